Background: an optimization exercise with open tools, aiming at small area, a short achievable clock period and few clock cycles. Do not read the settings as production practice.
Where RTL was checked, it was by simulation tests only, not by an equivalence proof against the original.
Runs are listed by start time; runs that overlapped did not see each other's results, and the first one shown may already differ from the original design.
Some runs may be left out. An edit can pass the tests and still lose a function that they never use.
For run 3, only the layout was checked, not whether the RTL still works.
Power is estimated from default activity; no workload was simulated.

==> design/flow/run.sh <==
#!/bin/bash
# synth_recipe.tcl (not shown) runs the flow's synth.tcl, then flattens the netlist and writes it again
# the make line also repeats each setting of config.mk as NAME=value (left out here)
make -C /OpenROAD-flow-scripts/flow DESIGN_CONFIG=/design/flow/config.mk WORK_HOME=/design/flow/orfs CLKGATE_MAP_FILE= SYNTH_SCRIPT=/design/flow/synth_recipe.tcl finish
==> design/flow/config.mk <==
export PLATFORM = sky130hd
export DESIGN_NAME = alu
export DESIGN_NICKNAME = alu
export VERILOG_FILES = /design/flow/design.v
export SDC_FILE = /design/flow/constraint.sdc
export NUM_CORES = 4
export LEC_CHECK = 0
export CAP_MARGIN = 20
export CORE_MARGIN = 2
export CORE_UTILIZATION = 40
export SLEW_MARGIN = 20
==> design/flow/constraint.sdc <==
create_clock -name core_clock -period 24.0 [get_ports {clk}]
set_input_delay 4.8000 -clock core_clock [delete_from_list [all_inputs] [get_ports {clk}]]
set_output_delay 4.8000 -clock core_clock [all_outputs]
set_load 0.01 [all_outputs]
==> design/flow/design.v <==
module alu(
    input [31:0] A,          
    input [31:0] B,          
    input [2:0] ALUop,       
    input clk,               
    input reset,             
    output reg [31:0] Result,  
    output done              
);
wire [31:0] and_result, or_result, xor_result, nor_result, add_result, sub_result, less_than_result;
wire [31:0] mod_result;
wire mod_done;
wire mod_start = (ALUop == 3'b111);  
assign done = mod_done;
mod mod_instance (
    .clk(clk),          
    .reset(reset),      
    .start(mod_start),  
    .A(A),
    .B(B),
    .Result(mod_result),
    .done(mod_done)
);
and_module and_op(A, B, and_result);
or_module or_op(A, B, or_result);
xor_module xor_op(A, B, xor_result);
nor_module nor_op(A, B, nor_result);
cla_32bit add_op(A, B, 0, add_result);         
subtractor_32bit sub_op(A, B, sub_result);     
less_than_module lt_op(A, B, less_than_result);  
always @(*) begin
    Result = 32'b0;  
    case (ALUop)
        3'b000: Result = and_result;
        3'b001: Result = or_result;
        3'b010: Result = xor_result;
        3'b011: Result = nor_result;
        3'b101: Result = add_result;
        3'b110: Result = sub_result;
        3'b100: Result[0] = less_than_result;  
        3'b111: begin
                if (mod_done) begin
                    Result = mod_result;  
                end else begin
                    Result = 32'b0;  
                end
            end  
        default: Result = 32'b0;
    endcase
end
endmodule
module and_module(input [31:0] A, input [31:0] B, output [31:0] result);
    and and_gate0(result[0], A[0], B[0]);
    and and_gate1(result[1], A[1], B[1]);
	 and and_gate2(result[2], A[2], B[2]);
    and and_gate3(result[3], A[3], B[3]);
	 and and_gate4(result[4], A[4], B[4]);
	 and and_gate5(result[5], A[5], B[5]);
	 and and_gate6(result[6], A[6], B[6]);
	 and and_gate7(result[7], A[7], B[7]);
	 and and_gate8(result[8], A[8], B[8]);
	 and and_gate9(result[9], A[9], B[9]);
	 and and_gate10(result[10], A[10], B[10]);
	 and and_gate11(result[11], A[11], B[11]);
	 and and_gate12(result[12], A[12], B[12]);
	 and and_gate13(result[13], A[13], B[13]);
	 and and_gate14(result[14], A[14], B[14]);
	 and and_gate15(result[15], A[15], B[15]);
	 and and_gate16(result[16], A[16], B[16]);
	 and and_gate17(result[17], A[17], B[17]);
	 and and_gate18(result[18], A[18], B[18]);
	 and and_gate19(result[19], A[19], B[19]);
	 and and_gate20(result[20], A[20], B[20]);
	 and and_gate21(result[21], A[21], B[21]);
	 and and_gate22(result[22], A[22], B[22]);
	 and and_gate23(result[23], A[23], B[23]);
	 and and_gate24(result[24], A[24], B[24]);
	 and and_gate25(result[25], A[25], B[25]);
	 and and_gate26(result[26], A[26], B[26]);
	 and and_gate27(result[27], A[27], B[27]);
	 and and_gate28(result[28], A[28], B[28]);
	 and and_gate29(result[29], A[29], B[29]);
	 and and_gate30(result[30], A[30], B[30]);
	 and and_gate31(result[31], A[31], B[31]);
endmodule
module or_module(input [31:0] A, input [31:0] B, output [31:0] result);
    or or_gate0(result[0], A[0], B[0]);
    or or_gate1(result[1], A[1], B[1]);
	 or or_gate2(result[2], A[2], B[2]);
    or or_gate3(result[3], A[3], B[3]);
	 or or_gate4(result[4], A[4], B[4]);
	 or or_gate5(result[5], A[5], B[5]);
	 or or_gate6(result[6], A[6], B[6]);
	 or or_gate7(result[7], A[7], B[7]);
	 or or_gate8(result[8], A[8], B[8]);
	 or or_gate9(result[9], A[9], B[9]);
	 or or_gate10(result[10], A[10], B[10]);
	 or or_gate11(result[11], A[11], B[11]);
	 or or_gate12(result[12], A[12], B[12]);
	 or or_gate13(result[13], A[13], B[13]);
	 or or_gate14(result[14], A[14], B[14]);
	 or or_gate15(result[15], A[15], B[15]);
	 or or_gate16(result[16], A[16], B[16]);
	 or or_gate17(result[17], A[17], B[17]);
	 or or_gate18(result[18], A[18], B[18]);
	 or or_gate19(result[19], A[19], B[19]);
	 or or_gate20(result[20], A[20], B[20]);
	 or or_gate21(result[21], A[21], B[21]);
	 or or_gate22(result[22], A[22], B[22]);
	 or or_gate23(result[23], A[23], B[23]);
	 or or_gate24(result[24], A[24], B[24]);
	 or or_gate25(result[25], A[25], B[25]);
	 or or_gate26(result[26], A[26], B[26]);
	 or or_gate27(result[27], A[27], B[27]);
	 or or_gate28(result[28], A[28], B[28]);
	 or or_gate29(result[29], A[29], B[29]);
	 or or_gate30(result[30], A[30], B[30]);
	 or or_gate31(result[31], A[31], B[31]);
endmodule
module xor_module(input [31:0] A, input [31:0] B, output [31:0] result);
    xor xor_gate0(result[0], A[0], B[0]);
    xor xor_gate1(result[1], A[1], B[1]);
	 xor xor_gate2(result[2], A[2], B[2]);
    xor xor_gate3(result[3], A[3], B[3]);
	 xor xor_gate4(result[4], A[4], B[4]);
	 xor xor_gate5(result[5], A[5], B[5]);
	 xor xor_gate6(result[6], A[6], B[6]);
	 xor xor_gate7(result[7], A[7], B[7]);
	 xor xor_gate8(result[8], A[8], B[8]);
	 xor xor_gate9(result[9], A[9], B[9]);
	 xor xor_gate10(result[10], A[10], B[10]);
	 xor xor_gate11(result[11], A[11], B[11]);
	 xor xor_gate12(result[12], A[12], B[12]);
	 xor xor_gate13(result[13], A[13], B[13]);
	 xor xor_gate14(result[14], A[14], B[14]);
	 xor xor_gate15(result[15], A[15], B[15]);
	 xor xor_gate16(result[16], A[16], B[16]);
	 xor xor_gate17(result[17], A[17], B[17]);
	 xor xor_gate18(result[18], A[18], B[18]);
	 xor xor_gate19(result[19], A[19], B[19]);
	 xor xor_gate20(result[20], A[20], B[20]);
	 xor xor_gate21(result[21], A[21], B[21]);
	 xor xor_gate22(result[22], A[22], B[22]);
	 xor xor_gate23(result[23], A[23], B[23]);
	 xor xor_gate24(result[24], A[24], B[24]);
	 xor xor_gate25(result[25], A[25], B[25]);
	 xor xor_gate26(result[26], A[26], B[26]);
	 xor xor_gate27(result[27], A[27], B[27]);
	 xor xor_gate28(result[28], A[28], B[28]);
	 xor xor_gate29(result[29], A[29], B[29]);
	 xor xor_gate30(result[30], A[30], B[30]);
	 xor xor_gate31(result[31], A[31], B[31]);
endmodule
module nor_module(input [31:0] A, input [31:0] B, output [31:0] result);
    nor nor_gate0(result[0], A[0], B[0]);
    nor nor_gate1(result[1], A[1], B[1]);
	 nor nor_gate2(result[2], A[2], B[2]);
    nor nor_gate3(result[3], A[3], B[3]);
	 nor nor_gate4(result[4], A[4], B[4]);
	 nor nor_gate5(result[5], A[5], B[5]);
	 nor nor_gate6(result[6], A[6], B[6]);
	 nor nor_gate7(result[7], A[7], B[7]);
	 nor nor_gate8(result[8], A[8], B[8]);
	 nor nor_gate9(result[9], A[9], B[9]);
	 nor nor_gate10(result[10], A[10], B[10]);
	 nor nor_gate11(result[11], A[11], B[11]);
	 nor nor_gate12(result[12], A[12], B[12]);
	 nor nor_gate13(result[13], A[13], B[13]);
	 nor nor_gate14(result[14], A[14], B[14]);
	 nor nor_gate15(result[15], A[15], B[15]);
	 nor nor_gate16(result[16], A[16], B[16]);
	 nor nor_gate17(result[17], A[17], B[17]);
	 nor nor_gate18(result[18], A[18], B[18]);
	 nor nor_gate19(result[19], A[19], B[19]);
	 nor nor_gate20(result[20], A[20], B[20]);
	 nor nor_gate21(result[21], A[21], B[21]);
	 nor nor_gate22(result[22], A[22], B[22]);
	 nor nor_gate23(result[23], A[23], B[23]);
	 nor nor_gate24(result[24], A[24], B[24]);
	 nor nor_gate25(result[25], A[25], B[25]);
	 nor nor_gate26(result[26], A[26], B[26]);
	 nor nor_gate27(result[27], A[27], B[27]);
	 nor nor_gate28(result[28], A[28], B[28]);
	 nor nor_gate29(result[29], A[29], B[29]);
	 nor nor_gate30(result[30], A[30], B[30]);
	 nor nor_gate31(result[31], A[31], B[31]);
endmodule
module cla_4bit(
    input [3:0] a,          
    input [3:0] b,          
    input cin,              
    output [3:0] sum,       
    output cout             
);
    wire [3:0] g, p;         
    wire [4:0] c;            
    and and_g0(g[0], a[0], b[0]);  
    and and_g1(g[1], a[1], b[1]);  
    and and_g2(g[2], a[2], b[2]);  
    and and_g3(g[3], a[3], b[3]);  
    xor xor_p0(p[0], a[0], b[0]);  
    xor xor_p1(p[1], a[1], b[1]);  
    xor xor_p2(p[2], a[2], b[2]);  
    xor xor_p3(p[3], a[3], b[3]);  
    buf buf_c0(c[0], cin);  
    wire temp_and0, temp_and1, temp_and2, temp_and3;
    and and_temp0(temp_and0, p[0], c[0]);  
    and and_temp1(temp_and1, p[1], c[1]);  
    and and_temp2(temp_and2, p[2], c[2]);  
    and and_temp3(temp_and3, p[3], c[3]);  
    or or_c1(c[1], g[0], temp_and0);      
    or or_c2(c[2], g[1], temp_and1);      
    or or_c3(c[3], g[2], temp_and2);      
    or or_c4(c[4], g[3], temp_and3);      
    xor xor_sum0(sum[0], p[0], c[0]);  
    xor xor_sum1(sum[1], p[1], c[1]);  
    xor xor_sum2(sum[2], p[2], c[2]);  
    xor xor_sum3(sum[3], p[3], c[3]);  
    buf buf_cout(cout, c[4]);  
endmodule
module cla_32bit(
    input [31:0] a,          
    input [31:0] b,          
    input cin,               
    output [31:0] sum,       
    output cout              
);
    wire [7:0] carry;         
    cla_4bit cla0(a[3:0], b[3:0], cin, sum[3:0], carry[0]);     
    cla_4bit cla1(a[7:4], b[7:4], carry[0], sum[7:4], carry[1]);  
    cla_4bit cla2(a[11:8], b[11:8], carry[1], sum[11:8], carry[2]);  
    cla_4bit cla3(a[15:12], b[15:12], carry[2], sum[15:12], carry[3]);  
    cla_4bit cla4(a[19:16], b[19:16], carry[3], sum[19:16], carry[4]);  
    cla_4bit cla5(a[23:20], b[23:20], carry[4], sum[23:20], carry[5]);  
    cla_4bit cla6(a[27:24], b[27:24], carry[5], sum[27:24], carry[6]);  
    cla_4bit cla7(a[31:28], b[31:28], carry[6], sum[31:28], carry[7]);  
    buf buf_cout(cout, carry[7]);
endmodule
module subtractor_32bit(
    input [31:0] A,           
    input [31:0] B,           
    output [31:0] Result,     
    output CarryOut           
);
    wire [31:0] B_complement;  
    wire CarryIn = 1'b1;       
	 not (B_complement[0], B[0]);
    not (B_complement[1], B[1]);
	 not (B_complement[2], B[2]);
    not (B_complement[3], B[3]);
	 not (B_complement[4], B[4]);
	 not (B_complement[5], B[5]);
	 not (B_complement[6], B[6]);
	 not (B_complement[7], B[7]);
	 not (B_complement[8], B[8]);
	 not (B_complement[9], B[9]);
	 not (B_complement[10], B[10]);
	 not (B_complement[11], B[11]);
	 not (B_complement[12], B[12]);
	 not (B_complement[13], B[13]);
	 not (B_complement[14], B[14]);
	 not (B_complement[15], B[15]);
	 not (B_complement[16], B[16]);
	 not (B_complement[17], B[17]);
	 not (B_complement[18], B[18]);
	 not (B_complement[19], B[19]);
	 not (B_complement[20], B[20]);
	 not (B_complement[21], B[21]);
	 not (B_complement[22], B[22]);
	 not (B_complement[23], B[23]);
	 not (B_complement[24], B[24]);
	 not (B_complement[25], B[25]);
	 not (B_complement[26], B[26]);
	 not (B_complement[27], B[27]);
	 not (B_complement[28], B[28]);
	 not (B_complement[29], B[29]);
	 not (B_complement[30], B[30]);
	 not (B_complement[31], B[31]);
    cla_32bit adder(
        .a(A),
        .b(B_complement),
        .cin(CarryIn),
        .sum(Result),
        .cout(CarryOut)
    );
endmodule
module less_than_module(
    input [31:0] A,        
    input [31:0] B,        
    output LessThan        
);
    wire [31:0] notA, sum;  
    wire carryOut;         
	 not not_gate0(notA[0], A[0]);
    not not_gate1(notA[1], A[1]);
	 not not_gate2(notA[2], A[2]);
    not not_gate3(notA[3], A[3]);
	 not not_gate4(notA[4], A[4]);
	 not not_gate5(notA[5], A[5]);
	 not not_gate6(notA[6], A[6]);
	 not not_gate7(notA[7], A[7]);
	 not not_gate8(notA[8], A[8]);
	 not not_gate9(notA[9], A[9]);
	 not not_gate10(notA[10], A[10]);
	 not not_gate11(notA[11], A[11]);
	 not not_gate12(notA[12], A[12]);
	 not not_gate13(notA[13], A[13]);
	 not not_gate14(notA[14], A[14]);
	 not not_gate15(notA[15], A[15]);
	 not not_gate16(notA[16], A[16]);
	 not not_gate17(notA[17], A[17]);
	 not not_gate18(notA[18], A[18]);
	 not not_gate19(notA[19], A[19]);
	 not not_gate20(notA[20], A[20]);
	 not not_gate21(notA[21], A[21]);
	 not not_gate22(notA[22], A[22]);
	 not not_gate23(notA[23], A[23]);
	 not not_gate24(notA[24], A[24]);
	 not not_gate25(notA[25], A[25]);
	 not not_gate26(notA[26], A[26]);
	 not not_gate27(notA[27], A[27]);
	 not not_gate28(notA[28], A[28]);
	 not not_gate29(notA[29], A[29]);
	 not not_gate30(notA[30], A[30]);
	 not not_gate31(notA[31], A[31]);
    cla_32bit adder(
        .a(notA),
        .b(B),
        .cin(1'b1),        
        .sum(sum),
        .cout(carryOut)
    );
    not buf_LessThan(LessThan, carryOut);
endmodule
module mod_cu(
    input clk,                 
    input reset,               
    input start,               
    input [31:0] A,            
    input [31:0] B,            
    input subtract_ack,        
    output reg subtract,       
    output reg load,           
    output reg done            
);
    parameter IDLE = 0, LOAD = 1, CALCULATE = 2, DONE_STATE = 3;
    reg [1:0] state;             
    reg [1:0] next_state;        
    always @(posedge clk or posedge reset) begin
        if (reset) begin
            state <= IDLE;       
        end else begin
            state <= next_state;  
        end
    end
    always @(*) begin
        load = 0;                
        subtract = 0;            
        done = 0;                
        next_state = state;      
        case (state)
            IDLE: begin
                if (start) next_state = LOAD;  
            end
            LOAD: begin
                load = 1;             
                next_state = CALCULATE;
            end
            CALCULATE: begin
                subtract = 1;         
                if (subtract_ack) next_state = DONE_STATE;  
            end
            DONE_STATE: begin
                done = 1;             
                if (!start) next_state = IDLE;  
            end
        endcase
    end
endmodule
module mod_dp(
    input clk,                 
    input reset,               
    input [31:0] A,            
    input [31:0] B,            
    input load,                
    input subtract,            
    output reg [31:0] Result,  
    output reg subtract_ack    
);
    reg [31:0] temp_A;          
    reg processing;             
    wire [31:0] subtractor_output;          
    wire subtractor_carry_out;              
    subtractor_32bit subtractor(
        .A(temp_A),
        .B(B),
        .Result(subtractor_output),
        .CarryOut(subtractor_carry_out)
    );
    always @(posedge clk or posedge reset) begin
        if (reset) begin
            temp_A <= 0;             
            Result <= 0;             
            processing <= 0;         
            subtract_ack <= 0;       
        end else begin
            if (load) begin
                temp_A <= A;         
                processing <= 1;     
                subtract_ack <= 0;   
            end else if (subtract && processing) begin
                if (temp_A >= B && B != 0) begin
                    temp_A <= temp_A - B;  
                end else begin
                    processing <= 0;     
                    subtract_ack <= 1;   
                end
            end
            if (!processing) begin
                Result <= temp_A;     
            end
        end
    end
endmodule
module mod(
    input clk,                   
    input reset,                 
    input start,                 
    input [31:0] A,              
    input [31:0] B,              
    output [31:0] Result,        
    output done                   
);
    wire subtract, load, subtract_ack;    
    wire [31:0] mod_result;              
    mod_cu control_unit(
        .clk(clk),
        .reset(reset),
        .start(start),
        .A(A),
        .B(B),
        .subtract_ack(subtract_ack),     
        .subtract(subtract),
        .load(load),
        .done(done)
    );
    mod_dp datapath(
        .clk(clk),
        .reset(reset),
        .A(A),
        .B(B),
        .load(load),
        .subtract(subtract),
        .Result(mod_result),
        .subtract_ack(subtract_ack)      
    );
    assign Result = mod_result;
endmodule
==> results of run 1 <==
## worst max-delay path, delay by kind of cell
family / cells / cell delay [ns]
compound gates: 3 / 0.45
fa+ha+maj: 31 / 12.23
buf+inv: 3 / 1.25
## stage by stage
stage               util (%)  instance area, sq um  std cells  power (mW)  hold slack [ns]
floorplan                  -                  9320       1069       0.607            0.449
global placement        46.5                 10600       1443       0.742            0.471
detailed placement      46.5                 10600       1443       0.749            0.479
CTS                     47.7                 10900       1458       0.884            0.494
global route            47.8                 10900       1459       0.960            0.508
finish                  47.8                 10900       1459       0.882            0.494
## state kept, by name, summed over array words and instances (netlist names)
register and count:
mod_instance.datapath.Result 32, mod_instance.control_unit.state 2, mod_instance.datapath.processing 1, mod_instance.datapath.temp_A 32, mod_instance.datapath.subtract_ack 1
## worst paths after layout
| kind | from | to | slack (ns) |
|---|---|---|---|
| min in group asynchronous | reset | mod_instance.datapath.Result[3]$_DFFE_PP0N_ | 4.91 |
| setup / recovery | B[0] | Result[30] | 0.44 |
| setup reg to reg | mod_instance.datapath.temp_A[0]$_DFFE_PP0P_ | mod_instance.datapath.temp_A[30]$_DFFE_PP0P_ | 19.89 |
| hold reg to reg | mod_instance.datapath.Result[0]$_DFFE_PP0N_ | mod_instance.datapath.Result[0]$_DFFE_PP0N_ | 0.49 |
| hold / removal | mod_instance.datapath.Result[0]$_DFFE_PP0N_ | mod_instance.datapath.Result[0]$_DFFE_PP0N_ | 0.49 |
| max in group asynchronous | reset | mod_instance.datapath.temp_A[21]$_DFFE_PP0P_ | 18.47 |
## cell usage in the layout (no fill, tap or decap), types with 3 or more instances in the layout
cell,count
buf_2,3
and3_1,3
a21oi_1,97
o21ai_1,16
o21bai_1,4
clkdlybuf4s50_1,98
dfrtp_1,68
a211oi_1,8
xor2_1,9
inv_1,92
and2_1,3
mux2i_1,51
nand2_1,99
a21o_1,11
nand3_1,14
clkbuf_16,9
nand2b_1,7
a31oi_1,6
nor3b_1,7
xnor2_1,14
nand4_1,7
nor2_1,60
o31ai_1,5
o21a_1,10
or3_1,7
o21ai_0,69
nor4_1,11
ha_1,133
a221oi_1,32
a2111oi_0,3
nor3_1,18
buf_4,13
fa_1,61
nor2b_1,14
o2111ai_1,3
mux2_2,30
## area by class of cell
cell class | instances | area [sq um]
Fill cell | 2239 | 11900
Multi-Input combinational cell | 855 | 7050
Sequential cell | 68 | 1700
Timing Repair Buffer | 115 | 1110
Tap cell | 313 | 392
Inverter | 93 | 349
Clock buffer | 13 | 260
Clock inverter | 2 | 10.0
## cell families (layout without fill, tap and decap cells)
group | Yosys count | count (layout)
buffers and inverters | 146 | 223
AO/OA/AOI/OAI | 294 | 294
adder cells (fa/ha/maj) | 195 | 195
flip-flops | 68 | 68
AND/OR/NAND/NOR | 262 | 262
XOR/XNOR | 23 | 23
multiplexers | 81 | 81
## per-layer routing
| layer | GRT usage [%] | vias up | part of all wire (%) |
|---|---|---|---|
| li1 | - | 3926 | - |
| met1 | 32.2 | 3908 | 48 |
| met2 | 36.8 | 184 | 46 |
| met3 | 2.80 | 21 | 4.1 |
| met4 | 5.33 | 0 | 1.6 |
| met5 | 0 | - | 0 |
## power by group
group          total, mW  switching [mW]  internal (mW)
Clock              0.131          0.0563         0.0750
Combinational      0.539           0.296          0.244
Sequential         0.212          0.0392          0.173
Total              0.882           0.391          0.491
==> report_table.html, run 1 <==
<table>
<tr><th>Metric</th><th>Value</th></tr>
<tr><th colspan="2">Setup path</th></tr>
<tr><td>Cell with the biggest individual delay on the critical path</td><td>clkdlybuf4s50_1</td></tr>
<tr><td>Most numerous cell on the critical path</td><td>fa_1</td></tr>
<tr><td>Data required time of the critical path</td><td>19.20 ns</td></tr>
<tr><td>Worst path max stage delay</td><td>0.61 ns</td></tr>
<tr><td>Worst Reg-to-Reg Cells</td><td>12</td></tr>
<tr><td>Critical Path Source Type</td><td>input port</td></tr>
<tr><td>CP Capture Type</td><td>output port</td></tr>
<tr><td>Worst Setup Path Type</td><td>input port to output port</td></tr>
<tr><td>Maximum net fanout on the critical path</td><td>5</td></tr>
<tr><td>Worst EP arrival</td><td>18.76 ns</td></tr>
<tr><th colspan="2">Layout</th></tr>
<tr><td>Proportion of layout cells with a drive suffix above 1</td><td>6.11%</td></tr>
<tr><td>Final net count</td><td>1,406</td></tr>
<tr><td>Ant diodes</td><td>0</td></tr>
<tr><td>Signed area change from the synthesized netlist to the final layout</td><td>16.7%</td></tr>
<tr><th colspan="2">CTS</th></tr>
<tr><td>Number of buffers added to fix hold violations after cts</td><td>0</td></tr>
<tr><td>H-Tree Level Count</td><td>3</td></tr>
<tr><td>Clock transition at path regs</td><td>0.06 ns</td></tr>
<tr><td>Library cell used as clock root buffer</td><td>clkbuf_16</td></tr>
<tr><td>Insertion delay of the later-clocked pin in the worst-skew pair</td><td>0.35 ns</td></tr>
<tr><td>Number of sinks handled by clock tree synthesis</td><td>68</td></tr>
<tr><td>Number of post-CTS setup repair buffers</td><td>0</td></tr>
<tr><td>CTS tree</td><td>yes</td></tr>
<tr><td>Number of instances resized during post-cts repair</td><td>0</td></tr>
<tr><td>Clock buffer depth</td><td>2</td></tr>
<tr><td>Number of clock buffers inserted by TritonCTS</td><td>9</td></tr>
<tr><th colspan="2">Die</th></tr>
<tr><td>Core area</td><td>0.0228 sq mm</td></tr>
<tr><td>I/O Pins</td><td>about 100</td></tr>
<tr><td>Effective utilization at floorplan</td><td>40.9%</td></tr>
<tr><td>Die area</td><td>0.0245 sq mm</td></tr>
<tr><td>Horizontal die dimension</td><td>between 150 and 200 microns</td></tr>
<tr><td>Vertical extent of the die</td><td>157 microns</td></tr>
<tr><td>Number of core rows</td><td>55</td></tr>
<tr><th colspan="2">STA</th></tr>
<tr><td>Sum Neg Setup Slack</td><td>0 ns</td></tr>
<tr><td>Part of the cycle the worst path needs</td><td>98.1%</td></tr>
<tr><td>FMAX</td><td>about 42 MHz</td></tr>
<tr><td>Setup slack of the critical path after layout</td><td>0.445 ns</td></tr>
<tr><td>Fin. max-slew vios</td><td>0</td></tr>
<tr><td>Normalized max-slew margin</td><td>40.5%</td></tr>
<tr><td>Setup Skew</td><td>roughly 0.011 ns</td></tr>
<tr><td>Actual transition at the worst max-transition pin</td><td>0.893 ns</td></tr>
<tr><td>Number of hold-slack violations in the final timing report</td><td>0</td></tr>
<tr><td>Unrepaired setup endpoints after global routing</td><td>false</td></tr>
<tr><td>Count of endpoints failing setup in the final report</td><td>0</td></tr>
<tr><td>Final min period</td><td>between 20 and 25 ns</td></tr>
<tr><th colspan="2">Global route</th></tr>
<tr><td>Initial antenna violation count</td><td>0</td></tr>
<tr><td>Maximum number of pins on one net before global-route repair</td><td>between 60 and 70</td></tr>
<tr><td>GRT Util Overall</td><td>22.7%</td></tr>
<tr><td>Wire length of the first global-routing pass</td><td>about 43,000 microns</td></tr>
<tr><td>Vias in the first global route</td><td>approximately 8,000</td></tr>
<tr><td>GR Overflow Total</td><td>0</td></tr>
<tr><th colspan="2">Logic synthesis</th></tr>
<tr><td>Multiplexer share of the synthesized area</td><td>9.10%</td></tr>
<tr><td>Compound-Gate Fraction of Synth Area</td><td>20.1%</td></tr>
<tr><td>Synthesized area per cell</td><td>8.72 sq um</td></tr>
<tr><td>Cell type with the largest total area after synthesis</td><td>dfrtp_1</td></tr>
<tr><td>Main combinational cell family by area after synthesis</td><td>adder cells</td></tr>
<tr><td>Leading register cell type out of synthesis</td><td>dfrtp_1</td></tr>
<tr><td>Xor and xnor fraction of the mapped netlist area</td><td>2.16%</td></tr>
<tr><td>Most area-consuming cells after synthesis</td><td>dfrtp_1 18%, ha_1 18%, fa_1 13%</td></tr>
<tr><td>Post-Synthesis Cell Area</td><td>about 0.0093 sq mm</td></tr>
<tr><td>Area fraction of the dominant cell type after synthesis</td><td>18.3%</td></tr>
<tr><td>Syn. warnings</td><td>5</td></tr>
<tr><td>Synth Instances</td><td>1,069</td></tr>
<tr><td>Post-synth ARST share</td><td>100%</td></tr>
<tr><td>Register bit total from synthesis</td><td>68</td></tr>
<tr><td>Number of flops mapped to enable cells by yosys</td><td>0</td></tr>
<tr><td>Distinct cell type count of the synthesized netlist</td><td>68</td></tr>
<tr><td>Most frequent cells after synthesis</td><td>134 x ha_1, 99 x nand2_1, 97 x a21oi_1</td></tr>
<tr><td>Adder and majority cell fraction of the synthesized area</td><td>between 30% and 40%</td></tr>
<tr><td>Seq/Total Area, Yosys</td><td>18.3%</td></tr>
<tr><td>Synthesized net count</td><td>1,333</td></tr>
<tr><td>Share of synthesized cell area in and, or, nand and nor gates</td><td>13.1%</td></tr>
<tr><td>Most used standard cell by instance count after synthesis</td><td>ha_1</td></tr>
<tr><th colspan="2">Place</th></tr>
<tr><td>Pre-CTS setup slack</td><td>around 0.44 ns</td></tr>
<tr><td>Dpl hpwl</td><td>20,200 microns</td></tr>
<tr><td>RePlAce Congestion</td><td>roughly 0.86</td></tr>
<tr><td>Port Buffers</td><td>101</td></tr>
<tr><th colspan="2">Job</th></tr>
<tr><td>Number of max-cap violations</td><td>0</td></tr>
<tr><th colspan="2">Detailed routing</th></tr>
<tr><td>DRT antenna net count</td><td>0</td></tr>
<tr><td>Routed Wire Length</td><td>27,000 microns</td></tr>
<tr><td>DRC violation count after routing</td><td>0</td></tr>
<tr><td>Post-DR vias/cell</td><td>5.51</td></tr>
<tr><td>Routed length per placed instance</td><td>18.5 microns</td></tr>
<tr><td>Number of design-rule violations left by the first detailed-router iteration</td><td>440</td></tr>
<tr><td>Number of detailed-route iterations in the first pass</td><td>5</td></tr>
<tr><td>Via Count</td><td>~8,000</td></tr>
<tr><th colspan="2">Power</th></tr>
<tr><td>Power density of the placed cells</td><td>81.1 mW/mm^2</td></tr>
<tr><td>Static leakage</td><td>approximately 4.8 nW</td></tr>
<tr><td>Worst voltage drop across the vdd grid</td><td>about 0.044 mV</td></tr>
<tr><th colspan="2">Min path</th></tr>
<tr><td>Class of the tightest hold or removal check</td><td>flop to flop</td></tr>
<tr><td>Cell depth of the worst hold path</td><td>2</td></tr>
<tr><th colspan="2">Status</th></tr>
<tr><td>Run status</td><td>no timing/DRC/antenna violations</td></tr>
</table>
Testbench counts, summed over its fixed seeds: cycles 1,205,805.
==> run 2: changes to the inputs <==
==> design/flow/design.v (replaced) <==
module alu(
    input [31:0] A,
    input [31:0] B,
    input [2:0] ALUop,
    input clk,
    input reset,
    output reg [31:0] Result,
    output done
);
wire [31:0] mod_result;
wire mod_sel = (ALUop == 3'b111);
mod mod_instance (
    .clk(clk),
    .reset(reset),
    .start(mod_sel),
    .A(A),
    .B(B),
    .Result(mod_result),
    .done(done)
);
always @(*) begin
    case (ALUop)
        3'b000: Result = A & B;
        3'b001: Result = A | B;
        3'b010: Result = A ^ B;
        3'b011: Result = ~(A | B);
        3'b100: Result = {31'b0, A > B};
        3'b101: Result = A + B;
        3'b110: Result = A - B;
        default: Result = mod_result;
    endcase
end
endmodule
module mod_cu #(parameter CW = 5) (
    input clk,
    input reset,
    input start,               
    input [CW-1:0] cnt,        
    output first,              
    output load,               
    output last,               
    output done
);
    reg active;                
    always @(posedge clk or posedge reset) begin
        if (reset) active <= 1'b0;
        else       active <= start;
    end
    assign load  = start & ~active;
    assign last  = (cnt == 0);
    assign done  = active & last;
    assign first = load;
endmodule
module mod_dp #(parameter R_STEPS = 4, parameter CW = 5) (
    input clk,
    input [31:0] A,
    input [31:0] B,
    input load,
    input last,
    input done,
    output [31:0] Result,
    output reg [CW-1:0] cnt
);
    localparam DW = 32 + R_STEPS - 1;
    localparam NG = (32 + R_STEPS - 1) / R_STEPS;    
    reg [31:0] R;
    reg [DW-1:0] D;
    function [5:0] clz;
        input [31:0] x;
        integer i;
        begin
            clz = 6'd32;
            for (i = 0; i < 32; i = i + 1)
                if (x[i]) clz = 31 - i;
        end
    endfunction
    wire [5:0] ca = clz(A);
    wire [5:0] cb = clz(B);
    wire [6:0] dd = {1'b0, cb} - {1'b0, ca};
    wire [5:0] d = dd[6] ? 6'd0 : dd[5:0];
    wire [CW-1:0] g = d / R_STEPS;                      
    wire [DW-1:0] d0 = ({{(R_STEPS-1){1'b0}}, B} << (R_STEPS - 1)) << (g * R_STEPS);
    reg [31:0] r;
    reg [DW:0] diff;
    integer j;
    always @(*) begin
        r = R;
        for (j = 0; j < R_STEPS; j = j + 1) begin
            diff = {{(DW+1-32){1'b0}}, r} - {1'b0, D >> j};
            if (!diff[DW]) r = diff[31:0];
        end
    end
    always @(posedge clk) begin
        if (load) begin
            R   <= A;
            D   <= d0;
            cnt <= g;
        end else begin
            R   <= r;
            D   <= last ? {DW{1'b0}} : (D >> R_STEPS);
            cnt <= last ? cnt : cnt - 1'b1;
        end
    end
    assign Result = done ? r : 32'd0;
endmodule
module mod #(parameter R_STEPS = 4) (
    input clk,
    input reset,
    input start,               
    input [31:0] A,
    input [31:0] B,
    output [31:0] Result,      
    output done
);
    localparam CW = 5;
    wire [CW-1:0] cnt;
    wire last, first, load;
    mod_cu #(.CW(CW)) control_unit(
        .clk(clk), .reset(reset), .start(start),
        .cnt(cnt), .first(first), .load(load), .last(last), .done(done)
    );
    mod_dp #(.R_STEPS(R_STEPS), .CW(CW)) datapath(
        .clk(clk), .A(A), .B(B), .load(load), .last(last),
        .done(done), .Result(Result), .cnt(cnt)
    );
endmodule
==> run 2 against run 1 <==
Still clean on timing, DRC and antenna. Global-route usage up 6.2 points. Die area grew 85%. Clock skew up 0.0015 ns. Clock-buffer cell count down 2. Synthesized cell count up 130%. Fmax rose by 27%. Area after synthesis grew 88%. Critical path depth rose by 9. Routed wire length is 150% higher. First-iteration DRC count rose to 4.0 times the previous value. Cell count up 110%.
==> report_table.html, run 2 <==
<table>
<tr><th>Metric</th><th>Value</th></tr>
<tr><th colspan="2">Status</th></tr>
<tr><td>Run status</td><td>no timing/DRC/antenna violations</td></tr>
<tr><th colspan="2">Detailed routing</th></tr>
<tr><td>Routed Wire Length</td><td>66,800 microns (+150%)</td></tr>
<tr><td>DRC violation count after routing</td><td>0 (unchanged)</td></tr>
<tr><td>Routed length per placed instance</td><td>21.8 microns (+18%)</td></tr>
<tr><td>Via Count</td><td>19,200 (+140%)</td></tr>
<tr><td>Post-DR vias/cell</td><td>6.29 (+14%)</td></tr>
<tr><td>Number of design-rule violations left by the first detailed-router iteration</td><td>1,763 (+300%)</td></tr>
<tr><td>Number of detailed-route iterations in the first pass</td><td>5 (unchanged)</td></tr>
<tr><td>DRT antenna net count</td><td>0 (unchanged)</td></tr>
<tr><th colspan="2">Logic synthesis</th></tr>
<tr><td>Distinct cell type count of the synthesized netlist</td><td>90 (+32%)</td></tr>
<tr><td>Post-synth ARST share</td><td>1.37% (-99 points)</td></tr>
<tr><td>Most frequent cells after synthesis</td><td>247 x nor2_1, 243 x a21oi_1, 231 x ha_1</td></tr>
<tr><td>Xor and xnor fraction of the mapped netlist area</td><td>6.96% (+4.8 points)</td></tr>
<tr><td>Main combinational cell family by area after synthesis</td><td>compound AO/OA/AOI/OAI gates</td></tr>
<tr><td>Area fraction of the dominant cell type after synthesis</td><td>16.5% (-1.7 points)</td></tr>
<tr><td>Syn. warnings</td><td>3 (-2)</td></tr>
<tr><td>Adder and majority cell fraction of the synthesized area</td><td>17.2% (-14 points)</td></tr>
<tr><td>Most area-consuming cells after synthesis</td><td>ha_1 17%, dfxtp_1 7.8%, a21oi_1 7.0%</td></tr>
<tr><td>Most used standard cell by instance count after synthesis</td><td>nor2_1</td></tr>
<tr><td>Synth Instances</td><td>2,441 (+130%)</td></tr>
<tr><td>Seq/Total Area, Yosys</td><td>8.61% (-9.6 points)</td></tr>
<tr><td>Share of synthesized cell area in and, or, nand and nor gates</td><td>18.9% (+5.8 points)</td></tr>
<tr><td>Compound-Gate Fraction of Synth Area</td><td>33.1% (+13 points)</td></tr>
<tr><td>Register bit total from synthesis</td><td>73 (+7.4%)</td></tr>
<tr><td>Cell type with the largest total area after synthesis</td><td>ha_1</td></tr>
<tr><td>Number of flops mapped to enable cells by yosys</td><td>4 (+4)</td></tr>
<tr><td>Multiplexer share of the synthesized area</td><td>9.04% (-0.059 points)</td></tr>
<tr><td>Synthesized area per cell</td><td>7.17 sq um (-18%)</td></tr>
<tr><td>Post-Synthesis Cell Area</td><td>0.0175 sq mm (+88%)</td></tr>
<tr><td>Leading register cell type out of synthesis</td><td>dfxtp_1</td></tr>
<tr><td>Synthesized net count</td><td>2,747 (+110%)</td></tr>
<tr><th colspan="2">STA</th></tr>
<tr><td>Actual transition at the worst max-transition pin</td><td>1.01 ns (+0.116 ns)</td></tr>
<tr><td>Number of hold-slack violations in the final timing report</td><td>0 (unchanged)</td></tr>
<tr><td>Sum Neg Setup Slack</td><td>0 ns (unchanged)</td></tr>
<tr><td>Count of endpoints failing setup in the final report</td><td>0 (unchanged)</td></tr>
<tr><td>Setup Skew</td><td>0.0128 ns (+0.00146 ns)</td></tr>
<tr><td>Normalized max-slew margin</td><td>32.2% (-8.3 points)</td></tr>
<tr><td>Part of the cycle the worst path needs</td><td>77.5% (-21 points)</td></tr>
<tr><td>Fin. max-slew vios</td><td>0 (unchanged)</td></tr>
<tr><td>Final min period</td><td>18.60 ns (-4.96 ns)</td></tr>
<tr><td>FMAX</td><td>53.8 MHz (+27%)</td></tr>
<tr><td>Unrepaired setup endpoints after global routing</td><td>false</td></tr>
<tr><th colspan="2">Place</th></tr>
<tr><td>Dpl hpwl</td><td>54,400 microns (+170%)</td></tr>
<tr><td>RePlAce Congestion</td><td>0.955 (+11%)</td></tr>
<tr><td>Port Buffers</td><td>101 (unchanged)</td></tr>
<tr><th colspan="2">CTS</th></tr>
<tr><td>Number of post-CTS setup repair buffers</td><td>0 (unchanged)</td></tr>
<tr><td>Library cell used as clock root buffer</td><td>clkbuf_16</td></tr>
<tr><td>Number of sinks handled by clock tree synthesis</td><td>73 (+7.4%)</td></tr>
<tr><td>CTS tree</td><td>yes</td></tr>
<tr><td>H-Tree Level Count</td><td>3 (unchanged)</td></tr>
<tr><td>Clock buffer depth</td><td>2 (unchanged)</td></tr>
<tr><td>Number of instances resized during post-cts repair</td><td>0 (unchanged)</td></tr>
<tr><td>Clock transition at path regs</td><td>0.07 ns (about the same)</td></tr>
<tr><td>Insertion delay of the later-clocked pin in the worst-skew pair</td><td>0.36 ns (about the same)</td></tr>
<tr><td>Number of buffers added to fix hold violations after cts</td><td>0 (unchanged)</td></tr>
<tr><td>Number of clock buffers inserted by TritonCTS</td><td>9 (unchanged)</td></tr>
<tr><th colspan="2">Job</th></tr>
<tr><td>Number of max-cap violations</td><td>0 (unchanged)</td></tr>
<tr><th colspan="2">Setup path</th></tr>
<tr><td>Worst Setup Path Type</td><td>flop to output port</td></tr>
<tr><td>Worst EP arrival</td><td>13.80 ns (-4.96 ns)</td></tr>
<tr><td>Critical Path Source Type</td><td>flop</td></tr>
<tr><td>Maximum net fanout on the critical path</td><td>32 (+27)</td></tr>
<tr><td>Data required time of the critical path</td><td>19.20 ns (about the same)</td></tr>
<tr><td>Cell with the biggest individual delay on the critical path</td><td>nor3_1</td></tr>
<tr><td>CP Capture Type</td><td>output port</td></tr>
<tr><td>Worst path max stage delay</td><td>0.88 ns (+0.27 ns)</td></tr>
<tr><th colspan="2">Layout</th></tr>
<tr><td>Register containing the most flip-flops in the final layout</td><td>mod_instance.datapath.D</td></tr>
<tr><td>Max FFs per register</td><td>35</td></tr>
<tr><td>Signed area change from the synthesized netlist to the final layout</td><td>9.98%</td></tr>
<tr><td>Top flop regs</td><td>mod_instance.datapath.D x35, mod_instance.datapath.R x32, mod_instance.datapath.cnt x5</td></tr>
<tr><td>Proportion of layout cells with a drive suffix above 1</td><td>5.09% (-1.0 points)</td></tr>
<tr><td>Most used cells in the layout excluding fill and tap cells</td><td>246 x nor2_1, 243 x a21oi_1, 231 x ha_1, 173 x inv_1, 157 x o21ai_0</td></tr>
<tr><td>Leading cell type in the layout, fill and taps excluded</td><td>nor2_1</td></tr>
<tr><td>Number of filler instances in the final layout</td><td>4,483 (+100%)</td></tr>
<tr><td>Final net count</td><td>2,775 (+97%)</td></tr>
<tr><th colspan="2">Global route</th></tr>
<tr><td>Wire length of the first global-routing pass</td><td>103,000 microns (+140%)</td></tr>
<tr><td>GR Overflow Total</td><td>0 (unchanged)</td></tr>
<tr><td>Initial antenna violation count</td><td>3 (+3)</td></tr>
<tr><td>GRT Util Overall</td><td>28.9% (+6.2 points)</td></tr>
<tr><td>Maximum number of pins on one net before global-route repair</td><td>55 (-20%)</td></tr>
<tr><td>Vias in the first global route</td><td>18,200 (+130%)</td></tr>
<tr><th colspan="2">Die</th></tr>
<tr><td>Die area</td><td>0.0454 sq mm (+85%)</td></tr>
<tr><td>Horizontal die dimension</td><td>213 microns (+36%)</td></tr>
<tr><td>Core area</td><td>0.0432 sq mm (+90%)</td></tr>
<tr><td>Number of core rows</td><td>76 (+38%)</td></tr>
<tr><td>Effective utilization at floorplan</td><td>40.5% (-0.41 points)</td></tr>
<tr><td>Vertical extent of the die</td><td>213 microns (+36%)</td></tr>
<tr><td>I/O Pins</td><td>102 (unchanged)</td></tr>
<tr><th colspan="2">Min path</th></tr>
<tr><td>Class of the tightest hold or removal check</td><td>flop to flop</td></tr>
</table>
## run 2: cell types whose count changed in the layout (fill, tap and decap cells not counted), moves of 41 or more
cell and change:
xnor2_1 +85, nor3_1 +41, dfxtp_1 +68, ha_1 +98
a21o_1 +51, fa_1 -55, a21oi_1 +146, dfrtp_1 -67
nand2_1 +57, inv_1 +81, nor2_1 +186, o21ai_0 +88
a211oi_1 +44
## run 2: final cells by class
cell class | instances | area [sq um] | area share (%)
inverters | 174 | 653 | 3.39
clock buffers | 11 | 233 | 1.21
repair buffers | 119 | 1130 | 5.89
diodes | 1 | 2.50 | 0.0130
well taps | 585 | 732 | 3.80
clock inverters | 5 | 40.0 | 0.208
multi-input cells | 2092 | 14900 | 77.7
flip-flops and latches | 73 | 1510 | 7.83
## run 2: path summary, 6_finish.rpt
check                                                    start                                         end  slack [ns]  cells past startpoint
setup / recovery            mod_instance.datapath.D[4]$_DFF_P_                                  Result[30]        5.40                     46
hold / removal             mod_instance.datapath.D[14]$_DFF_P_         mod_instance.datapath.D[10]$_DFF_P_        0.48                      2
setup reg to reg            mod_instance.datapath.D[4]$_DFF_P_         mod_instance.datapath.R[10]$_DFF_P_       11.02                     46
hold reg to reg            mod_instance.datapath.D[14]$_DFF_P_         mod_instance.datapath.D[10]$_DFF_P_        0.48                      2
max in group asynchronous                                reset  mod_instance.control_unit.active$_DFF_PP0_       19.31                      2
min in group asynchronous                                reset  mod_instance.control_unit.active$_DFF_PP0_        4.59                      2
## run 2: stage by stage
stage | util [%] | hold slack (ns) | cells | setup slack [ns] | area [sq um]
floorplan | - | 0.425 | 2441 | 8.84 | 17500
global placement | 43.9 | 0.467 | 3043 | 6.05 | 19000
detailed placement | 43.9 | 0.471 | 3043 | 5.67 | 19000
CTS | 44.6 | 0.477 | 3059 | 5.27 | 19200
global route | 44.6 | 0.502 | 3059 | 4.68 | 19200
finish | 44.6 | 0.483 | 3060 | 5.40 | 19200
## run 2: logic make-up after synthesis
family                     count (synthesis)
AOI/OAI and AO/OA                        870
and+or+nand+nor                          703
buffers and inverters                    276
adders and majority gates                237
muxes                                    143
xor gates and xnor gates                 139
DFF                                       73
## run 2: critical path, delay by kind of cell (launching register included)
kind / cells / cell delay, ns
flip-flops: 1 / 0.32
multiplexers: 3 / 0.79
adder cells (fa/ha/maj): 6 / 1.91
AO/OA/AOI/OAI: 18 / 5.45
AND/OR/NAND/NOR: 12 / 3.43
buffers and inverters: 7 / 1.52
## run 2: per-layer routing
metal | up-vias | share of wire [%] | GRT usage, %
li1 | 9119 | - | -
met1 | 9169 | 45 | 39.9
met2 | 853 | 45 | 47.6
met3 | 108 | 6.6 | 1.76
met4 | 0 | 3.5 | 10.1
met5 | - | 0 | 0
Testbench counts for the RTL of run 2, summed over its fixed seeds: cycles 2,131.
Power of run 2 is not shown: default switching activity piles up to over one toggle a cycle in this logic, so the estimate is an artifact.
==> run 3: changes to the inputs <==
==> design/flow/design.v (replaced) <==
module alu(
    input [31:0] A,
    input [31:0] B,
    input [2:0] ALUop,
    input clk,
    input reset,
    output reg [31:0] Result,
    output done
);
wire mod_sel = (ALUop == 3'b111);
wire [31:0] mod_result;
wire [31:0] diff;              
wire no_borrow;                
mod #(.R_STEPS(2)) mod_instance (
    .clk(clk),
    .reset(reset),
    .start(mod_sel),
    .ALUop(ALUop),
    .A(A),
    .B(B),
    .Result(mod_result),
    .diff(diff),
    .no_borrow(no_borrow),
    .done(done)
);
always @(*) begin
    case (ALUop)
        3'b000: Result = A & B;
        3'b001: Result = A | B;
        3'b010: Result = A ^ B;
        3'b011: Result = ~(A | B);
        3'b100: Result = {31'b0, no_borrow};
        3'b101: Result = diff;
        3'b110: Result = diff;
        default: Result = mod_result;
    endcase
end
endmodule
module mod_cu(
    input clk,
    input reset,
    input start,               
    input [4:0] g,             
    output load,               
    output last,               
    output done
);
    reg active;                
    reg [4:0] cnt;
    always @(posedge clk or posedge reset) begin
        if (reset) begin
            active <= 1'b0;
            cnt    <= 5'd0;
        end else begin
            active <= start;
            if (load)       cnt <= g;
            else if (!last) cnt <= cnt - 5'd1;
        end
    end
    assign load = start & ~active;
    assign last = (cnt == 5'd0);
    assign done = active & last;
endmodule
module mod_dp #(parameter R_STEPS = 2) (
    input clk,
    input [2:0] ALUop,
    input [31:0] A,
    input [31:0] B,
    input load,
    input last,
    input done,
    output [4:0] g,
    output [31:0] Result,
    output [31:0] diff,
    output no_borrow
);
    localparam DW = 32 + R_STEPS - 1;
    reg [31:0] R;
    reg [DW-1:0] D;
    function [2:0] lz4;
        input [3:0] x;
        begin
            lz4[2] = ~|x;
            lz4[1] = ~|x[3:2];
            lz4[0] = ~x[3] & (x[2] | ~x[1]);
        end
    endfunction
    function [5:0] lz32;
        input [31:0] x;
        reg [2:0] n [0:7];
        reg [3:0] m [0:3];
        reg [4:0] k [0:1];
        integer i;
        begin
            for (i = 0; i < 8; i = i + 1) n[i] = lz4(x[31-4*i -: 4]);
            for (i = 0; i < 4; i = i + 1)
                m[i] = n[2*i][2] ? {n[2*i+1][2], 1'b1, n[2*i+1][1:0]} : {2'b00, n[2*i][1:0]};
            for (i = 0; i < 2; i = i + 1)
                k[i] = m[2*i][3] ? {m[2*i+1][3], 1'b1, m[2*i+1][2:0]} : {2'b00, m[2*i][2:0]};
            lz32 = k[0][4] ? {k[1][4], 1'b1, k[1][3:0]} : {2'b00, k[0][3:0]};
        end
    endfunction
    wire [5:0] ca = lz32(A);
    wire [5:0] cb = lz32(B);
    wire [6:0] dd = {1'b0, cb} - {1'b0, ca};
    wire [4:0] d = dd[6] ? 5'd0 : dd[4:0];
    assign g = d / R_STEPS;
    wire [DW-1:0] dn = {B, {(R_STEPS-1){1'b0}}} << (g * R_STEPS);
    wire alu_mode = ~(ALUop == 3'b111);
    wire add = (ALUop == 3'b101);
    wire bin = alu_mode & ~ALUop[1];
    wire [31:0] rc [0:R_STEPS];
    assign rc[0] = R;
    genvar j;
    generate for (j = 0; j < R_STEPS - 1; j = j + 1) begin : chain
        wire b;
        wire [31:0] df;
        mod_step #(.DW(DW - j)) st(.r(rc[j]), .d(D[DW-1:j]), .bin(1'b0), .q(rc[j+1]), .diff(df), .bout(b));
    end endgenerate
    wire [31:0] r_last = alu_mode ? A : rc[R_STEPS-1];
    wire [31:0] d_last = alu_mode ? (B ^ {32{add}}) : D[31 + R_STEPS - 1:R_STEPS - 1];
    wire bout_last;
    mod_step #(.DW(32)) st_last(.r(r_last), .d(d_last), .bin(bin), .q(rc[R_STEPS]), .diff(diff), .bout(bout_last));
    assign no_borrow = ~bout_last;
    always @(posedge clk) begin
        if (load) begin
            R <= A;
            D <= dn;
        end else begin
            R <= rc[R_STEPS];
            D <= last ? {DW{1'b0}} : (D >> R_STEPS);
        end
    end
    assign Result = done ? rc[R_STEPS] : 32'd0;
endmodule
module mod_step #(parameter DW = 33) (
    input [31:0] r,
    input [DW-1:0] d,
    input bin,
    output [31:0] q,
    output [31:0] diff,
    output bout
);
    wire [32:0] b;
    pfx32 borrow(.g(~r & d[31:0]), .p(~(r ^ d[31:0])), .cin(bin), .c(b));
    generate
        if (DW > 32) assign bout = b[32] | (|d[DW-1:32]);
        else         assign bout = b[32];
    endgenerate
    assign diff = r ^ d[31:0] ^ b[31:0];
    assign q = bout ? r : diff;
endmodule
module pfx32(input [31:0] g, input [31:0] p, input cin, output [32:0] c);
  wire G0c = g[0] | (p[0] & cin);
  wire G2 = g[1] | (p[1] & G0c);
  wire G3 = g[3] | (p[3] & g[2]);
  wire P3 = p[3] & p[2];
  wire G4 = g[5] | (p[5] & g[4]);
  wire P4 = p[5] & p[4];
  wire G5 = g[7] | (p[7] & g[6]);
  wire P5 = p[7] & p[6];
  wire G6 = g[9] | (p[9] & g[8]);
  wire P6 = p[9] & p[8];
  wire G7 = g[11] | (p[11] & g[10]);
  wire P7 = p[11] & p[10];
  wire G8 = g[13] | (p[13] & g[12]);
  wire P8 = p[13] & p[12];
  wire G9 = g[15] | (p[15] & g[14]);
  wire P9 = p[15] & p[14];
  wire G10 = g[17] | (p[17] & g[16]);
  wire P10 = p[17] & p[16];
  wire G11 = g[19] | (p[19] & g[18]);
  wire P11 = p[19] & p[18];
  wire G12 = g[21] | (p[21] & g[20]);
  wire P12 = p[21] & p[20];
  wire G13 = g[23] | (p[23] & g[22]);
  wire P13 = p[23] & p[22];
  wire G14 = g[25] | (p[25] & g[24]);
  wire P14 = p[25] & p[24];
  wire G15 = g[27] | (p[27] & g[26]);
  wire P15 = p[27] & p[26];
  wire G16 = g[29] | (p[29] & g[28]);
  wire P16 = p[29] & p[28];
  wire G17 = g[31] | (p[31] & g[30]);
  wire P17 = p[31] & p[30];
  wire G18 = G3 | (P3 & G2);
  wire G19 = G5 | (P5 & G4);
  wire P19 = P5 & P4;
  wire G20 = G7 | (P7 & G6);
  wire P20 = P7 & P6;
  wire G21 = G9 | (P9 & G8);
  wire P21 = P9 & P8;
  wire G22 = G11 | (P11 & G10);
  wire P22 = P11 & P10;
  wire G23 = G13 | (P13 & G12);
  wire P23 = P13 & P12;
  wire G24 = G15 | (P15 & G14);
  wire P24 = P15 & P14;
  wire G25 = G17 | (P17 & G16);
  wire P25 = P17 & P16;
  wire G26 = G19 | (P19 & G18);
  wire G27 = G21 | (P21 & G20);
  wire P27 = P21 & P20;
  wire G28 = G23 | (P23 & G22);
  wire P28 = P23 & P22;
  wire G29 = G25 | (P25 & G24);
  wire P29 = P25 & P24;
  wire G30 = G27 | (P27 & G26);
  wire G31 = G29 | (P29 & G28);
  wire P31 = P29 & P28;
  wire G32 = G31 | (P31 & G30);
  wire G33 = G28 | (P28 & G30);
  wire G34 = G20 | (P20 & G26);
  wire G35 = G22 | (P22 & G30);
  wire G36 = G24 | (P24 & G33);
  wire G37 = G4 | (P4 & G18);
  wire G38 = G6 | (P6 & G26);
  wire G39 = G8 | (P8 & G34);
  wire G40 = G10 | (P10 & G30);
  wire G41 = G12 | (P12 & G35);
  wire G42 = G14 | (P14 & G33);
  wire G43 = G16 | (P16 & G36);
  wire G44 = g[2] | (p[2] & G2);
  wire G45 = g[4] | (p[4] & G18);
  wire G46 = g[6] | (p[6] & G37);
  wire G47 = g[8] | (p[8] & G26);
  wire G48 = g[10] | (p[10] & G38);
  wire G49 = g[12] | (p[12] & G34);
  wire G50 = g[14] | (p[14] & G39);
  wire G51 = g[16] | (p[16] & G30);
  wire G52 = g[18] | (p[18] & G40);
  wire G53 = g[20] | (p[20] & G35);
  wire G54 = g[22] | (p[22] & G41);
  wire G55 = g[24] | (p[24] & G33);
  wire G56 = g[26] | (p[26] & G42);
  wire G57 = g[28] | (p[28] & G36);
  wire G58 = g[30] | (p[30] & G43);
  assign c[0] = cin;
  assign c[1] = G0c;
  assign c[2] = G2;
  assign c[3] = G44;
  assign c[4] = G18;
  assign c[5] = G45;
  assign c[6] = G37;
  assign c[7] = G46;
  assign c[8] = G26;
  assign c[9] = G47;
  assign c[10] = G38;
  assign c[11] = G48;
  assign c[12] = G34;
  assign c[13] = G49;
  assign c[14] = G39;
  assign c[15] = G50;
  assign c[16] = G30;
  assign c[17] = G51;
  assign c[18] = G40;
  assign c[19] = G52;
  assign c[20] = G35;
  assign c[21] = G53;
  assign c[22] = G41;
  assign c[23] = G54;
  assign c[24] = G33;
  assign c[25] = G55;
  assign c[26] = G42;
  assign c[27] = G56;
  assign c[28] = G36;
  assign c[29] = G57;
  assign c[30] = G43;
  assign c[31] = G58;
  assign c[32] = G32;
endmodule
module mod #(parameter R_STEPS = 2) (
    input clk,
    input reset,
    input start,               
    input [2:0] ALUop,
    input [31:0] A,
    input [31:0] B,
    output [31:0] Result,      
    output [31:0] diff,
    output no_borrow,
    output done
);
    wire load, last;
    wire [4:0] g;
    mod_cu control_unit(
        .clk(clk), .reset(reset), .start(start), .g(g),
        .load(load), .last(last), .done(done)
    );
    mod_dp #(.R_STEPS(R_STEPS)) datapath(
        .clk(clk), .ALUop(ALUop), .A(A), .B(B), .load(load), .last(last),
        .done(done), .g(g), .Result(Result), .diff(diff), .no_borrow(no_borrow)
    );
endmodule
==> run 3 against run 2 <==
First-iteration DRC count shrank 40%. Clock-buffer cell count is 1 lower. Synthesized cell count shrank 39%. Area after synthesis is 35% lower. Setup slack improved by 1.6 ns. Final area fell by 33%. Via count fell by 40%. Clock skew is 0.0038 ns higher. Largest cell class unchanged. Flip-flop and latch count fell by 2. Routed wire length decreased by 34%.
==> report_table.html, run 3 <==
<table>
<tr><th>Metric</th><th>Value</th></tr>
<tr><th colspan="2">Global route</th></tr>
<tr><td>Vias in the first global route</td><td>10,900 (-40%)</td></tr>
<tr><td>Initial antenna violation count</td><td>0 (-3)</td></tr>
<tr><td>Maximum number of pins on one net before global-route repair</td><td>81 (+47%)</td></tr>
<tr><td>GRT Util Overall</td><td>29.7% (+0.83 points)</td></tr>
<tr><td>GR Overflow Total</td><td>0 (unchanged)</td></tr>
<tr><td>Wire length of the first global-routing pass</td><td>65,800 microns (-36%)</td></tr>
<tr><th colspan="2">CTS</th></tr>
<tr><td>CTS tree</td><td>yes</td></tr>
<tr><td>Number of buffers added to fix hold violations after cts</td><td>0 (unchanged)</td></tr>
<tr><td>Insertion delay of the later-clocked pin in the worst-skew pair</td><td>0.37 ns (about the same)</td></tr>
<tr><td>H-Tree Level Count</td><td>3 (unchanged)</td></tr>
<tr><td>Number of sinks handled by clock tree synthesis</td><td>71 (-2.7%)</td></tr>
<tr><td>Clock buffer depth</td><td>2 (unchanged)</td></tr>
<tr><td>Number of post-CTS setup repair buffers</td><td>0 (unchanged)</td></tr>
<tr><td>Number of clock buffers inserted by TritonCTS</td><td>9 (unchanged)</td></tr>
<tr><td>Number of instances resized during post-cts repair</td><td>0 (unchanged)</td></tr>
<tr><td>Library cell used as clock root buffer</td><td>clkbuf_16</td></tr>
<tr><td>Clock transition at path regs</td><td>0.07 ns (about the same)</td></tr>
<tr><th colspan="2">Place</th></tr>
<tr><td>Dpl hpwl</td><td>33,800 microns (-38%)</td></tr>
<tr><td>RePlAce Congestion</td><td>0.971 (+1.7%)</td></tr>
<tr><td>Port Buffers</td><td>101 (unchanged)</td></tr>
<tr><th colspan="2">Die</th></tr>
<tr><td>Die area</td><td>0.0297 sq mm (-35%)</td></tr>
<tr><td>Number of core rows</td><td>61 (-20%)</td></tr>
<tr><td>Core area</td><td>0.0279 sq mm (-35%)</td></tr>
<tr><td>I/O Pins</td><td>102 (unchanged)</td></tr>
<tr><td>Effective utilization at floorplan</td><td>40.7% (+0.21 points)</td></tr>
<tr><td>Vertical extent of the die</td><td>172 microns (-19%)</td></tr>
<tr><td>Horizontal die dimension</td><td>172 microns (-19%)</td></tr>
<tr><th colspan="2">Logic synthesis</th></tr>
<tr><td>Cell type with the largest total area after synthesis</td><td>ha_1</td></tr>
<tr><td>Most area-consuming cells after synthesis</td><td>ha_1 14%, dfxtp_1 11%, mux2i_1 7.5%</td></tr>
<tr><td>Syn. warnings</td><td>15 (+12)</td></tr>
<tr><td>Most used standard cell by instance count after synthesis</td><td>inv_1</td></tr>
<tr><td>Most frequent cells after synthesis</td><td>153 x inv_1, 131 x ha_1, 124 x nand2_1</td></tr>
<tr><td>Leading register cell type out of synthesis</td><td>dfxtp_1</td></tr>
<tr><td>Number of flops mapped to enable cells by yosys</td><td>0 (-4)</td></tr>
<tr><td>Seq/Total Area, Yosys</td><td>12.8% (+4.2 points)</td></tr>
<tr><td>Post-Synthesis Cell Area</td><td>0.0113 sq mm (-35%)</td></tr>
<tr><td>Area fraction of the dominant cell type after synthesis</td><td>14.4% (-2.1 points)</td></tr>
<tr><td>Synth Instances</td><td>1,500 (-39%)</td></tr>
<tr><td>Synthesized net count</td><td>1,734 (-37%)</td></tr>
<tr><td>Register bit total from synthesis</td><td>71 (-2.7%)</td></tr>
<tr><td>Post-synth ARST share</td><td>8.45% (+7.1 points)</td></tr>
<tr><td>Synthesized area per cell</td><td>7.57 sq um (+5.5%)</td></tr>
<tr><td>Distinct cell type count of the synthesized netlist</td><td>68 (-24%)</td></tr>
<tr><th colspan="2">Setup path</th></tr>
<tr><td>Worst EP arrival</td><td>12.19 ns (-1.61 ns)</td></tr>
<tr><td>Critical Path Source Type</td><td>input port</td></tr>
<tr><td>CP Capture Type</td><td>output port</td></tr>
<tr><td>Data required time of the critical path</td><td>19.20 ns (about the same)</td></tr>
<tr><td>CP cell instances</td><td>buf_2, buf_4, nand3_4, inv_2, buf_4, nor2_1, a21oi_1, fa_1, inv_1, fa_1, a21oi_1, nor2_1, o311a_1, nor2_1, o21ai_0, o21a_1, buf_4, nor3_1, a21oi_1, o221ai_1, clkdlybuf4s50_1</td></tr>
<tr><td>Worst Reg-to-Reg Cells</td><td>25 (-46%)</td></tr>
<tr><td>Launch point of the worst reg-to-reg path</td><td>mod_instance.datapath.R[0]$_DFF_P_</td></tr>
<tr><td>Maximum net fanout on the critical path</td><td>80 (+150%)</td></tr>
<tr><td>Cell with the biggest individual delay on the critical path</td><td>nor3_1</td></tr>
<tr><td>Worst path max stage delay</td><td>0.77 ns (-0.11 ns)</td></tr>
<tr><td>Worst setup slack for register-to-register paths</td><td>16.41 ns (+5.39 ns)</td></tr>
<tr><td>Worst Setup Path Type</td><td>input port to output port</td></tr>
<tr><td>Capture point of the worst reg-to-reg path</td><td>mod_instance.datapath.R[7]$_DFF_P_</td></tr>
<tr><th colspan="2">Power</th></tr>
<tr><td>Power density of the placed cells</td><td>89.7 mW/mm^2</td></tr>
<tr><td>Worst voltage drop across the vdd grid</td><td>around 0.047 mV</td></tr>
<tr><td>Static leakage</td><td>around 6.1 nW</td></tr>
<tr><th colspan="2">Detailed routing</th></tr>
<tr><td>Post-DR vias/cell</td><td>6.05 (-3.9%)</td></tr>
<tr><td>Routed Wire Length</td><td>43,800 microns (-34%)</td></tr>
<tr><td>Routed length per placed instance</td><td>22.8 microns (+4.4%)</td></tr>
<tr><td>DRC violation count after routing</td><td>0 (unchanged)</td></tr>
<tr><td>Number of design-rule violations left by the first detailed-router iteration</td><td>1,059 (-40%)</td></tr>
<tr><td>Number of detailed-route iterations in the first pass</td><td>9 (+4)</td></tr>
<tr><td>DRT antenna net count</td><td>0 (unchanged)</td></tr>
<tr><td>Via Count</td><td>11,600 (-40%)</td></tr>
<tr><th colspan="2">STA</th></tr>
<tr><td>Actual transition at the worst max-transition pin</td><td>1.07 ns (+0.0587 ns)</td></tr>
<tr><td>Unrepaired setup endpoints after global routing</td><td>false</td></tr>
<tr><td>Part of the cycle the worst path needs</td><td>70.8% (-6.7 points)</td></tr>
<tr><td>Sum Neg Setup Slack</td><td>0 ns (unchanged)</td></tr>
<tr><td>Number of hold-slack violations in the final timing report</td><td>0 (unchanged)</td></tr>
<tr><td>Fin. max-slew vios</td><td>0 (unchanged)</td></tr>
<tr><td>Setup Skew</td><td>0.0165 ns (+0.00377 ns)</td></tr>
<tr><td>Normalized max-slew margin</td><td>28.2% (-4.0 points)</td></tr>
<tr><td>Final min period</td><td>16.99 ns (-1.61 ns)</td></tr>
<tr><td>Count of endpoints failing setup in the final report</td><td>0 (unchanged)</td></tr>
<tr><td>FMAX</td><td>58.9 MHz (+9.5%)</td></tr>
<tr><th colspan="2">Min path</th></tr>
<tr><td>Class of the tightest hold or removal check</td><td>flop to flop</td></tr>
<tr><td>Endpoint of the worst hold path</td><td>mod_instance.datapath.D[0]$_SDFF_PP0_</td></tr>
<tr><td>Start point of the worst hold path</td><td>mod_instance.datapath.D[2]$_DFF_P_</td></tr>
<tr><td>Cell depth of the worst hold path</td><td>2 (unchanged)</td></tr>
<tr><th colspan="2">Job</th></tr>
<tr><td>Number of max-cap violations</td><td>0 (unchanged)</td></tr>
<tr><th colspan="2">Layout</th></tr>
<tr><td>Ant diodes</td><td>0 (-1)</td></tr>
<tr><td>Max FFs per register</td><td>33 (-5.7%)</td></tr>
<tr><td>Post-layout utilization of the core</td><td>46.6% (+2.0 points)</td></tr>
<tr><td>Signed area change from the synthesized netlist to the final layout</td><td>14.4%</td></tr>
<tr><td>Proportion of layout cells with a drive suffix above 1</td><td>4.52% (-0.57 points)</td></tr>
<tr><td>Final net count</td><td>1,776 (-36%)</td></tr>
<tr><td>Register containing the most flip-flops in the final layout</td><td>mod_instance.datapath.D</td></tr>
<tr><td>Top flop regs</td><td>mod_instance.datapath.D x33, mod_instance.datapath.R x32, mod_instance.control_unit.cnt x5</td></tr>
<tr><td>Most used cells in the layout excluding fill and tap cells</td><td>153 x inv_1, 131 x ha_1, 123 x nand2_1, 112 x a21oi_1, 101 x o21ai_0</td></tr>
<tr><td>Leading cell type in the layout, fill and taps excluded</td><td>inv_1</td></tr>
<tr><th colspan="2">Status</th></tr>
<tr><td>Run status</td><td>no timing/DRC/antenna violations</td></tr>
</table>
==> run 3: cell types whose count changed in the layout (fill, tap and decap cells not counted), moves of 26 or more <==
| cell | delta |
|---|---|
| a21o_1 | -26 |
| xnor2_1 | -45 |
| nor2_1 | -147 |
| fa_1 | +28 |
| nor3_1 | -33 |
| nand3_1 | -26 |
| mux2_2 | -30 |
| nand2_1 | -33 |
| o21ai_0 | -56 |
| nand2b_1 | -27 |
| a21oi_1 | -131 |
| ha_1 | -100 |
==> run 3: worst max-delay path, delay by kind of cell <==
kind / cells / cell delay [ns]
AO/OA/AOI/OAI: 7 / 2.25
adder cells (fa/ha/maj): 2 / 0.59
buffers and inverters: 7 / 2.65
AND/OR/NAND/NOR: 5 / 1.84
==> run 3: stage by stage <==
stage	total power, mW	std cells	cell area [sq um]	worst slack, ns	hold WS (ns)
final	1.16	1925	13000	7.01	0.522
after CTS	1.15	1924	13000	7.17	0.527
after global placement	0.988	1908	12700	7.27	0.514
after floorplan	0.751	1500	11300	10.23	0.451
after global routing	1.26	1925	13000	6.62	0.559
after detailed placement	0.999	1908	12700	7.17	0.515
==> run 3: report_power, final <==
group / internal (mW) / switching, mW / total, mW / leakage, nW
registers: 0.171 / 0.0605 / 0.231 / 0.617
clock network: 0.0790 / 0.0705 / 0.150 / 0.149
logic: 0.325 / 0.458 / 0.783 / 5.31
==> run 3: cells by family after synthesis <==
logic type | Yosys count | synth area share, %
buffers and inverters | 240 | 8.07
adder cells (fa/ha/maj) | 165 | 20.4
flip-flops | 71 | 12.8
XOR/XNOR | 89 | 6.87
AO/OA/AOI/OAI | 480 | 28.4
AND/OR/NAND/NOR | 355 | 14.5
multiplexers | 100 | 8.99
==> run 3: final cells by class <==
| class | instances | area (sq um) |
|---|---|---|
| clock buffers | 10 | 250 |
| clock inverters | 6 | 56.3 |
| fillers | 2834 | 14900 |
| inverters | 154 | 578 |
| multi-input cells | 1189 | 9040 |
| flip-flops and latches | 71 | 1450 |
| well taps | 378 | 473 |
| repair buffers | 117 | 1130 |
==> run 3: how the worst max path moves through the flow <==
stage                   from         end
floorplan           ALUop[0]  Result[30]
global placement    ALUop[0]  Result[27]
detailed placement  ALUop[0]  Result[15]
CTS                 ALUop[0]  Result[19]
global route        ALUop[0]  Result[15]
finish              ALUop[0]  Result[15]
==> run 3: metal layers <==
layer  vias up  GRT usage (%)  wire [microns]
met5         -              0               0
met1      5574           41.6           19500
li1       5442              -               -
met2       542           45.6           18900
met3        81           6.13            4160
met4         0           9.39            1310
==> run 4: changes to the inputs <==
--- a/design/flow/design.v
+++ b/design/flow/design.v
@@ -24,15 +24,21 @@
     .done(done)
 );
+wire t11 = ~ALUop[1];
+wire t10 = ALUop[1] ^ ALUop[0];
+wire t00 = ALUop[1] & ALUop[0];
+wire [31:0] both = A & B;
+wire [31:0] any = A | B;
+reg [31:0] logic_res;
+integer i;
+always @(*)
+    for (i = 0; i < 32; i = i + 1)
+        logic_res[i] = both[i] ? t11 : (any[i] ? t10 : t00);
+wire is_logic = ~ALUop[2];
+wire is_arith = ALUop[2] & (ALUop[1] ^ ALUop[0]);
+wire is_gt = ALUop[2] & ~ALUop[1] & ~ALUop[0];
+wire mod_done = mod_sel & done;
 always @(*) begin
-    case (ALUop)
-        3'b000: Result = A & B;
-        3'b001: Result = A | B;
-        3'b010: Result = A ^ B;
-        3'b011: Result = ~(A | B);
-        3'b100: Result = {31'b0, no_borrow};
-        3'b101: Result = diff;
-        3'b110: Result = diff;
-        default: Result = mod_result;
-    endcase
+    Result = (logic_res & {32{is_logic}}) | (diff & {32{is_arith}}) | (mod_result & {32{mod_done}});
+    Result[0] = Result[0] | (is_gt & no_borrow);
 end
 endmodule
@@ -118,5 +124,5 @@
         mod_step #(.DW(DW - j)) st(.r(rc[j]), .d(D[DW-1:j]), .bin(1'b0), .q(rc[j+1]), .diff(df), .bout(b));
     end endgenerate
-    wire [31:0] r_last = alu_mode ? A : rc[R_STEPS-1];
+    wire [31:0] r_last = (alu_mode | load) ? A : rc[R_STEPS-1];
     wire [31:0] d_last = alu_mode ? (B ^ {32{add}}) : D[31 + R_STEPS - 1:R_STEPS - 1];
     wire bout_last;
@@ -124,13 +130,9 @@
     assign no_borrow = ~bout_last;
     always @(posedge clk) begin
-        if (load) begin
-            R <= A;
-            D <= dn;
-        end else begin
-            R <= rc[R_STEPS];
-            D <= last ? {DW{1'b0}} : (D >> R_STEPS);
-        end
+        R <= rc[R_STEPS];
+        if (load) D <= dn;
+        else      D <= last ? {DW{1'b0}} : (D >> R_STEPS);
     end
-    assign Result = done ? rc[R_STEPS] : 32'd0;
+    assign Result = rc[R_STEPS];
 endmodule
 module mod_step #(parameter DW = 33) (
==> run 4 against run 3 <==
Non-clock buffer count rose by 5. Still clean on timing, DRC and antenna. Synthesized cell count decreased by 6.4%. Area after synthesis down 11%. Critical path depth is 2 lower. Flip-flop and latch count stayed put. Worst hold slack worse by 0.011 ns. Largest power group unchanged. Core utilization down 0.29 points.
==> report_table.html, run 4 <==
<table>
<tr><th>Metric</th><th>Value</th></tr>
<tr><th colspan="2">CTS</th></tr>
<tr><td>Insertion delay of the later-clocked pin in the worst-skew pair</td><td>0.37 ns (about the same)</td></tr>
<tr><td>Number of post-CTS setup repair buffers</td><td>0 (unchanged)</td></tr>
<tr><td>Number of instances resized during post-cts repair</td><td>0 (unchanged)</td></tr>
<tr><td>CTS tree</td><td>yes</td></tr>
<tr><td>Library cell used as clock root buffer</td><td>clkbuf_16</td></tr>
<tr><td>Number of clock buffers inserted by TritonCTS</td><td>9 (unchanged)</td></tr>
<tr><td>Number of sinks handled by clock tree synthesis</td><td>71 (unchanged)</td></tr>
<tr><td>Number of buffers added to fix hold violations after cts</td><td>0 (unchanged)</td></tr>
<tr><td>Clock transition at path regs</td><td>0.06 ns (about the same)</td></tr>
<tr><td>Clock buffer depth</td><td>2 (unchanged)</td></tr>
<tr><td>H-Tree Level Count</td><td>3 (unchanged)</td></tr>
<tr><th colspan="2">Place</th></tr>
<tr><td>RePlAce Congestion</td><td>0.946 (-2.5%)</td></tr>
<tr><td>Port Buffers</td><td>101 (unchanged)</td></tr>
<tr><td>Dpl hpwl</td><td>28,900 microns (-14%)</td></tr>
<tr><td>Number of cells in the design after placement</td><td>1,743 (-8.6%)</td></tr>
<tr><th colspan="2">Layout</th></tr>
<tr><td>Final standard cell count with taps included and fillers excluded</td><td>1,759 (-8.6%)</td></tr>
<tr><td>Top flop regs</td><td>mod_instance.datapath.D x33, mod_instance.datapath.R x32, mod_instance.control_unit.cnt x5</td></tr>
<tr><td>Post-layout utilization of the core</td><td>46.3% (-0.29 points)</td></tr>
<tr><td>Final net count</td><td>1,597 (-10%)</td></tr>
<tr><td>Proportion of layout cells with a drive suffix above 1</td><td>4.90% (+0.37 points)</td></tr>
<tr><td>Signed area change from the synthesized netlist to the final layout</td><td>14.3% (about the same)</td></tr>
<tr><td>Most used cells in the layout excluding fill and tap cells</td><td>151 x nor2_1, 150 x nand2_1, 130 x a21oi_1, 101 x clkdlybuf4s50_1, 88 x inv_1</td></tr>
<tr><td>Max FFs per register</td><td>33 (unchanged)</td></tr>
<tr><td>Leading cell type in the layout, fill and taps excluded</td><td>nor2_1</td></tr>
<tr><td>Register containing the most flip-flops in the final layout</td><td>mod_instance.datapath.D</td></tr>
<tr><td>Ant diodes</td><td>0 (unchanged)</td></tr>
<tr><th colspan="2">Die</th></tr>
<tr><td>Core area</td><td>0.0250 sq mm (-10%)</td></tr>
<tr><td>Die area</td><td>0.0267 sq mm (-10%)</td></tr>
<tr><td>Effective utilization at floorplan</td><td>40.5% (-0.22 points)</td></tr>
<tr><td>Vertical extent of the die</td><td>163 microns (-5.3%)</td></tr>
<tr><td>I/O Pins</td><td>102 (unchanged)</td></tr>
<tr><td>Number of core rows</td><td>58 (-4.9%)</td></tr>
<tr><td>Horizontal die dimension</td><td>163 microns (-5.3%)</td></tr>
<tr><th colspan="2">Setup path</th></tr>
<tr><td>Most numerous cell on the critical path</td><td>buf_4</td></tr>
<tr><td>Worst Setup Path Type</td><td>input port to output port</td></tr>
<tr><td>Capture point of the worst reg-to-reg path</td><td>mod_instance.datapath.R[30]$_DFF_P_</td></tr>
<tr><td>Worst setup slack for register-to-register paths</td><td>17.05 ns (+0.64 ns)</td></tr>
<tr><td>Kind of cell adding the most delay to the critical path</td><td>compound AO/OA/AOI/OAI gates</td></tr>
<tr><td>Worst Reg-to-Reg Cells</td><td>25 (unchanged)</td></tr>
<tr><td>Count of buffer and inverter cells on the critical path</td><td>6 (-1)</td></tr>
<tr><td>Maximum net fanout on the critical path</td><td>77 (-3.8%)</td></tr>
<tr><td>Data required time of the critical path</td><td>19.20 ns (about the same)</td></tr>
<tr><td>Worst path max stage delay</td><td>0.96 ns (+0.19 ns)</td></tr>
<tr><td>CP Capture Type</td><td>output port</td></tr>
<tr><td>Critical path depth in cells</td><td>19 (-9.5%)</td></tr>
<tr><td>Critical path origin</td><td>ALUop[1]</td></tr>
<tr><td>Endpoint of the most critical setup path</td><td>Result[27]</td></tr>
<tr><td>CP cell instances</td><td>clkdlybuf4s50_1, buf_4, ha_1, and3_2, buf_4, mux2i_1, fa_1, inv_1, fa_1, o21a_1, o21ai_1, a21o_1, o211ai_1, o41ai_2, a2111o_1, o22ai_2, buf_4, a221o_1, clkdlybuf4s50_1</td></tr>
<tr><td>Cell with the biggest individual delay on the critical path</td><td>a2111o_1</td></tr>
<tr><td>Critical Path Source Type</td><td>input port</td></tr>
<tr><td>Launch point of the worst reg-to-reg path</td><td>mod_instance.datapath.D[10]$_DFF_P_</td></tr>
<tr><td>Worst EP arrival</td><td>12.02 ns (-0.17 ns)</td></tr>
<tr><th colspan="2">Detailed routing</th></tr>
<tr><td>DRT antenna net count</td><td>0 (unchanged)</td></tr>
<tr><td>Post-DR vias/cell</td><td>5.98 (-1.1%)</td></tr>
<tr><td>Number of design-rule violations left by the first detailed-router iteration</td><td>1,003 (-5.3%)</td></tr>
<tr><td>Routed Wire Length</td><td>37,900 microns (-14%)</td></tr>
<tr><td>Via Count</td><td>10,500 (-9.6%)</td></tr>
<tr><td>Number of detailed-route iterations in the first pass</td><td>7 (-2)</td></tr>
<tr><td>Routed length per placed instance</td><td>21.5 microns (-5.5%)</td></tr>
<tr><td>DRC violation count after routing</td><td>0 (unchanged)</td></tr>
<tr><th colspan="2">Logic synthesis</th></tr>
<tr><td>Post-Synthesis Cell Area</td><td>0.0101 sq mm (-11%)</td></tr>
<tr><td>Seq/Total Area, Yosys</td><td>14.3% (+1.5 points)</td></tr>
<tr><td>Synth Instances</td><td>1,404 (-6.4%)</td></tr>
<tr><td>Distinct cell type count of the synthesized netlist</td><td>70 (+2.9%)</td></tr>
<tr><td>Synthesized area per cell</td><td>7.23 sq um (-4.5%)</td></tr>
<tr><td>Syn. warnings</td><td>15 (unchanged)</td></tr>
<tr><td>Area fraction of the dominant cell type after synthesis</td><td>12.8% (-1.6 points)</td></tr>
<tr><td>Cell type with the largest total area after synthesis</td><td>dfxtp_1</td></tr>
<tr><td>Most frequent cells after synthesis</td><td>153 x nor2_1, 152 x nand2_1, 130 x a21oi_1</td></tr>
<tr><td>Leading register cell type out of synthesis</td><td>dfxtp_1</td></tr>
<tr><td>Most used standard cell by instance count after synthesis</td><td>nor2_1</td></tr>
<tr><td>Register bit total from synthesis</td><td>71 (unchanged)</td></tr>
<tr><td>Number of flops mapped to enable cells by yosys</td><td>0 (unchanged)</td></tr>
<tr><td>Synthesized net count</td><td>1,577 (-9.1%)</td></tr>
<tr><td>Most area-consuming cells after synthesis</td><td>dfxtp_1 13%, ha_1 8.6%, mux2i_1 8.3%</td></tr>
<tr><td>Post-synth ARST share</td><td>8.45% (unchanged)</td></tr>
<tr><th colspan="2">Global route</th></tr>
<tr><td>Initial antenna violation count</td><td>0 (unchanged)</td></tr>
<tr><td>Maximum number of pins on one net before global-route repair</td><td>78 (-3.7%)</td></tr>
<tr><td>Wire length of the first global-routing pass</td><td>57,000 microns (-13%)</td></tr>
<tr><td>GRT Util Overall</td><td>28.2% (-1.5 points)</td></tr>
<tr><td>Vias in the first global route</td><td>9,816 (-9.7%)</td></tr>
<tr><td>GR Overflow Total</td><td>0 (unchanged)</td></tr>
<tr><th colspan="2">Power</th></tr>
<tr><td>Static leakage</td><td>5.17 nW (-15%)</td></tr>
<tr><td>Power density of the placed cells</td><td>86.7 mW/mm^2 (-3.4%)</td></tr>
<tr><td>Total power of the final layout</td><td>1.00 mW (-14%)</td></tr>
<tr><td>Worst voltage drop across the vdd grid</td><td>0.0452 mV (-4.3%)</td></tr>
<tr><th colspan="2">Status</th></tr>
<tr><td>Run status</td><td>no timing/DRC/antenna violations</td></tr>
<tr><th colspan="2">STA</th></tr>
<tr><td>Number of hold-slack violations in the final timing report</td><td>0 (unchanged)</td></tr>
<tr><td>Normalized max-slew margin</td><td>24.0% (-4.1 points)</td></tr>
<tr><td>Final min period</td><td>16.82 ns (-0.173 ns)</td></tr>
<tr><td>Fin. max-slew vios</td><td>0 (unchanged)</td></tr>
<tr><td>Sum Neg Setup Slack</td><td>0 ns (unchanged)</td></tr>
<tr><td>Unrepaired setup endpoints after global routing</td><td>false</td></tr>
<tr><td>Part of the cycle the worst path needs</td><td>70.1% (-0.72 points)</td></tr>
<tr><td>Count of endpoints failing setup in the final report</td><td>0 (unchanged)</td></tr>
<tr><td>Actual transition at the worst max-transition pin</td><td>1.14 ns (+0.0708 ns)</td></tr>
<tr><td>FMAX</td><td>59.5 MHz (+1.0%)</td></tr>
<tr><td>Setup Skew</td><td>0.0166 ns (+0.0000607 ns)</td></tr>
<tr><th colspan="2">Job</th></tr>
<tr><td>Number of max-cap violations</td><td>0 (unchanged)</td></tr>
<tr><th colspan="2">Min path</th></tr>
<tr><td>Class of the tightest hold or removal check</td><td>flop to flop</td></tr>
</table>
## run 4: per-layer routing
metal / global-route usage [%] / wire [microns] / up-vias
met5: 0 / 0 / -
met4: 8.09 / 1020 / 0
met3: 6.27 / 3800 / 60
met2: 44.1 / 16500 / 461
met1: 39.0 / 16500 / 4985
li1: - / - / 5014
## run 4: tightest hold or removal path, cell delays in order, from the launching register on
cell,delay [ns]
dfxtp_1,0.34
nand2_1,0.07
o21ai_1,0.05
## run 4: logic make-up after synthesis
family | Yosys count | synth area share (%)
compound gates | 390 | 25.6
xor+xnor | 68 | 5.87
fa+ha+maj | 104 | 15.3
buf+inv | 201 | 7.62
flops | 71 | 14.3
mux | 111 | 11.3
simple gates | 459 | 20.0
## run 4: how the worst min path moves through the flow
stage                                  startpoint  depth (start not counted)  slack, ns                                  to
4_1_cts        mod_instance.datapath.D[3]$_DFF_P_                          2       0.50  mod_instance.datapath.D[1]$_DFF_P_
2_1_floorplan  mod_instance.datapath.D[3]$_DFF_P_                          2       0.45  mod_instance.datapath.D[1]$_DFF_P_
3_3_place_gp   mod_instance.datapath.D[3]$_DFF_P_                          2       0.49  mod_instance.datapath.D[1]$_DFF_P_
6_report       mod_instance.datapath.D[3]$_DFF_P_                          2       0.51  mod_instance.datapath.D[1]$_DFF_P_
5_1_grt        mod_instance.datapath.D[3]$_DFF_P_                          2       0.52  mod_instance.datapath.D[1]$_DFF_P_
3_5_place_dp   mod_instance.datapath.D[3]$_DFF_P_                          2       0.49  mod_instance.datapath.D[1]$_DFF_P_
## run 4: layout make-up
class	instances	area [sq um]
clock buffers	10	229
multi-input cells	1132	7950
well taps	330	413
fillers	2574	13400
flip-flops and latches	71	1450
clock inverters	6	45.0
repair buffers	122	1170
inverters	88	330
## run 4: where the power goes
group | internal [mW] | leakage [nW] | switching, mW
sequential | 0.163 | 0.617 | 0.0571
clock | 0.0708 | 0.126 | 0.0650
combinational | 0.275 | 4.42 | 0.373
total | 0.509 | 5.17 | 0.495
## run 4: metrics by stage
stage                     instance area (sq um)  setup WS (ns)  hold slack, ns
after floorplan                           10100           9.71           0.445
after global routing                      11600           6.92           0.524
after detailed placement                  11300           7.26           0.494
after CTS                                 11600           7.23           0.503
after global placement                    11300           7.39           0.491
final                                     11600           7.18           0.510
Testbench counts for the RTL of run 4, summed over its fixed seeds: cycles 2,985.
==> run 5: changes to the inputs <==
==> design/flow/flow/run.sh (new file) <==
#!/bin/bash
# The standard layout (standard.sh: standard synthesis, floorplan, place,
# CTS, route, finish) with two changes to how it is made:
#  - setup repair aims at 10 ns of slack instead of 0, so the resizer sizes up
#    the gates on the longest paths;
#  - the port buffers are sky130_fd_sc_hd__buf_2 instead of the default pick.
# The constraints (constraint.sdc) are the standard flow's, unchanged.
set -euo pipefail
bash standard.sh SETUP_SLACK_MARGIN=10 \
    "BUFFER_PORTS_ARGS=-buffer_cell sky130_fd_sc_hd__buf_2" \
    finish > flow_make.log 2>&1
==> design/flow/standard.sh (new file) <==
#!/bin/bash
# synth_recipe.tcl (not shown) runs the flow's synth.tcl, then flattens the netlist and writes it again
# the make line also repeats each setting of config.mk as NAME=value (left out here)
make -C /OpenROAD-flow-scripts/flow DESIGN_CONFIG=/design/flow/config.mk WORK_HOME=/design/flow/orfs CLKGATE_MAP_FILE= SYNTH_SCRIPT=/design/flow/synth_recipe.tcl "${@:-finish}"
removed: design/flow/run.sh
==> run 5 against run 4 <==
Still clean on timing, DRC and antenna. Worst hold slack worse by 0.0040 ns. Flip-flop and latch count stayed put. Global-route usage is 1.1 points higher. Routed wire length rose by 7.4%. Sequential power decreased by 3%. Total power grew 3.7%. Clock power is 21% higher. Final area rose by 2.1%. Critical path type unchanged.
==> report_table.html, run 5 <==
<table>
<tr><th>Metric</th><th>Value</th></tr>
<tr><th colspan="2">Status</th></tr>
<tr><td>Run status</td><td>no timing/DRC/antenna violations</td></tr>
<tr><th colspan="2">Detailed routing</th></tr>
<tr><td>Number of detailed-route iterations in the first pass</td><td>6 (-1)</td></tr>
<tr><td>Post-DR vias/cell</td><td>6.11 (+2.1%)</td></tr>
<tr><td>DRC violation count after routing</td><td>0 (unchanged)</td></tr>
<tr><td>Routed Wire Length</td><td>40,700 microns (+7.4%)</td></tr>
<tr><td>Via Count</td><td>10,900 (+3.9%)</td></tr>
<tr><td>Number of design-rule violations left by the first detailed-router iteration</td><td>1,265 (+26%)</td></tr>
<tr><td>DRT antenna net count</td><td>0 (unchanged)</td></tr>
<tr><td>Routed length per placed instance</td><td>22.7 microns (+5.6%)</td></tr>
<tr><th colspan="2">Logic synthesis</th></tr>
<tr><td>Post-Synthesis Cell Area</td><td>0.0101 sq mm (unchanged)</td></tr>
<tr><td>Seq/Total Area, Yosys</td><td>14.3% (unchanged)</td></tr>
<tr><td>Post-synth ARST share</td><td>8.45% (unchanged)</td></tr>
<tr><td>Area fraction of the dominant cell type after synthesis</td><td>12.8% (unchanged)</td></tr>
<tr><td>Leading register cell type out of synthesis</td><td>dfxtp_1</td></tr>
<tr><td>Synth Instances</td><td>1,404 (unchanged)</td></tr>
<tr><td>Cell type with the largest total area after synthesis</td><td>dfxtp_1</td></tr>
<tr><td>Most area-consuming cells after synthesis</td><td>dfxtp_1 13%, ha_1 8.6%, mux2i_1 8.3%</td></tr>
<tr><td>Syn. warnings</td><td>15 (unchanged)</td></tr>
<tr><td>Most used standard cell by instance count after synthesis</td><td>nor2_1</td></tr>
<tr><td>Register bit total from synthesis</td><td>71 (unchanged)</td></tr>
<tr><td>Synthesized net count</td><td>1,577 (unchanged)</td></tr>
<tr><td>Number of flops mapped to enable cells by yosys</td><td>0 (unchanged)</td></tr>
<tr><td>Most frequent cells after synthesis</td><td>153 x nor2_1, 152 x nand2_1, 130 x a21oi_1</td></tr>
<tr><td>Synthesized area per cell</td><td>7.23 sq um (unchanged)</td></tr>
<tr><td>Distinct cell type count of the synthesized netlist</td><td>70 (unchanged)</td></tr>
<tr><th colspan="2">Setup path</th></tr>
<tr><td>Critical Path Source Type</td><td>input port</td></tr>
<tr><td>Worst path max stage delay</td><td>0.56 ns (-0.40 ns)</td></tr>
<tr><td>Count of buffer and inverter cells on the critical path</td><td>8 (+2)</td></tr>
<tr><td>CP cell instances</td><td>buf_16, ha_4, and3_4, buf_12, nor2_1, a21oi_2, inv_1, ha_1, a21oi_1, a21boi_1, o311a_1, a21o_1, o211ai_1, buf_4, o41ai_4, buf_4, a2111o_2, o22ai_4, buf_12, buf_6, a221o_1, buf_2</td></tr>
<tr><td>Worst EP arrival</td><td>9.09 ns (-2.93 ns)</td></tr>
<tr><td>Data required time of the critical path</td><td>19.20 ns (about the same)</td></tr>
<tr><td>CP Capture Type</td><td>output port</td></tr>
<tr><td>Maximum net fanout on the critical path</td><td>19 (-75%)</td></tr>
<tr><td>Worst Setup Path Type</td><td>input port to output port</td></tr>
<tr><td>Cell with the biggest individual delay on the critical path</td><td>a2111o_2</td></tr>
<tr><td>Kind of cell adding the most delay to the critical path</td><td>compound AO/OA/AOI/OAI gates</td></tr>
<tr><th colspan="2">STA</th></tr>
<tr><td>Unrepaired setup endpoints after global routing</td><td>true</td></tr>
<tr><td>Setup slack of the critical path after layout</td><td>10.11 ns (+2.93 ns)</td></tr>
<tr><td>FMAX</td><td>72.0 MHz (+21%)</td></tr>
<tr><td>Sum Neg Setup Slack</td><td>0 ns (unchanged)</td></tr>
<tr><td>Setup Skew</td><td>0.0109 ns (-0.00569 ns)</td></tr>
<tr><td>Final min period</td><td>13.89 ns (-2.93 ns)</td></tr>
<tr><td>Normalized max-slew margin</td><td>25.7% (+1.7 points)</td></tr>
<tr><td>Worst hold-check slack</td><td>0.506 ns (-0.00404 ns)</td></tr>
<tr><td>Fin. max-slew vios</td><td>0 (unchanged)</td></tr>
<tr><td>Actual transition at the worst max-transition pin</td><td>1.11 ns (-0.0264 ns)</td></tr>
<tr><td>Part of the cycle the worst path needs</td><td>57.9% (-12 points)</td></tr>
<tr><td>Number of hold-slack violations in the final timing report</td><td>0 (unchanged)</td></tr>
<tr><td>Count of endpoints failing setup in the final report</td><td>0 (unchanged)</td></tr>
<tr><th colspan="2">Power</th></tr>
<tr><td>Switching part of the total power</td><td>48.2% (-1.1 points)</td></tr>
<tr><td>Switching component of the power</td><td>0.502 mW (+1.4%)</td></tr>
<tr><td>Fraction of power consumed by the clock network</td><td>15.8% (+2.3 points)</td></tr>
<tr><td>Static leakage</td><td>5.54 nW (+7.2%)</td></tr>
<tr><td>Total power of the final layout</td><td>1.04 mW (+3.7%)</td></tr>
<tr><td>Cell internal power dissipation</td><td>0.539 mW (+5.8%)</td></tr>
<tr><td>Power density of the placed cells</td><td>88.0 mW/mm^2 (+1.5%)</td></tr>
<tr><td>Share of power burned in registers</td><td>20.6% (-1.4 points)</td></tr>
<tr><td>Gate power share</td><td>63.6% (-0.9 points)</td></tr>
<tr><td>Worst voltage drop across the vdd grid</td><td>0.0408 mV (-9.6%)</td></tr>
<tr><th colspan="2">Die</th></tr>
<tr><td>I/O Pins</td><td>102 (unchanged)</td></tr>
<tr><td>Die area</td><td>0.0267 sq mm (unchanged)</td></tr>
<tr><td>Horizontal die dimension</td><td>163 microns (unchanged)</td></tr>
<tr><td>Vertical extent of the die</td><td>163 microns (unchanged)</td></tr>
<tr><td>Core area</td><td>0.0250 sq mm (unchanged)</td></tr>
<tr><td>Number of core rows</td><td>58 (unchanged)</td></tr>
<tr><td>Effective utilization at floorplan</td><td>40.5% (unchanged)</td></tr>
<tr><th colspan="2">CTS</th></tr>
<tr><td>Library cell used as clock root buffer</td><td>clkbuf_16</td></tr>
<tr><td>Number of sinks handled by clock tree synthesis</td><td>71 (unchanged)</td></tr>
<tr><td>Number of clock buffers inserted by TritonCTS</td><td>9 (unchanged)</td></tr>
<tr><td>CTS tree</td><td>yes</td></tr>
<tr><td>Clock transition at path regs</td><td>0.06 ns (about the same)</td></tr>
<tr><td>Clock buffer depth</td><td>2 (unchanged)</td></tr>
<tr><td>H-Tree Level Count</td><td>3 (unchanged)</td></tr>
<tr><td>Insertion delay of the later-clocked pin in the worst-skew pair</td><td>0.36 ns (about the same)</td></tr>
<tr><th colspan="2">Place</th></tr>
<tr><td>Pre-CTS setup slack</td><td>7.79 ns (+0.531 ns)</td></tr>
<tr><td>Dpl hpwl</td><td>29,200 microns (+0.96%)</td></tr>
<tr><td>Port Buffers</td><td>101 (unchanged)</td></tr>
<tr><td>DP Area</td><td>0.0108 sq mm (-4.5%)</td></tr>
<tr><td>Number of cells in the design after placement</td><td>1,742 (-0.057%)</td></tr>
<tr><td>RePlAce Congestion</td><td>0.933 (-1.4%)</td></tr>
<tr><th colspan="2">Layout</th></tr>
<tr><td>Signed area change from the synthesized netlist to the final layout</td><td>16.7%</td></tr>
<tr><td>Top flop regs</td><td>mod_instance.datapath.D x33, mod_instance.datapath.R x32, mod_instance.control_unit.cnt x5</td></tr>
<tr><td>Leading cell type in the layout, fill and taps excluded</td><td>nand2_1</td></tr>
<tr><td>Post-layout utilization of the core</td><td>47.3% (+0.98 points)</td></tr>
<tr><td>Final net count</td><td>1,627 (+1.9%)</td></tr>
<tr><td>Max FFs per register</td><td>33 (unchanged)</td></tr>
<tr><td>Multi-input combinational cell area</td><td>0.00814 sq mm (+2.4%)</td></tr>
<tr><td>Register containing the most flip-flops in the final layout</td><td>mod_instance.datapath.D</td></tr>
<tr><td>Register area</td><td>0.00145 sq mm (unchanged)</td></tr>
<tr><td>Number of filler instances in the final layout</td><td>2,537 (-1.4%)</td></tr>
<tr><td>Most used cells in the layout excluding fill and tap cells</td><td>150 x nand2_1, 149 x nor2_1, 121 x a21oi_1, 99 x buf_2, 88 x inv_1</td></tr>
<tr><td>Proportion of layout cells with a drive suffix above 1</td><td>15.2% (+10 points)</td></tr>
<tr><td>Final standard cell count with taps included and fillers excluded</td><td>1,789 (+1.7%)</td></tr>
<tr><td>Ant diodes</td><td>0 (unchanged)</td></tr>
<tr><td>Final std cell area, no fill</td><td>0.0118 sq mm (+2.1%)</td></tr>
<tr><th colspan="2">Min path</th></tr>
<tr><td>Class of the tightest hold or removal check</td><td>flop to flop</td></tr>
<tr><th colspan="2">Global route</th></tr>
<tr><td>Maximum number of pins on one net before global-route repair</td><td>68 (-13%)</td></tr>
<tr><td>Vias in the first global route</td><td>9,932 (+1.2%)</td></tr>
<tr><td>GR Overflow Total</td><td>0 (unchanged)</td></tr>
<tr><td>Wire length of the first global-routing pass</td><td>58,900 microns (+3.5%)</td></tr>
<tr><td>Initial antenna violation count</td><td>0 (unchanged)</td></tr>
<tr><td>GRT Util Overall</td><td>29.4% (+1.1 points)</td></tr>
<tr><th colspan="2">Job</th></tr>
<tr><td>Number of max-cap violations</td><td>0 (unchanged)</td></tr>
</table>
[run 5: changes by cell type in the layout (fill, tap and decap cells not counted), sizes merged]
cell,before,now
buf,21,144
nand2,152,153
clkdlybuf4s50,101,0
clkbuf,10,14
bufbuf,0,3
bufinv,0,3
clkinvlp,3,0
[run 5: path summary, 6_finish.rpt]
kind,start,slack (ns),end,cells past startpoint
setup reg to reg,mod_instance.datapath.D[10]$_DFF_P_,17.27,mod_instance.datapath.R[30]$_DFF_P_,25
setup / recovery,ALUop[1],10.11,Result[18],22
hold / removal,mod_instance.datapath.D[3]$_DFF_P_,0.51,mod_instance.datapath.D[1]$_DFF_P_,2
hold reg to reg,mod_instance.datapath.D[3]$_DFF_P_,0.51,mod_instance.datapath.D[1]$_DFF_P_,2
max in group asynchronous,reset,19.37,mod_instance.control_unit.active$_DFF_PP0_,2
min in group asynchronous,reset,4.38,mod_instance.control_unit.cnt[4]$_DFFE_PP0P_,2
[run 5: cell type report]
type,instances,area share [%]
flip-flops and latches,71,12.3
multi-input cells,1133,68.8
inverters,88,2.79
clock buffers,10,1.93
well taps,330,3.49
repair buffers,151,9.77
clock inverters,6,0.983
[run 5: per-layer routing]
metal / up-vias / global-route usage (%) / part of all wire (%)
li1: 5079 / - / -
met1: 5153 / 40.7 / 43
met2: 603 / 46.3 / 44
met3: 92 / 4.29 / 9.4
met4: 0 / 10.5 / 4.0
met5: - / 0 / 0
[run 5: timing repair]
item / CTS / global route
gates cloned: 5 / 5
hold buffers: 0 / 0
resized for setup: 33 / 24
pin swaps: 6 / 8
endpoints found under the setup margin: 32 / 32
setup buffers: 8 / 13
[run 5: kinds of logic (layout without fill, tap and decap cells)]
kind of cell	after synthesis	count (layout)	share of synthesized area, %
flops	71	71	14.3
fa+ha+maj	104	104	15.3
buf+inv	201	255	7.62
mux	111	111	11.3
simple gates	459	460	20.0
xor+xnor	68	68	5.87
compound gates	390	390	25.6
[run 5: worst register-to-register path: stages, from the launching register on]
cell and delay (ns):
dfxtp_1 0.52, ha_1 0.33, and4_1 0.22, nor2b_1 0.14, o311ai_1 0.47, nand3_1 0.23
and2_1 0.24, a21o_1 0.21, a21o_1 0.19, a21o_1 0.19, fa_1 0.46, nor3_1 0.19
a21oi_1 0.09, a21oi_1 0.31, inv_1 0.09, ha_1 0.34, a21o_1 0.18, a221oi_2 0.29
nor2_1 0.09, a211oi_2 0.29, o41ai_4 0.16, o31ai_2 0.32, o21bai_1 0.10, a21oi_1 0.19
fa_2 0.48, mux2_1 0.31
[run 5: power by group through the flow]
stage	combinational (mW)	sequential, mW	clock [mW]
6_report	0.662	0.214	0.165
4_1_cts	0.642	0.211	0.166
3_5_place_dp	0.625	0.213	0
5_1_grt	0.732	0.217	0.170
2_1_floorplan	0.469	0.191	0
3_3_place_gp	0.621	0.214	0
==> run 6: changes to the inputs <==
--- a/design/flow/design.v
+++ b/design/flow/design.v
@@ -12,5 +12,5 @@
 wire [31:0] diff;              
 wire no_borrow;                
-mod #(.R_STEPS(2)) mod_instance (
+mod #(.R_STEPS(3)) mod_instance (
     .clk(clk),
     .reset(reset),
@@ -47,5 +47,5 @@
     input reset,
     input start,               
-    input [4:0] g,             
+    input [3:0] g,             
     output load,               
     output last,               
@@ -53,17 +53,17 @@
 );
     reg active;                
-    reg [4:0] cnt;
+    reg [3:0] cnt;
     always @(posedge clk or posedge reset) begin
         if (reset) begin
             active <= 1'b0;
-            cnt    <= 5'd0;
+            cnt    <= 4'd0;
         end else begin
             active <= start;
             if (load)       cnt <= g;
-            else if (!last) cnt <= cnt - 5'd1;
+            else if (!last) cnt <= cnt - 4'd1;
         end
     end
     assign load = start & ~active;
-    assign last = (cnt == 5'd0);
+    assign last = (cnt == 4'd0);
     assign done = active & last;
 endmodule
@@ -76,5 +76,5 @@
     input last,
     input done,
-    output [4:0] g,
+    output [3:0] g,
     output [31:0] Result,
     output [31:0] diff,
@@ -111,6 +111,13 @@
     wire [6:0] dd = {1'b0, cb} - {1'b0, ca};
     wire [4:0] d = dd[6] ? 5'd0 : dd[4:0];
-    assign g = d / R_STEPS;
-    wire [DW-1:0] dn = {B, {(R_STEPS-1){1'b0}}} << (g * R_STEPS);
+    wire [4:0] gq = d / R_STEPS;
+    assign g = gq[3:0];
+    reg [DW-1:0] dn;
+    integer k;
+    always @(*) begin
+        dn = {B, {(R_STEPS-1){1'b0}}};
+        for (k = 0; k < 4; k = k + 1)
+            if (g[k]) dn = dn << (R_STEPS << k);
+    end
     wire alu_mode = ~(ALUop == 3'b111);
     wire add = (ALUop == 3'b101);
@@ -127,5 +134,5 @@
     wire [31:0] d_last = alu_mode ? (B ^ {32{add}}) : D[31 + R_STEPS - 1:R_STEPS - 1];
     wire bout_last;
-    mod_step #(.DW(32)) st_last(.r(r_last), .d(d_last), .bin(bin), .q(rc[R_STEPS]), .diff(diff), .bout(bout_last));
+    mod_step #(.DW(32), .FAST(1)) st_last(.r(r_last), .d(d_last), .bin(bin), .q(rc[R_STEPS]), .diff(diff), .bout(bout_last));
     assign no_borrow = ~bout_last;
     always @(posedge clk) begin
@@ -136,5 +143,5 @@
     assign Result = rc[R_STEPS];
 endmodule
-module mod_step #(parameter DW = 33) (
+module mod_step #(parameter DW = 33, parameter FAST = 0) (
     input [31:0] r,
     input [DW-1:0] d,
@@ -145,5 +152,8 @@
 );
     wire [32:0] b;
-    pfx32 borrow(.g(~r & d[31:0]), .p(~(r ^ d[31:0])), .cin(bin), .c(b));
+    generate
+        if (FAST) pfx32f borrow(.g(~r & d[31:0]), .p(~(r ^ d[31:0])), .cin(bin), .c(b));
+        else      pfx32 borrow(.g(~r & d[31:0]), .p(~(r ^ d[31:0])), .cin(bin), .c(b));
+    endgenerate
     generate
         if (DW > 32) assign bout = b[32] | (|d[DW-1:32]);
@@ -272,4 +282,267 @@
   assign c[32] = G32;
 endmodule
+module pfx32f(input [31:0] g, input [31:0] p, input cin, output [32:0] c);
+  wire G0c = g[0] | (p[0] & cin);
+  wire G2 = g[1] | (p[1] & G0c);
+  wire G3 = g[2] | (p[2] & g[1]);
+  wire P3 = p[2] & p[1];
+  wire G4 = g[3] | (p[3] & g[2]);
+  wire P4 = p[3] & p[2];
+  wire G5 = g[4] | (p[4] & g[3]);
+  wire P5 = p[4] & p[3];
+  wire G6 = g[5] | (p[5] & g[4]);
+  wire P6 = p[5] & p[4];
+  wire G7 = g[6] | (p[6] & g[5]);
+  wire P7 = p[6] & p[5];
+  wire G8 = g[7] | (p[7] & g[6]);
+  wire P8 = p[7] & p[6];
+  wire G9 = g[8] | (p[8] & g[7]);
+  wire P9 = p[8] & p[7];
+  wire G10 = g[9] | (p[9] & g[8]);
+  wire P10 = p[9] & p[8];
+  wire G11 = g[10] | (p[10] & g[9]);
+  wire P11 = p[10] & p[9];
+  wire G12 = g[11] | (p[11] & g[10]);
+  wire P12 = p[11] & p[10];
+  wire G13 = g[12] | (p[12] & g[11]);
+  wire P13 = p[12] & p[11];
+  wire G14 = g[13] | (p[13] & g[12]);
+  wire P14 = p[13] & p[12];
+  wire G15 = g[14] | (p[14] & g[13]);
+  wire P15 = p[14] & p[13];
+  wire G16 = g[15] | (p[15] & g[14]);
+  wire P16 = p[15] & p[14];
+  wire G17 = g[16] | (p[16] & g[15]);
+  wire P17 = p[16] & p[15];
+  wire G18 = g[17] | (p[17] & g[16]);
+  wire P18 = p[17] & p[16];
+  wire G19 = g[18] | (p[18] & g[17]);
+  wire P19 = p[18] & p[17];
+  wire G20 = g[19] | (p[19] & g[18]);
+  wire P20 = p[19] & p[18];
+  wire G21 = g[20] | (p[20] & g[19]);
+  wire P21 = p[20] & p[19];
+  wire G22 = g[21] | (p[21] & g[20]);
+  wire P22 = p[21] & p[20];
+  wire G23 = g[22] | (p[22] & g[21]);
+  wire P23 = p[22] & p[21];
+  wire G24 = g[23] | (p[23] & g[22]);
+  wire P24 = p[23] & p[22];
+  wire G25 = g[24] | (p[24] & g[23]);
+  wire P25 = p[24] & p[23];
+  wire G26 = g[25] | (p[25] & g[24]);
+  wire P26 = p[25] & p[24];
+  wire G27 = g[26] | (p[26] & g[25]);
+  wire P27 = p[26] & p[25];
+  wire G28 = g[27] | (p[27] & g[26]);
+  wire P28 = p[27] & p[26];
+  wire G29 = g[28] | (p[28] & g[27]);
+  wire P29 = p[28] & p[27];
+  wire G30 = g[29] | (p[29] & g[28]);
+  wire P30 = p[29] & p[28];
+  wire G31 = g[30] | (p[30] & g[29]);
+  wire P31 = p[30] & p[29];
+  wire G32 = g[31] | (p[31] & g[30]);
+  wire P32 = p[31] & p[30];
+  wire G33 = G3 | (P3 & G0c);
+  wire G34 = G4 | (P4 & G2);
+  wire G35 = G5 | (P5 & G3);
+  wire P35 = P5 & P3;
+  wire G36 = G6 | (P6 & G4);
+  wire P36 = P6 & P4;
+  wire G37 = G7 | (P7 & G5);
+  wire P37 = P7 & P5;
+  wire G38 = G8 | (P8 & G6);
+  wire P38 = P8 & P6;
+  wire G39 = G9 | (P9 & G7);
+  wire P39 = P9 & P7;
+  wire G40 = G10 | (P10 & G8);
+  wire P40 = P10 & P8;
+  wire G41 = G11 | (P11 & G9);
+  wire P41 = P11 & P9;
+  wire G42 = G12 | (P12 & G10);
+  wire P42 = P12 & P10;
+  wire G43 = G13 | (P13 & G11);
+  wire P43 = P13 & P11;
+  wire G44 = G14 | (P14 & G12);
+  wire P44 = P14 & P12;
+  wire G45 = G15 | (P15 & G13);
+  wire P45 = P15 & P13;
+  wire G46 = G16 | (P16 & G14);
+  wire P46 = P16 & P14;
+  wire G47 = G17 | (P17 & G15);
+  wire P47 = P17 & P15;
+  wire G48 = G18 | (P18 & G16);
+  wire P48 = P18 & P16;
+  wire G49 = G19 | (P19 & G17);
+  wire P49 = P19 & P17;
+  wire G50 = G20 | (P20 & G18);
+  wire P50 = P20 & P18;
+  wire G51 = G21 | (P21 & G19);
+  wire P51 = P21 & P19;
+  wire G52 = G22 | (P22 & G20);
+  wire P52 = P22 & P20;
+  wire G53 = G23 | (P23 & G21);
+  wire P53 = P23 & P21;
+  wire G54 = G24 | (P24 & G22);
+  wire P54 = P24 & P22;
+  wire G55 = G25 | (P25 & G23);
+  wire P55 = P25 & P23;
+  wire G56 = G26 | (P26 & G24);
+  wire P56 = P26 & P24;
+  wire G57 = G27 | (P27 & G25);
+  wire P57 = P27 & P25;
+  wire G58 = G28 | (P28 & G26);
+  wire P58 = P28 & P26;
+  wire G59 = G29 | (P29 & G27);
+  wire P59 = P29 & P27;
+  wire G60 = G30 | (P30 & G28);
+  wire P60 = P30 & P28;
+  wire G61 = G31 | (P31 & G29);
+  wire P61 = P31 & P29;
+  wire G62 = G32 | (P32 & G30);
+  wire P62 = P32 & P30;
+  wire G63 = G35 | (P35 & G0c);
+  wire G64 = G36 | (P36 & G2);
+  wire G65 = G37 | (P37 & G33);
+  wire G66 = G38 | (P38 & G34);
+  wire G67 = G39 | (P39 & G35);
+  wire P67 = P39 & P35;
+  wire G68 = G40 | (P40 & G36);
+  wire P68 = P40 & P36;
+  wire G69 = G41 | (P41 & G37);
+  wire P69 = P41 & P37;
+  wire G70 = G42 | (P42 & G38);
+  wire P70 = P42 & P38;
+  wire G71 = G43 | (P43 & G39);
+  wire P71 = P43 & P39;
+  wire G72 = G44 | (P44 & G40);
+  wire P72 = P44 & P40;
+  wire G73 = G45 | (P45 & G41);
+  wire P73 = P45 & P41;
+  wire G74 = G46 | (P46 & G42);
+  wire P74 = P46 & P42;
+  wire G75 = G47 | (P47 & G43);
+  wire P75 = P47 & P43;
+  wire G76 = G48 | (P48 & G44);
+  wire P76 = P48 & P44;
+  wire G77 = G49 | (P49 & G45);
+  wire P77 = P49 & P45;
+  wire G78 = G50 | (P50 & G46);
+  wire P78 = P50 & P46;
+  wire G79 = G51 | (P51 & G47);
+  wire P79 = P51 & P47;
+  wire G80 = G52 | (P52 & G48);
+  wire P80 = P52 & P48;
+  wire G81 = G53 | (P53 & G49);
+  wire P81 = P53 & P49;
+  wire G82 = G54 | (P54 & G50);
+  wire P82 = P54 & P50;
+  wire G83 = G55 | (P55 & G51);
+  wire P83 = P55 & P51;
+  wire G84 = G56 | (P56 & G52);
+  wire P84 = P56 & P52;
+  wire G85 = G57 | (P57 & G53);
+  wire P85 = P57 & P53;
+  wire G86 = G58 | (P58 & G54);
+  wire P86 = P58 & P54;
+  wire G87 = G59 | (P59 & G55);
+  wire P87 = P59 & P55;
+  wire G88 = G60 | (P60 & G56);
+  wire P88 = P60 & P56;
+  wire G89 = G61 | (P61 & G57);
+  wire P89 = P61 & P57;
+  wire G90 = G62 | (P62 & G58);
+  wire P90 = P62 & P58;
+  wire G91 = G67 | (P67 & G0c);
+  wire G92 = G68 | (P68 & G2);
+  wire G93 = G69 | (P69 & G33);
+  wire G94 = G70 | (P70 & G34);
+  wire G95 = G71 | (P71 & G63);
+  wire G96 = G72 | (P72 & G64);
+  wire G97 = G73 | (P73 & G65);
+  wire G98 = G74 | (P74 & G66);
+  wire G99 = G75 | (P75 & G67);
+  wire P99 = P75 & P67;
+  wire G100 = G76 | (P76 & G68);
+  wire P100 = P76 & P68;
+  wire G101 = G77 | (P77 & G69);
+  wire P101 = P77 & P69;
+  wire G102 = G78 | (P78 & G70);
+  wire P102 = P78 & P70;
+  wire G103 = G79 | (P79 & G71);
+  wire P103 = P79 & P71;
+  wire G104 = G80 | (P80 & G72);
+  wire P104 = P80 & P72;
+  wire G105 = G81 | (P81 & G73);
+  wire P105 = P81 & P73;
+  wire G106 = G82 | (P82 & G74);
+  wire P106 = P82 & P74;
+  wire G107 = G83 | (P83 & G75);
+  wire P107 = P83 & P75;
+  wire G108 = G84 | (P84 & G76);
+  wire P108 = P84 & P76;
+  wire G109 = G85 | (P85 & G77);
+  wire P109 = P85 & P77;
+  wire G110 = G86 | (P86 & G78);
+  wire P110 = P86 & P78;
+  wire G111 = G87 | (P87 & G79);
+  wire P111 = P87 & P79;
+  wire G112 = G88 | (P88 & G80);
+  wire P112 = P88 & P80;
+  wire G113 = G89 | (P89 & G81);
+  wire P113 = P89 & P81;
+  wire G114 = G90 | (P90 & G82);
+  wire P114 = P90 & P82;
+  wire G115 = G99 | (P99 & G0c);
+  wire G116 = G100 | (P100 & G2);
+  wire G117 = G101 | (P101 & G33);
+  wire G118 = G102 | (P102 & G34);
+  wire G119 = G103 | (P103 & G63);
+  wire G120 = G104 | (P104 & G64);
+  wire G121 = G105 | (P105 & G65);
+  wire G122 = G106 | (P106 & G66);
+  wire G123 = G107 | (P107 & G91);
+  wire G124 = G108 | (P108 & G92);
+  wire G125 = G109 | (P109 & G93);
+  wire G126 = G110 | (P110 & G94);
+  wire G127 = G111 | (P111 & G95);
+  wire G128 = G112 | (P112 & G96);
+  wire G129 = G113 | (P113 & G97);
+  wire G130 = G114 | (P114 & G98);
+  assign c[0] = cin;
+  assign c[1] = G0c;
+  assign c[2] = G2;
+  assign c[3] = G33;
+  assign c[4] = G34;
+  assign c[5] = G63;
+  assign c[6] = G64;
+  assign c[7] = G65;
+  assign c[8] = G66;
+  assign c[9] = G91;
+  assign c[10] = G92;
+  assign c[11] = G93;
+  assign c[12] = G94;
+  assign c[13] = G95;
+  assign c[14] = G96;
+  assign c[15] = G97;
+  assign c[16] = G98;
+  assign c[17] = G115;
+  assign c[18] = G116;
+  assign c[19] = G117;
+  assign c[20] = G118;
+  assign c[21] = G119;
+  assign c[22] = G120;
+  assign c[23] = G121;
+  assign c[24] = G122;
+  assign c[25] = G123;
+  assign c[26] = G124;
+  assign c[27] = G125;
+  assign c[28] = G126;
+  assign c[29] = G127;
+  assign c[30] = G128;
+  assign c[31] = G129;
+  assign c[32] = G130;
+endmodule
 module mod #(parameter R_STEPS = 2) (
     input clk,
@@ -285,5 +558,5 @@
 );
     wire load, last;
-    wire [4:0] g;
+    wire [3:0] g;
     mod_cu control_unit(
         .clk(clk), .reset(reset), .start(start), .g(g),
==> run 6 against run 5 <==
Non-clock buffer count grew 22. Sequential power is 13% higher. Synthesized cell count increased by 16%. Worst hold slack improved by 0.057 ns. Global-route usage fell by 0.79 points. Critical endpoint is now Result[0]. Largest power group unchanged.
==> report_table.html, run 6 <==
<table>
<tr><th>Metric</th><th>Value</th></tr>
<tr><th colspan="2">Status</th></tr>
<tr><td>Run status</td><td>no timing/DRC/antenna violations</td></tr>
<tr><th colspan="2">Layout</th></tr>
<tr><td>Register containing the most flip-flops in the final layout</td><td>mod_instance.datapath.D</td></tr>
<tr><td>Multi-input combinational cell area</td><td>0.0104 sq mm (+28%)</td></tr>
<tr><td>Most used cells in the layout excluding fill and tap cells</td><td>135 x nor2_1, 134 x nand2_1, 118 x inv_1, 116 x mux2i_1, 107 x a21oi_1</td></tr>
<tr><td>Post-layout utilization of the core</td><td>47.8% (+0.56 points)</td></tr>
<tr><td>Proportion of layout cells with a drive suffix above 1</td><td>19.7% (+4.5 points)</td></tr>
<tr><td>Number of filler instances in the final layout</td><td>3,026 (+19%)</td></tr>
<tr><td>Signed area change from the synthesized netlist to the final layout</td><td>18.5%</td></tr>
<tr><td>Register area</td><td>0.00145 sq mm (+0.17%)</td></tr>
<tr><td>Leading cell type in the layout, fill and taps excluded</td><td>nor2_1</td></tr>
<tr><td>Final net count</td><td>1,901 (+17%)</td></tr>
<tr><td>Max FFs per register</td><td>34 (+3.0%)</td></tr>
<tr><td>Top flop regs</td><td>mod_instance.datapath.D x34, mod_instance.datapath.R x32, mod_instance.control_unit.cnt x4</td></tr>
<tr><th colspan="2">CTS</th></tr>
<tr><td>Clock buffer depth</td><td>2 (unchanged)</td></tr>
<tr><td>Number of sinks handled by clock tree synthesis</td><td>71 (unchanged)</td></tr>
<tr><td>Insertion delay of the later-clocked pin in the worst-skew pair</td><td>0.36 ns (about the same)</td></tr>
<tr><td>H-Tree Level Count</td><td>3 (unchanged)</td></tr>
<tr><td>Number of clock buffers inserted by TritonCTS</td><td>9 (unchanged)</td></tr>
<tr><td>Clock transition at path regs</td><td>0.06 ns (about the same)</td></tr>
<tr><td>Library cell used as clock root buffer</td><td>clkbuf_16</td></tr>
<tr><td>CTS tree</td><td>yes</td></tr>
<tr><th colspan="2">Detailed routing</th></tr>
<tr><td>Via Count</td><td>12,800 (+18%)</td></tr>
<tr><td>Number of detailed-route iterations in the first pass</td><td>6 (unchanged)</td></tr>
<tr><td>Routed Wire Length</td><td>47,600 microns (+17%)</td></tr>
<tr><td>Number of design-rule violations left by the first detailed-router iteration</td><td>1,186 (-6.2%)</td></tr>
<tr><td>Routed length per placed instance</td><td>22.7 microns (-0.13%)</td></tr>
<tr><td>DRT antenna net count</td><td>0 (unchanged)</td></tr>
<tr><td>Post-DR vias/cell</td><td>6.13 (+0.41%)</td></tr>
<tr><td>DRC violation count after routing</td><td>0 (unchanged)</td></tr>
<tr><th colspan="2">STA</th></tr>
<tr><td>FMAX</td><td>71.6 MHz (-0.57%)</td></tr>
<tr><td>Part of the cycle the worst path needs</td><td>58.2% (+0.33 points)</td></tr>
<tr><td>Count of endpoints failing setup in the final report</td><td>0 (unchanged)</td></tr>
<tr><td>Normalized max-slew margin</td><td>21.1% (-4.6 points)</td></tr>
<tr><td>Fin. max-slew vios</td><td>0 (unchanged)</td></tr>
<tr><td>Actual transition at the worst max-transition pin</td><td>1.17 ns (+0.0561 ns)</td></tr>
<tr><td>Final min period</td><td>13.97 ns (+0.0799 ns)</td></tr>
<tr><td>Sum Neg Setup Slack</td><td>0 ns (unchanged)</td></tr>
<tr><td>Setup Skew</td><td>0.00795 ns (-0.00296 ns)</td></tr>
<tr><td>Unrepaired setup endpoints after global routing</td><td>true</td></tr>
<tr><td>Number of hold-slack violations in the final timing report</td><td>0 (unchanged)</td></tr>
<tr><th colspan="2">Logic synthesis</th></tr>
<tr><td>Seq/Total Area, Yosys</td><td>11.8% (-2.5 points)</td></tr>
<tr><td>Post-synth ARST share</td><td>7.04% (-1.4 points)</td></tr>
<tr><td>Cell type with the largest total area after synthesis</td><td>mux2i_1</td></tr>
<tr><td>Most used standard cell by instance count after synthesis</td><td>nor2_1</td></tr>
<tr><td>Syn. warnings</td><td>15 (unchanged)</td></tr>
<tr><td>Area fraction of the dominant cell type after synthesis</td><td>10.9% (-1.9 points)</td></tr>
<tr><td>Most area-consuming cells after synthesis</td><td>mux2i_1 11%, ha_1 11%, dfxtp_1 11%</td></tr>
<tr><td>Post-Synthesis Cell Area</td><td>0.0123 sq mm (+21%)</td></tr>
<tr><td>Synthesized area per cell</td><td>7.55 sq um (+4.5%)</td></tr>
<tr><td>Leading register cell type out of synthesis</td><td>dfxtp_1</td></tr>
<tr><td>Synthesized net count</td><td>1,837 (+16%)</td></tr>
<tr><td>Number of flops mapped to enable cells by yosys</td><td>0 (unchanged)</td></tr>
<tr><td>Register bit total from synthesis</td><td>71 (unchanged)</td></tr>
<tr><td>Distinct cell type count of the synthesized netlist</td><td>84 (+20%)</td></tr>
<tr><td>Synth Instances</td><td>1,627 (+16%)</td></tr>
<tr><td>Most frequent cells after synthesis</td><td>141 x nor2_1, 137 x nand2_1, 134 x mux2i_1</td></tr>
<tr><th colspan="2">Min path</th></tr>
<tr><td>Start point of the worst hold path</td><td>mod_instance.datapath.D[3]$_DFF_P_</td></tr>
<tr><td>Class of the tightest hold or removal check</td><td>flop to flop</td></tr>
<tr><th colspan="2">Die</th></tr>
<tr><td>Number of core rows</td><td>64 (+10%)</td></tr>
<tr><td>I/O Pins</td><td>102 (unchanged)</td></tr>
<tr><td>Die area</td><td>0.0321 sq mm (+21%)</td></tr>
<tr><td>Vertical extent of the die</td><td>179 microns (+9.8%)</td></tr>
<tr><td>Effective utilization at floorplan</td><td>40.4% (-0.13 points)</td></tr>
<tr><td>Horizontal die dimension</td><td>179 microns (+9.8%)</td></tr>
<tr><td>Core area</td><td>0.0304 sq mm (+22%)</td></tr>
<tr><th colspan="2">Place</th></tr>
<tr><td>Dpl hpwl</td><td>34,300 microns (+17%)</td></tr>
<tr><td>RePlAce Congestion</td><td>0.960 (+2.9%)</td></tr>
<tr><td>Port Buffers</td><td>101 (unchanged)</td></tr>
<tr><th colspan="2">Setup path</th></tr>
<tr><td>Maximum net fanout on the critical path</td><td>33 (+14)</td></tr>
<tr><td>CP Capture Type</td><td>output port</td></tr>
<tr><td>Critical path origin</td><td>ALUop[1]</td></tr>
<tr><td>Data required time of the critical path</td><td>19.20 ns (about the same)</td></tr>
<tr><td>Worst setup slack for register-to-register paths</td><td>15.25 ns (-2.02 ns)</td></tr>
<tr><td>Worst EP arrival</td><td>9.17 ns (+0.08 ns)</td></tr>
<tr><td>Critical Path Source Type</td><td>input port</td></tr>
<tr><td>Launch point of the worst reg-to-reg path</td><td>mod_instance.datapath.R[0]$_DFF_P_</td></tr>
<tr><td>Worst Setup Path Type</td><td>input port to output port</td></tr>
<tr><th colspan="2">Power</th></tr>
<tr><td>Power density of the placed cells</td><td>134 mW/mm^2 (+52%)</td></tr>
<tr><td>Total power of the final layout</td><td>1.95 mW (+87%)</td></tr>
<tr><td>Static leakage</td><td>6.29 nW (+14%)</td></tr>
<tr><td>Worst voltage drop across the vdd grid</td><td>0.0527 mV (+29%)</td></tr>
<tr><th colspan="2">Global route</th></tr>
<tr><td>Maximum number of pins on one net before global-route repair</td><td>68 (unchanged)</td></tr>
<tr><td>Vias in the first global route</td><td>11,900 (+20%)</td></tr>
<tr><td>Initial antenna violation count</td><td>3 (+3)</td></tr>
<tr><td>Wire length of the first global-routing pass</td><td>69,500 microns (+18%)</td></tr>
<tr><td>GRT Util Overall</td><td>28.6% (-0.79 points)</td></tr>
<tr><td>GR Overflow Total</td><td>0 (unchanged)</td></tr>
<tr><th colspan="2">Job</th></tr>
<tr><td>Number of max-cap violations</td><td>0 (unchanged)</td></tr>
</table>
[run 6: final timing paths]
check,end,cells past startpoint
worst max-delay path,Result[0],20
worst max register to register,mod_instance.datapath.R[26]$_DFF_P_,40
worst min register to register,mod_instance.datapath.D[0]$_SDFF_PP0_,2
min in group asynchronous,mod_instance.control_unit.cnt[0]$_DFFE_PP0P_,2
worst min-delay path,mod_instance.datapath.D[0]$_SDFF_PP0_,2
max in group asynchronous,mod_instance.control_unit.active$_DFF_PP0_,2
[run 6: power by group]
part	total, mW	internal (mW)	switching (mW)
clock	0.154	0.0920	0.0625
combinational	1.56	0.696	0.859
sequential	0.241	0.167	0.0738
[run 6: layer usage]
layer | GRT usage, % | wire length, microns
met2 | 45.4 | 21400
met1 | 40.3 | 20400
met3 | 2.76 | 4170
met5 | 0 | 0
met4 | 9.71 | 1620
[run 6: logic make-up (layout without fill, tap and decap cells)]
kind of cell             Yosys count  in the layout  share of synthesized area [%]
XOR/XNOR                         104            104                           7.47
AO/OA/AOI/OAI                    456            456                           25.1
buffers and inverters            241            309                           7.89
flip-flops                        71             71                           11.8
multiplexers                     173            173                           14.5
other                              0              3                              0
AND/OR/NAND/NOR                  441            442                           16.7
adder cells (fa/ha/maj)          141            141                           16.5
[run 6: what timing repair did]
| action | 4_1_cts | 5_1_grt |
|---|---|---|
| gates resized for setup | 68 | 80 |
| setup endpoints to repair | 32 | 32 |
| hold buffers | 0 | 0 |
| gates cloned | 4 | 5 |
| buffers inserted | 30 | 20 |
| pin swaps | 29 | 46 |
[run 6: worst max-delay path: stages]
cell	delay, ns
buf_12	0.18
ha_2	0.28
buf_12	0.17
and3_1	0.22
buf_12	0.12
buf_4	0.16
mux2i_1	0.30
ha_2	0.37
a21o_1	0.19
a221o_1	0.33
a21oi_2	0.19
nor3_2	0.09
a211oi_4	0.29
o21ai_2	0.10
o31a_1	0.33
a21oi_4	0.21
buf_12	0.13
nor2_4	0.08
a221o_1	0.44
buf_2	0.17
[run 6: cell type report]
| class | instances | area share (%) |
|---|---|---|
| well taps | 396 | 3.40 |
| repair buffers | 173 | 9.63 |
| multi-input cells | 1316 | 71.6 |
| diodes | 3 | 0.0516 |
| clock inverters | 6 | 0.645 |
| clock buffers | 10 | 1.57 |
| flip-flops and latches | 71 | 9.99 |
| inverters | 120 | 3.09 |
[run 6: per-stage QoR]
| stage | setup WS (ns) | cell area (sq um) | hold slack (ns) | cells |
|---|---|---|---|---|
| 5_1_grt | 9.90 | 14600 | 0.589 | 2095 |
| 6_report | 10.03 | 14600 | 0.563 | 2095 |
| 2_1_floorplan | 10.18 | 12300 | 0.471 | 1627 |
| 3_3_place_gp | 8.19 | 12900 | 0.575 | 2017 |
| 4_1_cts | 10.01 | 14000 | 0.576 | 2067 |
| 3_5_place_dp | 8.12 | 12900 | 0.567 | 2017 |
Testbench counts for the RTL of run 6, summed over its fixed seeds: cycles 2,414.
==> run 7: changes to the inputs <==
--- a/design/flow/design.v
+++ b/design/flow/design.v
@@ -10,18 +10,17 @@
 wire mod_sel = (ALUop == 3'b111);
 wire [31:0] mod_result;
-wire [31:0] diff;              
-wire no_borrow;                
-mod #(.R_STEPS(3)) mod_instance (
+mod #(.R_STEPS(2)) mod_instance (
     .clk(clk),
     .reset(reset),
     .start(mod_sel),
-    .ALUop(ALUop),
     .A(A),
     .B(B),
     .Result(mod_result),
-    .diff(diff),
-    .no_borrow(no_borrow),
     .done(done)
 );
+wire [31:0] y = B ^ {32{~ALUop[0]}};
+wire [32:0] c;
+pfx32f add_carry(.g(A & y), .p(A ^ y), .cin(ALUop[1]), .c(c));
+wire [31:0] sum = A ^ y ^ c[31:0];
 wire t11 = ~ALUop[1];
 wire t10 = ALUop[1] ^ ALUop[0];
@@ -39,6 +38,6 @@
 wire mod_done = mod_sel & done;
 always @(*) begin
-    Result = (logic_res & {32{is_logic}}) | (diff & {32{is_arith}}) | (mod_result & {32{mod_done}});
-    Result[0] = Result[0] | (is_gt & no_borrow);
+    Result = (logic_res & {32{is_logic}}) | (sum & {32{is_arith}}) | (mod_result & {32{mod_done}});
+    Result[0] = Result[0] | (is_gt & c[32]);
 end
 endmodule
@@ -70,14 +69,10 @@
 module mod_dp #(parameter R_STEPS = 2) (
     input clk,
-    input [2:0] ALUop,
     input [31:0] A,
     input [31:0] B,
     input load,
     input last,
-    input done,
     output [3:0] g,
-    output [31:0] Result,
-    output [31:0] diff,
-    output no_borrow
+    output [31:0] Result
 );
     localparam DW = 32 + R_STEPS - 1;
@@ -120,24 +115,20 @@
             if (g[k]) dn = dn << (R_STEPS << k);
     end
-    wire alu_mode = ~(ALUop == 3'b111);
-    wire add = (ALUop == 3'b101);
-    wire bin = alu_mode & ~ALUop[1];
     wire [31:0] rc [0:R_STEPS];
     assign rc[0] = R;
     genvar j;
-    generate for (j = 0; j < R_STEPS - 1; j = j + 1) begin : chain
-        wire b;
+    generate for (j = 0; j < R_STEPS; j = j + 1) begin : chain
         wire [31:0] df;
+        wire b;
         mod_step #(.DW(DW - j)) st(.r(rc[j]), .d(D[DW-1:j]), .bin(1'b0), .q(rc[j+1]), .diff(df), .bout(b));
     end endgenerate
-    wire [31:0] r_last = (alu_mode | load) ? A : rc[R_STEPS-1];
-    wire [31:0] d_last = alu_mode ? (B ^ {32{add}}) : D[31 + R_STEPS - 1:R_STEPS - 1];
-    wire bout_last;
-    mod_step #(.DW(32), .FAST(1)) st_last(.r(r_last), .d(d_last), .bin(bin), .q(rc[R_STEPS]), .diff(diff), .bout(bout_last));
-    assign no_borrow = ~bout_last;
     always @(posedge clk) begin
-        R <= rc[R_STEPS];
-        if (load) D <= dn;
-        else      D <= last ? {DW{1'b0}} : (D >> R_STEPS);
+        if (load) begin
+            R <= A;
+            D <= dn;
+        end else begin
+            R <= rc[R_STEPS];
+            D <= last ? {DW{1'b0}} : (D >> R_STEPS);
+        end
     end
     assign Result = rc[R_STEPS];
@@ -549,10 +540,7 @@
     input reset,
     input start,               
-    input [2:0] ALUop,
     input [31:0] A,
     input [31:0] B,
     output [31:0] Result,      
-    output [31:0] diff,
-    output no_borrow,
     output done
 );
@@ -564,6 +552,6 @@
     );
     mod_dp #(.R_STEPS(R_STEPS)) datapath(
-        .clk(clk), .ALUop(ALUop), .A(A), .B(B), .load(load), .last(last),
-        .done(done), .g(g), .Result(Result), .diff(diff), .no_borrow(no_borrow)
+        .clk(clk), .A(A), .B(B), .load(load), .last(last),
+        .g(g), .Result(Result)
     );
 endmodule
==> design/flow/flow/run.sh (replaced) <==
#!/bin/bash
# The standard layout (standard.sh: standard synthesis, floorplan, place,
# CTS, route, finish) with two changes to how it is made:
#  - setup repair aims at 12 ns of slack instead of 0, so the resizer sizes up
#    the gates on the longest paths;
#  - the port buffers are sky130_fd_sc_hd__buf_2 instead of the default pick.
# The constraints (constraint.sdc) are the standard flow's, unchanged.
set -euo pipefail
bash standard.sh SETUP_SLACK_MARGIN=12 \
    "BUFFER_PORTS_ARGS=-buffer_cell sky130_fd_sc_hd__buf_2" \
    finish > flow_make.log 2>&1
==> run 7 against run 6 <==
Critical endpoint is now Result[30]. Worst hold slack got worse by 0.036 ns. Area after synthesis decreased by 9.9%. Cell count fell by 13%. Core utilization down 1.8 points. Non-clock buffer count down 41. Fmax up 11%. Global-route usage decreased by 3.6 points. Critical path type unchanged. Total power decreased by 10%. Combinational power shrank 12%. Clock power is about 10% lower.
==> report_table.html, run 7 <==
<table>
<tr><th>Metric</th><th>Value</th></tr>
<tr><th colspan="2">Status</th></tr>
<tr><td>Run status</td><td>no timing/DRC/antenna violations</td></tr>
<tr><th colspan="2">STA</th></tr>
<tr><td>Count of endpoints failing setup in the final report</td><td>0 (unchanged)</td></tr>
<tr><td>Final min period</td><td>12.62 ns (-1.35 ns)</td></tr>
<tr><td>Setup Skew</td><td>0.0100 ns (+0.00206 ns)</td></tr>
<tr><td>Number of hold-slack violations in the final timing report</td><td>0 (unchanged)</td></tr>
<tr><td>FMAX</td><td>79.3 MHz (+11%)</td></tr>
<tr><td>Fin. max-slew vios</td><td>0 (unchanged)</td></tr>
<tr><td>Actual transition at the worst max-transition pin</td><td>1.02 ns (-0.153 ns)</td></tr>
<tr><td>Sum Neg Setup Slack</td><td>0 ns (unchanged)</td></tr>
<tr><td>Normalized max-slew margin</td><td>31.8% (+11 points)</td></tr>
<tr><td>Unrepaired setup endpoints after global routing</td><td>true</td></tr>
<tr><td>Part of the cycle the worst path needs</td><td>52.6% (-5.6 points)</td></tr>
<tr><td>Worst hold-check slack</td><td>0.527 ns (-0.0356 ns)</td></tr>
<tr><th colspan="2">Logic synthesis</th></tr>
<tr><td>Synthesized net count</td><td>1,595 (-13%)</td></tr>
<tr><td>Synthesized area per cell</td><td>7.95 sq um (+5.3%)</td></tr>
<tr><td>Most used standard cell by instance count after synthesis</td><td>mux2i_1</td></tr>
<tr><td>Synth Instances</td><td>1,392 (-14%)</td></tr>
<tr><td>Most area-consuming cells after synthesis</td><td>dfxtp_1 12%, ha_1 11%, mux2i_1 11%</td></tr>
<tr><td>Cell type with the largest total area after synthesis</td><td>dfxtp_1</td></tr>
<tr><td>Leading register cell type out of synthesis</td><td>dfxtp_1</td></tr>
<tr><td>Syn. warnings</td><td>15 (unchanged)</td></tr>
<tr><td>Distinct cell type count of the synthesized netlist</td><td>82 (-2.4%)</td></tr>
<tr><td>Register bit total from synthesis</td><td>70 (-1.4%)</td></tr>
<tr><td>Area fraction of the dominant cell type after synthesis</td><td>11.8% (+0.84 points)</td></tr>
<tr><td>Most frequent cells after synthesis</td><td>118 x mux2i_1, 104 x a21oi_1, 100 x ha_1</td></tr>
<tr><td>Post-synth ARST share</td><td>7.14% (+0.10 points)</td></tr>
<tr><td>Post-Synthesis Cell Area</td><td>0.0111 sq mm (-9.9%)</td></tr>
<tr><td>Number of flops mapped to enable cells by yosys</td><td>0 (unchanged)</td></tr>
<tr><td>Seq/Total Area, Yosys</td><td>12.9% (+1.1 points)</td></tr>
<tr><th colspan="2">Layout</th></tr>
<tr><td>Final net count</td><td>1,644 (-14%)</td></tr>
<tr><td>Post-layout utilization of the core</td><td>46.1% (-1.8 points)</td></tr>
<tr><td>Max FFs per register</td><td>33 (-2.9%)</td></tr>
<tr><td>Leading cell type in the layout, fill and taps excluded</td><td>mux2i_1</td></tr>
<tr><td>Top flop regs</td><td>mod_instance.datapath.D x33, mod_instance.datapath.R x32, mod_instance.control_unit.cnt x4</td></tr>
<tr><td>Signed area change from the synthesized netlist to the final layout</td><td>12.8%</td></tr>
<tr><td>Proportion of layout cells with a drive suffix above 1</td><td>16.3% (-3.4 points)</td></tr>
<tr><td>Final std cell area, no fill</td><td>0.0125 sq mm (-14%)</td></tr>
<tr><td>Number of filler instances in the final layout</td><td>2,711 (-10%)</td></tr>
<tr><td>Register containing the most flip-flops in the final layout</td><td>mod_instance.datapath.D</td></tr>
<tr><td>Most used cells in the layout excluding fill and tap cells</td><td>117 x mux2i_1, 99 x ha_1, 98 x buf_2, 94 x nand2_1, 93 x a21oi_1</td></tr>
<tr><th colspan="2">Setup path</th></tr>
<tr><td>CP cell instances</td><td>buf_16, xor2_4, fa_2, inv_2, fa_2, a211o_1, a2111oi_4, nor3_2, nor2_2, o21bai_2, o22ai_2, o31a_1, o21ai_2, xor2_1, a221o_1, buf_2</td></tr>
<tr><td>Critical Path Source Type</td><td>input port</td></tr>
<tr><td>CP Capture Type</td><td>output port</td></tr>
<tr><td>Critical path depth in cells</td><td>16 (-20%)</td></tr>
<tr><td>Cell with the biggest individual delay on the critical path</td><td>fa_2</td></tr>
<tr><td>Most numerous cell on the critical path</td><td>fa_2</td></tr>
<tr><td>Worst setup slack for register-to-register paths</td><td>17.56 ns (+2.31 ns)</td></tr>
<tr><td>Count of buffer and inverter cells on the critical path</td><td>3 (-3)</td></tr>
<tr><td>Maximum net fanout on the critical path</td><td>2 (-94%)</td></tr>
<tr><td>Worst Reg-to-Reg Cells</td><td>22 (-45%)</td></tr>
<tr><td>Worst EP arrival</td><td>7.82 ns (-1.35 ns)</td></tr>
<tr><td>Worst Setup Path Type</td><td>input port to output port</td></tr>
<tr><td>Kind of cell adding the most delay to the critical path</td><td>compound AO/OA/AOI/OAI gates</td></tr>
<tr><td>Worst path max stage delay</td><td>0.36 ns (-0.08 ns)</td></tr>
<tr><td>Data required time of the critical path</td><td>19.20 ns (about the same)</td></tr>
<tr><td>Launch point of the worst reg-to-reg path</td><td>mod_instance.datapath.R[0]$_DFF_P_</td></tr>
<tr><td>Endpoint of the most critical setup path</td><td>Result[30]</td></tr>
<tr><td>Capture point of the worst reg-to-reg path</td><td>mod_instance.datapath.R[18]$_DFF_P_</td></tr>
<tr><td>Critical path origin</td><td>ALUop[0]</td></tr>
<tr><th colspan="2">CTS</th></tr>
<tr><td>Clock transition at path regs</td><td>0.06 ns (about the same)</td></tr>
<tr><td>Number of sinks handled by clock tree synthesis</td><td>70 (-1.4%)</td></tr>
<tr><td>Number of clock buffers inserted by TritonCTS</td><td>9 (unchanged)</td></tr>
<tr><td>Insertion delay of the later-clocked pin in the worst-skew pair</td><td>0.34 ns (-0.02 ns)</td></tr>
<tr><td>H-Tree Level Count</td><td>3 (unchanged)</td></tr>
<tr><td>Clock buffer depth</td><td>2 (unchanged)</td></tr>
<tr><td>Number of buffers added to fix hold violations after cts</td><td>0 (unchanged)</td></tr>
<tr><td>CTS tree</td><td>yes</td></tr>
<tr><td>Library cell used as clock root buffer</td><td>clkbuf_16</td></tr>
<tr><th colspan="2">Power</th></tr>
<tr><td>Gate power share</td><td>79.0% (-0.7 points)</td></tr>
<tr><td>Static leakage</td><td>5.57 nW (-12%)</td></tr>
<tr><td>Cell internal power dissipation</td><td>0.824 mW (-14%)</td></tr>
<tr><td>Switching part of the total power</td><td>53.0% (+2.0 points)</td></tr>
<tr><td>Share of power burned in registers</td><td>13.2% (+0.8 points)</td></tr>
<tr><td>Worst voltage drop across the vdd grid</td><td>0.0584 mV (+11%)</td></tr>
<tr><td>Switching component of the power</td><td>0.930 mW (-6.6%)</td></tr>
<tr><td>Fraction of power consumed by the clock network</td><td>7.9% (about the same)</td></tr>
<tr><td>Power density of the placed cells</td><td>140 mW/mm^2 (+4.8%)</td></tr>
<tr><th colspan="2">Global route</th></tr>
<tr><td>Wire length of the first global-routing pass</td><td>56,600 microns (-19%)</td></tr>
<tr><td>GR Overflow Total</td><td>0 (unchanged)</td></tr>
<tr><td>Maximum number of pins on one net before global-route repair</td><td>70 (+2.9%)</td></tr>
<tr><td>GRT Util Overall</td><td>25.0% (-3.6 points)</td></tr>
<tr><td>Initial antenna violation count</td><td>1 (-2)</td></tr>
<tr><td>Vias in the first global route</td><td>10,100 (-15%)</td></tr>
<tr><th colspan="2">Die</th></tr>
<tr><td>Effective utilization at floorplan</td><td>40.9% (+0.47 points)</td></tr>
<tr><td>I/O Pins</td><td>102 (unchanged)</td></tr>
<tr><td>Number of core rows</td><td>60 (-6.3%)</td></tr>
<tr><td>Core area</td><td>0.0271 sq mm (-11%)</td></tr>
<tr><td>Vertical extent of the die</td><td>170 microns (-5.0%)</td></tr>
<tr><td>Die area</td><td>0.0290 sq mm (-9.7%)</td></tr>
<tr><td>Horizontal die dimension</td><td>170 microns (-5.0%)</td></tr>
<tr><th colspan="2">Job</th></tr>
<tr><td>Number of max-cap violations</td><td>0 (unchanged)</td></tr>
<tr><th colspan="2">Min path</th></tr>
<tr><td>Class of the tightest hold or removal check</td><td>flop to flop</td></tr>
<tr><td>Cell depth of the worst hold path</td><td>2 (unchanged)</td></tr>
<tr><th colspan="2">Detailed routing</th></tr>
<tr><td>Routed length per placed instance</td><td>20.1 microns (-11%)</td></tr>
<tr><td>DRT antenna net count</td><td>0 (unchanged)</td></tr>
<tr><td>Routed Wire Length</td><td>36,600 microns (-23%)</td></tr>
<tr><td>DRC violation count after routing</td><td>0 (unchanged)</td></tr>
<tr><td>Via Count</td><td>10,700 (-17%)</td></tr>
<tr><td>Number of design-rule violations left by the first detailed-router iteration</td><td>802 (-32%)</td></tr>
<tr><td>Number of detailed-route iterations in the first pass</td><td>5 (-1)</td></tr>
<tr><td>Post-DR vias/cell</td><td>5.86 (-4.5%)</td></tr>
<tr><th colspan="2">Place</th></tr>
<tr><td>RePlAce Congestion</td><td>0.930 (-3.1%)</td></tr>
<tr><td>Dpl hpwl</td><td>28,100 microns (-18%)</td></tr>
<tr><td>Port Buffers</td><td>101 (unchanged)</td></tr>
<tr><td>DP Area</td><td>0.0118 sq mm (-8.8%)</td></tr>
</table>
[run 7: changes by cell type after synthesis, moves of 16 or more]
cell | before | now
nor2_1 | 141 | 72
nand2_1 | 137 | 95
xor2_1 | 55 | 15
a211oi_1 | 31 | 68
o221ai_1 | 34 | 1
nor2b_1 | 14 | 45
xnor2_1 | 48 | 78
inv_1 | 120 | 91
clkbuf_1 | 89 | 66
a2bb2oi_1 | 17 | 0
a21oi_1 | 120 | 104
mux2i_1 | 134 | 118
[run 7: worst min-delay path, stage by stage, from the launching register on]
cell	delay (ns)
dfxtp_1	0.35
nand2_1	0.07
o21ai_0	0.06
[run 7: power by group through the flow]
stage	registers, mW	logic [mW]	clock network (mW)
after floorplan	0.212	0.973	0
after global placement	0.232	1.30	0
after detailed placement	0.233	1.33	0
after CTS	0.231	1.35	0.138
after global routing	0.237	1.53	0.143
final	0.231	1.38	0.138
[run 7: layout make-up]
class | instances | area, sq um | share of cell area [%]
clock inverter | 4 | 55.1 | 0.441
clock buffer | 12 | 246 | 1.97
timing repair buffer | 132 | 826 | 6.61
multi-input combinational | 1135 | 9100 | 72.9
tap | 372 | 465 | 3.73
timing repair inverter | 1 | 8.76 | 0.0701
inverter | 92 | 358 | 2.86
sequential | 70 | 1430 | 11.4
antenna | 1 | 2.50 | 0.0200
[run 7: how the worst min path moves through the flow]
stage | startpoint | endpoint | slack (ns)
finish | mod_instance.datapath.D[13]$_DFF_P_ | mod_instance.datapath.D[11]$_DFF_P_ | 0.53
CTS | mod_instance.datapath.D[13]$_DFF_P_ | mod_instance.datapath.D[11]$_DFF_P_ | 0.53
floorplan | mod_instance.datapath.D[14]$_DFF_P_ | mod_instance.datapath.D[12]$_DFF_P_ | 0.47
global placement | mod_instance.datapath.D[13]$_DFF_P_ | mod_instance.datapath.D[11]$_DFF_P_ | 0.52
detailed placement | mod_instance.datapath.D[13]$_DFF_P_ | mod_instance.datapath.D[11]$_DFF_P_ | 0.52
global route | mod_instance.datapath.D[12]$_DFF_P_ | mod_instance.datapath.D[10]$_DFF_P_ | 0.57
[run 7: logic make-up (layout without fill, tap and decap cells)]
family                   after synthesis  count (layout)  synth area share, %
adder cells (fa/ha/maj)              135             135                 17.5
XOR/XNOR                              93              93                 7.36
AND/OR/NAND/NOR                      324             324                 14.7
multiplexers                         152             152                 14.3
flip-flops                            70              70                 12.9
other                                  0               1                    0
buffers and inverters                187             241                 6.88
AO/OA/AOI/OAI                        431             431                 26.4
[run 7: per-stage QoR]
| step | worst slack, ns | power (mW) | std cells |
|---|---|---|---|
| 3_3_place_gp | 10.29 | 1.54 | 1779 |
| 4_1_cts | 11.24 | 1.72 | 1808 |
| 6_report | 11.38 | 1.75 | 1819 |
| 2_1_floorplan | 11.53 | 1.19 | 1392 |
| 5_1_grt | 11.27 | 1.91 | 1819 |
| 3_5_place_dp | 10.26 | 1.56 | 1779 |
[run 7: what timing repair did]
action,in CTS,in global routing
gates cloned,2,0
setup endpoints to repair,32,32
pin swaps,26,22
setup buffers,11,10
resized for setup,19,22
[run 7: routing by layer]
metal | GRT usage (%) | share of wire (%) | vias to the layer above
met3 | 2.02 | 5.1 | 48
met2 | 41.3 | 46 | 313
li1 | - | - | 5161
met5 | 0 | 0 | -
met4 | 6.61 | 2.2 | 0
met1 | 35.0 | 46 | 5134
Testbench counts for the RTL of run 7, summed over its fixed seeds: cycles 2,985.
==> run 8: changes to the inputs <==
--- a/design/flow/design.v
+++ b/design/flow/design.v
@@ -21,5 +21,5 @@
 wire [31:0] y = B ^ {32{~ALUop[0]}};
 wire [32:0] c;
-pfx32f add_carry(.g(A & y), .p(A ^ y), .cin(ALUop[1]), .c(c));
+pfx32s add_carry(.g(A & y), .p(A ^ y), .cin(ALUop[1]), .c(c));
 wire [31:0] sum = A ^ y ^ c[31:0];
 wire t11 = ~ALUop[1];
@@ -536,4 +536,169 @@
   assign c[32] = G130;
 endmodule
+module pfx32s(input [31:0] g, input [31:0] p, input cin, output [32:0] c);
+  wire G0c = g[0] | (p[0] & cin);
+  wire G2 = g[1] | (p[1] & G0c);
+  wire G3 = g[3] | (p[3] & g[2]);
+  wire P3 = p[3] & p[2];
+  wire G4 = g[5] | (p[5] & g[4]);
+  wire P4 = p[5] & p[4];
+  wire G5 = g[7] | (p[7] & g[6]);
+  wire P5 = p[7] & p[6];
+  wire G6 = g[9] | (p[9] & g[8]);
+  wire P6 = p[9] & p[8];
+  wire G7 = g[11] | (p[11] & g[10]);
+  wire P7 = p[11] & p[10];
+  wire G8 = g[13] | (p[13] & g[12]);
+  wire P8 = p[13] & p[12];
+  wire G9 = g[15] | (p[15] & g[14]);
+  wire P9 = p[15] & p[14];
+  wire G10 = g[17] | (p[17] & g[16]);
+  wire P10 = p[17] & p[16];
+  wire G11 = g[19] | (p[19] & g[18]);
+  wire P11 = p[19] & p[18];
+  wire G12 = g[21] | (p[21] & g[20]);
+  wire P12 = p[21] & p[20];
+  wire G13 = g[23] | (p[23] & g[22]);
+  wire P13 = p[23] & p[22];
+  wire G14 = g[25] | (p[25] & g[24]);
+  wire P14 = p[25] & p[24];
+  wire G15 = g[27] | (p[27] & g[26]);
+  wire P15 = p[27] & p[26];
+  wire G16 = g[29] | (p[29] & g[28]);
+  wire P16 = p[29] & p[28];
+  wire G17 = g[31] | (p[31] & g[30]);
+  wire P17 = p[31] & p[30];
+  wire G18 = g[2] | (p[2] & G2);
+  wire G19 = G3 | (P3 & G2);
+  wire G20 = g[6] | (p[6] & G4);
+  wire P20 = p[6] & P4;
+  wire G21 = G5 | (P5 & G4);
+  wire P21 = P5 & P4;
+  wire G22 = g[10] | (p[10] & G6);
+  wire P22 = p[10] & P6;
+  wire G23 = G7 | (P7 & G6);
+  wire P23 = P7 & P6;
+  wire G24 = g[14] | (p[14] & G8);
+  wire P24 = p[14] & P8;
+  wire G25 = G9 | (P9 & G8);
+  wire P25 = P9 & P8;
+  wire G26 = g[18] | (p[18] & G10);
+  wire P26 = p[18] & P10;
+  wire G27 = G11 | (P11 & G10);
+  wire P27 = P11 & P10;
+  wire G28 = g[22] | (p[22] & G12);
+  wire P28 = p[22] & P12;
+  wire G29 = G13 | (P13 & G12);
+  wire P29 = P13 & P12;
+  wire G30 = g[26] | (p[26] & G14);
+  wire P30 = p[26] & P14;
+  wire G31 = G15 | (P15 & G14);
+  wire P31 = P15 & P14;
+  wire G32 = g[30] | (p[30] & G16);
+  wire P32 = p[30] & P16;
+  wire G33 = G17 | (P17 & G16);
+  wire P33 = P17 & P16;
+  wire G34 = g[4] | (p[4] & G19);
+  wire G35 = G4 | (P4 & G19);
+  wire G36 = G20 | (P20 & G19);
+  wire G37 = G21 | (P21 & G19);
+  wire G38 = g[12] | (p[12] & G23);
+  wire P38 = p[12] & P23;
+  wire G39 = G8 | (P8 & G23);
+  wire P39 = P8 & P23;
+  wire G40 = G24 | (P24 & G23);
+  wire P40 = P24 & P23;
+  wire G41 = G25 | (P25 & G23);
+  wire P41 = P25 & P23;
+  wire G42 = g[20] | (p[20] & G27);
+  wire P42 = p[20] & P27;
+  wire G43 = G12 | (P12 & G27);
+  wire P43 = P12 & P27;
+  wire G44 = G28 | (P28 & G27);
+  wire P44 = P28 & P27;
+  wire G45 = G29 | (P29 & G27);
+  wire P45 = P29 & P27;
+  wire G46 = g[28] | (p[28] & G31);
+  wire P46 = p[28] & P31;
+  wire G47 = G16 | (P16 & G31);
+  wire P47 = P16 & P31;
+  wire G48 = G32 | (P32 & G31);
+  wire P48 = P32 & P31;
+  wire G49 = G33 | (P33 & G31);
+  wire P49 = P33 & P31;
+  wire G50 = g[8] | (p[8] & G37);
+  wire G51 = G6 | (P6 & G37);
+  wire G52 = G22 | (P22 & G37);
+  wire G53 = G23 | (P23 & G37);
+  wire G54 = G38 | (P38 & G37);
+  wire G55 = G39 | (P39 & G37);
+  wire G56 = G40 | (P40 & G37);
+  wire G57 = G41 | (P41 & G37);
+  wire G58 = g[24] | (p[24] & G45);
+  wire P58 = p[24] & P45;
+  wire G59 = G14 | (P14 & G45);
+  wire P59 = P14 & P45;
+  wire G60 = G30 | (P30 & G45);
+  wire P60 = P30 & P45;
+  wire G61 = G31 | (P31 & G45);
+  wire P61 = P31 & P45;
+  wire G62 = G46 | (P46 & G45);
+  wire P62 = P46 & P45;
+  wire G63 = G47 | (P47 & G45);
+  wire P63 = P47 & P45;
+  wire G64 = G48 | (P48 & G45);
+  wire P64 = P48 & P45;
+  wire G65 = G49 | (P49 & G45);
+  wire P65 = P49 & P45;
+  wire G66 = g[16] | (p[16] & G57);
+  wire G67 = G10 | (P10 & G57);
+  wire G68 = G26 | (P26 & G57);
+  wire G69 = G27 | (P27 & G57);
+  wire G70 = G42 | (P42 & G57);
+  wire G71 = G43 | (P43 & G57);
+  wire G72 = G44 | (P44 & G57);
+  wire G73 = G45 | (P45 & G57);
+  wire G74 = G58 | (P58 & G57);
+  wire G75 = G59 | (P59 & G57);
+  wire G76 = G60 | (P60 & G57);
+  wire G77 = G61 | (P61 & G57);
+  wire G78 = G62 | (P62 & G57);
+  wire G79 = G63 | (P63 & G57);
+  wire G80 = G64 | (P64 & G57);
+  wire G81 = G65 | (P65 & G57);
+  assign c[0] = cin;
+  assign c[1] = G0c;
+  assign c[2] = G2;
+  assign c[3] = G18;
+  assign c[4] = G19;
+  assign c[5] = G34;
+  assign c[6] = G35;
+  assign c[7] = G36;
+  assign c[8] = G37;
+  assign c[9] = G50;
+  assign c[10] = G51;
+  assign c[11] = G52;
+  assign c[12] = G53;
+  assign c[13] = G54;
+  assign c[14] = G55;
+  assign c[15] = G56;
+  assign c[16] = G57;
+  assign c[17] = G66;
+  assign c[18] = G67;
+  assign c[19] = G68;
+  assign c[20] = G69;
+  assign c[21] = G70;
+  assign c[22] = G71;
+  assign c[23] = G72;
+  assign c[24] = G73;
+  assign c[25] = G74;
+  assign c[26] = G75;
+  assign c[27] = G76;
+  assign c[28] = G77;
+  assign c[29] = G78;
+  assign c[30] = G79;
+  assign c[31] = G80;
+  assign c[32] = G81;
+endmodule
 module mod #(parameter R_STEPS = 2) (
     input clk,
==> run 8 against run 7 <==
Still clean on timing, DRC and antenna. Non-clock buffer count decreased by 7. Sequential power hardly changed. Area after synthesis is 4.4% lower. Clock-buffer cell count decreased by 3. Die area is 4.3% lower. Flip-flop and latch count unchanged. Clock skew rose by 0.0026 ns. Combinational power about the same. Worst hold slack worse by 0.011 ns. First-iteration DRC count grew 14%. Core utilization increased by 0.31 points. Setup slack got worse by 0.18 ns. Critical path type unchanged. Largest power group unchanged.
==> report_table.html, run 8 <==
<table>
<tr><th>Metric</th><th>Value</th></tr>
<tr><th colspan="2">Status</th></tr>
<tr><td>Run status</td><td>no timing/DRC/antenna violations</td></tr>
<tr><th colspan="2">Die</th></tr>
<tr><td>Die area</td><td>0.0278 sq mm (-4.3%)</td></tr>
<tr><td>I/O Pins</td><td>102 (unchanged)</td></tr>
<tr><td>Core area</td><td>0.0261 sq mm (-3.8%)</td></tr>
<tr><td>Effective utilization at floorplan</td><td>40.6% (-0.22 points)</td></tr>
<tr><td>Vertical extent of the die</td><td>167 microns (-2.2%)</td></tr>
<tr><td>Horizontal die dimension</td><td>167 microns (-2.2%)</td></tr>
<tr><td>Number of core rows</td><td>59 (-1.7%)</td></tr>
<tr><th colspan="2">Min path</th></tr>
<tr><td>Cell depth of the worst hold path</td><td>2 (unchanged)</td></tr>
<tr><td>Start point of the worst hold path</td><td>mod_instance.datapath.D[18]$_DFF_P_</td></tr>
<tr><td>Class of the tightest hold or removal check</td><td>flop to flop</td></tr>
<tr><td>Endpoint of the worst hold path</td><td>mod_instance.datapath.D[16]$_DFF_P_</td></tr>
<tr><th colspan="2">STA</th></tr>
<tr><td>Count of endpoints failing setup in the final report</td><td>0 (unchanged)</td></tr>
<tr><td>Unrepaired setup endpoints after global routing</td><td>true</td></tr>
<tr><td>Final min period</td><td>12.79 ns (+0.177 ns)</td></tr>
<tr><td>Fin. max-slew vios</td><td>0 (unchanged)</td></tr>
<tr><td>Part of the cycle the worst path needs</td><td>53.3% (+0.74 points)</td></tr>
<tr><td>Sum Neg Setup Slack</td><td>0 ns (unchanged)</td></tr>
<tr><td>Number of hold-slack violations in the final timing report</td><td>0 (unchanged)</td></tr>
<tr><td>Setup slack of the critical path after layout</td><td>11.21 ns (-0.177 ns)</td></tr>
<tr><td>Setup Skew</td><td>0.0126 ns (+0.00261 ns)</td></tr>
<tr><td>FMAX</td><td>78.2 MHz (-1.4%)</td></tr>
<tr><td>Normalized max-slew margin</td><td>37.8% (+6.0 points)</td></tr>
<tr><td>Actual transition at the worst max-transition pin</td><td>0.926 ns (-0.0893 ns)</td></tr>
<tr><th colspan="2">Logic synthesis</th></tr>
<tr><td>Cell type with the largest total area after synthesis</td><td>dfxtp_1</td></tr>
<tr><td>Post-Synthesis Cell Area</td><td>0.0106 sq mm (-4.4%)</td></tr>
<tr><td>Post-synth ARST share</td><td>7.14% (unchanged)</td></tr>
<tr><td>Area fraction of the dominant cell type after synthesis</td><td>12.3% (+0.54 points)</td></tr>
<tr><td>Seq/Total Area, Yosys</td><td>13.5% (+0.59 points)</td></tr>
<tr><td>Synthesized net count</td><td>1,519 (-4.8%)</td></tr>
<tr><td>Most used standard cell by instance count after synthesis</td><td>ha_1</td></tr>
<tr><td>Most frequent cells after synthesis</td><td>99 x ha_1, 98 x a21oi_1, 93 x inv_1</td></tr>
<tr><td>Syn. warnings</td><td>15 (unchanged)</td></tr>
<tr><td>Synth Instances</td><td>1,313 (-5.7%)</td></tr>
<tr><td>Distinct cell type count of the synthesized netlist</td><td>74 (-9.8%)</td></tr>
<tr><td>Most area-consuming cells after synthesis</td><td>dfxtp_1 12%, ha_1 12%, mux2i_1 8.4%</td></tr>
<tr><td>Synthesized area per cell</td><td>8.07 sq um (+1.4%)</td></tr>
<tr><td>Register bit total from synthesis</td><td>70 (unchanged)</td></tr>
<tr><td>Leading register cell type out of synthesis</td><td>dfxtp_1</td></tr>
<tr><td>Number of flops mapped to enable cells by yosys</td><td>0 (unchanged)</td></tr>
<tr><th colspan="2">Global route</th></tr>
<tr><td>GRT Util Overall</td><td>25.1% (+0.15 points)</td></tr>
<tr><td>Maximum number of pins on one net before global-route repair</td><td>62 (-11%)</td></tr>
<tr><td>Wire length of the first global-routing pass</td><td>55,200 microns (-2.5%)</td></tr>
<tr><td>Initial antenna violation count</td><td>0 (-1)</td></tr>
<tr><td>GR Overflow Total</td><td>0 (unchanged)</td></tr>
<tr><td>Vias in the first global route</td><td>9,559 (-5.6%)</td></tr>
<tr><th colspan="2">Setup path</th></tr>
<tr><td>Maximum net fanout on the critical path</td><td>2 (unchanged)</td></tr>
<tr><td>CP Capture Type</td><td>output port</td></tr>
<tr><td>Data required time of the critical path</td><td>19.20 ns (about the same)</td></tr>
<tr><td>Worst EP arrival</td><td>7.99 ns (+0.17 ns)</td></tr>
<tr><td>Capture point of the worst reg-to-reg path</td><td>mod_instance.datapath.R[14]$_DFF_P_</td></tr>
<tr><td>Worst setup slack for register-to-register paths</td><td>17.54 ns (-0.02 ns)</td></tr>
<tr><td>Worst Reg-to-Reg Cells</td><td>26 (+18%)</td></tr>
<tr><td>Worst Setup Path Type</td><td>input port to output port</td></tr>
<tr><td>Critical Path Source Type</td><td>input port</td></tr>
<tr><td>Critical path origin</td><td>B[0]</td></tr>
<tr><td>Launch point of the worst reg-to-reg path</td><td>mod_instance.datapath.R[0]$_DFF_P_</td></tr>
<tr><th colspan="2">Layout</th></tr>
<tr><td>Top flop regs</td><td>mod_instance.datapath.D x33, mod_instance.datapath.R x32, mod_instance.control_unit.cnt x4</td></tr>
<tr><td>Max FFs per register</td><td>33 (unchanged)</td></tr>
<tr><td>Ant diodes</td><td>0 (-1)</td></tr>
<tr><td>Final net count</td><td>1,565 (-4.8%)</td></tr>
<tr><td>Register containing the most flip-flops in the final layout</td><td>mod_instance.datapath.D</td></tr>
<tr><td>Most used cells in the layout excluding fill and tap cells</td><td>98 x ha_1, 97 x buf_2, 90 x inv_1, 89 x mux2i_1, 84 x nor2_1</td></tr>
<tr><td>Signed area change from the synthesized netlist to the final layout</td><td>14.2%</td></tr>
<tr><td>Proportion of layout cells with a drive suffix above 1</td><td>18.9% (+2.7 points)</td></tr>
<tr><td>Leading cell type in the layout, fill and taps excluded</td><td>ha_1</td></tr>
<tr><th colspan="2">CTS</th></tr>
<tr><td>Clock transition at path regs</td><td>0.06 ns (about the same)</td></tr>
<tr><td>CTS tree</td><td>yes</td></tr>
<tr><td>Insertion delay of the later-clocked pin in the worst-skew pair</td><td>0.34 ns (about the same)</td></tr>
<tr><td>H-Tree Level Count</td><td>3 (unchanged)</td></tr>
<tr><td>Number of buffers added to fix hold violations after cts</td><td>0 (unchanged)</td></tr>
<tr><td>Library cell used as clock root buffer</td><td>clkbuf_16</td></tr>
<tr><td>Number of sinks handled by clock tree synthesis</td><td>70 (unchanged)</td></tr>
<tr><td>Clock buffer depth</td><td>2 (unchanged)</td></tr>
<tr><td>Number of clock buffers inserted by TritonCTS</td><td>9 (unchanged)</td></tr>
<tr><th colspan="2">Place</th></tr>
<tr><td>Port Buffers</td><td>101 (unchanged)</td></tr>
<tr><td>Pre-CTS setup slack</td><td>10.14 ns (-0.122 ns)</td></tr>
<tr><td>Dpl hpwl</td><td>28,100 microns (about the same)</td></tr>
<tr><td>RePlAce Congestion</td><td>0.973 (+4.7%)</td></tr>
<tr><th colspan="2">Detailed routing</th></tr>
<tr><td>Via Count</td><td>10,200 (-4.6%)</td></tr>
<tr><td>Number of detailed-route iterations in the first pass</td><td>6 (+1)</td></tr>
<tr><td>Number of design-rule violations left by the first detailed-router iteration</td><td>918 (+14%)</td></tr>
<tr><td>Routed Wire Length</td><td>35,700 microns (-2.5%)</td></tr>
<tr><td>DRT antenna net count</td><td>0 (unchanged)</td></tr>
<tr><td>Routed length per placed instance</td><td>21.0 microns (+4.4%)</td></tr>
<tr><td>Post-DR vias/cell</td><td>5.98 (+2.1%)</td></tr>
<tr><td>DRC violation count after routing</td><td>0 (unchanged)</td></tr>
<tr><th colspan="2">Power</th></tr>
<tr><td>Static leakage</td><td>5.53 nW (-0.70%)</td></tr>
<tr><td>Worst voltage drop across the vdd grid</td><td>0.0562 mV (-3.8%)</td></tr>
<tr><td>Power density of the placed cells</td><td>146 mW/mm^2 (+3.8%)</td></tr>
<tr><th colspan="2">Job</th></tr>
<tr><td>Number of max-cap violations</td><td>0 (unchanged)</td></tr>
</table>
run 8: cell count changes after synthesis, sizes merged, moves of 10 or more:
cell	change
xnor2	-15
mux2i	-28
mux4	+10
nand2	-17
a211oi	-12
xor2	+11
nor2	+15
a22oi	+11
run 8: metal layers:
| layer | vias to the layer above | track usage [%] | routed length [microns] |
|---|---|---|---|
| li1 | 4858 | - | - |
| met1 | 4873 | 36.6 | 16600 |
| met2 | 373 | 39.5 | 16100 |
| met3 | 62 | 2.31 | 2110 |
| met4 | 0 | 7.38 | 966 |
| met5 | - | 0 | 0 |
run 8: worst max path at each step:
stage and to:
6_report Result[26], 3_5_place_dp Result[0], 5_1_grt Result[15], 4_1_cts Result[31], 3_3_place_gp Result[0], 2_1_floorplan Result[31]
run 8: layout make-up:
type	instances	area, sq um
Fill cell	2605	14000
Multi-Input combinational cell	1060	8720
Sequential cell	70	1430
Timing Repair Buffer	125	790
Tap cell	335	419
Inverter	93	362
Clock buffer	9	225
Clock inverter	7	146
run 8: cells by family (layout without fill, tap and decap cells):
logic type / count (synthesis) / after routing / synth area share (%)
muxes: 139 / 139 / 14.9
and+or+nand+nor: 299 / 299 / 13.8
adders and majority gates: 137 / 137 / 18.9
buffers and inverters: 183 / 234 / 6.83
xor gates and xnor gates: 89 / 89 / 7.36
DFF: 70 / 70 / 13.5
AOI/OAI and AO/OA: 396 / 396 / 24.7
run 8: worst max-delay path, stage by stage:
cell      delay [ns]
buf_12          0.11
xor2_4          0.16
fa_2            0.22
inv_2           0.04
fa_2            0.35
a21o_1          0.16
a21o_1          0.17
a2111o_1        0.40
nand4b_1        0.22
a211oi_2        0.15
or2_4           0.29
a21oi_4         0.20
o21bai_4        0.08
a21oi_2         0.14
xor2_1          0.21
o221ai_2        0.11
buf_2           0.17
run 8: repair_timing:
item | 4_1_cts | 5_1_grt
pin swaps | 16 | 25
gates cloned | 1 | 0
setup endpoints to repair | 32 | 32
buffers inserted | 13 | 0
resized for setup | 35 | 25
run 8: report_power, final:
group | total, mW | switching, mW | internal [mW]
combinational | 1.36 | 0.788 | 0.571
clock | 0.168 | 0.0557 | 0.113
sequential | 0.233 | 0.0530 | 0.180
total | 1.76 | 0.897 | 0.864
run 8: per-stage QoR:
| step | power (mW) | cells | utilization [%] | hold slack [ns] | cell area (sq um) |
|---|---|---|---|---|---|
| CTS | 1.74 | 1698 | 45.9 | 0.523 | 12000 |
| global route | 1.94 | 1699 | 46.4 | 0.570 | 12100 |
| finish | 1.76 | 1699 | 46.4 | 0.516 | 12100 |
| global placement | 1.53 | 1668 | 43.4 | 0.506 | 11300 |
| detailed placement | 1.55 | 1668 | 43.4 | 0.515 | 11300 |
| floorplan | 1.22 | 1313 | - | 0.475 | 10700 |
Testbench counts for the RTL of run 8, summed over its fixed seeds: cycles 2,985.
==> run 9: changes to the inputs <==
==> design/flow/flow/run.sh (replaced) <==
#!/bin/bash
# The standard layout (standard.sh: standard synthesis, floorplan, place,
# CTS, route, finish) with three changes to how it is made:
#  - setup repair aims at 11 ns of slack instead of 0, so the resizer sizes up
#    the gates on the longest paths;
#  - the port buffers are sky130_fd_sc_hd__buf_2 instead of the default pick;
#  - the clock tree is built from sky130_fd_sc_hd__clkbuf_8.
# The constraints (constraint.sdc) are the standard flow's, unchanged.
set -euo pipefail
bash standard.sh SETUP_SLACK_MARGIN=11 \
    "BUFFER_PORTS_ARGS=-buffer_cell sky130_fd_sc_hd__buf_2" \
    CTS_BUF_LIST=sky130_fd_sc_hd__clkbuf_8 \
    finish > flow_make.log 2>&1
==> run 9 against run 8 <==
Still clean. Combinational power barely moved. Worst hold slack improved by 0.0087 ns. Flip-flop and latch count did not move. Clock skew fell by 0.0011 ns. Final area fell by 4.4%. Routed wire length fell by 1.3%. Global-route usage fell by 0.31 points. Fmax fell by 0.53%. Setup slack got worse by 0.067 ns.
==> report_table.html, run 9 <==
<table>
<tr><th>Metric</th><th>Value</th></tr>
<tr><th colspan="2">Logic synthesis</th></tr>
<tr><td>Post-Synthesis Cell Area</td><td>0.0106 sq mm (unchanged)</td></tr>
<tr><td>Synthesized net count</td><td>1,519 (unchanged)</td></tr>
<tr><td>Post-synth ARST share</td><td>7.14% (unchanged)</td></tr>
<tr><td>Most used standard cell by instance count after synthesis</td><td>ha_1</td></tr>
<tr><td>Synthesized area per cell</td><td>8.07 sq um (unchanged)</td></tr>
<tr><td>Most area-consuming cells after synthesis</td><td>dfxtp_1 12%, ha_1 12%, mux2i_1 8.4%</td></tr>
<tr><td>Most frequent cells after synthesis</td><td>99 x ha_1, 98 x a21oi_1, 93 x inv_1</td></tr>
<tr><td>Synth Instances</td><td>1,313 (unchanged)</td></tr>
<tr><td>Syn. warnings</td><td>15 (unchanged)</td></tr>
<tr><td>Leading register cell type out of synthesis</td><td>dfxtp_1</td></tr>
<tr><td>Register bit total from synthesis</td><td>70 (unchanged)</td></tr>
<tr><td>Distinct cell type count of the synthesized netlist</td><td>74 (unchanged)</td></tr>
<tr><td>Area fraction of the dominant cell type after synthesis</td><td>12.3% (unchanged)</td></tr>
<tr><td>Cell type with the largest total area after synthesis</td><td>dfxtp_1</td></tr>
<tr><td>Number of flops mapped to enable cells by yosys</td><td>0 (unchanged)</td></tr>
<tr><td>Seq/Total Area, Yosys</td><td>13.5% (unchanged)</td></tr>
<tr><th colspan="2">Place</th></tr>
<tr><td>RePlAce Congestion</td><td>0.946 (-2.8%)</td></tr>
<tr><td>Dpl hpwl</td><td>27,900 microns (-0.73%)</td></tr>
<tr><td>Port Buffers</td><td>101 (unchanged)</td></tr>
<tr><td>Pre-CTS setup slack</td><td>10.04 ns (-0.0962 ns)</td></tr>
<tr><th colspan="2">Layout</th></tr>
<tr><td>Post-layout utilization of the core</td><td>44.3% (-2.1 points)</td></tr>
<tr><td>Top flop regs</td><td>mod_instance.datapath.D x33, mod_instance.datapath.R x32, mod_instance.control_unit.cnt x4</td></tr>
<tr><td>Number of filler instances in the final layout</td><td>2,628 (+0.88%)</td></tr>
<tr><td>Ant diodes</td><td>0 (unchanged)</td></tr>
<tr><td>Final net count</td><td>1,551 (-0.89%)</td></tr>
<tr><td>Max FFs per register</td><td>33 (unchanged)</td></tr>
<tr><td>Register containing the most flip-flops in the final layout</td><td>mod_instance.datapath.D</td></tr>
<tr><td>Most used cells in the layout excluding fill and tap cells</td><td>98 x ha_1, 98 x buf_2, 96 x a21oi_1, 93 x inv_1, 89 x mux2i_1</td></tr>
<tr><td>Signed area change from the synthesized netlist to the final layout</td><td>9.12%</td></tr>
<tr><td>Register area</td><td>0.00143 sq mm (unchanged)</td></tr>
<tr><td>Multi-input combinational cell area</td><td>0.00853 sq mm (-2.2%)</td></tr>
<tr><td>Proportion of layout cells with a drive suffix above 1</td><td>15.2% (-3.7 points)</td></tr>
<tr><th colspan="2">Die</th></tr>
<tr><td>Vertical extent of the die</td><td>167 microns (unchanged)</td></tr>
<tr><td>Horizontal die dimension</td><td>167 microns (unchanged)</td></tr>
<tr><td>Die area</td><td>0.0278 sq mm (unchanged)</td></tr>
<tr><td>I/O Pins</td><td>102 (unchanged)</td></tr>
<tr><td>Core area</td><td>0.0261 sq mm (unchanged)</td></tr>
<tr><td>Number of core rows</td><td>59 (unchanged)</td></tr>
<tr><td>Effective utilization at floorplan</td><td>40.6% (unchanged)</td></tr>
<tr><th colspan="2">CTS</th></tr>
<tr><td>Library cell used as clock root buffer</td><td>clkbuf_8</td></tr>
<tr><td>Clock transition at path regs</td><td>0.08 ns (+0.02 ns)</td></tr>
<tr><td>CTS tree</td><td>yes</td></tr>
<tr><td>Number of buffers added to fix hold violations after cts</td><td>0 (unchanged)</td></tr>
<tr><td>Number of clock buffers inserted by TritonCTS</td><td>9 (unchanged)</td></tr>
<tr><td>H-Tree Level Count</td><td>3 (unchanged)</td></tr>
<tr><td>Clock buffer depth</td><td>2 (unchanged)</td></tr>
<tr><td>Number of sinks handled by clock tree synthesis</td><td>70 (unchanged)</td></tr>
<tr><td>Insertion delay of the later-clocked pin in the worst-skew pair</td><td>0.36 ns (+0.02 ns)</td></tr>
<tr><th colspan="2">Setup path</th></tr>
<tr><td>Worst EP arrival</td><td>8.06 ns (+0.07 ns)</td></tr>
<tr><td>Worst setup slack for register-to-register paths</td><td>17.04 ns (-0.50 ns)</td></tr>
<tr><td>Maximum net fanout on the critical path</td><td>7 (+5)</td></tr>
<tr><td>Critical Path Source Type</td><td>input port</td></tr>
<tr><td>Worst Setup Path Type</td><td>input port to output port</td></tr>
<tr><td>CP Capture Type</td><td>output port</td></tr>
<tr><td>Data required time of the critical path</td><td>19.20 ns (about the same)</td></tr>
<tr><th colspan="2">STA</th></tr>
<tr><td>FMAX</td><td>77.8 MHz (-0.53%)</td></tr>
<tr><td>Setup slack of the critical path after layout</td><td>11.14 ns (-0.0675 ns)</td></tr>
<tr><td>Number of hold-slack violations in the final timing report</td><td>0 (unchanged)</td></tr>
<tr><td>Normalized max-slew margin</td><td>42.2% (+4.4 points)</td></tr>
<tr><td>Part of the cycle the worst path needs</td><td>53.6% (+0.28 points)</td></tr>
<tr><td>Count of endpoints failing setup in the final report</td><td>0 (unchanged)</td></tr>
<tr><td>Fin. max-slew vios</td><td>0 (unchanged)</td></tr>
<tr><td>Final min period</td><td>12.86 ns (+0.0675 ns)</td></tr>
<tr><td>Actual transition at the worst max-transition pin</td><td>0.867 ns (-0.0587 ns)</td></tr>
<tr><td>Unrepaired setup endpoints after global routing</td><td>true</td></tr>
<tr><td>Sum Neg Setup Slack</td><td>0 ns (unchanged)</td></tr>
<tr><td>Setup Skew</td><td>0.0115 ns (-0.00115 ns)</td></tr>
<tr><th colspan="2">Detailed routing</th></tr>
<tr><td>Number of detailed-route iterations in the first pass</td><td>5 (-1)</td></tr>
<tr><td>Number of design-rule violations left by the first detailed-router iteration</td><td>797 (-13%)</td></tr>
<tr><td>Via Count</td><td>9,914 (-2.5%)</td></tr>
<tr><td>Routed length per placed instance</td><td>20.9 microns (-0.49%)</td></tr>
<tr><td>Post-DR vias/cell</td><td>5.88 (-1.7%)</td></tr>
<tr><td>Routed Wire Length</td><td>35,200 microns (-1.3%)</td></tr>
<tr><td>DRC violation count after routing</td><td>0 (unchanged)</td></tr>
<tr><td>DRT antenna net count</td><td>0 (unchanged)</td></tr>
<tr><th colspan="2">Power</th></tr>
<tr><td>Worst voltage drop across the vdd grid</td><td>0.0711 mV (+26%)</td></tr>
<tr><td>Power density of the placed cells</td><td>144 mW/mm^2 (-1.4%)</td></tr>
<tr><td>Static leakage</td><td>5.28 nW (-4.4%)</td></tr>
<tr><th colspan="2">Global route</th></tr>
<tr><td>GR Overflow Total</td><td>0 (unchanged)</td></tr>
<tr><td>Vias in the first global route</td><td>9,489 (-0.73%)</td></tr>
<tr><td>Wire length of the first global-routing pass</td><td>54,400 microns (-1.3%)</td></tr>
<tr><td>GRT Util Overall</td><td>24.8% (-0.31 points)</td></tr>
<tr><td>Initial antenna violation count</td><td>0 (unchanged)</td></tr>
<tr><td>Maximum number of pins on one net before global-route repair</td><td>69 (+11%)</td></tr>
<tr><th colspan="2">Status</th></tr>
<tr><td>Run status</td><td>no timing/DRC/antenna violations</td></tr>
<tr><th colspan="2">Job</th></tr>
<tr><td>Number of max-cap violations</td><td>0 (unchanged)</td></tr>
<tr><th colspan="2">Min path</th></tr>
<tr><td>Class of the tightest hold or removal check</td><td>flop to flop</td></tr>
</table>
## run 9: critical path, stage by stage
cell,delay [ns]
buf_2,0.19
inv_1,0.10
fa_1,0.41
inv_1,0.08
fa_2,0.21
a21o_1,0.11
a21o_1,0.15
a2111o_1,0.17
nand4b_1,0.23
a211oi_2,0.38
o2111ai_2,0.16
a31oi_2,0.21
buf_4,0.15
xnor2_1,0.11
o22ai_1,0.11
a31oi_1,0.19
o21ai_0,0.14
buf_2,0.17
## run 9: cell type report
class / count / area share (%)
sequential: 70 / 12.3
clock buffer: 11 / 1.31
tap: 335 / 3.63
clock inverter: 5 / 0.303
inverter: 93 / 3.05
timing repair buffer: 111 / 5.54
multi-input combinational: 1060 / 73.8
## run 9: layer usage
metal | routed length [microns] | GRT usage (%) | vias up
met3 | 2060 | 2.64 | 51
met4 | 942 | 7.61 | 0
li1 | - | - | 4821
met2 | 15900 | 39.2 | 335
met1 | 16300 | 35.7 | 4707
met5 | 0 | 0 | -
## run 9: cell families after synthesis
kind of cell	count (synthesis)	synth area share, %
AO/OA/AOI/OAI	396	24.7
XOR/XNOR	89	7.36
adder cells (fa/ha/maj)	137	18.9
buffers and inverters	183	6.83
flip-flops	70	13.5
multiplexers	139	14.9
AND/OR/NAND/NOR	299	13.8
## run 9: stage by stage
stage          std cells  power, mW  area, sq um  hold WS [ns]
2_1_floorplan       1313       1.20        10600         0.475
3_3_place_gp        1666       1.53        11200         0.512
3_5_place_dp        1666       1.55        11200         0.513
4_1_cts             1685       1.65        11500         0.524
5_1_grt             1685       1.84        11600         0.577
6_report            1685       1.66        11600         0.525
## run 9: timing repair
action                     in CTS  in global routing
buffers inserted                2                  0
pin swaps                       4                  6
setup endpoints to repair      24                 18
gates resized for setup        17                  7
gates cloned                    1                  0
## run 9: final timing paths
kind / start / endpoint / cells after the start
setup / recovery: A[0] / Result[29] / 18
hold / removal: mod_instance.datapath.D[15]$_DFF_P_ / mod_instance.datapath.D[13]$_DFF_P_ / 2
setup reg to reg: mod_instance.datapath.R[0]$_DFF_P_ / mod_instance.datapath.R[8]$_DFF_P_ / 25
hold reg to reg: mod_instance.datapath.D[15]$_DFF_P_ / mod_instance.datapath.D[13]$_DFF_P_ / 2
max in group asynchronous: reset / mod_instance.control_unit.cnt[3]$_DFFE_PP0P_ / 2
min in group asynchronous: reset / mod_instance.control_unit.cnt[2]$_DFFE_PP0P_ / 2
## run 9: report_power, final
part	switching [mW]	internal, mW	total (mW)
clock	0.0484	0.0430	0.0914
sequential	0.0550	0.180	0.235
combinational	0.777	0.557	1.33
total	0.881	0.780	1.66

==> port drivers added, routing unchanged <==
How much do the figures lean on ideal ports? The routed layouts below were timed once more, with nothing changed but the port constraints.
Step 1 assumes that a clkbuf_16 drives the clock port and a buf_2 every other input.
Step 2 adds t to the input delays and takes it off the output delays; t is the mean of the earliest and latest rising clock arrival at the registers after step 1. Input paths then give back, and output paths get back, about the clock's delay inside the block.
Slacks: ideal / step 1 / step 2; pairs: ideal / step 1.
run | t (ns) | setup slack, ns | pins driven straight from the clock port
run 1 | 0.393 | 0.445 / 0.415 / 0.415 | 1
run 2 | 0.394 | 5.400 / 5.359 / 5.753 | 1
run 3 | 0.410 | 7.012 / 6.989 / 6.989 | 1
run 4 | 0.408 | 7.185 / 7.163 / 7.163 | 1
run 5 | 0.401 | 10.113 / 9.933 / 9.933 | 1
run 6 | 0.403 | 10.033 / 9.963 / 9.963 | 1
run 7 | 0.378 | 11.385 / 11.284 / 11.284 | 1
run 8 | 0.379 | 11.207 / 11.059 / 11.059 | 1
run 9 | 0.384 | 11.140 / 10.991 / 10.991 | 1
After both steps every run listed still meets setup and hold. The setup slack of run 5, which loses most, moves by -0.180 ns with the drivers and by -0.180 ns with both steps.
